From an optimization exercise on the open Yosys and OpenROAD flow, aimed at small area, a short achievable clock period and few clock cycles; shortcuts taken in it are not production practice.
At most, simulation tests tie the RTL to the original design; equivalence was not proved.
Order is by start time. A run may have started before the one above it ended, and the first run may already hold edits.
Some runs may be left out. An edit can pass the tests and still lose a function that they never use.
No functional check of the RTL was part of run 1.

==> flow/design.v <==
module CHIP #(                                                                                  
    parameter BIT_W = 32                                                                        
)(                                                                                              
        input               i_clk,                                                              
        input               i_rst_n,                                                            
        input  [BIT_W-1:0]  i_IMEM_data,                                                        
        output [BIT_W-1:0]  o_IMEM_addr,                                                        
        output              o_IMEM_cen,                                                         
        input               i_DMEM_stall,                                                       
        input  [BIT_W-1:0]  i_DMEM_rdata,                                                       
        output              o_DMEM_cen,                                                         
        output              o_DMEM_wen,                                                         
        output [BIT_W-1:0]  o_DMEM_addr,                                                        
        output [BIT_W-1:0]  o_DMEM_wdata,                                                       
        output              o_finish,                                                           
        input               i_cache_finish,                                                     
        output              o_proc_finish                                                       
);                                                                                              
    reg [BIT_W-1:0] PC;
    wire [BIT_W-1:0] next_PC;
    wire [31:0] pc_4, pc_jump, pc_branch, pc_imm, pc_rs1;
    wire [BIT_W-1:0] imm;
    wire [4:0] rs1, rs2, rd;
    wire [BIT_W-1:0] rs1_data, rs2_data, rd_data;
    wire [6:0] opcode;
    wire branch, mem_read, mem_write, reg_write, mem_to_reg, alu_src, jal_signal, jalr_signal, alu_usePC;
    wire [2:0] alu_op;
    wire [2:0] func3;
    wire [6:0] func7;
    wire [3:0] alu_signal;
    wire [BIT_W-1:0] alu_input1, alu_input2, alu_result;
    wire alu_branch;
    wire [BIT_W-1:0] mul_result;
    wire do_mul;
    wire mul_done;
    wire [BIT_W-1:0] alu_mul_result;
    assign o_IMEM_cen = !o_finish;  
    assign o_proc_finish = o_finish;  
    assign o_IMEM_addr = PC;  
    assign o_DMEM_cen = mem_read | mem_write;  
    assign o_DMEM_wen = mem_write;  
    assign o_DMEM_addr = alu_result;  
    assign o_DMEM_wdata = rs2_data;  
    assign opcode = i_IMEM_data[6:0];
    assign func3 = i_IMEM_data[14:12];
    assign func7 = i_IMEM_data[31:25];
    assign rs1 = i_IMEM_data[19:15];
    assign rs2 = i_IMEM_data[24:20];
    assign rd = i_IMEM_data[11:7];
    assign alu_input1 = alu_usePC ? PC : rs1_data;
    assign alu_input2 = alu_src ? imm : rs2_data;
    assign pc_4 = PC+32'd4;
    assign pc_imm = PC+imm;
    assign pc_branch = (branch & alu_branch) ? pc_imm : pc_4;
    assign pc_rs1 = jalr_signal ? rs1_data : PC;   
    assign pc_jump = pc_rs1 + imm;
    assign next_PC = (jal_signal | jalr_signal) ? pc_jump : pc_branch;
    assign alu_mul_result = do_mul ? mul_result : alu_result;
    assign rd_data = mem_to_reg ? i_DMEM_rdata : alu_mul_result;
    Control control0(
        .opcode     (opcode),
        .branch     (branch),
        .mem_read   (mem_read),
        .mem_write  (mem_write),
        .reg_write  (reg_write),
        .mem_to_reg (mem_to_reg),
        .alu_src    (alu_src),
        .alu_op     (alu_op),
        .jal_signal (jal_signal),
        .jalr_signal(jalr_signal),
        .alu_usePC  (alu_usePC),
        .o_finish   (o_finish)
    );
    Reg_file reg0(               
        .i_clk  (i_clk),             
        .i_rst_n(i_rst_n),         
        .wen    (reg_write),          
        .rs1    (rs1),                
        .rs2    (rs2),                
        .rd     (rd),                 
        .wdata  (rd_data),
        .rdata1 (rs1_data),           
        .rdata2 (rs2_data)
    );
    ALU_control alu_control0(
        .alu_op     (alu_op),
        .func3      (func3),
        .func7      (func7),
        .do_mul     (do_mul),
        .alu_signal (alu_signal)   
    );
    ALU alu0(
        .alu_input1 (alu_input1),
        .alu_input2 (alu_input2),
        .alu_signal (alu_signal),
        .alu_result    (alu_result),
        .alu_branch   (alu_branch)
    );
    Imm_Gen imm_gen0(
        .inst   (i_IMEM_data),
        .imm    (imm)
    );
    MULDIV_unit muldiv0(
        .i_clk  (i_clk),
        .i_rst_n(i_rst_n),
        .do_mul (do_mul),
        .mul_input1 (alu_input1),
        .mul_input2 (alu_input2),
        .mul_result (mul_result),
        .mul_done   (mul_done)
    );
    always @(posedge i_clk or negedge i_rst_n) begin
        if (!i_rst_n) begin
            PC <= 32'h00010000;  
        end
        else begin
            if (opcode == 7'b0000000) begin  
                PC <= PC;
            end
            else begin
                if(i_DMEM_stall == 1'b1 || mul_done == 1'b0) begin
                    PC <= PC;
                end
                else begin 
                    PC <= next_PC;
                end
            end
        end
    end
endmodule
module Control (opcode, o_finish, branch, mem_read, mem_write, reg_write, mem_to_reg, alu_src, jal_signal, jalr_signal, alu_usePC, alu_op);
    input [6:0] opcode;
    output reg  o_finish, branch, mem_read, mem_write, reg_write, mem_to_reg, alu_src, jal_signal, jalr_signal, alu_usePC;
    output reg [2:0] alu_op;
    localparam  AUIPC = 7'b0010111;
    localparam  JAL = 7'b1101111;
    localparam  JALR = 7'b1100111;
    localparam  BRANCH = 7'b1100011;
    localparam  LOAD = 7'b0000011;
    localparam  STORE = 7'b0100011;
    localparam  OPERATION_IMM = 7'b0010011;
    localparam  OPERATION = 7'b0110011;
    localparam  ECALL = 7'b1110011;
    localparam  ALUOP_ADD = 3'b000;  
    localparam  ALUOP_OPETATION = 3'b001;  
    localparam  ALUOP_IMM_OPETATION = 3'b010;  
    localparam  ALUOP_BRANCH = 3'b011;   
    localparam  ALUOP_ADD4 = 3'b100;  
    localparam  ALUOP_ECALL = 3'b101;  
    localparam  ALUOP_DONOTHING = 3'b110;  
    always @(*) begin
        case(opcode)
            AUIPC: begin  
                o_finish = 0;
                branch = 0;
                mem_read = 0;
                mem_write = 0;
                reg_write = 1;  
                mem_to_reg = 0;
                alu_src = 1;  
                jal_signal = 0;
                jalr_signal = 0;
                alu_usePC = 1;
                alu_op = ALUOP_ADD;
            end
            JAL: begin  
                o_finish = 0;
                branch = 0;
                mem_read = 0;
                mem_write = 0;
                reg_write = 1;  
                mem_to_reg = 0;
                alu_src = 1;  
                jal_signal = 1;
                jalr_signal = 0;
                alu_usePC = 1;
                alu_op = ALUOP_ADD4;
            end
            JALR: begin  
                o_finish = 0;
                branch = 0;
                mem_read = 0;
                mem_write = 0;
                reg_write = 1;  
                mem_to_reg = 0;
                alu_src = 1;  
                jal_signal = 0;
                jalr_signal = 1;
                alu_usePC = 1;
                alu_op = ALUOP_ADD4;
            end
            BRANCH: begin 
                o_finish = 0;
                branch = 1;
                mem_read = 0;
                mem_write = 0;
                reg_write = 0;
                mem_to_reg = 0;
                alu_src = 0;
                jal_signal = 0;
                jalr_signal = 0;
                alu_usePC = 0;
                alu_op = ALUOP_BRANCH;
            end
            LOAD: begin  
                o_finish = 0;
                branch = 0;
                mem_read = 1;  
                mem_write = 0;
                reg_write = 1;  
                mem_to_reg = 1;  
                alu_src = 1;  
                jal_signal = 0;
                jalr_signal = 0;
                alu_usePC = 0;
                alu_op = ALUOP_ADD;
            end
            STORE: begin  
                o_finish = 0;
                branch = 0;
                mem_read = 0;
                mem_write = 1;  
                reg_write = 0;
                mem_to_reg = 0;
                alu_src = 1;  
                jal_signal = 0;
                jalr_signal = 0;
                alu_usePC = 0;
                alu_op = ALUOP_ADD;
            end
            OPERATION_IMM: begin
                o_finish = 0;
                branch = 0;
                mem_read = 0;
                mem_write = 0;
                reg_write = 1;  
                mem_to_reg = 0;
                alu_src = 1;  
                jal_signal = 0;
                jalr_signal = 0;
                alu_usePC = 0;
                alu_op = ALUOP_IMM_OPETATION;
            end
            OPERATION: begin
                o_finish = 0;
                branch = 0;
                mem_read = 0;
                mem_write = 0;
                reg_write = 1;  
                mem_to_reg = 0;
                alu_src = 0;
                jal_signal = 0;
                jalr_signal = 0;
                alu_usePC = 0;
                alu_op = ALUOP_OPETATION; 
            end
            ECALL: begin
                o_finish = 1;  
                branch = 0;
                mem_read = 0;
                mem_write = 0;
                reg_write = 0;
                mem_to_reg = 0;
                alu_src = 0;
                jal_signal = 0;
                jalr_signal = 0;
                alu_usePC = 0;
                alu_op = ALUOP_ECALL;
            end
            default: begin
                o_finish = 0;
                branch = 0;
                mem_read = 0;
                mem_write = 0;
                reg_write = 0;
                mem_to_reg = 0;
                alu_src = 0;
                jal_signal = 0;
                jalr_signal = 0;
                alu_usePC = 0;
                alu_op = ALUOP_DONOTHING;
            end
        endcase
    end
endmodule
module Imm_Gen (inst, imm);
    localparam BIT_W = 32;
    input  [BIT_W-1:0]  inst;
    output reg [BIT_W-1:0]  imm;
    localparam  AUIPC = 7'b0010111;
    localparam  JAL = 7'b1101111;
    localparam  JALR = 7'b1100111;
    localparam  BRANCH = 7'b1100011;
    localparam  LOAD = 7'b0000011;
    localparam  STORE = 7'b0100011;
    localparam  OPERATION_IMM = 7'b0010011;
    localparam  OPERATION = 7'b0110011;
    localparam  ECALL = 7'b1110011;
    always @(*) begin
        case(inst[6:0])
            AUIPC: begin 
                imm = {inst[31:12], 12'b0};
            end
            JAL: begin 
                if(inst[31] == 1'b0) begin
                    imm = {11'b0, inst[31], inst[19:12], inst[20], inst[30:21], 1'b0};
                end
                else begin
                    imm = {{11{1'b1}}, inst[31], inst[19:12], inst[20], inst[30:21], 1'b0};  
                end
            end
            JALR: begin 
                imm = {20'b0, inst[31:20]};
            end
            BRANCH: begin 
                if(inst[31] == 1'b0) begin
                    imm = {{19{1'b0}}, inst[31], inst[7], inst[30:25], inst[11:8], 1'b0};
                end
                else begin
                    imm = {{19{1'b1}}, inst[31], inst[7], inst[30:25], inst[11:8], 1'b0};  
                end
            end
            LOAD: begin
                imm = {20'b0, inst[31:20]};
            end
            STORE: begin 
                imm = {20'b0, inst[31:25], inst[11:7]};
            end
            OPERATION_IMM: begin
                if(inst[14:12]== 3'b101 | inst[14:12]== 3'b001) begin  
                    imm = { {27{inst[31]}}, inst[24:20]};
                end
                else begin
                    imm = { {20{inst[31]}}, inst[31:20]};  
                end
            end
            default: begin
                imm = {32'b0};
            end
        endcase
    end
endmodule
module ALU_control (alu_op, func3, func7, do_mul, alu_signal);
    input  [2:0]        alu_op;
    input  [2:0]        func3;
    input  [6:0]        func7;
    output reg          do_mul;
    output reg [3:0]    alu_signal;  
    localparam  ALUOP_ADD = 3'b000;  
    localparam  ALUOP_OPETATION = 3'b001;  
    localparam  ALUOP_IMM_OPETATION = 3'b010;  
    localparam  ALUOP_BRANCH = 3'b011;   
    localparam  ALUOP_ADD4 = 3'b100;  
    localparam  ALUOP_ECALL = 3'b101;  
    localparam  ALUOP_DONOTHING = 3'b110;  
    localparam ALU_AND = 4'b0000;
    localparam ALU_OR  = 4'b0001;
    localparam ALU_ADD = 4'b0010;
    localparam ALU_SUB = 4'b0011;
    localparam ALU_SLL = 4'b0100;
    localparam ALU_SLT = 4'b0101;
    localparam ALU_SRA = 4'b0110;
    localparam ALU_BEQ = 4'b0111;
    localparam ALU_BNE = 4'b1000;
    localparam ALU_BLT = 4'b1001;
    localparam ALU_BGE = 4'b1010;
    localparam ALU_ADD4 = 4'b1011;
    localparam ALU_DONOTHING = 4'b1111;
    always @(*) begin
        case(alu_op)
            ALUOP_ADD: begin
                do_mul = 0;
                alu_signal = ALU_ADD;  
            end
            ALUOP_OPETATION: begin
                if (func7[5]==1'b1) begin
                    do_mul = 0;
                    alu_signal = ALU_SUB;  
                end
                else if(func7[0]==1'b1) begin
                    do_mul = 1;
                    alu_signal = ALU_DONOTHING;
                end
                else begin
                    do_mul = 0;
                    case(func3)
                    3'b000: alu_signal = ALU_ADD;
                    3'b110: alu_signal = ALU_OR;
                    3'b111: alu_signal = ALU_AND;
                    default: alu_signal = ALU_DONOTHING;
                endcase
                end
            end
            ALUOP_IMM_OPETATION: begin
                do_mul = 0;
                case(func3)
                    3'b000: alu_signal = ALU_ADD;
                    3'b001: alu_signal = ALU_SLL;
                    3'b010: alu_signal = ALU_SLT;
                    3'b101: alu_signal = ALU_SRA;
                    default: alu_signal = ALU_DONOTHING;
                endcase
            end
            ALUOP_BRANCH: begin
                do_mul = 0;
                case (func3)
                    3'b000: alu_signal = ALU_BEQ;  
                    3'b001: alu_signal = ALU_BNE;  
                    3'b100: alu_signal = ALU_BLT;  
                    3'b101: alu_signal = ALU_BGE;  
                    default: alu_signal = ALU_DONOTHING;
                endcase
            end
            ALUOP_ADD4: begin
                do_mul = 0;
                alu_signal = ALU_ADD4;
            end
            default: begin
                do_mul = 0;
                alu_signal = ALU_DONOTHING;  
            end
        endcase
    end
endmodule
module ALU (alu_input1, alu_input2, alu_signal, alu_result, alu_branch);
    localparam BIT_W = 32;
    input  [BIT_W-1:0]  alu_input1;
    input  [BIT_W-1:0]  alu_input2;
    input  [3:0]        alu_signal;
    output reg [BIT_W-1:0]  alu_result;
    output reg  alu_branch;  
    localparam ALU_AND = 4'b0000;
    localparam ALU_OR  = 4'b0001;
    localparam ALU_ADD = 4'b0010;
    localparam ALU_SUB = 4'b0011;
    localparam ALU_SLL = 4'b0100;
    localparam ALU_SLT = 4'b0101;
    localparam ALU_SRA = 4'b0110;
    localparam ALU_BEQ = 4'b0111;
    localparam ALU_BNE = 4'b1000;
    localparam ALU_BLT = 4'b1001;
    localparam ALU_BGE = 4'b1010;
    localparam ALU_ADD4 = 4'b1011;
    localparam ALU_DONOTHING = 4'b1111;
    always @(*) begin
        case(alu_signal)
            ALU_AND: begin
                alu_result = alu_input1 & alu_input2;
                alu_branch = 1'b0;
            end
            ALU_OR: begin
                alu_result = alu_input1 | alu_input2;
                alu_branch = 1'b0;
            end
            ALU_ADD: begin
                alu_result = alu_input1 + alu_input2;
                alu_branch = 1'b0;
            end
            ALU_SUB: begin
                alu_result = alu_input1 - alu_input2;
                alu_branch = 1'b0;
            end
            ALU_SLL: begin
                alu_result = alu_input1 << alu_input2;
                alu_branch = 1'b0;
            end
            ALU_SLT: begin
                alu_result = ($signed(alu_input1) < $signed(alu_input2)) ? 32'h1 : 32'h0;
                alu_branch = 1'b0;
            end
            ALU_SRA: begin
                alu_result = $signed(alu_input1) >>> alu_input2;  
                alu_branch = 1'b0;
            end
            ALU_BEQ: begin
                alu_result = 1'b0;
                alu_branch = (alu_input1 == alu_input2) ? 32'h1 : 32'h0; 
            end
            ALU_BNE: begin
                alu_result = 1'b0;
                alu_branch = (alu_input1 != alu_input2) ? 32'h1 : 32'h0; 
            end
            ALU_BLT: begin
                alu_result = 1'b0;
                alu_branch = ($signed(alu_input1) < $signed(alu_input2)) ? 32'h1 : 32'h0; 
            end
            ALU_BGE: begin
                alu_result = 1'b0;
                alu_branch = ( $signed(alu_input1) >= $signed(alu_input2)) ? 32'h1 : 32'h0; 
            end
            ALU_ADD4: begin
                alu_result = alu_input1 + 32'h4;
                alu_branch = 1'b0;
            end
            default: begin
                alu_result = 32'h0;
                alu_branch = 1'b0;
            end
        endcase
    end
endmodule
module Reg_file(i_clk, i_rst_n, wen, rs1, rs2, rd, wdata, rdata1, rdata2);
    parameter BITS = 32;
    parameter word_depth = 32;
    parameter addr_width = 5;  
    input i_clk, i_rst_n, wen;  
    input [BITS-1:0] wdata;
    input [addr_width-1:0] rs1, rs2, rd;
    output [BITS-1:0] rdata1, rdata2;
    reg [BITS-1:0] mem [0:word_depth-1];
    reg [BITS-1:0] mem_nxt [0:word_depth-1];
    integer i;
    assign rdata1 = mem[rs1];
    assign rdata2 = mem[rs2];
    always @(*) begin
        for (i=0; i<word_depth; i=i+1)
            mem_nxt[i] = (wen && (rd == i)) ? wdata : mem[i];
    end
    always @(posedge i_clk or negedge i_rst_n) begin
        if (!i_rst_n) begin
            mem[0] <= 0;
            for (i=1; i<word_depth; i=i+1) begin
                case(i)
                    32'd2: mem[i] <= 32'hbffffff0;
                    32'd3: mem[i] <= 32'h10008000;
                    default: mem[i] <= 32'h0;
                endcase
            end
        end
        else begin
            mem[0] <= 0;
            for (i=1; i<word_depth; i=i+1)
                mem[i] <= mem_nxt[i];
        end       
    end
endmodule
module MULDIV_unit(i_clk, i_rst_n, do_mul, mul_input1, mul_input2, mul_result, mul_done);
    localparam BITS = 32;
    input i_clk, i_rst_n, do_mul;
    input [BITS-1:0] mul_input1, mul_input2;
    output [BITS-1:0] mul_result;
    output reg mul_done;
    localparam IDLE = 2'b00;
    localparam MUL  = 2'b01;
    localparam OUT  = 2'b10;
    reg  [ 1:0] state, state_next;
    reg  [ 4:0] counter, counter_next;
    reg  [63:0] shreg, shreg_next;
    reg  [31:0] alu_in, alu_in_next;
    reg  [32:0] alu_out;
    assign mul_result = shreg[31:0];
    always @(*) begin
        case(state)
            IDLE: begin
                if (do_mul) begin
                    state_next = MUL;
                    counter_next = 0;
                    mul_done = 0;
                end
                else begin
                    state_next = IDLE;
                    counter_next = 0;
                    mul_done = 1;
                end
            end
            MUL : begin 
                if (counter == 5'd31) begin
                    state_next = OUT;
                    counter_next = counter + 1;
                    mul_done = 0;
                end
                else begin
                    state_next = MUL;
                    counter_next = counter + 1;
                    mul_done = 0;
                end
            end
            OUT : begin
                state_next = IDLE;
                counter_next = 0;
                mul_done = 1;
            end
            default : begin
                state_next = OUT;
                counter_next = 0;
                mul_done = 1;
        end
        endcase
    end
    always @(*) begin
    case(state)
    IDLE: begin           
        if (do_mul)  alu_in_next = mul_input2;
        else alu_in_next = 0;
    end
    MUL:alu_in_next = alu_in;
    OUT : alu_in_next = 0;
    default: alu_in_next = alu_in;
    endcase
    end
    always @(*) begin
    case(state)
    IDLE: begin
        if (do_mul)  shreg_next = {32'b0,mul_input1};
        else shreg_next = 0;
    end
    MUL:    shreg_next = {alu_out,shreg[31:1]};
    OUT:    shreg_next = 64'b0;
    default: shreg_next = 64'b0;
    endcase
    end
    always @(*) begin
        if(state == MUL) begin
            if(shreg[0] == 1) alu_out = shreg[63:32] + alu_in;
            else alu_out=shreg[63:32];
        end
        else alu_out = 0;
    end
    always @(posedge i_clk or negedge i_rst_n) begin
    if (!i_rst_n) begin
        alu_in <= 0;
        counter <= 0;
        shreg <= 0;
        state <= IDLE;
    end
    else begin 
        alu_in <= alu_in_next;
        counter <= counter_next;
        shreg <= shreg_next;
        state <= state_next;
    end
    end
endmodule
==> flow/run.sh <==
#!/bin/bash
# synth_recipe.tcl (not shown) runs the flow's synth.tcl, then flattens the netlist and writes it again
# the make line also repeats each setting of config.mk as NAME=value (left out here)
make -C /OpenROAD-flow-scripts/flow DESIGN_CONFIG=/design/flow/config.mk WORK_HOME=/design/flow/orfs CLKGATE_MAP_FILE= SYNTH_SCRIPT=/design/flow/synth_recipe.tcl finish
==> flow/config.mk <==
export PLATFORM = sky130hd
export DESIGN_NAME = CHIP
export DESIGN_NICKNAME = CHIP
export VERILOG_FILES = /design/flow/design.v
export SDC_FILE = /design/flow/constraint.sdc
export NUM_CORES = 4
export LEC_CHECK = 0
export CAP_MARGIN = 20
export CORE_MARGIN = 2
export CORE_UTILIZATION = 35
export SLEW_MARGIN = 20
==> flow/constraint.sdc <==
create_clock -name core_clock -period 16.0 [get_ports {i_clk}]
set_input_delay 3.2000 -clock core_clock [delete_from_list [all_inputs] [get_ports {i_clk}]]
set_output_delay 3.2000 -clock core_clock [all_outputs]
set_load 0.01 [all_outputs]
==> summary.txt, run 1 <==
Clocking
  • Worst-path clk slew: 0.06 ns
  • Hold-fix buffers, CTS: 0
  • CTS Buf Count: about 130
  • TritonCTS clock tree: done
  • Clk buf depth: 3
  • PostCTS Resize Cnt: 0
  • Worst skew pair latency: 0.82 ns
  • Setup Fix Bufs, Post-CTS: 0
  • H-tree depth: 4
  • Root Driver: clkbuf_16
  • Clock sink total: around 1100

Drt
  • First-pass DRT Iterations: 12
  • DRT iter0 DRCs: about 16000
  • Vias per inst: 6.84
  • DR WL/cell: between 30 and 40 um
  • Via count: ~82000
  • DRC Markers: 0
  • Routed Antenna Nets: 0
  • Detailed Route WL: 418000 um

Worst hold path
  • Hold crit path type: reg -> reg

Global route
  • GRT overflow: 0
  • Global-route wire length before repair: approximately 580000 um
  • Met1 Track Usage GR: 0.477
  • Total track usage: 0.374
  • Largest net degree at the start of global routing: approximately 150
  • Met3 usage: 0.144
  • Vias in the first global route: roughly 76000
  • Antenna violations before repair: 36
  • Gr busiest metal: met2
  • GR Layer Usage met2: 0.514

Die
  • Rows: around 170
  • Core area: 210000 um^2
  • Die height: 463 um
  • Die width: roughly 460 um
  • Initial core utilization: 0.352
  • # IOs: about 170
  • Die Area: roughly 210000 um^2

Setup path
  • Critical path arrival: 12.04 ns
  • Buf/Inv on CP: 3
  • Crit path max-delay family: simple AND/OR/NAND/NOR gates
  • Critical path required time: about 13 ns
  • Worst setup EP type: output port
  • Startpoint types: primary input
  • CP max-delay cell: nor2_1
  • CP max FO: 13
  • Cells along the critical path: clkdlybuf4s50_1 > nand2_1 > nor2_1 > a2111oi_0 > and3_1 > nand3_1 > o21bai_1 > ha_1 > a21o_1 > a21oi_1 > inv_1 > o311a_1 > a311oi_1 > nor2_1 > a2111oi_0 > a21oi_1 > or4_1 > nand3b_1 > clkdlybuf4s50_1
  • Crit path kind: in -> out
  • CP max stage delay: approximately 1.1 ns

Layout
  • Final nets: 9381
  • Area Growth Syn to Fin: 13.0%
  • Most frequent cells in the layout: nand3_1 (1592), nand2_1 (1323), dfrtp_1 (1096)
  • Layout cells sized above 1: 0.0985
  • Most common cell after layout, fill and taps aside: nand3_1

Timing
  • Final period utilization: 0.953
  • RSZ-0062 raised after global routing: false
  • Relative max-transition margin: 0.0627
  • F_max: ~66 MHz
  • Final number of max-transition violations: 0
  • Finish-stage setup viols: 0
  • Final hold viol count: 0
  • Setup TNS: 0 ns
  • Least-Margin Pin Slew: approximately 1.4 ns
  • Clock Skew: approximately 0.067 ns
  • Final min period: 15.24 ns

Yosys
  • Synth async-reset ratio: 1.00
  • Netlist Area Pre-Place: ~74000 um^2
  • Post-synth EDFFs: 0
  • Post-Syn Nets: around 9600
  • #FFs+latches synth: around 1100
  • Register area share after synthesis: 0.383
  • Ys Warns: 9
  • Cell count after synthesis: 9339
  • Count of cell types in the netlist: 119
  • Prevailing post-synth register cell: dfrtp_1
  • Syn_area_per_cell: 7.90 um^2

Placement
  • Placer Congestion: around 1.1
  • Port Buffers: around 170
  • Final HPWL from detailed placement: 276000 um

Run status
  • Status: finished clean

Run
  • Max-cap viol count: 0
## state kept, by name (all words and copies together) (netlist names)
name / count
PC: 32
muldiv0.alu_in: 32
muldiv0.counter: 5
muldiv0.shreg: 64
muldiv0.state: 2
reg0.mem: 992
## logic make-up (layout without fill, tap and decap cells)
group | count (synthesis) | in the layout | share of synthesized area
buf+inv | 1016 | 899 | 0.0616
mux | 117 | 117 | 0.0184
compound gates | 2308 | 2308 | 0.192
xor+xnor | 159 | 159 | 0.0189
other cells | 0 | 16 | 0
flops | 1127 | 1127 | 0.383
fa+ha+maj | 199 | 199 | 0.0342
simple gates | 4413 | 4413 | 0.292
## worst reg2reg max path, delay by kind of cell (launching register included)
| family | cells | cell delay (ns) |
|---|---|---|
| AO/OA/AOI/OAI | 14 | 4.98 |
| AND/OR/NAND/NOR | 3 | 1.35 |
| buffers and inverters | 3 | 0.82 |
| adder cells (fa/ha/maj) | 1 | 0.41 |
| flip-flops | 1 | 0.39 |
| multiplexers | 1 | 0.11 |
## cells in the mapped netlist, types with 18 or more instances
| cell type | count | area (um^2) |
|---|---|---|
| a2111oi_0 | 36 | 315 |
| a211oi_1 | 66 | 495 |
| a21o_1 | 68 | 510 |
| a21oi_1 | 231 | 1160 |
| a221o_1 | 39 | 390 |
| a222oi_1 | 20 | 200 |
| a22o_1 | 32 | 280 |
| a22oi_1 | 98 | 736 |
| a31oi_1 | 89 | 557 |
| a32oi_1 | 18 | 158 |
| and2_1 | 28 | 175 |
| and3_1 | 140 | 876 |
| buf_1 | 43 | 161 |
| buf_2 | 244 | 1220 |
| buf_4 | 60 | 450 |
| buf_6 | 20 | 225 |
| clkbuf_1 | 486 | 1820 |
| clkbuf_2 | 21 | 105 |
| dfrtp_1 | 1097 | 27500 |
| dfstp_2 | 30 | 788 |
| ha_1 | 194 | 2430 |
| inv_1 | 124 | 465 |
| mux2_2 | 51 | 574 |
| mux2i_1 | 56 | 561 |
| nand2_1 | 1349 | 5060 |
| nand2b_1 | 53 | 332 |
| nand3_1 | 1597 | 7990 |
| nand3b_1 | 21 | 158 |
| nand4_1 | 402 | 2510 |
| nor2_1 | 411 | 1540 |
| nor2b_1 | 28 | 175 |
| nor3_1 | 91 | 455 |
| nor4_1 | 101 | 632 |
| o211ai_1 | 79 | 593 |
| o21a_1 | 26 | 195 |
| o21ai_0 | 1026 | 5130 |
| o21ai_1 | 212 | 1060 |
| o21bai_1 | 23 | 173 |
| o21bai_2 | 18 | 203 |
| o22ai_1 | 35 | 219 |
| o31a_1 | 27 | 236 |
| or3_1 | 26 | 163 |
| or4_1 | 23 | 173 |
| xnor2_1 | 101 | 885 |
| xor2_1 | 58 | 508 |
## per-layer routing
layer	up-vias	part of all wire
met5	-	0.00054
met2	7324	0.39
met4	34	0.090
met3	1996	0.15
li1	33600	-
met1	39400	0.36
## path summary, 6_finish.rpt
path	startpoint	endpoint	slack, ns	cells after the start
max in group asynchronous	i_rst_n	reg0.mem[11][11]	10.26	4
setup reg to reg	reg0.mem[16][7]	PC[31]	7.75	22
hold / removal	muldiv0.counter[0]	muldiv0.counter[0]	0.46	1
hold reg to reg	muldiv0.counter[0]	muldiv0.counter[0]	0.46	1
setup / recovery	i_IMEM_data[20]	o_DMEM_addr[0]	0.76	19
min in group asynchronous	i_rst_n	reg0.mem[11][21]	2.43	1
## through the flow
stage / cells / util / area [um^2] / hold slack (ns) / worst slack, ns
3_5_place_dp: 11800 / 0.375 / 78700 / 0.455 / 1.23
4_1_cts: 12000 / 0.397 / 83200 / 0.463 / 1.23
3_3_place_gp: 11800 / 0.375 / 78600 / 0.449 / 1.22
5_1_grt: 12000 / 0.398 / 83300 / 0.490 / 0.912
6_report: 12000 / 0.398 / 83400 / 0.463 / 0.757
2_1_floorplan: 9339 / - / 73800 / 0.433 / 4.00
## layout make-up
| cell class | count | area [um^2] |
|---|---|---|
| tap | 2805 | 3510 |
| sequential | 1127 | 28200 |
| timing repair buffer | 515 | 4640 |
| clock buffer | 193 | 3850 |
| clock inverter | 51 | 609 |
| fill | 21400 | 126000 |
| inverter | 140 | 526 |
| antenna | 16 | 40.0 |
| multi-input combinational | 7196 | 41900 |
Power of run 1 is not shown: the default activity estimate is doubtful for this run.
==> inputs of run 2 (changes only) <==
==> flow/design.v (replaced) <==
module CHIP #(
    parameter BIT_W = 32
)(
        input               i_clk,
        input               i_rst_n,
        input  [BIT_W-1:0]  i_IMEM_data,
        output [BIT_W-1:0]  o_IMEM_addr,
        output              o_IMEM_cen,
        input               i_DMEM_stall,
        input  [BIT_W-1:0]  i_DMEM_rdata,
        output              o_DMEM_cen,
        output              o_DMEM_wen,
        output [BIT_W-1:0]  o_DMEM_addr,
        output [BIT_W-1:0]  o_DMEM_wdata,
        output              o_finish,
        input               i_cache_finish,
        output              o_proc_finish
);
    reg  [31:0] pc_f;             
    reg  [31:0] ir_x;             
    reg  [31:0] pc_x;             
    reg         v_x;              
    reg  [31:0] m_res;            
    reg  [31:0] m_wdata;          
    reg  [4:0]  m_rd;
    reg         m_we;             
    reg         m_load, m_store, m_ecall;
    reg         m_started;        
    reg         mem_busy;         
    reg  [31:0] rf [1:31];
    reg  [31:1] rf_v;
    reg  [31:0] mul_a, mul_b, mul_acc;
    reg         mul_act;
    wire m_start     = (m_load | m_store) & ~mem_busy;
    wire load_done   = m_load & ~i_DMEM_stall & (~mem_busy | m_started);
    wire m_hold      = (m_load & ~load_done) | (m_store & mem_busy) | m_ecall;
    wire [31:0] wb_data = m_load ? i_DMEM_rdata : m_res;
    assign o_DMEM_cen   = m_load | m_store;
    assign o_DMEM_wen   = m_store;
    assign o_DMEM_addr  = m_res;
    assign o_DMEM_wdata = m_wdata;
    assign o_finish      = m_ecall;
    assign o_proc_finish = m_ecall;
    assign o_IMEM_cen    = ~m_ecall;
    assign o_IMEM_addr   = pc_f;
    wire [6:0] opc = ir_x[6:0];
    wire [2:0] f3  = ir_x[14:12];
    wire [4:0] rs1 = ir_x[19:15];
    wire [4:0] rs2 = ir_x[24:20];
    wire [4:0] rd  = ir_x[11:7];
    wire op_auipc = opc == 7'b0010111;
    wire op_jal   = opc == 7'b1101111;
    wire op_jalr  = opc == 7'b1100111;
    wire op_br    = opc == 7'b1100011;
    wire op_ld    = opc == 7'b0000011;
    wire op_st    = opc == 7'b0100011;
    wire op_imm   = opc == 7'b0010011;
    wire op_op    = opc == 7'b0110011;
    wire op_ecall = opc == 7'b1110011;
    wire is_sub = op_op & ir_x[30];
    wire is_mul = op_op & ~ir_x[30] & ir_x[25];
    wire use_rs1 = op_jalr | op_br | op_ld | op_st | op_imm | op_op;
    wire use_rs2 = op_br | op_st | op_op;
    wire wr_rd   = op_auipc | op_jal | op_jalr | op_ld | op_imm | op_op;
    wire fwd1 = m_we & ~m_load & (m_rd == rs1);
    wire fwd2 = m_we & ~m_load & (m_rd == rs2);
    reg [31:0] rs1v, rs2v;
    integer i;
    always @(*) begin
        rs1v = 32'd0;
        rs2v = 32'd0;
        for (i = 1; i < 32; i = i + 1) begin
            rs1v = rs1v | ({32{rf_v[i] & ~fwd1 & (rs1 == i)}} & rf[i]);
            rs2v = rs2v | ({32{rf_v[i] & ~fwd2 & (rs2 == i)}} & rf[i]);
        end
        rs1v = rs1v | ({32{~rf_v[2] & ~fwd1 & (rs1 == 5'd2)}} & 32'hbffffff0)
                    | ({32{~rf_v[3] & ~fwd1 & (rs1 == 5'd3)}} & 32'h10008000)
                    | ({32{fwd1}} & m_res);
        rs2v = rs2v | ({32{~rf_v[2] & ~fwd2 & (rs2 == 5'd2)}} & 32'hbffffff0)
                    | ({32{~rf_v[3] & ~fwd2 & (rs2 == 5'd3)}} & 32'h10008000)
                    | ({32{fwd2}} & m_res);
    end
    wire haz = m_load & m_we & ((use_rs1 & (m_rd == rs1)) | (use_rs2 & (m_rd == rs2)));
    wire [31:0] imm_i  = {{20{ir_x[31]}}, ir_x[31:20]};
    wire [31:0] imm_iz = {20'd0, ir_x[31:20]};
    wire [31:0] imm_sz = {20'd0, ir_x[31:25], ir_x[11:7]};
    wire [31:0] imm_b  = {{19{ir_x[31]}}, ir_x[31], ir_x[7], ir_x[30:25], ir_x[11:8], 1'b0};
    wire [31:0] imm_j  = {{11{ir_x[31]}}, ir_x[31], ir_x[19:12], ir_x[20], ir_x[30:21], 1'b0};
    wire [31:0] imm_u  = {ir_x[31:12], 12'd0};
    wire is_slt   = op_imm & (f3 == 3'b010);
    wire do_sub   = is_sub | op_br | is_slt;
    wire [31:0] opb_raw = use_rs2 & ~op_st ? rs2v :
                          op_st            ? imm_sz :
                          op_imm           ? imm_i  : imm_iz;
    wire [31:0] opb = opb_raw ^ {32{do_sub}};
    wire [31:0] sum = rs1v + opb + {31'd0, do_sub};
    wire lt  = (rs1v[31] ^ opb_raw[31]) ? rs1v[31] : sum[31];
    wire eq  = rs1v == rs2v;
    wire [31:0] pc_imm = pc_x + (op_br ? imm_b : op_jal ? imm_j : imm_u);
    wire [31:0] pc_4   = pc_x + 32'd4;
    wire        sh_left = ~f3[2];
    reg  [31:0] sh_in, sh_rev;
    always @(*) begin
        for (i = 0; i < 32; i = i + 1) sh_in[i] = sh_left ? rs1v[31-i] : rs1v[i];
    end
    wire        sh_fill = ~sh_left & rs1v[31];
    wire signed [32:0] sh_ext = {sh_fill, sh_in};
    wire [32:0] sh_sr = sh_ext >>> ir_x[24:20];
    wire [31:0] sh_r = ir_x[31] ? {32{sh_fill}} : sh_sr[31:0];
    always @(*) begin
        for (i = 0; i < 32; i = i + 1) sh_rev[i] = sh_left ? sh_r[31-i] : sh_r[i];
    end
    reg br_t;
    always @(*) begin
        case (f3)
            3'b000: br_t = eq;
            3'b001: br_t = ~eq;
            3'b100: br_t = lt;
            3'b101: br_t = ~lt;
            default: br_t = 1'b0;
        endcase
    end
    wire taken = v_x & ((op_br & br_t) | op_jal | op_jalr);
    wire [31:0] target = op_jalr ? sum : pc_imm;
    wire [31:0] pp0 = mul_b[0] ? mul_a        : 32'd0;
    wire [31:0] pp1 = mul_b[1] ? mul_a << 1   : 32'd0;
    wire [31:0] pp2 = mul_b[2] ? mul_a << 2   : 32'd0;
    wire [31:0] pp3 = mul_b[3] ? mul_a << 3   : 32'd0;
    wire [31:0] cs1_s = pp0 ^ pp1 ^ pp2;
    wire [31:0] cs1_c = ((pp0 & pp1) | (pp0 & pp2) | (pp1 & pp2)) << 1;
    wire [31:0] cs2_s = pp3 ^ mul_acc ^ cs1_s;
    wire [31:0] cs2_c = ((pp3 & mul_acc) | (pp3 & cs1_s) | (mul_acc & cs1_s)) << 1;
    wire [31:0] cs3_s = cs2_s ^ cs2_c ^ cs1_c;
    wire [31:0] cs3_c = ((cs2_s & cs2_c) | (cs2_s & cs1_c) | (cs2_c & cs1_c)) << 1;
    wire [31:0] acc_nx = cs3_s + cs3_c;
    wire        mul_fin = mul_act & ((mul_b[31:4] == 28'd0) | (mul_a[27:0] == 28'd0));
    wire        mul_wait = v_x & is_mul & ~mul_fin;
    reg [31:0] res;
    always @(*) begin
        res = 32'd0;
        if (op_auipc) res = pc_imm;
        else if (op_jal | op_jalr) res = pc_4;
        else if (op_ld | op_st) res = sum;
        else if (op_imm) begin
            case (f3)
                3'b000: res = sum;
                3'b001: res = sh_rev;
                3'b010: res = {31'd0, lt};
                3'b101: res = sh_rev;
                default: res = 32'd0;
            endcase
        end else if (op_op) begin
            if (ir_x[30]) res = sum;
            else if (ir_x[25]) res = acc_nx;
            else case (f3)
                3'b000: res = sum;
                3'b110: res = rs1v | rs2v;
                3'b111: res = rs1v & rs2v;
                default: res = 32'd0;
            endcase
        end
    end
    wire x_adv = ~m_hold & ~(v_x & (haz | mul_wait));
    always @(posedge i_clk or negedge i_rst_n) begin
        if (!i_rst_n) begin
            pc_f <= 32'h00010000;
            v_x  <= 1'b0;
            m_we <= 1'b0;
            m_load <= 1'b0;
            m_store <= 1'b0;
            m_ecall <= 1'b0;
            m_started <= 1'b0;
            mem_busy <= 1'b0;
            mul_act <= 1'b0;
            rf_v <= 31'd0;
        end else begin
            mem_busy  <= m_start ? i_DMEM_stall : (mem_busy & i_DMEM_stall);
            m_started <= m_load & ~load_done & (m_started | m_start);
            if (m_we) rf_v[m_rd] <= 1'b1;
            if (x_adv) mul_act <= 1'b0;
            else if (v_x & is_mul & ~haz) mul_act <= 1'b1;
            if (x_adv) begin
                pc_f <= taken ? target : pc_f + 32'd4;
                v_x  <= ~taken;
                m_we    <= v_x & wr_rd & (rd != 5'd0);
                m_load  <= v_x & op_ld;
                m_store <= v_x & op_st;
                m_ecall <= v_x & op_ecall;
            end else if (~m_hold) begin
                m_we    <= 1'b0;
                m_load  <= 1'b0;
                m_store <= 1'b0;
            end
        end
    end
    always @(posedge i_clk) begin
        if (m_we) rf[m_rd] <= wb_data;
        if (x_adv) begin
            ir_x    <= i_IMEM_data;
            pc_x    <= pc_f;
            m_res   <= res;
            m_wdata <= rs2v;
            m_rd    <= rd;
        end
        if (~mul_act) begin
            mul_a   <= rs1v;
            mul_b   <= rs2v;
            mul_acc <= 32'd0;
        end else begin
            mul_a   <= mul_a << 4;
            mul_b   <= mul_b >> 4;
            mul_acc <= acc_nx;
        end
    end
endmodule
==> summary.txt, run 2 <==
Die
  • # IOs: 169 (unchanged)
  • Initial core utilization: 0.353 (+0.000892)
  • Die height: 448 um (-3.3%)
  • Core area: 195000 um^2 (-6.9%)
  • Rows: 162 (-3.6%)
  • Die width: 448 um (-3.3%)
  • Die Area: 200000 um^2 (-6.6%)

Setup path
  • Startpoint types: flop
  • CP max-delay cell: a2111oi_0
  • CP max FO: 46 (+33)
  • Worst setup EP type: flop
  • CP max stage delay: 1.13 ns (about the same)
  • CP most frequent cell: buf_4
  • Buf/Inv on CP: 4 (+1)
  • Crit path max-delay family: simple AND/OR/NAND/NOR gates
  • Crit path kind: reg -> reg
  • Critical path required time: 16.59 ns (+3.79 ns)
  • Critical path arrival: 11.38 ns (-0.66 ns)

Drt
  • First-pass DRT Iterations: 14 (+2)
  • Routed Antenna Nets: 0 (unchanged)
  • Vias per inst: 7.15 (+4.5%)
  • DRT iter0 DRCs: 13900 (-14%)
  • DR WL/cell: 41.6 um (+20%)
  • Via count: 62500 (-24%)
  • DRC Markers: 0 (unchanged)
  • Detailed Route WL: 363000 um (-13%)

Yosys
  • Syn_area_per_cell: 11.8 um^2 (+49%)
  • Post-synth top cells: edfxtp_1 (1125), a22oi_1 (425), nand2_1 (384)
  • Mux cell area share after synthesis: 0.0377 (+0.0192)
  • Count of cell types in the netlist: 94 (-21%)
  • Synth area leader: edfxtp_1
  • Netlist Area Pre-Place: 68900 um^2 (-6.6%)
  • Synth area leaders: edfxtp_1 (49%), a22oi_1 (4.6%), ha_1 (3.1%), dfxtp_1 (2.8%), fa_1 (2.6%)
  • Ys Warns: 1 (-8)
  • Synth Area in Compound Gates: 0.191 (-0.000303)
  • Post-Syn Nets: 6165 (-36%)
  • Register area share after synthesis: 0.544 (+0.161)
  • Post-synth EDFFs: 1125 (+1125)
  • Synth async-reset ratio: 0.0550 (-0.945)
  • Cell count after synthesis: 5836 (-38%)
  • Prevailing post-synth register cell: edfxtp_1
  • Cell with the most instances after synthesis: edfxtp_1
  • #FFs+latches synth: 1292 (+15%)
  • Post-synthesis simple-gate area fraction: 0.115 (-0.177)
  • Xor-xnor portion of the synthesized cell area: 0.0241 (+0.00526)
  • Area share of the leading cell type in the synthesized netlist: 0.490 (+0.118)
  • Adder-cell area share of the yosys netlist: 0.0571 (+0.0228)
  • Largest family of logic cells by synthesized area: compound AO/OA/AOI/OAI gates

Timing
  • Clock Skew: 0.0736 ns (+0.00636 ns)
  • Least-Margin Pin Slew: 1.40 ns (+0.00500 ns)
  • F_max: 92.8 MHz (+41%)
  • Final hold viol count: 0 (unchanged)
  • Final period utilization: 0.674 (-0.279)
  • Setup TNS: 0 ns (unchanged)
  • RSZ-0062 raised after global routing: false
  • Relative max-transition margin: 0.0671 (+0.00441)
  • Final min period: 10.78 ns (-4.46 ns)
  • Final number of max-transition violations: 0 (unchanged)
  • Finish-stage setup viols: 0 (unchanged)

Clocking
  • Root Driver: clkbuf_16
  • Worst-path clk slew: 0.06 ns (about the same)
  • Clk buf depth: 3 (unchanged)
  • Hold-fix buffers, CTS: 0 (unchanged)
  • H-tree depth: 4 (unchanged)
  • TritonCTS clock tree: done
  • CTS Buf Count: 140 (+4.5%)
  • Setup Fix Bufs, Post-CTS: 0 (unchanged)
  • Clock sink total: 1292 (+15%)
  • Worst skew pair latency: 0.84 ns (+0.02 ns)
  • PostCTS Resize Cnt: 0 (unchanged)

Layout
  • Final Core Density: 0.406 (+0.00865)
  • Largest register FFs: 992 (unchanged)
  • Most frequent cells in the layout: edfxtp_1 (1125), a22oi_1 (425), nand2_1 (382)
  • Area Growth Syn to Fin: 15.1%
  • FILL cells: 18300 (-15%)
  • Biggest register: rf
  • Final nets: 6311 (-33%)
  • Most common cell after layout, fill and taps aside: edfxtp_1
  • Layout cells sized above 1: 0.117 (+0.0187)

Global route
  • Largest net degree at the start of global routing: 71 (-51%)
  • GRT overflow: 0 (unchanged)
  • Total track usage: 0.351 (-0.0232)
  • Global-route wire length before repair: 485000 um (-17%)
  • Vias in the first global route: 58000 (-24%)
  • Antenna violations before repair: 22 (-39%)

Placement
  • Port Buffers: 167 (unchanged)
  • Final HPWL from detailed placement: 220000 um (-20%)
  • Placer Congestion: 1.01 (-6.9%)

Run
  • Max-cap viol count: 0 (unchanged)

Run status
  • Status: finished clean

Worst hold path
  • Hold crit path type: reg -> reg
[run 2: changes by cell type after synthesis, sizes merged, moves of 96 or more]
cell / change
a221oi: +186
a22o: +111
a22oi: +327
and2: +137
buf: -281
clkbuf: -201
dfrtp: -1027
dfxtp: +96
edfxtp: +1125
nand2: -965
nand3: -1399
nand4: -273
nor2: -132
o21ai: -998
[run 2: cell families (layout without fill, tap and decap cells)]
logic type	count (synthesis)	count (layout)
fa+ha+maj	261	261
simple gates	1563	1563
mux	199	199
other cells	0	27
compound gates	1799	1799
buf+inv	533	791
xor+xnor	189	189
flops	1292	1292
[run 2: layout make-up]
class,instances,area [um^2],area share
clock buffer,169,3670,0.0463
sequential,1292,37500,0.472
multi-input combinational,4011,30000,0.378
clock inverter,85,921,0.0116
tap,2624,3280,0.0414
inverter,139,527,0.00664
antenna,27,67.6,0.000852
timing repair buffer,398,3420,0.0431
[run 2: metrics by stage]
stage          hold slack, ns  cell area [um^2]  worst slack (ns)  std cells
2_1_floorplan           0.450             68900              7.23       5836
3_3_place_gp            0.461             74600              6.16       8462
3_5_place_dp            0.475             74600              6.03       8462
4_1_cts                 0.485             79200              5.97       8716
5_1_grt                 0.493             79300              5.47       8719
6_report                0.484             79300              5.22       8745
[run 2: per-layer routing]
| metal | part of all wire | GRT usage |
|---|---|---|
| met5 | 0.00047 | 0.00293 |
| met4 | 0.088 | 0.240 |
| met3 | 0.17 | 0.163 |
| met2 | 0.40 | 0.495 |
| met1 | 0.34 | 0.423 |
[run 2: worst paths after layout]
kind / start / cells after the start / end / slack (ns)
min reg2reg: pc_f[17] / 0 / pc_x[17] / 0.48
min in group asynchronous: i_rst_n / 1 / mul_act / 2.34
max reg2reg: m_load / 29 / pc_f[29] / 5.22
min: pc_f[17] / 0 / pc_x[17] / 0.48
max: m_load / 29 / pc_f[29] / 5.22
max in group asynchronous: i_rst_n / 2 / rf_v[23] / 12.67
Testbench counts for the RTL of run 2, summed over its fixed seeds: cycles 136,821.
Power of run 2 is not shown: the default activity estimate is doubtful for this run.
==> inputs of run 3 (changes only) <==
==> flow/design.v (replaced) <==
module CHIP #(
    parameter BIT_W = 32
)(
        input               i_clk,
        input               i_rst_n,
        input  [BIT_W-1:0]  i_IMEM_data,
        output [BIT_W-1:0]  o_IMEM_addr,
        output              o_IMEM_cen,
        input               i_DMEM_stall,
        input  [BIT_W-1:0]  i_DMEM_rdata,
        output              o_DMEM_cen,
        output              o_DMEM_wen,
        output [BIT_W-1:0]  o_DMEM_addr,
        output [BIT_W-1:0]  o_DMEM_wdata,
        output              o_finish,
        input               i_cache_finish,
        output              o_proc_finish
);
    integer i;
    reg  [31:0] pc_f;
    reg  [31:0] ir_x;
    reg  [31:0] pc_x;
    reg         v_x;
    reg  [31:1] sel1_x, sel2_x;   
    reg  [31:0] m_res;            
    reg  [31:0] m_wdata;
    reg  [4:0]  m_rd;
    reg         m_we;             
    reg         m_load, m_store, m_ecall;
    reg         mem_busy;         
    reg         lp_v;             
    reg  [4:0]  lp_rd;
    reg         lb_v;             
    reg  [4:0]  lb_rd;
    reg  [31:0] lb_data;
    reg  [31:0] mul_a, mul_b, mul_acc;
    reg         mul_busy;         
    reg         mul_done;         
    reg  [4:0]  mul_rd;
    reg  [31:0] rf [1:31];        
    reg  [31:1] rf_v;             
    wire m_mem   = m_load | m_store;
    wire m_start = m_mem & ~mem_busy;
    wire m_hold  = (m_mem & mem_busy) | m_ecall;
    wire ld_cap  = ~i_DMEM_stall & ((m_load & m_start) | lp_v);
    wire [4:0] cap_rd = lp_v ? lp_rd : m_rd;
    assign o_DMEM_cen    = m_mem;
    assign o_DMEM_wen    = m_store;
    assign o_DMEM_addr   = m_res;
    assign o_DMEM_wdata  = m_wdata;
    assign o_finish      = m_ecall;
    assign o_proc_finish = m_ecall;
    assign o_IMEM_cen    = ~m_ecall;
    assign o_IMEM_addr   = pc_f;
    wire        lb_wr  = ~m_we & lb_v;
    wire        mul_wr = ~m_we & ~lb_v & mul_done;
    wire        rf_we  = m_we | lb_v | mul_done;
    wire [4:0]  rf_wa  = m_we ? m_rd  : lb_v ? lb_rd   : mul_rd;
    wire [31:0] rf_wd  = m_we ? m_res : lb_v ? lb_data : mul_acc;
    wire [6:0] opc = ir_x[6:0];
    wire [2:0] f3  = ir_x[14:12];
    wire [4:0] rs1 = ir_x[19:15];
    wire [4:0] rs2 = ir_x[24:20];
    wire [4:0] rd  = ir_x[11:7];
    wire op_auipc = opc == 7'b0010111;
    wire op_jal   = opc == 7'b1101111;
    wire op_jalr  = opc == 7'b1100111;
    wire op_br    = opc == 7'b1100011;
    wire op_ld    = opc == 7'b0000011;
    wire op_st    = opc == 7'b0100011;
    wire op_imm   = opc == 7'b0010011;
    wire op_op    = opc == 7'b0110011;
    wire op_ecall = opc == 7'b1110011;
    wire is_sub  = op_op & ir_x[30];
    wire is_mul  = op_op & ~ir_x[30] & ir_x[25];
    wire use_rs1 = op_jalr | op_br | op_ld | op_st | op_imm | op_op;
    wire use_rs2 = op_br | op_st | op_op;
    wire wr_rd   = (op_auipc | op_jal | op_jalr | op_ld | op_imm | op_op) & (rd != 5'd0);
    reg [31:0] rd1, rd2;
    reg        v1, v2;
    always @(*) begin
        rd1 = 32'd0;
        rd2 = 32'd0;
        v1  = 1'b0;
        v2  = 1'b0;
        for (i = 1; i < 32; i = i + 1) begin
            rd1 = rd1 | ({32{sel1_x[i]}} & rf[i]);
            rd2 = rd2 | ({32{sel2_x[i]}} & rf[i]);
            v1  = v1  | (sel1_x[i] & rf_v[i]);
            v2  = v2  | (sel2_x[i] & rf_v[i]);
        end
    end
    wire [31:0] init1 = ({32{sel1_x[2]}} & 32'hbffffff0) | ({32{sel1_x[3]}} & 32'h10008000);
    wire [31:0] init2 = ({32{sel2_x[2]}} & 32'hbffffff0) | ({32{sel2_x[3]}} & 32'h10008000);
    wire fm1 = m_we & (m_rd == rs1);
    wire fm2 = m_we & (m_rd == rs2);
    wire fu1 = mul_done & (mul_rd == rs1);
    wire fu2 = mul_done & (mul_rd == rs2);
    wire fl1 = lb_v & (lb_rd == rs1);
    wire fl2 = lb_v & (lb_rd == rs2);
    wire [31:0] rs1v = fm1 ? m_res : fu1 ? mul_acc : fl1 ? lb_data : v1 ? rd1 : init1;
    wire [31:0] rs2v = fm2 ? m_res : fu2 ? mul_acc : fl2 ? lb_data : v2 ? rd2 : init2;
    wire ld_m = m_load & (m_rd != 5'd0);
    wire mu_p = mul_busy | mul_done;
    wire haz = (ld_m & ((use_rs1 & (m_rd == rs1)) | (use_rs2 & (m_rd == rs2)) | (wr_rd & (m_rd == rd)))) |
               (lp_v & ((use_rs1 & (lp_rd == rs1)) | (use_rs2 & (lp_rd == rs2)) | (wr_rd & (lp_rd == rd)))) |
               (mul_busy & ((use_rs1 & (mul_rd == rs1)) | (use_rs2 & (mul_rd == rs2)))) |
               (mu_p & wr_rd & (mul_rd == rd)) |
               (mu_p & is_mul);
    wire [31:0] imm_i  = {{20{ir_x[31]}}, ir_x[31:20]};
    wire [31:0] imm_iz = {20'd0, ir_x[31:20]};
    wire [31:0] imm_sz = {20'd0, ir_x[31:25], ir_x[11:7]};
    wire [31:0] imm_b  = {{19{ir_x[31]}}, ir_x[31], ir_x[7], ir_x[30:25], ir_x[11:8], 1'b0};
    wire [31:0] imm_j  = {{11{ir_x[31]}}, ir_x[31], ir_x[19:12], ir_x[20], ir_x[30:21], 1'b0};
    wire [31:0] imm_u  = {ir_x[31:12], 12'd0};
    wire is_slt = op_imm & (f3 == 3'b010);
    wire do_sub = is_sub | is_slt;
    wire [31:0] opb_raw = (op_op | op_br) ? rs2v :
                          op_st           ? imm_sz :
                          op_imm          ? imm_i  : imm_iz;
    wire [31:0] opb = opb_raw ^ {32{do_sub}};
    wire [31:0] sum = rs1v + opb + {31'd0, do_sub};
    wire slt = (rs1v[31] ^ opb_raw[31]) ? rs1v[31] : sum[31];
    wire eq  = rs1v == rs2v;
    wire lt  = $signed(rs1v) < $signed(rs2v);
    wire [31:0] pc_imm = pc_x + (op_br ? imm_b : op_jal ? imm_j : imm_u);
    wire [31:0] pc_4   = pc_x + 32'd4;
    wire        sh_left = ~f3[2];
    reg  [31:0] sh_in, sh_out;
    always @(*) begin
        for (i = 0; i < 32; i = i + 1) sh_in[i] = sh_left ? rs1v[31-i] : rs1v[i];
    end
    wire               sh_fill = ~sh_left & rs1v[31];
    wire signed [32:0] sh_ext  = {sh_fill, sh_in};
    wire        [32:0] sh_sr   = sh_ext >>> ir_x[24:20];
    wire        [31:0] sh_r    = ir_x[31] ? {32{sh_fill}} : sh_sr[31:0];
    always @(*) begin
        for (i = 0; i < 32; i = i + 1) sh_out[i] = sh_left ? sh_r[31-i] : sh_r[i];
    end
    reg br_t;
    always @(*) begin
        case (f3)
            3'b000:  br_t = eq;
            3'b001:  br_t = ~eq;
            3'b100:  br_t = lt;
            3'b101:  br_t = ~lt;
            default: br_t = 1'b0;
        endcase
    end
    wire taken = v_x & ((op_br & br_t) | op_jal | op_jalr);
    wire [31:0] target = op_jalr ? sum : pc_imm;
    reg [31:0] res;
    always @(*) begin
        res = 32'd0;
        if (op_auipc) res = pc_imm;
        else if (op_jal | op_jalr) res = pc_4;
        else if (op_ld | op_st) res = sum;
        else if (op_imm) begin
            case (f3)
                3'b000:  res = sum;
                3'b001:  res = sh_out;
                3'b010:  res = {31'd0, slt};
                3'b101:  res = sh_out;
                default: res = 32'd0;
            endcase
        end else if (op_op) begin
            if (ir_x[30]) res = sum;
            else case (f3)
                3'b000:  res = sum;
                3'b110:  res = rs1v | rs2v;
                3'b111:  res = rs1v & rs2v;
                default: res = 32'd0;
            endcase
        end
    end
    wire [31:0] pp0 = mul_b[0] ? mul_a      : 32'd0;
    wire [31:0] pp1 = mul_b[1] ? mul_a << 1 : 32'd0;
    wire [31:0] pp2 = mul_b[2] ? mul_a << 2 : 32'd0;
    wire [31:0] pp3 = mul_b[3] ? mul_a << 3 : 32'd0;
    wire [31:0] cs1_s = pp0 ^ pp1 ^ pp2;
    wire [31:0] cs1_c = ((pp0 & pp1) | (pp0 & pp2) | (pp1 & pp2)) << 1;
    wire [31:0] cs2_s = pp3 ^ mul_acc ^ cs1_s;
    wire [31:0] cs2_c = ((pp3 & mul_acc) | (pp3 & cs1_s) | (mul_acc & cs1_s)) << 1;
    wire [31:0] cs3_s = cs2_s ^ cs2_c ^ cs1_c;
    wire [31:0] cs3_c = ((cs2_s & cs2_c) | (cs2_s & cs1_c) | (cs2_c & cs1_c)) << 1;
    wire [31:0] acc_nx = cs3_s + cs3_c;
    wire        mul_fin = (mul_b[31:4] == 28'd0) | (mul_a[27:0] == 28'd0);
    wire x_adv   = ~m_hold & ~(v_x & haz);
    wire mul_iss = x_adv & v_x & is_mul;
    reg [31:1] sel1_n, sel2_n;
    always @(*) begin
        for (i = 1; i < 32; i = i + 1) begin
            sel1_n[i] = i_IMEM_data[19:15] == i;
            sel2_n[i] = i_IMEM_data[24:20] == i;
        end
    end
    always @(posedge i_clk or negedge i_rst_n) begin
        if (!i_rst_n) begin
            pc_f     <= 32'h00010000;
            v_x      <= 1'b0;
            m_we     <= 1'b0;
            m_load   <= 1'b0;
            m_store  <= 1'b0;
            m_ecall  <= 1'b0;
            mem_busy <= 1'b0;
            lp_v     <= 1'b0;
            lb_v     <= 1'b0;
            mul_busy <= 1'b0;
            mul_done <= 1'b0;
            rf_v     <= 31'd0;
        end else begin
            mem_busy <= m_start ? i_DMEM_stall : (mem_busy & i_DMEM_stall);
            lp_v     <= (m_load & m_start & i_DMEM_stall) | (lp_v & i_DMEM_stall);
            if (ld_cap) lb_v <= cap_rd != 5'd0;
            else if (~m_we | (m_rd == lb_rd)) lb_v <= 1'b0;
            if (rf_we) rf_v[rf_wa] <= 1'b1;
            if (mul_iss) begin
                mul_busy <= 1'b1;
                mul_done <= 1'b0;
            end else if (mul_busy) begin
                mul_busy <= ~mul_fin;
                mul_done <= mul_fin & (mul_rd != 5'd0);
            end else if (mul_wr) begin
                mul_done <= 1'b0;
            end
            if (x_adv) begin
                pc_f    <= taken ? target : pc_f + 32'd4;
                v_x     <= ~taken;
                m_we    <= v_x & wr_rd & ~op_ld & ~is_mul;
                m_load  <= v_x & op_ld;
                m_store <= v_x & op_st;
                m_ecall <= v_x & op_ecall;
            end else if (~m_hold) begin
                m_we    <= 1'b0;
                m_load  <= 1'b0;
                m_store <= 1'b0;
            end
        end
    end
    always @(posedge i_clk) begin
        if (rf_we) rf[rf_wa] <= rf_wd;
        if (m_load & m_start) lp_rd <= m_rd;
        if (ld_cap) begin
            lb_rd   <= cap_rd;
            lb_data <= i_DMEM_rdata;
        end
        if (x_adv) begin
            ir_x    <= i_IMEM_data;
            sel1_x  <= sel1_n;
            sel2_x  <= sel2_n;
            pc_x    <= pc_f;
            m_res   <= res;
            m_wdata <= rs2v;
            m_rd    <= rd;
        end
        if (mul_iss) begin
            mul_a   <= rs1v;
            mul_b   <= rs2v;
            mul_acc <= 32'd0;
            mul_rd  <= rd;
        end else begin
            mul_a   <= mul_a << 4;
            mul_b   <= mul_b >> 4;
            mul_acc <= acc_nx;
        end
    end
endmodule
==> flow/flow/run.sh (new file) <==
#!/bin/bash
set -euo pipefail
bash standard.sh SETUP_SLACK_MARGIN=10 finish > flow_make.log 2>&1
==> flow/standard.sh (new file) <==
#!/bin/bash
# synth_recipe.tcl (not shown) runs the flow's synth.tcl, then flattens the netlist and writes it again
# the make line also repeats each setting of config.mk as NAME=value (left out here)
make -C /OpenROAD-flow-scripts/flow DESIGN_CONFIG=/design/flow/config.mk WORK_HOME=/design/flow/orfs CLKGATE_MAP_FILE= SYNTH_SCRIPT=/design/flow/synth_recipe.tcl "${@:-finish}"
removed: flow/run.sh
==> summary.txt, run 3 <==
Clocking
  • CTS Buf Count: 154 (+10%)
  • H-tree depth: 4 (unchanged)
  • Worst skew pair latency: 0.85 ns (about the same)
  • Clk buf depth: 3 (unchanged)
  • Clock sink total: 1403 (+8.6%)
  • Hold-fix buffers, CTS: 0 (unchanged)
  • TritonCTS clock tree: done
  • Worst-path clk slew: 0.06 ns (about the same)
  • Root Driver: clkbuf_16

Global route
  • Global-route wire length before repair: 507000 um (+4.6%)
  • Met3 usage: 0.135 (-0.0282)
  • GRT overflow: 0 (unchanged)
  • Total track usage: 0.335 (-0.0160)
  • GR Layer Usage met2: 0.485 (-0.0107)
  • Met1 Track Usage GR: 0.405 (-0.0179)
  • Vias in the first global route: 62600 (+8.0%)
  • Gr busiest metal: met2
  • Antenna violations before repair: 20 (-9.1%)
  • Largest net degree at the start of global routing: 173 (+140%)

Timing
  • Final hold viol count: 0 (unchanged)
  • Finish-stage setup viols: 0 (unchanged)
  • Setup TNS: 0 ns (unchanged)
  • Clock Skew: 0.0634 ns (-0.0103 ns)
  • Final period utilization: 0.394 (-0.280)
  • RSZ-0062 raised after global routing: true
  • Relative max-transition margin: 0.213 (+0.146)
  • Final min period: 6.31 ns (-4.48 ns)
  • Least-Margin Pin Slew: 1.18 ns (-0.218 ns)
  • Final number of max-transition violations: 0 (unchanged)
  • F_max: 159 MHz (+71%)

Layout
  • Layout cells sized above 1: 0.190 (+0.0725)
  • Area Growth Syn to Fin: 24.0%
  • Final Core Density: 0.436 (+0.0297)
  • Largest register FFs: 992 (unchanged)
  • Most frequent cells in the layout: edfxtp_1 (1234), nor2_1 (395), buf_4 (388)
  • FILL cells: 19000 (+3.9%)
  • Final nets: 7074 (+12%)
  • Design area: 91400 um^2 (+15%)
  • Biggest register: rf
  • Most common cell after layout, fill and taps aside: edfxtp_1

Setup path
  • FF-to-FF path depth: 18 (-38%)
  • Reg2reg end: m_res[30]
  • Crit path kind: reg -> reg
  • Critical path required time: 16.56 ns (-0.03 ns)
  • R2r setup slk: 9.69 ns (+4.48 ns)
  • Critical path arrival: 6.87 ns (-4.51 ns)
  • Startpoint types: flop
  • RR Startpoint: sel1_x[27]
  • CP max FO: 15 (-67%)
  • Worst setup EP type: flop

Yosys
  • Synth area leaders: edfxtp_1 (50%), a221oi_1 (4.3%), a22o_1 (4.0%), ha_1 (3.5%), a22oi_1 (2.8%)
  • Post-synth EDFFs: 1234 (+9.7%)
  • Post-synth top cells: edfxtp_1 (1234), nor2_1 (444), nand2_1 (395)
  • #FFs+latches synth: 1403 (+8.6%)
  • Post-Syn Nets: 6610 (+7.2%)
  • Count of cell types in the netlist: 97 (+3.2%)
  • Synth async-reset ratio: 0.0520 (-0.00292)
  • Netlist Area Pre-Place: 73700 um^2 (+7.0%)
  • Register area share after synthesis: 0.553 (+0.00950)
  • Ys Warns: 1 (unchanged)
  • Cell count after synthesis: 6248 (+7.1%)
  • Prevailing post-synth register cell: edfxtp_1
  • Cell with the most instances after synthesis: edfxtp_1
  • Syn_area_per_cell: 11.8 um^2 (about the same)
  • Area share of the leading cell type in the synthesized netlist: 0.503 (+0.0123)
  • Synth area leader: edfxtp_1

Die
  • Core area: 210000 um^2 (+7.4%)
  • # IOs: 169 (unchanged)
  • Initial core utilization: 0.352 (-0.00121)
  • Die height: 463 um (+3.4%)
  • Die width: 463 um (+3.4%)
  • Die Area: 214000 um^2 (+6.9%)
  • Rows: 168 (+3.7%)

Drt
  • Via count: 67300 (+7.6%)
  • DR WL/cell: 39.0 um (-6.2%)
  • DRC Markers: 0 (unchanged)
  • DRT iter0 DRCs: 14300 (+3.2%)
  • Detailed Route WL: 376000 um (+3.5%)
  • Routed Antenna Nets: 0 (unchanged)
  • Vias per inst: 6.97 (-2.5%)
  • First-pass DRT Iterations: 12 (-2)

Worst hold path
  • Hold depth: 2 (+2)
  • Min-Delay Endpoint: mul_b[17]
  • Hold crit path type: reg -> reg
  • Worst Hold Launch: mul_b[21]

Run
  • Max-cap viol count: 0 (unchanged)

Placement
  • Dpl cell area: 79800 um^2 (+7.0%)
  • Final HPWL from detailed placement: 224000 um (+2.2%)
  • Port Buffers: 167 (unchanged)
  • Placer Congestion: 1.01 (-0.88%)

Run status
  • Status: finished clean
-- run 3: per-stage QoR --
| step | setup WS, ns | hold slack [ns] | cells |
|---|---|---|---|
| 3_5_place_dp | 6.98 | 0.450 | 9070 |
| 4_1_cts | 9.87 | 0.466 | 9526 |
| 2_1_floorplan | 10.02 | 0.424 | 6248 |
| 5_1_grt | 9.61 | 0.483 | 9641 |
| 3_3_place_gp | 7.03 | 0.441 | 9069 |
| 6_report | 9.69 | 0.460 | 9650 |
-- run 3: worst max-delay path by stage --
stage,depth (start not counted),end,slack [ns],startpoint
2_1_floorplan,28,pc_f[12],10.02,ir_x[23]
3_3_place_gp,28,pc_f[30],7.03,lb_v
3_5_place_dp,25,pc_f[30],6.98,lb_v
4_1_cts,26,m_res[16],9.87,sel2_x[31]
5_1_grt,27,m_res[16],9.61,sel2_x[30]
6_report,18,m_res[30],9.69,sel1_x[27]
-- run 3: logic make-up (layout without fill, tap and decap cells) --
logic type,after synthesis,after routing,synth area share
compound gates,2052,2052,0.207
simple gates,1590,1592,0.104
flops,1403,1403,0.553
buf+inv,571,1155,0.0299
fa+ha+maj,295,295,0.0591
xor+xnor,214,214,0.0254
mux,123,123,0.0205
other cells,0,11,0
-- run 3: cell type report --
class | instances | area, um^2 | share of cell area
Sequential cell | 1403 | 40800 | 0.447
Multi-Input combinational cell | 4276 | 33800 | 0.370
Timing Repair Buffer | 733 | 7690 | 0.0842
Clock buffer | 184 | 4040 | 0.0442
Tap cell | 2805 | 3510 | 0.0384
Clock inverter | 94 | 931 | 0.0102
Inverter | 144 | 559 | 0.00612
Antenna cell | 11 | 27.5 | 0.000301
-- run 3: worst max-delay path, cell delays in order, from the launching register on --
cell and delay, ns:
edfxtp_1 0.33, buf_4 0.45, a221oi_1 0.19, and4_4 0.27, and2_4 0.16, buf_12 0.14
buf_12 0.13, buf_16 0.20, nor4_1 0.87, o31ai_1 0.25, o21a_2 0.29, inv_1 0.28
mux2i_1 0.16, a221o_1 0.46, mux4_2 0.56, o2111ai_1 0.68, o21a_1 0.21, nand2_1 0.06
a221o_1 0.30
-- run 3: metal layers --
metal | vias up | wire length (um) | part of all wire
met4 | 30 | 34700 | 0.092
met5 | - | 534 | 0.0014
met3 | 1979 | 58500 | 0.16
li1 | 25800 | - | -
met1 | 32700 | 128000 | 0.34
met2 | 6690 | 155000 | 0.41
-- run 3: what timing repair did --
item / in CTS / in global routing
setup buffers: 158 / 108
setup endpoints to repair: 67 / 61
cloned: 20 / 4
pin swaps: 115 / 144
resized for setup: 525 / 297
Testbench counts for the RTL of run 3, summed over its fixed seeds: cycles 119,799.
Power of run 3 is not shown: the default activity estimate is doubtful for this run.
==> inputs of run 4 (changes only) <==
--- a/flow/design.v
+++ b/flow/design.v
@@ -23,10 +23,12 @@
     reg         v_x;
     reg  [31:1] sel1_x, sel2_x;   
     reg  [31:0] m_res;            
-    reg  [31:0] m_wdata;
     reg  [4:0]  m_rd;
     reg         m_we;             
-    reg         m_load, m_store, m_ecall;
+    reg         m_ecall;
+    reg  [31:0] mq_addr, mq_wdata;
+    reg  [4:0]  mq_rd;
+    reg         mq_load, mq_store;
     reg         mem_busy;         
     reg         lp_v;             
     reg  [4:0]  lp_rd;
@@ -36,18 +38,19 @@
     reg  [31:0] mul_a, mul_b, mul_acc;
     reg         mul_busy;         
     reg         mul_done;         
+    reg         mul_dead;         
     reg  [4:0]  mul_rd;
     reg  [31:0] rf [1:31];        
     reg  [31:1] rf_v;             
-    wire m_mem   = m_load | m_store;
-    wire m_start = m_mem & ~mem_busy;
-    wire m_hold  = (m_mem & mem_busy) | m_ecall;
-    wire ld_cap  = ~i_DMEM_stall & ((m_load & m_start) | lp_v);
-    wire [4:0] cap_rd = lp_v ? lp_rd : m_rd;
-    assign o_DMEM_cen    = m_mem;
-    assign o_DMEM_wen    = m_store;
-    assign o_DMEM_addr   = m_res;
-    assign o_DMEM_wdata  = m_wdata;
+    wire mq_v     = mq_load | mq_store;
+    wire mq_go    = mq_v & ~(mq_load & lb_v & m_we);
+    wire mq_start = mq_go & ~mem_busy;
+    wire ld_cap   = ~i_DMEM_stall & ((mq_load & mq_start) | lp_v);
+    wire [4:0] cap_rd = lp_v ? lp_rd : mq_rd;
+    assign o_DMEM_cen    = mq_go;
+    assign o_DMEM_wen    = mq_store;
+    assign o_DMEM_addr   = mq_addr;
+    assign o_DMEM_wdata  = mq_wdata;
     assign o_finish      = m_ecall;
     assign o_proc_finish = m_ecall;
     assign o_IMEM_cen    = ~m_ecall;
@@ -100,12 +103,14 @@
     wire fl2 = lb_v & (lb_rd == rs2);
     wire [31:0] rs1v = fm1 ? m_res : fu1 ? mul_acc : fl1 ? lb_data : v1 ? rd1 : init1;
     wire [31:0] rs2v = fm2 ? m_res : fu2 ? mul_acc : fl2 ? lb_data : v2 ? rd2 : init2;
-    wire ld_m = m_load & (m_rd != 5'd0);
-    wire mu_p = mul_busy | mul_done;
-    wire haz = (ld_m & ((use_rs1 & (m_rd == rs1)) | (use_rs2 & (m_rd == rs2)) | (wr_rd & (m_rd == rd)))) |
+    wire ld_m = mq_load & (mq_rd != 5'd0);
+    wire x_mem = op_ld | op_st;
+    wire mu_b = mul_busy & ~mul_dead;
+    wire mu_p = mu_b | mul_done;
+    wire haz = (ld_m & ((use_rs1 & (mq_rd == rs1)) | (use_rs2 & (mq_rd == rs2)) | (wr_rd & (mq_rd == rd)))) |
+               (x_mem & mq_v & ~mq_start) | (op_ecall & mq_v) |
                (lp_v & ((use_rs1 & (lp_rd == rs1)) | (use_rs2 & (lp_rd == rs2)) | (wr_rd & (lp_rd == rd)))) |
-               (mul_busy & ((use_rs1 & (mul_rd == rs1)) | (use_rs2 & (mul_rd == rs2)))) |
-               (mu_p & wr_rd & (mul_rd == rd)) |
+               (mu_b & ((use_rs1 & (mul_rd == rs1)) | (use_rs2 & (mul_rd == rs2)))) |
                (mu_p & is_mul);
     wire [31:0] imm_i  = {{20{ir_x[31]}}, ir_x[31:20]};
     wire [31:0] imm_iz = {20'd0, ir_x[31:20]};
@@ -185,8 +190,9 @@
     wire [31:0] cs3_c = ((cs2_s & cs2_c) | (cs2_s & cs1_c) | (cs2_c & cs1_c)) << 1;
     wire [31:0] acc_nx = cs3_s + cs3_c;
     wire        mul_fin = (mul_b[31:4] == 28'd0) | (mul_a[27:0] == 28'd0);
-    wire x_adv   = ~m_hold & ~(v_x & haz);
+    wire x_adv   = ~m_ecall & ~(v_x & haz);
     wire mul_iss = x_adv & v_x & is_mul;
+    wire mul_kill = x_adv & v_x & wr_rd & mu_p & (mul_rd == rd);
     reg [31:1] sel1_n, sel2_n;
     always @(*) begin
         for (i = 1; i < 32; i = i + 1) begin
@@ -199,47 +205,55 @@
             pc_f     <= 32'h00010000;
             v_x      <= 1'b0;
             m_we     <= 1'b0;
-            m_load   <= 1'b0;
-            m_store  <= 1'b0;
+            mq_load  <= 1'b0;
+            mq_store <= 1'b0;
             m_ecall  <= 1'b0;
             mem_busy <= 1'b0;
             lp_v     <= 1'b0;
             lb_v     <= 1'b0;
             mul_busy <= 1'b0;
             mul_done <= 1'b0;
+            mul_dead <= 1'b0;
             rf_v     <= 31'd0;
         end else begin
-            mem_busy <= m_start ? i_DMEM_stall : (mem_busy & i_DMEM_stall);
-            lp_v     <= (m_load & m_start & i_DMEM_stall) | (lp_v & i_DMEM_stall);
+            mem_busy <= mq_start ? i_DMEM_stall : (mem_busy & i_DMEM_stall);
+            lp_v     <= (mq_load & mq_start & i_DMEM_stall) | (lp_v & i_DMEM_stall);
+            if (x_adv & v_x & x_mem) begin
+                mq_load  <= op_ld;
+                mq_store <= op_st;
+            end else if (mq_start) begin
+                mq_load  <= 1'b0;
+                mq_store <= 1'b0;
+            end
             if (ld_cap) lb_v <= cap_rd != 5'd0;
             else if (~m_we | (m_rd == lb_rd)) lb_v <= 1'b0;
             if (rf_we) rf_v[rf_wa] <= 1'b1;
             if (mul_iss) begin
                 mul_busy <= 1'b1;
                 mul_done <= 1'b0;
-            end else if (mul_busy) begin
-                mul_busy <= ~mul_fin;
-                mul_done <= mul_fin & (mul_rd != 5'd0);
-            end else if (mul_wr) begin
-                mul_done <= 1'b0;
+                mul_dead <= 1'b0;
+            end else begin
+                if (mul_kill) mul_dead <= 1'b1;
+                if (mul_busy) begin
+                    mul_busy <= ~mul_fin;
+                    mul_done <= mul_fin & ~mul_dead & ~mul_kill & (mul_rd != 5'd0);
+                end else if (mul_wr | mul_kill) begin
+                    mul_done <= 1'b0;
+                end
             end
             if (x_adv) begin
                 pc_f    <= taken ? target : pc_f + 32'd4;
                 v_x     <= ~taken;
                 m_we    <= v_x & wr_rd & ~op_ld & ~is_mul;
-                m_load  <= v_x & op_ld;
-                m_store <= v_x & op_st;
                 m_ecall <= v_x & op_ecall;
-            end else if (~m_hold) begin
+            end else begin
                 m_we    <= 1'b0;
-                m_load  <= 1'b0;
-                m_store <= 1'b0;
             end
         end
     end
     always @(posedge i_clk) begin
         if (rf_we) rf[rf_wa] <= rf_wd;
-        if (m_load & m_start) lp_rd <= m_rd;
+        if (mq_load & mq_start) lp_rd <= mq_rd;
         if (ld_cap) begin
             lb_rd   <= cap_rd;
             lb_data <= i_DMEM_rdata;
@@ -250,8 +264,12 @@
             sel2_x  <= sel2_n;
             pc_x    <= pc_f;
             m_res   <= res;
-            m_wdata <= rs2v;
             m_rd    <= rd;
+        end
+        if (x_adv & v_x & x_mem) begin
+            mq_addr  <= sum;
+            mq_wdata <= rs2v;
+            mq_rd    <= rd;
         end
         if (mul_iss) begin
             mul_a   <= rs1v;
--- a/flow/config.mk
+++ b/flow/config.mk
@@ -8,4 +8,6 @@
 export CAP_MARGIN = 20
 export CORE_MARGIN = 2
 export CORE_UTILIZATION = 35
+export CTS_CLUSTER_DIAMETER = 60
+export CTS_CLUSTER_SIZE = 20
 export SLEW_MARGIN = 20
==> summary.txt, run 4 <==
Yosys
  • Cell with the most instances after synthesis: edfxtp_1
  • Post-synth top cells: edfxtp_1 (1271), a22oi_1 (493), nor2_1 (431)
  • Synth area leader: edfxtp_1
  • Post-synth EDFFs: 1271 (+3.0%)
  • Prevailing post-synth register cell: edfxtp_1
  • Register area share after synthesis: 0.560 (+0.00626)
  • Count of cell types in the netlist: 94 (-3.1%)
  • Post-Syn Nets: 6678 (+1.0%)
  • Cell count after synthesis: 6316 (+1.1%)
  • Synth async-reset ratio: 0.0514 (-0.000678)
  • Netlist Area Pre-Place: 74900 um^2 (+1.6%)
  • Ys Warns: 1 (unchanged)
  • Area share of the leading cell type in the synthesized netlist: 0.509 (+0.00675)
  • Synth area leaders: edfxtp_1 (51%), a22oi_1 (4.9%), ha_1 (3.4%), a221oi_1 (3.0%), a22o_1 (2.7%)
  • Syn_area_per_cell: 11.9 um^2 (+0.54%)
  • #FFs+latches synth: 1441 (+2.7%)

Setup path
  • R2r setup slk: 9.44 ns (-0.25 ns)
  • Reg2reg end: m_res[24]
  • Crit path kind: reg -> reg
  • CP max FO: 22 (+7)
  • FF-to-FF path depth: 25 (+7)
  • CP max stage delay: 0.51 ns (-0.36 ns)
  • Startpoint types: flop
  • Critical path arrival: 7.04 ns (+0.17 ns)
  • CP max-delay cell: nor3_4
  • RR Startpoint: sel1_x[3]
  • Critical path required time: 16.49 ns (-0.07 ns)
  • Worst setup EP type: flop

Global route
  • Total track usage: 0.333 (-0.00203)
  • GRT overflow: 0 (unchanged)
  • Vias in the first global route: 62300 (-0.58%)
  • Global-route wire length before repair: 509000 um (+0.27%)
  • Antenna violations before repair: 23 (+15%)
  • Largest net degree at the start of global routing: 94 (-46%)

Clocking
  • Worst skew pair latency: 0.83 ns (-0.02 ns)
  • Clock sink total: 1441 (+2.7%)
  • Clk buf depth: 3 (unchanged)
  • H-tree depth: 3 (-1)
  • Worst-path clk slew: 0.08 ns (+0.02 ns)
  • Root Driver: clkbuf_16
  • CTS Buf Count: 108 (-30%)
  • TritonCTS clock tree: done

Layout
  • Biggest register: rf
  • Layout cells sized above 1: 0.160 (-0.0301)
  • Largest register FFs: 992 (unchanged)
  • Most frequent cells in the layout: edfxtp_1 (1271), a22oi_1 (491), nor2_1 (382)
  • Layout Cells excl Fill: 9583 (-0.69%)
  • Area Growth Syn to Fin: 20.3%
  • Final nets: 7030 (-0.62%)
  • Most common cell after layout, fill and taps aside: edfxtp_1

Die
  • Initial core utilization: 0.353 (+0.000804)
  • Die Area: 218000 um^2 (+1.6%)
  • Die height: 467 um (+0.81%)
  • # IOs: 169 (unchanged)
  • Core area: 213000 um^2 (+1.4%)
  • Rows: 169 (+0.60%)
  • Die width: 467 um (+0.81%)

Drt
  • First-pass DRT Iterations: 8 (-4)
  • Detailed Route WL: 378000 um (+0.45%)
  • Routed Antenna Nets: 0 (unchanged)
  • DR WL/cell: 39.4 um (+1.2%)
  • Vias per inst: 7.04 (+1.1%)
  • DRC Markers: 0 (unchanged)
  • Via count: 67500 (+0.36%)
  • DRT iter0 DRCs: 14300 (-0.077%)

Placement
  • Placed Cells: 9168 (+1.1%)
  • Final HPWL from detailed placement: 230000 um (+2.6%)
  • Port Buffers: 167 (unchanged)
  • Placer Congestion: 0.992 (-1.4%)

Timing
  • Final hold viol count: 0 (unchanged)
  • F_max: 153 MHz (-3.8%)
  • Clock Skew: 0.0850 ns (+0.0216 ns)
  • Least-Margin Pin Slew: 1.28 ns (+0.0994 ns)
  • Relative max-transition margin: 0.146 (-0.0663)
  • Final period utilization: 0.410 (+0.0156)
  • Finish-stage setup viols: 0 (unchanged)
  • Final min period: 6.56 ns (+0.250 ns)
  • Setup TNS: 0 ns (unchanged)
  • RSZ-0062 raised after global routing: true
  • Final number of max-transition violations: 0 (unchanged)

Run
  • Max-cap viol count: 0 (unchanged)

Worst hold path
  • Hold crit path type: reg -> reg
  • Worst Hold Launch: mul_b[4]
  • Min-Delay Endpoint: mul_b[0]
  • Hold depth: 2 (unchanged)

Run status
  • Status: finished clean
run 4: cell types whose count changed in the layout (fill, tap and decap cells not counted), moves of 37 or more:
| cell | before | now |
|---|---|---|
| clkbuf_16 | 161 | 111 |
| o211ai_1 | 21 | 61 |
| a22oi_1 | 269 | 491 |
| edfxtp_1 | 1234 | 1271 |
| a221oi_1 | 339 | 225 |
| a22o_1 | 340 | 230 |
| buf_4 | 388 | 328 |
run 4: what timing repair did:
action                     CTS  global route
resized for setup          466           211
pin swaps                  112           132
setup endpoints to repair   96           136
hold buffers                 0             0
setup buffers              136            60
gates cloned                13             2
run 4: worst max-delay path by stage:
stage	from	endpoint	slack, ns	cells after the start
6_report	sel1_x[3]	m_res[24]	9.44	25
5_1_grt	sel2_x[24]	m_res[24]	9.39	32
4_1_cts	sel1_x[10]	m_res[28]	9.59	25
3_5_place_dp	sel2_x[31]	pc_f[21]	7.04	29
3_3_place_gp	sel2_x[31]	pc_f[21]	7.03	29
2_1_floorplan	sel2_x[24]	m_res[28]	10.06	26
run 4: stage by stage:
stage	util	hold slack, ns	setup slack [ns]	cell area [um^2]
after global placement	0.382	0.467	7.03	81200
after floorplan	-	0.459	10.06	75000
final	0.424	0.485	9.44	90200
after CTS	0.417	0.485	9.59	88600
after detailed placement	0.382	0.480	7.04	81200
after global routing	0.424	0.512	9.39	90100
run 4: logic make-up (layout without fill, tap and decap cells):
kind of cell    count (synthesis)  count (layout)  share of synthesized area
fa+ha+maj                     294             294                     0.0580
other cells                     0              19                          0
buf+inv                       556             981                     0.0282
mux                           108             108                     0.0180
flops                        1441            1441                      0.560
simple gates                 1596            1598                      0.103
xor+xnor                      229             229                     0.0268
compound gates               2092            2092                      0.206
run 4: layout make-up:
type / instances / area (um^2)
clock buffers: 120 / 2800
multi-input cells: 4321 / 33600
inverters: 143 / 547
fillers: 19500 / 122000
clock inverters: 65 / 896
repair buffers: 653 / 6780
diodes: 19 / 47.5
well taps: 2821 / 3530
flip-flops and latches: 1441 / 42000
run 4: critical path, delay by kind of cell (launching register included):
kind                       cells  cell delay, ns
AOI/OAI and AO/OA             16            3.52
and+or+nand+nor                4            1.07
xor gates and xnor gates       1            0.15
DFF                            1            0.36
buffers and inverters          3            0.75
adders and majority gates      1            0.31
run 4: routing by layer:
metal,vias up,global-route usage,part of all wire
li1,25800,-,-
met1,32900,0.403,0.34
met2,6768,0.483,0.41
met3,1973,0.131,0.15
met4,24,0.235,0.095
met5,-,0.00483,0.0011
Testbench counts for the RTL of run 4, summed over its fixed seeds: cycles 115,314.
Power of run 4 is not shown: the default activity estimate is doubtful for this run.
==> inputs of run 5 (changes only) <==
==> flow/design.v (replaced) <==
module CHIP #(
    parameter BIT_W = 32
)(
        input               i_clk,
        input               i_rst_n,
        input  [BIT_W-1:0]  i_IMEM_data,
        output [BIT_W-1:0]  o_IMEM_addr,
        output              o_IMEM_cen,
        input               i_DMEM_stall,
        input  [BIT_W-1:0]  i_DMEM_rdata,
        output              o_DMEM_cen,
        output              o_DMEM_wen,
        output [BIT_W-1:0]  o_DMEM_addr,
        output [BIT_W-1:0]  o_DMEM_wdata,
        output              o_finish,
        input               i_cache_finish,
        output              o_proc_finish
);
    integer i;
    reg  [31:0] pc_f;
    reg  [31:0] ir_1;             
    reg         v_1;
    reg  [31:0] ir_2;             
    reg         v_2;
    reg  [31:0] op1_2, op2_2;     
    reg  [31:0] m_res;            
    reg  [4:0]  m_rd;
    reg         m_we;             
    reg         m_ecall;
    reg  [31:0] mq_addr, mq_wdata;
    reg  [4:0]  mq_rd;
    reg         mq_load, mq_store;
    reg         mq_go;            
    reg         mem_busy;         
    reg         lp_v;             
    reg  [4:0]  lp_rd;
    reg         lb_v;             
    reg  [4:0]  lb_rd;
    reg  [31:0] lb_data;
    reg  [31:0] mul_a, mul_b;
    reg  [31:0] mul_acc, mul_cy;  
    reg         mul_busy;         
    reg         mul_add;          
    reg         mul_done;         
    reg  [4:0]  mul_rd;
    reg  [31:0] rf [1:31];        
    reg  [31:1] rf_v;             
    wire [31:0] pc_1 = pc_f - 32'd4;
    wire [31:0] pc_2 = pc_f - 32'd8;
    wire mq_v     = mq_load | mq_store;
    wire mq_start = mq_go & ~mem_busy;
    wire ld_cap   = ~i_DMEM_stall & ((mq_load & mq_start) | lp_v);
    wire [4:0] cap_rd = lp_v ? lp_rd : mq_rd;
    assign o_DMEM_cen    = mq_go;
    assign o_DMEM_wen    = mq_store;
    assign o_DMEM_addr   = mq_addr;
    assign o_DMEM_wdata  = mq_wdata;
    assign o_finish      = m_ecall;
    assign o_proc_finish = m_ecall;
    assign o_IMEM_cen    = ~m_ecall;
    assign o_IMEM_addr   = pc_f;
    wire        mul_wr = ~m_we & ~lb_v & mul_done;
    wire        rf_we  = m_we | lb_v | mul_done;
    wire [4:0]  rf_wa  = m_we ? m_rd  : lb_v ? lb_rd   : mul_rd;
    wire [31:0] rf_wd  = m_we ? m_res : lb_v ? lb_data : mul_acc;
    wire [6:0] opc = ir_2[6:0];
    wire [2:0] f3  = ir_2[14:12];
    wire [4:0] rd2 = ir_2[11:7];
    wire op_auipc = opc == 7'b0010111;
    wire op_jal   = opc == 7'b1101111;
    wire op_jalr  = opc == 7'b1100111;
    wire op_br    = opc == 7'b1100011;
    wire op_ld    = opc == 7'b0000011;
    wire op_st    = opc == 7'b0100011;
    wire op_imm   = opc == 7'b0010011;
    wire op_op    = opc == 7'b0110011;
    wire op_ecall = opc == 7'b1110011;
    wire is_sub   = op_op & ir_2[30];
    wire is_mul   = op_op & ~ir_2[30] & ir_2[25];
    wire wr2      = (op_auipc | op_jal | op_jalr | op_ld | op_imm | op_op) & (rd2 != 5'd0);
    wire x_mem    = op_ld | op_st;
    wire [31:0] imm_i  = {{20{ir_2[31]}}, ir_2[31:20]};
    wire [31:0] imm_iz = {20'd0, ir_2[31:20]};
    wire [31:0] imm_sz = {20'd0, ir_2[31:25], ir_2[11:7]};
    wire [31:0] imm_b  = {{19{ir_2[31]}}, ir_2[31], ir_2[7], ir_2[30:25], ir_2[11:8], 1'b0};
    wire [31:0] imm_j  = {{11{ir_2[31]}}, ir_2[31], ir_2[19:12], ir_2[20], ir_2[30:21], 1'b0};
    wire [31:0] imm_u  = {ir_2[31:12], 12'd0};
    wire is_slt = op_imm & (f3 == 3'b010);
    wire do_sub = is_sub | is_slt;
    wire [31:0] opb_raw = (op_op | op_br) ? op2_2 :
                          op_st           ? imm_sz :
                          op_imm          ? imm_i  : imm_iz;
    wire [31:0] opb = opb_raw ^ {32{do_sub}};
    wire [31:0] sum = op1_2 + opb + {31'd0, do_sub};
    wire slt = (op1_2[31] ^ opb_raw[31]) ? op1_2[31] : sum[31];
    wire eq  = op1_2 == op2_2;
    wire lt  = $signed(op1_2) < $signed(op2_2);
    wire [31:0] pc_imm = pc_2 + (op_br ? imm_b : op_jal ? imm_j : imm_u);
    wire        sh_left = ~f3[2];
    reg  [31:0] sh_in, sh_out;
    always @(*) begin
        for (i = 0; i < 32; i = i + 1) sh_in[i] = sh_left ? op1_2[31-i] : op1_2[i];
    end
    wire               sh_fill = ~sh_left & op1_2[31];
    wire signed [32:0] sh_ext  = {sh_fill, sh_in};
    wire        [32:0] sh_sr   = sh_ext >>> ir_2[24:20];
    wire        [31:0] sh_r    = ir_2[31] ? {32{sh_fill}} : sh_sr[31:0];
    always @(*) begin
        for (i = 0; i < 32; i = i + 1) sh_out[i] = sh_left ? sh_r[31-i] : sh_r[i];
    end
    reg br_t;
    always @(*) begin
        case (f3)
            3'b000:  br_t = eq;
            3'b001:  br_t = ~eq;
            3'b100:  br_t = lt;
            3'b101:  br_t = ~lt;
            default: br_t = 1'b0;
        endcase
    end
    wire taken = v_2 & ((op_br & br_t) | op_jal | op_jalr);
    wire [31:0] target = op_jalr ? sum : pc_imm;
    reg [31:0] res;
    always @(*) begin
        res = 32'd0;
        if (op_auipc) res = pc_imm;
        else if (op_jal | op_jalr) res = pc_1;
        else if (op_imm) begin
            case (f3)
                3'b000:  res = sum;
                3'b001:  res = sh_out;
                3'b010:  res = {31'd0, slt};
                3'b101:  res = sh_out;
                default: res = 32'd0;
            endcase
        end else if (op_op) begin
            if (ir_2[30]) res = sum;
            else case (f3)
                3'b000:  res = sum;
                3'b110:  res = op1_2 | op2_2;
                3'b111:  res = op1_2 & op2_2;
                default: res = 32'd0;
            endcase
        end
    end
    wire [31:0] pp0 = mul_b[0] ? mul_a      : 32'd0;
    wire [31:0] pp1 = mul_b[1] ? mul_a << 1 : 32'd0;
    wire [31:0] pp2 = mul_b[2] ? mul_a << 2 : 32'd0;
    wire [31:0] pp3 = mul_b[3] ? mul_a << 3 : 32'd0;
    wire [31:0] cs1_s = mul_acc ^ mul_cy ^ pp0;
    wire [31:0] cs1_c = ((mul_acc & mul_cy) | (mul_acc & pp0) | (mul_cy & pp0)) << 1;
    wire [31:0] cs2_s = pp1 ^ pp2 ^ pp3;
    wire [31:0] cs2_c = ((pp1 & pp2) | (pp1 & pp3) | (pp2 & pp3)) << 1;
    wire [31:0] cs3_s = cs1_s ^ cs1_c ^ cs2_s;
    wire [31:0] cs3_c = ((cs1_s & cs1_c) | (cs1_s & cs2_s) | (cs1_c & cs2_s)) << 1;
    wire [31:0] cs4_s = cs3_s ^ cs3_c ^ cs2_c;
    wire [31:0] cs4_c = ((cs3_s & cs3_c) | (cs3_s & cs2_c) | (cs3_c & cs2_c)) << 1;
    wire        mul_fin = (mul_b[31:4] == 28'd0) | (mul_a[27:0] == 28'd0);
    wire        mu_p    = mul_busy | mul_add | mul_done;
    wire hold2 = v_2 & ((x_mem & mq_v & ~mq_start) | (is_mul & mu_p) | (op_ecall & mq_v));
    wire adv2  = ~m_ecall & ~hold2;
    wire mul_iss = adv2 & v_2 & is_mul;
    wire [6:0] opc1 = ir_1[6:0];
    wire [4:0] rs1 = ir_1[19:15];
    wire [4:0] rs2 = ir_1[24:20];
    wire [4:0] rd1 = ir_1[11:7];
    wire u1_1  = (opc1 == 7'b1100111) | (opc1 == 7'b1100011) | (opc1 == 7'b0000011) |
                 (opc1 == 7'b0100011) | (opc1 == 7'b0010011) | (opc1 == 7'b0110011);
    wire u2_1  = (opc1 == 7'b1100011) | (opc1 == 7'b0100011) | (opc1 == 7'b0110011);
    wire wr_1  = ((opc1 == 7'b0010111) | (opc1 == 7'b1101111) | (opc1 == 7'b1100111) |
                  (opc1 == 7'b0000011) | (opc1 == 7'b0010011) | (opc1 == 7'b0110011)) & (rd1 != 5'd0);
    reg [31:1] sel1_1, sel2_1;
    always @(*) begin
        for (i = 1; i < 32; i = i + 1) begin
            sel1_1[i] = rs1 == i;
            sel2_1[i] = rs2 == i;
        end
    end
    reg [31:0] rv1, rv2;
    reg        vv1, vv2;
    always @(*) begin
        rv1 = 32'd0;
        rv2 = 32'd0;
        vv1 = 1'b0;
        vv2 = 1'b0;
        for (i = 1; i < 32; i = i + 1) begin
            rv1 = rv1 | ({32{sel1_1[i]}} & rf[i]);
            rv2 = rv2 | ({32{sel2_1[i]}} & rf[i]);
            vv1 = vv1 | (sel1_1[i] & rf_v[i]);
            vv2 = vv2 | (sel2_1[i] & rf_v[i]);
        end
    end
    wire [31:0] init1 = ({32{sel1_1[2]}} & 32'hbffffff0) | ({32{sel1_1[3]}} & 32'h10008000);
    wire [31:0] init2 = ({32{sel2_1[2]}} & 32'hbffffff0) | ({32{sel2_1[3]}} & 32'h10008000);
    wire f2ok = v_2 & wr2 & ~op_ld & ~is_mul;
    wire fx1 = f2ok & (rd2 == rs1);
    wire fx2 = f2ok & (rd2 == rs2);
    wire fm1 = m_we & (m_rd == rs1);
    wire fm2 = m_we & (m_rd == rs2);
    wire fu1 = mul_done & (mul_rd == rs1);
    wire fu2 = mul_done & (mul_rd == rs2);
    wire fl1 = lb_v & (lb_rd == rs1);
    wire fl2 = lb_v & (lb_rd == rs2);
    wire [31:0] rs1v = fx1 ? res : fm1 ? m_res : fu1 ? mul_acc : fl1 ? lb_data : vv1 ? rv1 : init1;
    wire [31:0] rs2v = fx2 ? res : fm2 ? m_res : fu2 ? mul_acc : fl2 ? lb_data : vv2 ? rv2 : init2;
    wire p2 = v_2 & (op_ld | is_mul) & (rd2 != 5'd0);
    wire pq = mq_load & (mq_rd != 5'd0);
    wire haz1 = (p2   & ((u1_1 & (rd2   == rs1)) | (u2_1 & (rd2   == rs2)) | (wr_1 & (rd2   == rd1)))) |
                (pq   & ((u1_1 & (mq_rd == rs1)) | (u2_1 & (mq_rd == rs2)) | (wr_1 & (mq_rd == rd1)))) |
                (lp_v & ((u1_1 & (lp_rd == rs1)) | (u2_1 & (lp_rd == rs2)) | (wr_1 & (lp_rd == rd1)))) |
                ((mul_busy | mul_add) & ((u1_1 & (mul_rd == rs1)) | (u2_1 & (mul_rd == rs2)))) |
                (mu_p & wr_1 & (mul_rd == rd1));
    wire adv1 = adv2 & ~(v_1 & haz1);
    wire m_we_n     = adv2 & v_2 & wr2 & ~op_ld & ~is_mul;
    wire mq_enter   = adv2 & v_2 & x_mem;
    wire mq_load_n  = mq_enter ? op_ld : mq_load & ~mq_start;
    wire mq_store_n = mq_enter ? op_st : mq_store & ~mq_start;
    wire lb_v_n     = ld_cap ? (cap_rd != 5'd0) : lb_v & m_we & (m_rd != lb_rd);
    wire redirect = adv2 & taken;
    always @(posedge i_clk or negedge i_rst_n) begin
        if (!i_rst_n) begin
            pc_f     <= 32'h00010000;
            v_1      <= 1'b0;
            v_2      <= 1'b0;
            m_we     <= 1'b0;
            m_ecall  <= 1'b0;
            mq_load  <= 1'b0;
            mq_store <= 1'b0;
            mq_go    <= 1'b0;
            mem_busy <= 1'b0;
            lp_v     <= 1'b0;
            lb_v     <= 1'b0;
            mul_busy <= 1'b0;
            mul_add  <= 1'b0;
            mul_done <= 1'b0;
            rf_v     <= 31'd0;
        end else begin
            mem_busy <= mq_start ? i_DMEM_stall : (mem_busy & i_DMEM_stall);
            lp_v     <= (mq_load & mq_start & i_DMEM_stall) | (lp_v & i_DMEM_stall);
            mq_load  <= mq_load_n;
            mq_store <= mq_store_n;
            lb_v     <= lb_v_n;
            mq_go    <= (mq_load_n | mq_store_n) & ~(mq_load_n & lb_v_n & m_we_n);
            if (rf_we) rf_v[rf_wa] <= 1'b1;
            if (mul_iss) begin
                mul_busy <= 1'b1;
                mul_done <= 1'b0;
            end else if (mul_busy) begin
                mul_busy <= ~mul_fin;
                mul_add  <= mul_fin;
            end else if (mul_add) begin
                mul_add  <= 1'b0;
                mul_done <= mul_rd != 5'd0;
            end else if (mul_wr) begin
                mul_done <= 1'b0;
            end
            m_we <= m_we_n;
            if (adv2) m_ecall <= v_2 & op_ecall;
            if (redirect) begin
                pc_f <= target;
                v_1  <= 1'b0;
                v_2  <= 1'b0;
            end else begin
                if (adv2) v_2 <= adv1 & v_1;
                if (adv1) begin
                    pc_f <= pc_f + 32'd4;
                    v_1  <= 1'b1;
                end
            end
        end
    end
    always @(posedge i_clk) begin
        if (rf_we) rf[rf_wa] <= rf_wd;
        if (mq_load & mq_start) lp_rd <= mq_rd;
        if (ld_cap) begin
            lb_rd   <= cap_rd;
            lb_data <= i_DMEM_rdata;
        end
        if (adv1) begin
            ir_1   <= i_IMEM_data;
            ir_2   <= ir_1;
            op1_2  <= rs1v;
            op2_2  <= rs2v;
        end
        if (adv2) begin
            m_res <= res;
            m_rd  <= rd2;
        end
        if (mq_enter) begin
            mq_addr  <= sum;
            mq_wdata <= op2_2;
            mq_rd    <= rd2;
        end
        if (mul_iss) begin
            mul_a   <= op1_2;
            mul_b   <= op2_2;
            mul_acc <= 32'd0;
            mul_cy  <= 32'd0;
            mul_rd  <= rd2;
        end else if (mul_add) begin
            mul_acc <= mul_acc + mul_cy;
            mul_cy  <= 32'd0;
        end else begin
            mul_a   <= mul_a << 4;
            mul_b   <= mul_b >> 4;
            mul_acc <= cs4_s;
            mul_cy  <= cs4_c;
        end
    end
endmodule
==> flow/flow/run.sh (replaced) <==
#!/bin/bash
set -euo pipefail
bash standard.sh SETUP_SLACK_MARGIN=11.3 finish > flow_make.log 2>&1
==> summary.txt, run 5 <==
Layout
  • Largest register FFs: 992 (unchanged)
  • Most common cell after layout, fill and taps aside: edfxtp_1
  • Final Core Density: 0.408 (-0.0161)
  • Area Growth Syn to Fin: 16.2%
  • Biggest register: rf
  • Most frequent cells in the layout: edfxtp_1 (1337), a22oi_1 (716), nand2_1 (521)
  • Layout cells sized above 1: 0.152 (-0.00767)
  • Final nets: 7539 (+7.2%)

Drt
  • Detailed Route WL: 380000 um (+0.53%)
  • Vias per inst: 6.72 (-4.6%)
  • DR WL/cell: 37.2 um (-5.8%)
  • First-pass DRT Iterations: 12 (+4)
  • DRC Markers: 0 (unchanged)
  • DRT iter0 DRCs: 13200 (-7.5%)
  • Via count: 68700 (+1.8%)
  • Routed Antenna Nets: 0 (unchanged)

Placement
  • Placer Congestion: 1.00 (+0.88%)
  • Final HPWL from detailed placement: 236000 um (+2.5%)
  • Pre-CTS WS: 9.10 ns (+2.05 ns)
  • Port Buffers: 167 (unchanged)

Clocking
  • Worst-path clk slew: 0.07 ns (about the same)
  • Root Driver: clkbuf_16
  • CTS Buf Count: 112 (+3.7%)
  • Clock sink total: 1474 (+2.3%)
  • TritonCTS clock tree: done
  • Worst skew pair latency: 0.84 ns (about the same)
  • H-tree depth: 3 (unchanged)
  • Clk buf depth: 3 (unchanged)

Yosys
  • Count of cell types in the netlist: 97 (+3.2%)
  • Synth area leaders: edfxtp_1 (50%), a22oi_1 (6.8%), ha_1 (3.6%), fa_1 (2.9%), nand2_1 (2.5%)
  • Cell with the most instances after synthesis: edfxtp_1
  • #FFs+latches synth: 1474 (+2.3%)
  • Post-Syn Nets: 7328 (+9.7%)
  • Area share of the leading cell type in the synthesized netlist: 0.504 (-0.00553)
  • Synth area leader: edfxtp_1
  • Post-synth EDFFs: 1337 (+5.2%)
  • Syn_area_per_cell: 11.5 um^2 (-2.8%)
  • Register area share after synthesis: 0.543 (-0.0167)
  • Netlist Area Pre-Place: 79700 um^2 (+6.3%)
  • Ys Warns: 1 (unchanged)
  • Synth async-reset ratio: 0.0516 (+0.000207)
  • Cell count after synthesis: 6911 (+9.4%)
  • Post-synth top cells: edfxtp_1 (1337), a22oi_1 (723), nand2_1 (537)
  • Prevailing post-synth register cell: edfxtp_1

Timing
  • Final min period: 5.07 ns (-1.48 ns)
  • RSZ-0062 raised after global routing: true
  • Relative max-transition margin: 0.144 (-0.00246)
  • Finish-stage setup viols: 0 (unchanged)
  • Final hold viol count: 0 (unchanged)
  • Clock Skew: 0.0885 ns (+0.00355 ns)
  • Final number of max-transition violations: 0 (unchanged)
  • Setup TNS: 0 ns (unchanged)
  • F_max: 197 MHz (+29%)
  • Least-Margin Pin Slew: 1.28 ns (-0.00495 ns)
  • Final period utilization: 0.317 (-0.0928)
  • Worst Slack Setup Final: 10.93 ns (+1.48 ns)

Die
  • Die height: 481 um (+3.1%)
  • Die Area: 232000 um^2 (+6.3%)
  • Rows: 175 (+3.6%)
  • # IOs: 169 (unchanged)
  • Die width: 481 um (+3.1%)
  • Core area: 227000 um^2 (+6.7%)
  • Initial core utilization: 0.351 (-0.00131)

Setup path
  • CP max-delay cell: nor4b_1
  • Critical path required time: 16.52 ns (+0.03 ns)
  • Crit path max-delay family: simple AND/OR/NAND/NOR gates
  • Buf/Inv on CP: 4 (+1)
  • Critical path arrival: 5.59 ns (-1.45 ns)
  • CP max FO: 26 (+18%)
  • Cells along the critical path: buf_4 > or3b_2 > nor2_4 > buf_4 > a221o_1 > nor4_1 > nand2_1 > buf_4 > buf_4 > nor4b_1 > o311ai_0 > o211ai_1 > a22oi_2
  • CP max stage delay: 0.94 ns (+0.43 ns)
  • Startpoint types: flop
  • CP most frequent cell: buf_4
  • Crit path kind: reg -> reg
  • Worst setup EP type: flop

Global route
  • Global-route wire length before repair: 514000 um (+1.2%)
  • Antenna violations before repair: 17 (-26%)
  • Largest net degree at the start of global routing: 75 (-20%)
  • GRT overflow: 0 (unchanged)
  • Vias in the first global route: 64400 (+3.4%)
  • Total track usage: 0.316 (-0.0175)

Worst hold path
  • Hold crit path type: reg -> reg

Run
  • Max-cap viol count: 0 (unchanged)

Run status
  • Status: finished clean
==> run 5: final cells by class <==
class,count,area (um^2)
antenna,12,30.0
clock buffer,128,2930
clock inverter,66,847
fill,21300,134000
inverter,374,1410
multi-input combinational,4593,35500
sequential,1474,43300
tap,3009,3760
timing repair buffer,567,4840
==> run 5: repair_timing <==
| action | in CTS | in global routing |
|---|---|---|
| hold buffers | 0 | 0 |
| endpoints found under the setup margin | 268 | 111 |
| setup buffers | 106 | 55 |
| pin swaps | 54 | 81 |
| resized for setup | 350 | 183 |
| cloned | 3 | 0 |
==> run 5: path summary, 6_finish.rpt <==
path | slack [ns] | from | cells after the start | end
worst min register to register | 0.42 | ir_1[25] | 0 | ir_2[25]
worst max register to register | 10.93 | ir_1[23] | 13 | op2_2[20]
worst min-delay path | 0.42 | ir_1[25] | 0 | ir_2[25]
max in group asynchronous | 12.50 | i_rst_n | 2 | m_we
min in group asynchronous | 2.35 | i_rst_n | 1 | pc_f[9]
worst max-delay path | 10.93 | ir_1[23] | 13 | op2_2[20]
==> run 5: cells by family after synthesis <==
group                      share of synthesized area
adders and majority gates                     0.0659
buffers and inverters                         0.0416
and+or+nand+nor                                0.107
xor gates and xnor gates                      0.0294
DFF                                            0.543
muxes                                         0.0303
AOI/OAI and AO/OA                              0.183
==> run 5: per-stage QoR <==
stage / hold slack, ns / std cells / cell area [um^2]
2_1_floorplan: 0.400 / 6911 / 79700
3_3_place_gp: 0.408 / 9849 / 85700
3_5_place_dp: 0.406 / 9852 / 85800
4_1_cts: 0.422 / 10200 / 91200
5_1_grt: 0.429 / 10200 / 92600
6_report: 0.420 / 10200 / 92600
==> run 5: metal layers <==
metal | routed length (um) | vias up | GRT usage
met5 | 164 | - | 0.00476
met4 | 30300 | 12 | 0.191
met3 | 55900 | 1660 | 0.118
met2 | 159000 | 6356 | 0.463
met1 | 134000 | 33600 | 0.394
li1 | - | 27100 | -
==> run 5: worst register-to-register path, stage by stage, from the launching register on <==
cell,delay [ns]
edfxtp_1,0.33
buf_4,0.32
or3b_2,0.64
nor2_4,0.16
buf_4,0.55
a221o_1,0.26
nor4_1,0.06
nand2_1,0.07
buf_4,0.31
buf_4,0.55
nor4b_1,0.99
o311ai_0,0.31
o211ai_1,0.21
a22oi_2,0.08
Testbench counts for the RTL of run 5, summed over its fixed seeds: cycles 127,900.
Power of run 5 is not shown: the default activity estimate is doubtful for this run.
==> inputs of run 6 (changes only) <==
--- a/flow/design.v
+++ b/flow/design.v
@@ -30,10 +30,12 @@
     reg  [31:0] mq_addr, mq_wdata;
     reg  [4:0]  mq_rd;
     reg         mq_load, mq_store;
+    reg         mq_dead;          
     reg         mq_go;            
     reg         mem_busy;         
     reg         lp_v;             
     reg  [4:0]  lp_rd;
+    reg         lp_dead;
     reg         lb_v;             
     reg  [4:0]  lb_rd;
     reg  [31:0] lb_data;
@@ -42,6 +44,7 @@
     reg         mul_busy;         
     reg         mul_add;          
     reg         mul_done;         
+    reg         mul_dead;         
     reg  [4:0]  mul_rd;
     reg  [31:0] rf [1:31];        
     reg  [31:1] rf_v;             
@@ -51,6 +54,7 @@
     wire mq_start = mq_go & ~mem_busy;
     wire ld_cap   = ~i_DMEM_stall & ((mq_load & mq_start) | lp_v);
     wire [4:0] cap_rd = lp_v ? lp_rd : mq_rd;
+    wire cap_ok = ld_cap & ~(lp_v ? lp_dead : mq_dead);
     assign o_DMEM_cen    = mq_go;
     assign o_DMEM_wen    = mq_store;
     assign o_DMEM_addr   = mq_addr;
@@ -156,7 +160,8 @@
     wire [31:0] cs4_s = cs3_s ^ cs3_c ^ cs2_c;
     wire [31:0] cs4_c = ((cs3_s & cs3_c) | (cs3_s & cs2_c) | (cs3_c & cs2_c)) << 1;
     wire        mul_fin = (mul_b[31:4] == 28'd0) | (mul_a[27:0] == 28'd0);
-    wire        mu_p    = mul_busy | mul_add | mul_done;
+    wire        mu_b    = (mul_busy | mul_add) & ~mul_dead;
+    wire        mu_p    = mu_b | mul_done;
     wire hold2 = v_2 & ((x_mem & mq_v & ~mq_start) | (is_mul & mu_p) | (op_ecall & mq_v));
     wire adv2  = ~m_ecall & ~hold2;
     wire mul_iss = adv2 & v_2 & is_mul;
@@ -201,21 +206,28 @@
     wire fu2 = mul_done & (mul_rd == rs2);
     wire fl1 = lb_v & (lb_rd == rs1);
     wire fl2 = lb_v & (lb_rd == rs2);
-    wire [31:0] rs1v = fx1 ? res : fm1 ? m_res : fu1 ? mul_acc : fl1 ? lb_data : vv1 ? rv1 : init1;
-    wire [31:0] rs2v = fx2 ? res : fm2 ? m_res : fu2 ? mul_acc : fl2 ? lb_data : vv2 ? rv2 : init2;
+    wire fc1 = cap_ok & (cap_rd == rs1);      
+    wire fc2 = cap_ok & (cap_rd == rs2);
+    wire [31:0] rs1v = fx1 ? res : fm1 ? m_res : fc1 ? i_DMEM_rdata : fu1 ? mul_acc : fl1 ? lb_data : vv1 ? rv1 : init1;
+    wire [31:0] rs2v = fx2 ? res : fm2 ? m_res : fc2 ? i_DMEM_rdata : fu2 ? mul_acc : fl2 ? lb_data : vv2 ? rv2 : init2;
     wire p2 = v_2 & (op_ld | is_mul) & (rd2 != 5'd0);
     wire pq = mq_load & (mq_rd != 5'd0);
-    wire haz1 = (p2   & ((u1_1 & (rd2   == rs1)) | (u2_1 & (rd2   == rs2)) | (wr_1 & (rd2   == rd1)))) |
-                (pq   & ((u1_1 & (mq_rd == rs1)) | (u2_1 & (mq_rd == rs2)) | (wr_1 & (mq_rd == rd1)))) |
-                (lp_v & ((u1_1 & (lp_rd == rs1)) | (u2_1 & (lp_rd == rs2)) | (wr_1 & (lp_rd == rd1)))) |
-                ((mul_busy | mul_add) & ((u1_1 & (mul_rd == rs1)) | (u2_1 & (mul_rd == rs2)))) |
-                (mu_p & wr_1 & (mul_rd == rd1));
+    wire haz1 = (p2   & ((u1_1 & (rd2   == rs1)) | (u2_1 & (rd2   == rs2)))) |
+                (pq & ~(mq_start & ~i_DMEM_stall) & ((u1_1 & (mq_rd == rs1)) | (u2_1 & (mq_rd == rs2)))) |
+                (lp_v & i_DMEM_stall & ((u1_1 & (lp_rd == rs1)) | (u2_1 & (lp_rd == rs2)))) |
+                (mu_b & ((u1_1 & (mul_rd == rs1)) | (u2_1 & (mul_rd == rs2))));
     wire adv1 = adv2 & ~(v_1 & haz1);
+    wire kw      = adv1 & v_1 & wr_1 & ~taken;    
+    wire kill_2  = kw & (rd2 == rd1);
+    wire kill_q  = kw & (mq_rd == rd1);
+    wire kill_p  = kw & (lp_rd == rd1);
+    wire kill_m  = kw & (mul_rd == rd1);
     wire m_we_n     = adv2 & v_2 & wr2 & ~op_ld & ~is_mul;
     wire mq_enter   = adv2 & v_2 & x_mem;
     wire mq_load_n  = mq_enter ? op_ld : mq_load & ~mq_start;
     wire mq_store_n = mq_enter ? op_st : mq_store & ~mq_start;
-    wire lb_v_n     = ld_cap ? (cap_rd != 5'd0) : lb_v & m_we & (m_rd != lb_rd);
+    wire cap_dead   = lp_v ? (lp_dead | kill_p) : (mq_dead | kill_q);
+    wire lb_v_n     = ld_cap ? (cap_rd != 5'd0) & ~cap_dead : lb_v & m_we & (m_rd != lb_rd);
     wire redirect = adv2 & taken;
     always @(posedge i_clk or negedge i_rst_n) begin
         if (!i_rst_n) begin
@@ -233,6 +245,7 @@
             mul_busy <= 1'b0;
             mul_add  <= 1'b0;
             mul_done <= 1'b0;
+            mul_dead <= 1'b0;
             rf_v     <= 31'd0;
         end else begin
             mem_busy <= mq_start ? i_DMEM_stall : (mem_busy & i_DMEM_stall);
@@ -244,15 +257,20 @@
             if (rf_we) rf_v[rf_wa] <= 1'b1;
             if (mul_iss) begin
                 mul_busy <= 1'b1;
-                mul_done <= 1'b0;
-            end else if (mul_busy) begin
-                mul_busy <= ~mul_fin;
-                mul_add  <= mul_fin;
-            end else if (mul_add) begin
                 mul_add  <= 1'b0;
-                mul_done <= mul_rd != 5'd0;
-            end else if (mul_wr) begin
                 mul_done <= 1'b0;
+                mul_dead <= kill_2;
+            end else begin
+                if (kill_m) mul_dead <= 1'b1;
+                if (mul_busy) begin
+                    mul_busy <= ~mul_fin;
+                    mul_add  <= mul_fin;
+                end else if (mul_add) begin
+                    mul_add  <= 1'b0;
+                    mul_done <= (mul_rd != 5'd0) & ~mul_dead & ~kill_m;
+                end else if (mul_wr | kill_m) begin
+                    mul_done <= 1'b0;
+                end
             end
             m_we <= m_we_n;
             if (adv2) m_ecall <= v_2 & op_ecall;
@@ -271,7 +289,14 @@
     end
     always @(posedge i_clk) begin
         if (rf_we) rf[rf_wa] <= rf_wd;
-        if (mq_load & mq_start) lp_rd <= mq_rd;
+        if (mq_load & mq_start) begin
+            lp_rd   <= mq_rd;
+            lp_dead <= mq_dead | kill_q;
+        end else if (kill_p) begin
+            lp_dead <= 1'b1;
+        end
+        if (mq_enter)    mq_dead <= kill_2;
+        else if (kill_q) mq_dead <= 1'b1;
         if (ld_cap) begin
             lb_rd   <= cap_rd;
             lb_data <= i_DMEM_rdata;
==> summary.txt, run 6 <==
Run status
  • Status: finished clean

Global route
  • Largest net degree at the start of global routing: 71 (-5.3%)
  • GRT overflow: 0 (unchanged)
  • Total track usage: 0.321 (+0.00565)
  • Antenna violations before repair: 17 (unchanged)
  • Global-route wire length before repair: 535000 um (+4.0%)
  • Vias in the first global route: 66400 (+3.1%)

Yosys
  • Count of cell types in the netlist: 113 (+16%)
  • Post-synthesis simple-gate area fraction: 0.118 (+0.0111)
  • Synth area leader: edfxtp_1
  • Prevailing post-synth register cell: edfxtp_1
  • Synth area leaders: edfxtp_1 (50%), a22oi_1 (7.8%), ha_1 (3.6%), fa_1 (2.9%), nand2_1 (2.8%)
  • Ys Warns: 1 (unchanged)
  • Synth async-reset ratio: 0.0521 (+0.000572)
  • Largest family of logic cells by synthesized area: compound AO/OA/AOI/OAI gates
  • Netlist Area Pre-Place: 81200 um^2 (+1.8%)
  • Cell count after synthesis: 7197 (+4.1%)
  • Xor-xnor portion of the synthesized cell area: 0.0294 (-0.0000529)
  • Post-Syn Nets: 7614 (+3.9%)
  • Adder-cell area share of the yosys netlist: 0.0647 (-0.00119)
  • Register area share after synthesis: 0.534 (-0.00875)
  • Post-synth EDFFs: 1339 (+0.15%)
  • Synth Area in Compound Gates: 0.183 (about the same)
  • Cell with the most instances after synthesis: edfxtp_1
  • Post-synth top cells: edfxtp_1 (1339), a22oi_1 (839), nand2_1 (597)
  • Mux cell area share after synthesis: 0.0290 (-0.00136)
  • #FFs+latches synth: 1477 (+0.20%)
  • Syn_area_per_cell: 11.3 um^2 (-2.2%)
  • Area share of the leading cell type in the synthesized netlist: 0.495 (-0.00835)

Layout
  • Layout cells sized above 1: 0.151 (-0.00128)
  • Biggest register: rf
  • Most common cell after layout, fill and taps aside: edfxtp_1
  • Final nets: 7850 (+4.1%)
  • Largest register FFs: 992 (unchanged)
  • Area Growth Syn to Fin: 16.6%
  • FILL cells: 21600 (+1.5%)
  • Most frequent cells in the layout: edfxtp_1 (1339), a22oi_1 (839), nand2_1 (590)

Setup path
  • Crit path kind: reg -> reg
  • Critical path required time: 16.53 ns (about the same)
  • Startpoint types: flop
  • CP max FO: 33 (+27%)
  • Critical path arrival: 5.29 ns (-0.30 ns)
  • Worst setup EP type: flop

Drt
  • Via count: 71600 (+4.1%)
  • Routed Antenna Nets: 0 (unchanged)
  • First-pass DRT Iterations: 12 (unchanged)
  • Vias per inst: 6.77 (+0.76%)
  • DRT iter0 DRCs: 14100 (+6.2%)
  • DR WL/cell: 37.5 um (+0.87%)
  • Detailed Route WL: 396000 um (+4.2%)
  • DRC Markers: 0 (unchanged)

Timing
  • Setup TNS: 0 ns (unchanged)
  • Final number of max-transition violations: 0 (unchanged)
  • Relative max-transition margin: 0.167 (+0.0234)
  • Least-Margin Pin Slew: 1.24 ns (-0.0378 ns)
  • Final hold viol count: 0 (unchanged)
  • Clock Skew: 0.108 ns (+0.0196 ns)
  • Final period utilization: 0.298 (-0.0193)
  • F_max: 210 MHz (+6.5%)
  • RSZ-0062 raised after global routing: true
  • Finish-stage setup viols: 0 (unchanged)
  • Final min period: 4.76 ns (-0.309 ns)

Placement
  • Final HPWL from detailed placement: 247000 um (+4.6%)
  • Port Buffers: 167 (unchanged)
  • Placer Congestion: 1.01 (+1.1%)

Clocking
  • H-tree depth: 3 (unchanged)
  • Worst skew pair latency: 0.88 ns (+0.04 ns)
  • Root Driver: clkbuf_16
  • Clk buf depth: 3 (unchanged)
  • TritonCTS clock tree: done
  • Worst-path clk slew: 0.08 ns (about the same)
  • CTS Buf Count: 120 (+7.1%)
  • Clock sink total: 1477 (+0.20%)

Die
  • Rows: 176 (+0.57%)
  • Core area: 230000 um^2 (+1.5%)
  • Die width: 486 um (+0.91%)
  • Initial core utilization: 0.352 (+0.00103)
  • # IOs: 169 (unchanged)
  • Die height: 486 um (+0.91%)
  • Die Area: 236000 um^2 (+1.8%)

Run
  • Max-cap viol count: 0 (unchanged)

Worst hold path
  • Hold crit path type: reg -> reg
==> run 6: cell count changes after synthesis, sizes merged, moves of 27 or more <==
cell and change:
a221oi -46, nor2 +101, clkbuf -30, a211oi +31
buf +31, nand2 +61, a22oi +116, nand4 +27
nor3 +52, o21ai +57, nand3 -51, a21oi -40
a22o -71
==> run 6: what timing repair did <==
action                                  in CTS  in global routing
pin swaps                                   30                 48
gates resized for setup                    377                169
cloned                                       5                  3
buffers inserted                           108                 58
endpoints found under the setup margin     459                156
hold buffers                                 0                  0
==> run 6: final timing paths <==
path,from,endpoint,slack [ns],cells after the start
worst max register to register,ir_1[24],op2_2[31],11.24,13
worst min-delay path,ir_1[30],ir_2[30],0.42,0
worst max-delay path,ir_1[24],op2_2[31],11.24,13
max in group asynchronous,i_rst_n,m_we,12.51,2
min in group asynchronous,i_rst_n,m_ecall,2.34,1
worst min register to register,ir_1[30],ir_2[30],0.42,0
==> run 6: kinds of logic after synthesis <==
| kind of cell | count (synthesis) |
|---|---|
| AO/OA/AOI/OAI | 2104 |
| XOR/XNOR | 272 |
| adder cells (fa/ha/maj) | 350 |
| buffers and inverters | 844 |
| flip-flops | 1477 |
| multiplexers | 189 |
| AND/OR/NAND/NOR | 1961 |
==> run 6: area by class of cell <==
type,count,area [um^2],area share
Tap cell,3026,3790,0.0400
Inverter,372,1400,0.0148
Clock inverter,87,1160,0.0123
Timing Repair Buffer,585,5090,0.0538
Multi-Input combinational cell,4877,36700,0.387
Clock buffer,131,3130,0.0331
Sequential cell,1477,43400,0.459
Antenna cell,9,22.5,0.000238
==> run 6: through the flow <==
stage	cell area, um^2	hold slack, ns	util	setup slack (ns)	cells
after detailed placement	87400	0.406	0.380	8.81	10200
final	94700	0.422	0.411	11.24	10600
after floorplan	81300	0.400	-	10.92	7197
after global routing	94600	0.428	0.411	11.21	10600
after global placement	87400	0.404	0.379	8.83	10200
after CTS	93400	0.420	0.405	11.25	10500
==> run 6: worst max-delay path, stage by stage (launching register included) <==
cell and delay [ns]:
edfxtp_1 0.33, buf_4 0.37, or3b_2 0.63, nor2_4 0.11, buf_4 0.47, a22o_1 0.24
or4_4 0.14, or2_2 0.11, buf_6 0.53, nand3_1 0.61, a221oi_1 0.42, or3_1 0.14
a311o_1 0.22, o41ai_2 0.10
==> run 6: per-layer routing <==
| metal | wire length [um] | part of all wire | vias to the layer above | GRT usage |
|---|---|---|---|---|
| li1 | - | - | 28100 | - |
| met4 | 32900 | 0.083 | 22 | 0.203 |
| met5 | 659 | 0.0017 | - | 0.00408 |
| met3 | 60000 | 0.15 | 1809 | 0.116 |
| met1 | 138000 | 0.35 | 34900 | 0.400 |
| met2 | 165000 | 0.42 | 6739 | 0.472 |
Testbench counts for the RTL of run 6, summed over its fixed seeds: cycles 123,264.
Power of run 6 is not shown: the default activity estimate is doubtful for this run.
==> inputs of run 7 (changes only) <==
--- a/flow/design.v
+++ b/flow/design.v
@@ -23,6 +23,10 @@
     reg  [31:0] ir_2;             
     reg         v_2;
     reg  [31:0] op1_2, op2_2;     
+    reg c_auipc, c_jal, c_jalr, c_br, c_ld, c_st, c_ecall, c_mul, c_wr, c_sub;
+    reg c_brs2, c_bsz, c_bii;
+    reg c_rsum, c_rsh, c_rslt, c_ror, c_rand, c_rlink;
+    reg c_beq, c_bne, c_blt, c_bge;
     reg  [31:0] m_res;            
     reg  [4:0]  m_rd;
     reg         m_we;             
@@ -67,40 +71,33 @@
     wire        rf_we  = m_we | lb_v | mul_done;
     wire [4:0]  rf_wa  = m_we ? m_rd  : lb_v ? lb_rd   : mul_rd;
     wire [31:0] rf_wd  = m_we ? m_res : lb_v ? lb_data : mul_acc;
-    wire [6:0] opc = ir_2[6:0];
-    wire [2:0] f3  = ir_2[14:12];
     wire [4:0] rd2 = ir_2[11:7];
-    wire op_auipc = opc == 7'b0010111;
-    wire op_jal   = opc == 7'b1101111;
-    wire op_jalr  = opc == 7'b1100111;
-    wire op_br    = opc == 7'b1100011;
-    wire op_ld    = opc == 7'b0000011;
-    wire op_st    = opc == 7'b0100011;
-    wire op_imm   = opc == 7'b0010011;
-    wire op_op    = opc == 7'b0110011;
-    wire op_ecall = opc == 7'b1110011;
-    wire is_sub   = op_op & ir_2[30];
-    wire is_mul   = op_op & ~ir_2[30] & ir_2[25];
-    wire wr2      = (op_auipc | op_jal | op_jalr | op_ld | op_imm | op_op) & (rd2 != 5'd0);
-    wire x_mem    = op_ld | op_st;
+    wire op_jal   = c_jal;
+    wire op_jalr  = c_jalr;
+    wire op_br    = c_br;
+    wire op_ld    = c_ld;
+    wire op_st    = c_st;
+    wire op_ecall = c_ecall;
+    wire is_mul   = c_mul;
+    wire wr2      = c_wr;
+    wire x_mem    = c_ld | c_st;
     wire [31:0] imm_i  = {{20{ir_2[31]}}, ir_2[31:20]};
     wire [31:0] imm_iz = {20'd0, ir_2[31:20]};
     wire [31:0] imm_sz = {20'd0, ir_2[31:25], ir_2[11:7]};
     wire [31:0] imm_b  = {{19{ir_2[31]}}, ir_2[31], ir_2[7], ir_2[30:25], ir_2[11:8], 1'b0};
     wire [31:0] imm_j  = {{11{ir_2[31]}}, ir_2[31], ir_2[19:12], ir_2[20], ir_2[30:21], 1'b0};
     wire [31:0] imm_u  = {ir_2[31:12], 12'd0};
-    wire is_slt = op_imm & (f3 == 3'b010);
-    wire do_sub = is_sub | is_slt;
-    wire [31:0] opb_raw = (op_op | op_br) ? op2_2 :
-                          op_st           ? imm_sz :
-                          op_imm          ? imm_i  : imm_iz;
+    wire do_sub = c_sub;
+    wire [31:0] opb_raw = c_brs2 ? op2_2 :
+                          c_bsz  ? imm_sz :
+                          c_bii  ? imm_i  : imm_iz;
     wire [31:0] opb = opb_raw ^ {32{do_sub}};
     wire [31:0] sum = op1_2 + opb + {31'd0, do_sub};
     wire slt = (op1_2[31] ^ opb_raw[31]) ? op1_2[31] : sum[31];
     wire eq  = op1_2 == op2_2;
     wire lt  = $signed(op1_2) < $signed(op2_2);
     wire [31:0] pc_imm = pc_2 + (op_br ? imm_b : op_jal ? imm_j : imm_u);
-    wire        sh_left = ~f3[2];
+    wire        sh_left = ~ir_2[14];
     reg  [31:0] sh_in, sh_out;
     always @(*) begin
         for (i = 0; i < 32; i = i + 1) sh_in[i] = sh_left ? op1_2[31-i] : op1_2[i];
@@ -112,41 +109,16 @@
     always @(*) begin
         for (i = 0; i < 32; i = i + 1) sh_out[i] = sh_left ? sh_r[31-i] : sh_r[i];
     end
-    reg br_t;
-    always @(*) begin
-        case (f3)
-            3'b000:  br_t = eq;
-            3'b001:  br_t = ~eq;
-            3'b100:  br_t = lt;
-            3'b101:  br_t = ~lt;
-            default: br_t = 1'b0;
-        endcase
-    end
-    wire taken = v_2 & ((op_br & br_t) | op_jal | op_jalr);
+    wire br_t  = (c_beq & eq) | (c_bne & ~eq) | (c_blt & lt) | (c_bge & ~lt);
+    wire taken = v_2 & (br_t | op_jal | op_jalr);
     wire [31:0] target = op_jalr ? sum : pc_imm;
-    reg [31:0] res;
-    always @(*) begin
-        res = 32'd0;
-        if (op_auipc) res = pc_imm;
-        else if (op_jal | op_jalr) res = pc_1;
-        else if (op_imm) begin
-            case (f3)
-                3'b000:  res = sum;
-                3'b001:  res = sh_out;
-                3'b010:  res = {31'd0, slt};
-                3'b101:  res = sh_out;
-                default: res = 32'd0;
-            endcase
-        end else if (op_op) begin
-            if (ir_2[30]) res = sum;
-            else case (f3)
-                3'b000:  res = sum;
-                3'b110:  res = op1_2 | op2_2;
-                3'b111:  res = op1_2 & op2_2;
-                default: res = 32'd0;
-            endcase
-        end
-    end
+    wire [31:0] res = ({32{c_rsum}}  & sum) |
+                      ({32{c_rsh}}   & sh_out) |
+                      ({32{c_rslt}}  & {31'd0, slt}) |
+                      ({32{c_ror}}   & (op1_2 | op2_2)) |
+                      ({32{c_rand}}  & (op1_2 & op2_2)) |
+                      ({32{c_auipc}} & pc_imm) |
+                      ({32{c_rlink}} & pc_1);
     wire [31:0] pp0 = mul_b[0] ? mul_a      : 32'd0;
     wire [31:0] pp1 = mul_b[1] ? mul_a << 1 : 32'd0;
     wire [31:0] pp2 = mul_b[2] ? mul_a << 2 : 32'd0;
@@ -182,21 +154,14 @@
         end
     end
     reg [31:0] rv1, rv2;
-    reg        vv1, vv2;
     always @(*) begin
-        rv1 = 32'd0;
-        rv2 = 32'd0;
-        vv1 = 1'b0;
-        vv2 = 1'b0;
+        rv1 = ({32{sel1_1[2] & ~rf_v[2]}} & 32'hbffffff0) | ({32{sel1_1[3] & ~rf_v[3]}} & 32'h10008000);
+        rv2 = ({32{sel2_1[2] & ~rf_v[2]}} & 32'hbffffff0) | ({32{sel2_1[3] & ~rf_v[3]}} & 32'h10008000);
         for (i = 1; i < 32; i = i + 1) begin
-            rv1 = rv1 | ({32{sel1_1[i]}} & rf[i]);
-            rv2 = rv2 | ({32{sel2_1[i]}} & rf[i]);
-            vv1 = vv1 | (sel1_1[i] & rf_v[i]);
-            vv2 = vv2 | (sel2_1[i] & rf_v[i]);
+            rv1 = rv1 | ({32{sel1_1[i] & rf_v[i]}} & rf[i]);
+            rv2 = rv2 | ({32{sel2_1[i] & rf_v[i]}} & rf[i]);
         end
     end
-    wire [31:0] init1 = ({32{sel1_1[2]}} & 32'hbffffff0) | ({32{sel1_1[3]}} & 32'h10008000);
-    wire [31:0] init2 = ({32{sel2_1[2]}} & 32'hbffffff0) | ({32{sel2_1[3]}} & 32'h10008000);
     wire f2ok = v_2 & wr2 & ~op_ld & ~is_mul;
     wire fx1 = f2ok & (rd2 == rs1);
     wire fx2 = f2ok & (rd2 == rs2);
@@ -208,8 +173,8 @@
     wire fl2 = lb_v & (lb_rd == rs2);
     wire fc1 = cap_ok & (cap_rd == rs1);      
     wire fc2 = cap_ok & (cap_rd == rs2);
-    wire [31:0] rs1v = fx1 ? res : fm1 ? m_res : fc1 ? i_DMEM_rdata : fu1 ? mul_acc : fl1 ? lb_data : vv1 ? rv1 : init1;
-    wire [31:0] rs2v = fx2 ? res : fm2 ? m_res : fc2 ? i_DMEM_rdata : fu2 ? mul_acc : fl2 ? lb_data : vv2 ? rv2 : init2;
+    wire [31:0] rs1v = fx1 ? res : fm1 ? m_res : fc1 ? i_DMEM_rdata : fu1 ? mul_acc : fl1 ? lb_data : rv1;
+    wire [31:0] rs2v = fx2 ? res : fm2 ? m_res : fc2 ? i_DMEM_rdata : fu2 ? mul_acc : fl2 ? lb_data : rv2;
     wire p2 = v_2 & (op_ld | is_mul) & (rd2 != 5'd0);
     wire pq = mq_load & (mq_rd != 5'd0);
     wire haz1 = (p2   & ((u1_1 & (rd2   == rs1)) | (u2_1 & (rd2   == rs2)))) |
@@ -217,6 +182,16 @@
                 (lp_v & i_DMEM_stall & ((u1_1 & (lp_rd == rs1)) | (u2_1 & (lp_rd == rs2)))) |
                 (mu_b & ((u1_1 & (mul_rd == rs1)) | (u2_1 & (mul_rd == rs2))));
     wire adv1 = adv2 & ~(v_1 & haz1);
+    wire [2:0] f31  = ir_1[14:12];
+    wire d_auipc = opc1 == 7'b0010111;
+    wire d_jal   = opc1 == 7'b1101111;
+    wire d_jalr  = opc1 == 7'b1100111;
+    wire d_br    = opc1 == 7'b1100011;
+    wire d_ld    = opc1 == 7'b0000011;
+    wire d_st    = opc1 == 7'b0100011;
+    wire d_imm   = opc1 == 7'b0010011;
+    wire d_op    = opc1 == 7'b0110011;
+    wire d_ecall = opc1 == 7'b1110011;
     wire kw      = adv1 & v_1 & wr_1 & ~taken;    
     wire kill_2  = kw & (rd2 == rd1);
     wire kill_q  = kw & (mq_rd == rd1);
@@ -304,13 +279,34 @@
         if (adv1) begin
             ir_1   <= i_IMEM_data;
             ir_2   <= ir_1;
+            c_auipc <= d_auipc;
+            c_jal   <= d_jal;
+            c_jalr  <= d_jalr;
+            c_br    <= d_br;
+            c_ld    <= d_ld;
+            c_st    <= d_st;
+            c_ecall <= d_ecall;
+            c_mul   <= d_op & ~ir_1[30] & ir_1[25];
+            c_wr    <= wr_1;
+            c_sub   <= (d_op & ir_1[30]) | (d_imm & (f31 == 3'b010));
+            c_brs2  <= d_op | d_br;
+            c_bsz   <= d_st;
+            c_bii   <= d_imm;
+            c_rsum  <= (d_imm & (f31 == 3'b000)) | (d_op & (ir_1[30] | (f31 == 3'b000)));
+            c_rsh   <= d_imm & (f31[1:0] == 2'b01);
+            c_rslt  <= d_imm & (f31 == 3'b010);
+            c_ror   <= d_op & ~ir_1[30] & (f31 == 3'b110);
+            c_rand  <= d_op & ~ir_1[30] & (f31 == 3'b111);
+            c_rlink <= d_jal | d_jalr;
+            c_beq   <= d_br & (f31 == 3'b000);
+            c_bne   <= d_br & (f31 == 3'b001);
+            c_blt   <= d_br & (f31 == 3'b100);
+            c_bge   <= d_br & (f31 == 3'b101);
             op1_2  <= rs1v;
             op2_2  <= rs2v;
         end
-        if (adv2) begin
-            m_res <= res;
-            m_rd  <= rd2;
-        end
+        m_res <= res;                 
+        m_rd  <= rd2;
         if (mq_enter) begin
             mq_addr  <= sum;
             mq_wdata <= op2_2;
@@ -322,14 +318,11 @@
             mul_acc <= 32'd0;
             mul_cy  <= 32'd0;
             mul_rd  <= rd2;
-        end else if (mul_add) begin
-            mul_acc <= mul_acc + mul_cy;
-            mul_cy  <= 32'd0;
         end else begin
             mul_a   <= mul_a << 4;
             mul_b   <= mul_b >> 4;
-            mul_acc <= cs4_s;
-            mul_cy  <= cs4_c;
+            mul_acc <= mul_add ? mul_acc + mul_cy : cs4_s;
+            mul_cy  <= mul_add ? 32'd0 : cs4_c;
         end
     end
 endmodule
==> summary.txt, run 7 <==
Timing
  • Least-Margin Pin Slew: 1.35 ns (+0.113 ns)
  • Setup TNS: 0 ns (unchanged)
  • Clock Skew: 0.112 ns (+0.00374 ns)
  • RSZ-0062 raised after global routing: true
  • Final min period: 4.88 ns (+0.117 ns)
  • Final number of max-transition violations: 0 (unchanged)
  • Finish-stage setup viols: 0 (unchanged)
  • Final period utilization: 0.305 (+0.00729)
  • Final hold viol count: 0 (unchanged)
  • Worst Slack Setup Final: 11.12 ns (-0.117 ns)
  • Relative max-transition margin: 0.0920 (-0.0754)
  • F_max: 205 MHz (-2.4%)

Global route
  • Largest net degree at the start of global routing: 73 (+2.8%)
  • Antenna violations before repair: 30 (+13)
  • Global-route wire length before repair: 520000 um (-2.9%)
  • Vias in the first global route: 64400 (-2.9%)
  • Total track usage: 0.319 (-0.00202)
  • GRT overflow: 0 (unchanged)

Placement
  • Final HPWL from detailed placement: 237000 um (-3.7%)
  • Pre-CTS WS: 9.17 ns (+0.359 ns)
  • Placer Congestion: 1.00 (-0.62%)
  • Port Buffers: 167 (unchanged)
  • Dpl cell area: 85600 um^2 (-2.0%)
  • Placed Cells: 9911 (-2.5%)

Yosys
  • Synth area leaders: edfxtp_1 (47%), a22oi_1 (6.3%), dfxtp_1 (4.1%), ha_1 (3.6%), fa_1 (2.9%)
  • #FFs+latches synth: 1492 (+1.0%)
  • Count of cell types in the netlist: 92 (-19%)
  • Cell with the most instances after synthesis: edfxtp_1
  • Synth async-reset ratio: 0.0516 (-0.000524)
  • Register area share after synthesis: 0.537 (+0.00314)
  • Cell count after synthesis: 7004 (-2.7%)
  • Post-Syn Nets: 7421 (-2.5%)
  • Ys Warns: 1 (unchanged)
  • Post-synth EDFFs: 1253 (-6.4%)
  • Netlist Area Pre-Place: 79600 um^2 (-1.9%)
  • Post-synth top cells: edfxtp_1 (1253), a22oi_1 (673), nand2_1 (605)
  • Prevailing post-synth register cell: edfxtp_1
  • Synth area leader: edfxtp_1
  • Area share of the leading cell type in the synthesized netlist: 0.472 (-0.0230)
  • Syn_area_per_cell: 11.4 um^2 (+0.83%)

Setup path
  • Critical path required time: 16.62 ns (+0.09 ns)
  • Crit path kind: reg -> reg
  • Startpoint types: flop
  • CP max FO: 27 (-18%)
  • Worst setup EP type: flop
  • Critical path arrival: 5.49 ns (+0.20 ns)

Die
  • Die height: 481 um (-0.93%)
  • # IOs: 169 (unchanged)
  • Die width: 481 um (-0.93%)
  • Die Area: 231000 um^2 (-1.9%)
  • Initial core utilization: 0.351 (-0.00126)
  • Core area: 227000 um^2 (-1.5%)
  • Rows: 175 (-0.57%)

Run status
  • Status: finished clean

Drt
  • Detailed Route WL: 383000 um (-3.3%)
  • Vias per inst: 6.71 (-0.95%)
  • First-pass DRT Iterations: 11 (-1)
  • Routed Antenna Nets: 0 (unchanged)
  • DR WL/cell: 37.5 um (about the same)
  • Via count: 68600 (-4.2%)
  • DRC Markers: 0 (unchanged)
  • DRT iter0 DRCs: 13900 (-1.4%)

Clocking
  • Root Driver: clkbuf_16
  • Worst-path clk slew: 0.07 ns (about the same)
  • Worst skew pair latency: 0.86 ns (-0.02 ns)
  • Clock sink total: 1492 (+1.0%)
  • H-tree depth: 3 (unchanged)
  • Hold-fix buffers, CTS: 0 (unchanged)
  • TritonCTS clock tree: done
  • CTS Buf Count: 117 (-2.5%)
  • Clk buf depth: 3 (unchanged)

Layout
  • Final nets: 7523 (-4.2%)
  • Area Growth Syn to Fin: 14.3%
  • Design area: 91000 um^2 (-3.9%)
  • Most frequent cells in the layout: edfxtp_1 (1253), a22oi_1 (673), nand2_1 (602)
  • Largest register FFs: 992 (unchanged)
  • Biggest register: rf
  • Layout Cells excl Fill: 10200 (-3.3%)
  • Most common cell after layout, fill and taps aside: edfxtp_1
  • Layout cells sized above 1: 0.121 (-0.0297)

Run
  • Max-cap viol count: 0 (unchanged)

Worst hold path
  • Hold crit path type: reg -> reg
==> run 7: cell count changes in the layout (fill, tap and decap cells not counted), sizes merged, moves of 36 or more <==
| cell | change |
|---|---|
| a222oi | +67 |
| a22oi | -166 |
| and3 | +61 |
| buf | -121 |
| dfxtp | +101 |
| edfxtp | -86 |
| nand3 | -76 |
| o21ai | -78 |
| o22ai | -36 |
==> run 7: stage by stage <==
stage	hold WS (ns)	util
after CTS	0.436	0.398
final	0.429	0.401
after detailed placement	0.408	0.378
after floorplan	0.381	-
after global routing	0.452	0.401
after global placement	0.407	0.377
==> run 7: cell type report <==
type | instances | area (um^2)
clock buffer | 126 | 2970
antenna | 14 | 35.0
timing repair buffer | 462 | 3990
multi-input combinational | 4645 | 34900
inverter | 387 | 1460
tap | 3009 | 3760
sequential | 1492 | 42800
fill | 21600 | 136000
clock inverter | 82 | 1070
timing repair inverter | 1 | 5.00
==> run 7: worst paths after layout <==
kind                       cells past startpoint  slack, ns         to     start
setup / recovery                              12      11.12  op2_2[21]  ir_1[20]
hold / removal                                 0       0.43   ir_2[28]  ir_1[28]
setup reg to reg                              12      11.12  op2_2[21]  ir_1[20]
hold reg to reg                                0       0.43   ir_2[28]  ir_1[28]
max in group asynchronous                      2      12.45       m_we   i_rst_n
min in group asynchronous                      1       2.34    m_ecall   i_rst_n
==> run 7: worst max-delay path: stages, from the launching register on <==
cell	delay, ns
edfxtp_1	0.33
buf_4	0.37
and3b_1	0.77
and4_2	0.79
buf_4	0.60
a22oi_1	0.17
nand4_1	0.15
nor3_1	0.07
nand4_1	0.35
o211ai_1	0.23
and3_1	0.24
o311a_1	0.33
a21oi_1	0.19
==> run 7: timing repair <==
item / in CTS / in global routing
gates resized for setup: 267 / 54
endpoints found under the setup margin: 407 / 85
pin swaps: 4 / 8
gates cloned: 4 / 2
setup buffers: 53 / 24
==> run 7: metal layers <==
layer | wire, um | track usage
met5 | 516 | 0.00435
met4 | 33600 | 0.217
met3 | 57600 | 0.123
met2 | 158000 | 0.461
met1 | 133000 | 0.392
==> run 7: cells by family (layout without fill, tap and decap cells) <==
kind of cell | count (synthesis) | after routing | synth area share
simple gates | 1937 | 1937 | 0.121
compound gates | 1920 | 1920 | 0.175
flops | 1492 | 1492 | 0.537
buf+inv | 867 | 1058 | 0.0415
fa+ha+maj | 349 | 349 | 0.0659
xor+xnor | 256 | 256 | 0.0282
mux | 183 | 183 | 0.0302
other cells | 0 | 14 | 0
Testbench counts for the RTL of run 7, summed over its fixed seeds: cycles 123,264.
Power of run 7 is not shown: the default activity estimate is doubtful for this run.
==> inputs of run 8 (changes only) <==
--- a/flow/design.v
+++ b/flow/design.v
@@ -19,6 +19,8 @@
     integer i;
     reg  [31:0] pc_f;
     reg  [31:0] ir_1;             
+    reg  [3:0]  s1h_1, s2h_1;     
+    reg  [7:0]  s1l_1, s2l_1;     
     reg         v_1;
     reg  [31:0] ir_2;             
     reg         v_2;
@@ -149,8 +151,8 @@
     reg [31:1] sel1_1, sel2_1;
     always @(*) begin
         for (i = 1; i < 32; i = i + 1) begin
-            sel1_1[i] = rs1 == i;
-            sel2_1[i] = rs2 == i;
+            sel1_1[i] = s1h_1[i / 8] & s1l_1[i % 8];
+            sel2_1[i] = s2h_1[i / 8] & s2l_1[i % 8];
         end
     end
     reg [31:0] rv1, rv2;
@@ -278,6 +280,14 @@
         end
         if (adv1) begin
             ir_1   <= i_IMEM_data;
+            for (i = 0; i < 4; i = i + 1) begin
+                s1h_1[i] <= i_IMEM_data[19:18] == i;
+                s2h_1[i] <= i_IMEM_data[24:23] == i;
+            end
+            for (i = 0; i < 8; i = i + 1) begin
+                s1l_1[i] <= i_IMEM_data[17:15] == i;
+                s2l_1[i] <= i_IMEM_data[22:20] == i;
+            end
             ir_2   <= ir_1;
             c_auipc <= d_auipc;
             c_jal   <= d_jal;
==> summary.txt, run 8 <==
Run status
  • Status: finished clean

Worst hold path
  • Hold crit path type: reg -> reg
  • Worst Hold Launch: ir_1[31]

Setup path
  • Crit path kind: reg -> out
  • CP max FO: 1 (-96%)
  • Crit path max-delay family: flip-flops
  • RR Startpoint: c_bsz
  • CP max stage delay: 0.50 ns (-0.29 ns)
  • Critical path required time: 12.80 ns (-3.82 ns)
  • Cells along the critical path: buf_2
  • Buf/Inv on CP: 1 (-1)
  • Critical Path Source: mq_addr[1]
  • Critical path arrival: 1.49 ns (-4.00 ns)
  • CP max-delay cell: edfxtp_1
  • Startpoint types: flop
  • Worst setup EP type: output port

Run
  • Max-cap viol count: 0 (unchanged)

Clocking
  • TritonCTS clock tree: done
  • Clock sink total: 1516 (+1.6%)
  • Root Driver: clkbuf_16
  • Clk buf depth: 3 (unchanged)
  • Worst skew pair latency: 0.89 ns (+0.03 ns)
  • Hold-fix buffers, CTS: 0 (unchanged)
  • CTS Buf Count: 116 (-0.85%)
  • Worst-path clk slew: 0.07 ns (about the same)
  • H-tree depth: 3 (unchanged)

Yosys
  • Synth area leader: edfxtp_1
  • Count of cell types in the netlist: 109 (+18%)
  • Syn_area_per_cell: 11.9 um^2 (+4.6%)
  • Cell count after synthesis: 6670 (-4.8%)
  • Synth area leaders: edfxtp_1 (48%), a221oi_1 (4.3%), a22o_1 (4.1%), dfxtp_1 (4.1%), ha_1 (3.7%)
  • Prevailing post-synth register cell: edfxtp_1
  • Register area share after synthesis: 0.549 (+0.0114)
  • Synth async-reset ratio: 0.0508 (-0.000817)
  • #FFs+latches synth: 1516 (+1.6%)
  • Ys Warns: 1 (unchanged)
  • Netlist Area Pre-Place: 79300 um^2 (-0.42%)
  • Post-synth top cells: edfxtp_1 (1277), clkbuf_1 (420), nand2_1 (413)
  • Post-synth EDFFs: 1277 (+1.9%)
  • Cell with the most instances after synthesis: edfxtp_1
  • Area share of the leading cell type in the synthesized netlist: 0.484 (+0.0111)
  • Post-Syn Nets: 7087 (-4.5%)

Die
  • Die width: 480 um (-0.21%)
  • Initial core utilization: 0.352 (+0.00121)
  • Die Area: 230000 um^2 (-0.42%)
  • # IOs: 169 (unchanged)
  • Die height: 480 um (-0.21%)
  • Core area: 225000 um^2 (-0.76%)
  • Rows: 174 (-0.57%)

Drt
  • Detailed Route WL: 367000 um (-4.1%)
  • Routed Antenna Nets: 0 (unchanged)
  • DRC Markers: 0 (unchanged)
  • Via count: 66500 (-2.9%)
  • DRT iter0 DRCs: 12800 (-7.9%)
  • DR WL/cell: 37.4 um (-0.28%)
  • Vias per inst: 6.78 (+0.98%)
  • First-pass DRT Iterations: 10 (-1)

Global route
  • Vias in the first global route: 62800 (-2.5%)
  • Total track usage: 0.307 (-0.0123)
  • Global-route wire length before repair: 500000 um (-3.8%)
  • Largest net degree at the start of global routing: 96 (+32%)
  • Antenna violations before repair: 18 (-40%)
  • GRT overflow: 0 (unchanged)

Placement
  • Pre-CTS WS: 8.65 ns (-0.523 ns)
  • Placed Cells: 9529 (-3.9%)
  • Dpl cell area: 84800 um^2 (-0.99%)
  • Placer Congestion: 0.992 (-1.3%)
  • Final HPWL from detailed placement: 224000 um (-5.6%)
  • Port Buffers: 167 (unchanged)

Timing
  • Final hold viol count: 0 (unchanged)
  • Setup TNS: 0 ns (unchanged)
  • Final number of max-transition violations: 0 (unchanged)
  • Final min period: 4.69 ns (-0.186 ns)
  • Clock Skew: 0.138 ns (+0.0263 ns)
  • Relative max-transition margin: 0.118 (+0.0261)
  • RSZ-0062 raised after global routing: true
  • Final period utilization: 0.293 (-0.0116)
  • F_max: 213 MHz (+4.0%)
  • Least-Margin Pin Slew: 1.32 ns (-0.0320 ns)
  • Finish-stage setup viols: 0 (unchanged)
  • Worst Slack Setup Final: 11.31 ns (+0.186 ns)

Layout
  • Largest register FFs: 992 (unchanged)
  • Biggest register: rf
  • FILL cells: 21200 (-1.6%)
  • Layout Cells excl Fill: 9822 (-3.9%)
  • Final nets: 7148 (-5.0%)
  • Most common cell after layout, fill and taps aside: edfxtp_1
  • Design area: 90100 um^2 (-0.95%)
  • Most frequent cells in the layout: edfxtp_1 (1277), nand2_1 (410), a221oi_1 (383)
  • Area Growth Syn to Fin: 13.6%
  • Layout cells sized above 1: 0.120 (-0.000630)
==> run 8: worst paths after layout <==
kind / end / slack, ns / cells after the start
setup / recovery: o_DMEM_addr[1] / 11.31 / 1
hold / removal: ir_2[31] / 0.42 / 0
setup reg to reg: op1_2[20] / 11.39 / 16
hold reg to reg: ir_2[31] / 0.42 / 0
max in group asynchronous: lb_v / 12.38 / 2
min in group asynchronous: pc_f[20] / 2.32 / 1
==> run 8: routing by layer <==
metal	part of all wire	GRT usage	routed length, um
met1	0.35	0.378	129000
met2	0.41	0.447	152000
met3	0.15	0.122	55900
met4	0.082	0.195	30000
met5	0.00049	0.00456	180
==> run 8: kinds of logic after synthesis <==
group / Yosys count / synth area share
AOI/OAI and AO/OA: 1990 / 0.189
muxes: 188 / 0.0298
xor gates and xnor gates: 265 / 0.0294
DFF: 1516 / 0.549
and+or+nand+nor: 1497 / 0.0948
adders and majority gates: 349 / 0.0661
buffers and inverters: 865 / 0.0419
==> run 8: repair_timing <==
action	CTS	global route
resized for setup	268	60
pin swaps	7	17
gates cloned	6	1
buffers inserted	53	16
endpoints found under the setup margin	342	126
==> run 8: layout make-up <==
cell class                      instances  area [um^2]  area share
Sequential cell                      1516        43600       0.483
Multi-Input combinational cell       4290        33600       0.372
Timing Repair Buffer                  428         3820      0.0423
Tap cell                             2992         3740      0.0415
Clock buffer                          127         2950      0.0328
Inverter                              378         1430      0.0159
Clock inverter                         77         1020      0.0113
Antenna cell                           13         32.5    0.000361
Timing Repair inverter                  1         5.00   0.0000555
==> run 8: worst register-to-register path, stage by stage, from the launching register on <==
cell	delay, ns
edfxtp_1	0.43
buf_4	0.18
buf_4	0.15
mux2i_1	0.13
o21ai_0	0.23
xor2_1	0.18
ha_1	0.32
nor2b_2	0.21
o31a_1	0.34
o211ai_1	0.51
and2_1	0.26
o21ai_1	0.14
a221oi_2	0.33
xnor2_2	0.21
a221o_2	0.52
nor2_1	0.15
a21oi_1	0.07
==> run 8: through the flow <==
stage                      util  hold WS (ns)
final                     0.400         0.419
after global routing      0.400         0.428
after CTS                 0.398         0.422
after detailed placement  0.377         0.406
after global placement    0.377         0.405
after floorplan               -         0.381
Testbench counts for the RTL of run 8, summed over its fixed seeds: cycles 123,264.
Power of run 8 is not shown: the default activity estimate is doubtful for this run.

==> separate check: timing with driven ports <==
No port has a modelled driver above. Below, the same layouts with a new extraction and two added sets of constraints. Step 1 sets driving cells, clkbuf_16 on the clock port and buf_2 on the other inputs (assumed; they add their load-dependent delay and slew). Step 2 also shifts input and output timing later by t, the mid clock arrival at the registers, as if the neighbouring blocks saw the same clock. a / b / c = no drivers / after step 1 / after step 2; a / b = the first two.
run	shift t [ns]	slack for setup (ns)	worst hold slack (ns)	pins driven straight from the clock port
run 1	0.890	0.757 / 0.543 / 0.543	0.463 / 0.463 / 0.463	1
run 2	0.887	5.219 / 5.219 / 5.219	0.484 / 0.484 / 0.484	1
run 3	0.906	9.695 / 9.695 / 9.695	0.460 / 0.460 / 0.460	1
run 4	0.864	9.445 / 9.445 / 9.445	0.485 / 0.485 / 0.485	1
run 5	0.893	10.929 / 10.929 / 10.840	0.420 / 0.420 / 0.420	1
run 6	0.913	11.238 / 11.193 / 10.357	0.422 / 0.422 / 0.422	1
run 7	0.893	11.121 / 11.121 / 10.549	0.429 / 0.429 / 0.429	1
run 8	0.902	11.307 / 11.221 / 10.586	0.419 / 0.419 / 0.419	1
After both steps every run listed still meets setup and hold. For run 6, which loses most, drivers alone change the setup slack by -0.045 ns; drivers and shift together by -0.881 ns.
